From an optimization exercise on the open Yosys and OpenROAD flow, aimed at small area and a short achievable clock period; shortcuts taken in it are not production practice. Where RTL was checked, it was by simulation tests only, not by an equivalence proof against the original. Runs are listed by start time; runs that overlapped did not see each other's results, and the first one shown may already differ from the original design. The series may have gaps, and a smaller design here may also do less where the tests do not look. Only the layout flow was run in run 1; the RTL was not checked for function there.

<file path="flow/design.v">
module floatMult (
    floatA,
    floatB,
    product
);
    input [31:0] floatA, floatB;
    output reg [31:0] product;
    reg        sign;
    reg [ 7:0] exponent;
    reg [22:0] mantissa;
    reg [23:0] fractionA, fractionB;   
    reg [47:0] fraction;
    always @(floatA or floatB) begin
        if (floatA == 0 || floatB == 0) begin
            product = 0;
        end else begin
            sign = floatA[31] ^ floatB[31];
            exponent = floatA[30:23] + floatB[30:23] - 8'd127 + 8'd2;
            fractionA = {1'b1, floatA[22:0]};
            fractionB = {1'b1, floatB[22:0]};
            fraction = fractionA * fractionB;
            if (fraction[47] == 1'b1) begin
                fraction = fraction << 1;
                exponent = exponent - 1;
            end else if (fraction[46] == 1'b1) begin
                fraction = fraction << 2;
                exponent = exponent - 2;
            end else if (fraction[45] == 1'b1) begin
                fraction = fraction << 3;
                exponent = exponent - 3;
            end else if (fraction[44] == 1'b1) begin
                fraction = fraction << 4;
                exponent = exponent - 4;
            end else if (fraction[43] == 1'b1) begin
                fraction = fraction << 5;
                exponent = exponent - 5;
            end else if (fraction[42] == 1'b1) begin
                fraction = fraction << 6;
                exponent = exponent - 6;
            end else if (fraction[41] == 1'b1) begin
                fraction = fraction << 7;
                exponent = exponent - 7;
            end else if (fraction[40] == 1'b1) begin
                fraction = fraction << 8;
                exponent = exponent - 8;
            end else if (fraction[39] == 1'b1) begin
                fraction = fraction << 9;
                exponent = exponent - 9;
            end else if (fraction[38] == 1'b0) begin
                fraction = fraction << 10;
                exponent = exponent - 10;
            end else if (fraction[37] == 1'b1) begin
                fraction = fraction << 11;
                exponent = exponent - 11;
            end else if (fraction[36] == 1'b1) begin
                fraction = fraction << 12;
                exponent = exponent - 12;
            end else if (fraction[35] == 1'b1) begin
                fraction = fraction << 13;
                exponent = exponent - 13;
            end else if (fraction[34] == 1'b1) begin
                fraction = fraction << 14;
                exponent = exponent - 14;
            end else if (fraction[33] == 1'b1) begin
                fraction = fraction << 15;
                exponent = exponent - 15;
            end else if (fraction[32] == 1'b1) begin
                fraction = fraction << 16;
                exponent = exponent - 16;
            end else if (fraction[31] == 1'b1) begin
                fraction = fraction << 17;
                exponent = exponent - 17;
            end else if (fraction[30] == 1'b1) begin
                fraction = fraction << 18;
                exponent = exponent - 18;
            end else if (fraction[29] == 1'b0) begin
                fraction = fraction << 19;
                exponent = exponent - 19;
            end else if (fraction[28] == 1'b1) begin
                fraction = fraction << 20;
                exponent = exponent - 20;
            end else if (fraction[27] == 1'b1) begin
                fraction = fraction << 21;
                exponent = exponent - 21;
            end else if (fraction[26] == 1'b1) begin
                fraction = fraction << 22;
                exponent = exponent - 22;
            end else if (fraction[27] == 1'b1) begin
                fraction = fraction << 23;
                exponent = exponent - 23;
            end
            mantissa = fraction[47:25];
            product = {
                sign, exponent, mantissa
            };
        end
    end
endmodule
module floatAdd (
    floatA,
    floatB,
    sum
);
    input [31:0] floatA, floatB;
    output reg [31:0] sum;
    reg        sign;
    reg [ 7:0] exponent;
    reg [22:0] mantissa;
    reg [7:0] exponentA, exponentB;
    reg [23:0] fractionA, fractionB, fraction;   
    reg [7:0] shiftAmount;
    reg       cout;
    always @(floatA or floatB) begin
        exponentA = floatA[30:23];
        exponentB = floatB[30:23];
        fractionA = {1'b1, floatA[22:0]};
        fractionB = {1'b1, floatB[22:0]};
        exponent  = exponentA;
        if (floatA == 0) begin   
            sum = floatB;
        end else if (floatB == 0) begin   
            sum = floatA;
        end else if (floatA[30:0] == floatB[30:0] && floatA[31] ^ floatB[31] == 1'b1) begin
            sum = 0;
        end else begin
            if (exponentB > exponentA) begin
                shiftAmount = exponentB - exponentA;
                fractionA = fractionA >> (shiftAmount);
                exponent = exponentB;
            end else if (exponentA > exponentB) begin
                shiftAmount = exponentA - exponentB;
                fractionB = fractionB >> (shiftAmount);
                exponent = exponentA;
            end
            if (floatA[31] == floatB[31]) begin   
                {cout, fraction} = fractionA + fractionB;
                if (cout == 1'b1) begin
                    {cout, fraction} = {cout, fraction} >> 1;
                    exponent = exponent + 1;
                end
                sign = floatA[31];
            end else begin   
                if (floatA[31] == 1'b1) begin
                    {cout, fraction} = fractionB - fractionA;
                end else begin
                    {cout, fraction} = fractionA - fractionB;
                end
                sign = cout;
                if (cout == 1'b1) begin
                    fraction = -fraction;
                end else begin
                end
                if (fraction[23] == 0) begin
                    if (fraction[22] == 1'b1) begin
                        fraction = fraction << 1;
                        exponent = exponent - 1;
                    end else if (fraction[21] == 1'b1) begin
                        fraction = fraction << 2;
                        exponent = exponent - 2;
                    end else if (fraction[20] == 1'b1) begin
                        fraction = fraction << 3;
                        exponent = exponent - 3;
                    end else if (fraction[19] == 1'b1) begin
                        fraction = fraction << 4;
                        exponent = exponent - 4;
                    end else if (fraction[18] == 1'b1) begin
                        fraction = fraction << 5;
                        exponent = exponent - 5;
                    end else if (fraction[17] == 1'b1) begin
                        fraction = fraction << 6;
                        exponent = exponent - 6;
                    end else if (fraction[16] == 1'b1) begin
                        fraction = fraction << 7;
                        exponent = exponent - 7;
                    end else if (fraction[15] == 1'b1) begin
                        fraction = fraction << 8;
                        exponent = exponent - 8;
                    end else if (fraction[14] == 1'b1) begin
                        fraction = fraction << 9;
                        exponent = exponent - 9;
                    end else if (fraction[13] == 1'b1) begin
                        fraction = fraction << 10;
                        exponent = exponent - 10;
                    end else if (fraction[12] == 1'b1) begin
                        fraction = fraction << 11;
                        exponent = exponent - 11;
                    end else if (fraction[11] == 1'b1) begin
                        fraction = fraction << 12;
                        exponent = exponent - 12;
                    end else if (fraction[10] == 1'b1) begin
                        fraction = fraction << 13;
                        exponent = exponent - 13;
                    end else if (fraction[9] == 1'b1) begin
                        fraction = fraction << 14;
                        exponent = exponent - 14;
                    end else if (fraction[8] == 1'b1) begin
                        fraction = fraction << 15;
                        exponent = exponent - 15;
                    end else if (fraction[7] == 1'b1) begin
                        fraction = fraction << 16;
                        exponent = exponent - 16;
                    end else if (fraction[6] == 1'b1) begin
                        fraction = fraction << 17;
                        exponent = exponent - 17;
                    end else if (fraction[5] == 1'b1) begin
                        fraction = fraction << 18;
                        exponent = exponent - 18;
                    end else if (fraction[4] == 1'b1) begin
                        fraction = fraction << 19;
                        exponent = exponent - 19;
                    end else if (fraction[3] == 1'b1) begin
                        fraction = fraction << 20;
                        exponent = exponent - 20;
                    end else if (fraction[2] == 1'b1) begin
                        fraction = fraction << 21;
                        exponent = exponent - 21;
                    end else if (fraction[1] == 1'b1) begin
                        fraction = fraction << 22;
                        exponent = exponent - 22;
                    end else if (fraction[0] == 1'b1) begin
                        fraction = fraction << 23;
                        exponent = exponent - 23;
                    end
                end
            end
            mantissa = fraction[22:0];
            sum = {sign, exponent, mantissa};
        end
    end
endmodule
module processingElement (
    clk,
    reset,
    floatA,
    floatB,
    result
);
    parameter DATA_WIDTH = 32;
    input clk, reset;
    input [DATA_WIDTH-1:0] floatA, floatB;
    output reg [DATA_WIDTH-1:0] result;
    wire [DATA_WIDTH-1:0] multResult;
    wire [DATA_WIDTH-1:0] addResult;
    floatMult FM (
        floatA,
        floatB,
        multResult
    );
    floatAdd FADD (
        multResult,
        result,
        addResult
    );
    always @(posedge clk or posedge reset) begin
        if (reset == 1'b1) begin
            result <= 0;
        end else begin
            result <= addResult;
        end
    end
endmodule
</file>
<file path="flow/run.sh">
#!/bin/bash
# synth_recipe.tcl (not shown) runs the flow's synth.tcl, then flattens the netlist and writes it again
# the make line also repeats each setting of config.mk as NAME=value (left out here)
make -C /OpenROAD-flow-scripts/flow DESIGN_CONFIG=/design/flow/config.mk WORK_HOME=/design/flow/orfs CLKGATE_MAP_FILE= SYNTH_SCRIPT=/design/flow/synth_recipe.tcl finish
</file>
<file path="flow/config.mk">
export PLATFORM = sky130hd
export DESIGN_NAME = processingElement
export DESIGN_NICKNAME = processingElement
export VERILOG_FILES = /design/flow/design.v
export SDC_FILE = /design/flow/constraint.sdc
export NUM_CORES = 4
export LEC_CHECK = 0
export CAP_MARGIN = 20
export CORE_MARGIN = 2
export CORE_UTILIZATION = 40
export SLEW_MARGIN = 20
</file>
<file path="flow/constraint.sdc">
create_clock -name core_clock -period 24.0 [get_ports {clk}]
set_input_delay 4.8000 -clock core_clock [delete_from_list [all_inputs] [get_ports {clk}]]
set_output_delay 4.8000 -clock core_clock [all_outputs]
set_load 0.01 [all_outputs]
</file>
==> flow_summary.toml, run 1 <==
[synth]
synthDistinctLibCells = 128
synth_area_um2 = 45500
ys_ff_latch = 32
netlist_instances = 6272
ys.flop_type = "dfrtp_1"
yosysSeqAreaShare = 0.0176
synth-edff-count = 0
async_flop_share = 1.00
syn_avg_cell_area_um2 = 7.26
ys_warn_count = 3

[global_route]
grt_max_degree = 44
grt_util_all_layers = 0.358
antenna_found_initial = 3
grt_pass1_vias = 48600
grt_remaining_overflow = 0
grt_pass1_wl_mm = 322

[clocking]
clkSinkCount = 32
clk_latency_ps = 290
cts.clk_slew.worst_paths_ps = 70
cts_tree = "built"
root_buffer = "clkbuf_16"
cts_max_level = 2
cts_buffers = 5
cts_buffer_depth = 2

[timing]
fmax_ghz = 0.0429
setup_tns_ps = 0
worst_slew_margin_rel = 0.166
setup_viol = 0
fin_worst_skew_ps = 8.56
tightest_slew_ps = 1250
fin_crit_sh = 0.972
final_hold_viol_count = 0
rsz0062_at_grt = "no"
slew_violations = 0
period_minus_slack_ps = 23330

[critical_path]
crit_slowest_cell = "clkdlybuf4s50_1"
critPathKind = "input pin to flop"
worst_r2r_startpoint = "result[25]$_DFFE_PP0P_"
cp-end-kind = "flop"
slowest_delay_ps = 1150
path_max_fanout = 25
crit_path_start_kind = "input pin"
critPathLaunch = "floatA[14]"
crit_top_cell = "fa_1"
crit_arrival_ps = 23560
cp_data_required_time_ps = 24230

[finish]
drive_above_1_share = 0.0928
largest_reg_flops = 32
nets = 7105
syn_to_final_growth_pct = 9.05
top_register = "result"
multi_input_area_um2 = 40000
layout.area.seq_um2 = 801
fillCellCount = 11700
biggestRegsByFlops = "result x32"

[floorplan]
die_h_um = 341
row_count = 123
coreArea_um2 = 113000
fp.dieArea_um2 = 117000
ios = 98
die_w_um = 341
start_util = 0.404

[drt]
via_per_inst = 6.62
ant_nets = 0
dr.first_iter.drc_count = 8233
drcViolationCount = 0
firstDrtPassIters = 8
vias = 51200
wire_per_inst_um = 27.8
finalWirelength_mm = 215

[place]
place_congestion = 1.04
place_hpwl_mm = 164
io_buffer_count = 97

[run_status]
run_status = "finished clean"

[job]
maxCapViolCount = 0

[min_path]
min_path_type = "flop to flop"
min-delay-start = "result[0]$_DFFE_PP0P_"
-- cell usage after synthesis (15+ instances only) --
| master | count | share of area |
|---|---|---|
| a22oi_1 | 27 | 0.0045 |
| buf_1 | 24 | 0.0020 |
| mux2i_1 | 73 | 0.016 |
| buf_6 | 19 | 0.0047 |
| o221ai_1 | 88 | 0.017 |
| o211ai_1 | 88 | 0.015 |
| a211oi_1 | 110 | 0.018 |
| nor2b_1 | 22 | 0.0030 |
| nor3_1 | 142 | 0.016 |
| fa_1 | 488 | 0.21 |
| o21bai_1 | 23 | 0.0038 |
| a21oi_1 | 392 | 0.043 |
| o31ai_1 | 33 | 0.0054 |
| a311oi_1 | 49 | 0.0094 |
| o2111ai_1 | 38 | 0.0073 |
| clkbuf_1 | 347 | 0.029 |
| o21a_1 | 34 | 0.0056 |
| xnor2_1 | 184 | 0.035 |
| o22ai_1 | 56 | 0.0077 |
| o21ai_0 | 310 | 0.034 |
| or3_1 | 38 | 0.0052 |
| o21ai_1 | 30 | 0.0033 |
| a31oi_1 | 114 | 0.016 |
| a221oi_1 | 59 | 0.011 |
| nand2_1 | 566 | 0.047 |
| ha_1 | 321 | 0.088 |
| xor2_1 | 41 | 0.0079 |
| o311ai_0 | 30 | 0.0058 |
| nor4_1 | 57 | 0.0078 |
| and2_1 | 419 | 0.058 |
| dfrtp_1 | 32 | 0.018 |
| a211o_1 | 21 | 0.0040 |
| buf_4 | 23 | 0.0038 |
| nand4_1 | 61 | 0.0084 |
| and3_1 | 20 | 0.0027 |
| a22o_1 | 15 | 0.0029 |
| a2111oi_0 | 34 | 0.0065 |
| inv_1 | 720 | 0.059 |
| a21o_1 | 64 | 0.011 |
| nand3_1 | 148 | 0.016 |
| nand2b_1 | 34 | 0.0047 |
| nor2_1 | 420 | 0.035 |
| or4_1 | 20 | 0.0033 |
| buf_2 | 113 | 0.012 |
-- worst paths after layout --
path                                          end  slack (ps)  depth (start not counted)
max                        result[28]$_DFFE_PP0P_         670                         59
min                         result[0]$_DFFE_PP0P_         710                          2
max reg2reg                result[28]$_DFFE_PP0P_       14010                         34
min reg2reg                 result[0]$_DFFE_PP0P_         710                          2
max in group asynchronous  result[31]$_DFFE_PP0P_       18710                          3
min in group asynchronous  result[29]$_DFFE_PP0P_        4930                          3
-- routing by layer --
layer  global-route usage  part of all wire  vias up
met5              0.00368           0.00040        -
met4                0.130             0.047        6
met3               0.0950              0.13      743
met2                0.515              0.41     3738
met1                0.511              0.42    24900
li1                     -                 -    21800
-- cell usage in the layout (no fill, tap or decap), types with 34 or more instances in the layout --
cell,instances
o221ai_1,87
o22ai_1,55
inv_1,720
a221oi_1,59
a21o_1,64
and2_1,418
clkdlybuf4s50_1,76
ha_1,320
fa_1,488
nand3_1,148
a2111oi_0,34
nor3_1,142
o2111ai_1,38
xnor2_1,161
a311oi_1,49
a31oi_1,114
or3_1,37
nand4_1,61
o21a_1,34
nor4_1,57
a211oi_1,110
buf_4,364
nand2_1,566
o211ai_1,88
nand2b_1,34
nor2_1,418
a21oi_1,392
mux2i_1,71
o21ai_0,308
-- layout make-up --
type	count	share of cell area
clock buffers	5	0.00252
multi-input cells	4985	0.807
repair buffers	477	0.0813
clock inverters	3	0.000479
inverters	729	0.0551
flip-flops and latches	32	0.0161
well taps	1500	0.0378
diodes	1	0.0000504
-- cell families after synthesis --
family                   after synthesis  share of synthesized area
AO/OA/AOI/OAI                       1833                      0.279
AND/OR/NAND/NOR                     2016                      0.219
flip-flops                            32                     0.0176
adder cells (fa/ha/maj)              809                      0.303
buffers and inverters               1255                      0.112
multiplexers                          94                     0.0229
XOR/XNOR                             233                     0.0466
-- repair_timing --
action | 4_1_cts | 5_1_grt
gates resized for setup | 0 | 24
setup endpoints to repair | 0 | 20
hold buffers | 0 | 0
setup buffers | 0 | 5
-- through the flow --
step                std cells  setup WS (ps)  instance area, um2  hold slack, ps  utilization
finish                   7732            674               49700             713        0.441
global route             7731           19.3               49700             707        0.441
floorplan                6272           4610               45500             588            -
CTS                      7726            956               49600             695        0.440
detailed placement       7718            767               49400             678        0.439
global placement         7718            696               49400             669        0.439
-- worst max-delay path: cells and delay by family --
family	cells	cell delay, ps
compound gates	23	6370
fa+ha+maj	10	5050
simple gates	12	3350
buf+inv	10	2750
xor+xnor	2	740
mux	2	430
Power of run 1 is not shown: default switching activity piles up to over one toggle a cycle in this logic, so the estimate is an artifact.
## Run 2: large edit since run 1, in outline
flow/design.v: 261 -> 3347 lines; modules unchanged: 0
  floatMult: edited, 98 -> 20 lines
  mul24: new, 3247 lines, shown in part
  fa: new, 6 lines
  floatAdd: edited, 132 -> 36 lines
  processingElement: edited, 31 -> 38 lines
==> module floatMult as of run 2 <==
module floatMult (
    floatA,
    floatB,
    product,
    zero
);
    input [31:0] floatA, floatB;
    output [31:0] product;
    output zero;
    wire [24:0] fraction;
    wire [ 7:0] exponent = floatA[30:23] + floatB[30:23] + 8'd129 + fraction[24];
    mul24 MUL (
        .a({1'b1, floatA[22:0]}),
        .b({1'b1, floatB[22:0]}),
        .p(fraction)
    );
    assign zero    = (floatA == 32'd0) || (floatB == 32'd0);
    assign product = {floatA[31] ^ floatB[31], exponent,
                      fraction[24] ? fraction[23:1] : fraction[22:0]};
endmodule
==> module mul24 as of run 2, first 117 of 3247 lines <==
module mul24 (a, b, p);
    input [23:0] a, b;
    output [24:0] p;
    wire pp1;
    wire pp2;
    wire pp3;
    wire pp4;
    wire pp5;
    wire pp6;
    wire pp7;
    wire pp8;
    wire pp9;
    wire pp10;
    wire pp11;
    wire pp12;
    wire pp13;
    wire pp14;
    wire pp15;
    wire pp16;
    wire pp17;
    wire pp18;
    wire pp19;
    wire pp20;
    wire pp21;
    wire pp22;
    wire pp23;
    wire pp24;
    wire pp25;
    wire pp26;
    wire pp27;
    wire pp28;
    wire pp29;
    wire pp30;
    wire pp31;
    wire pp32;
    wire pp33;
    wire pp34;
    wire pp35;
    wire pp36;
    wire pp37;
    wire pp38;
    wire pp39;
    wire pp40;
    wire pp41;
    wire pp42;
    wire pp43;
    wire pp44;
    wire pp45;
    wire pp46;
    wire pp47;
    wire pp48;
    wire pp49;
    wire pp50;
    wire pp51;
    wire pp52;
    wire pp53;
    wire pp54;
    wire pp55;
    wire pp56;
    wire pp57;
    wire pp58;
    wire pp59;
    wire pp60;
    wire pp61;
    wire pp62;
    wire pp63;
    wire pp64;
    wire pp65;
    wire pp66;
    wire pp67;
    wire pp68;
    wire pp69;
    wire pp70;
    wire pp71;
    wire pp72;
    wire pp73;
    wire pp74;
    wire pp75;
    wire pp76;
    wire pp77;
    wire pp78;
    wire pp79;
    wire pp80;
    wire pp81;
    wire pp82;
    wire pp83;
    wire pp84;
    wire pp85;
    wire pp86;
    wire pp87;
    wire pp88;
    wire pp89;
    wire pp90;
    wire pp91;
    wire pp92;
    wire pp93;
    wire pp94;
    wire pp95;
    wire pp96;
    wire pp97;
    wire pp98;
    wire pp99;
    wire pp100;
    wire pp101;
    wire pp102;
    wire pp103;
    wire pp104;
    wire pp105;
    wire pp106;
    wire pp107;
    wire pp108;
    wire pp109;
    wire pp110;
    wire pp111;
    wire pp112;
    wire pp113;
    wire pp114;
==> module fa as of run 2 <==
module fa (a, b, c, s, co);
    input a, b, c;
    output s, co;
    assign s  = a ^ b ^ c;
    assign co = (a & b) | (a & c) | (b & c);
endmodule
==> module floatAdd as of run 2 <==
module floatAdd (
    pz,
    floatA,
    floatB,
    sum
);
    input pz;
    input [31:0] floatA, floatB;
    output reg [31:0] sum;
    wire aZero = pz || (floatA == 32'd0);
    wire bZero = (floatB == 32'd0);
    wire aGtB  = floatA[30:0] > floatB[30:0];
    wire eqOpp = (floatA[30:0] == floatB[30:0]) && (floatA[31] ^ floatB[31]);
    wire [31:0] big   = aGtB ? floatA : floatB;
    wire [31:0] sml = aGtB ? floatB : floatA;
    wire [7:0] shift = big[30:23] - sml[30:23];
    wire [23:0] fs = {1'b1, sml[22:0]} >> shift;
    wire sub = floatA[31] ^ floatB[31];
    wire [24:0] s = sub ? {2'b01, big[22:0]} - {1'b0, fs} : {2'b01, big[22:0]} + {1'b0, fs};
    reg [4:0] lz;
    integer i;
    always @(*) begin
        lz = 5'd0;
        for (i = 0; i < 24; i = i + 1)
            if (s[i]) lz = 5'd23 - i[4:0];
    end
    wire [23:0] sn = s[23:0] << lz;
    wire [7:0] expo = s[24] ? big[30:23] + 8'd1 : big[30:23] - {3'b000, lz};
    wire [22:0] mant = s[24] ? s[23:1] : sn[22:0];
    always @(*) begin
        if (aZero) sum = floatB;
        else if (bZero) sum = floatA;
        else if (eqOpp) sum = 32'd0;
        else sum = {big[31], expo, mant};
    end
endmodule
==> module processingElement as of run 2 <==
module processingElement (
    clk,
    reset,
    floatA,
    floatB,
    result
);
    input clk, reset;
    input [31:0] floatA, floatB;
    output [31:0] result;
    wire [31:0] prod;
    wire        prodZero;
    reg  [31:0] p;
    reg         pz;
    reg  [31:0] acc;
    floatMult FM (
        .floatA(floatA),
        .floatB(floatB),
        .product(prod),
        .zero(prodZero)
    );
    always @(posedge clk) p <= prod;
    always @(posedge clk or posedge reset) begin
        if (reset == 1'b1) begin
            pz  <= 1'b1;
            acc <= 32'd0;
        end else begin
            pz  <= prodZero;
            acc <= result;
        end
    end
    floatAdd FADD (
        .pz(pz),
        .floatA(p),
        .floatB(acc),
        .sum(result)
    );
endmodule
--- a/flow/config.mk
+++ b/flow/config.mk
@@ -5,7 +5,9 @@
 export SDC_FILE = /design/flow/constraint.sdc
 export NUM_CORES = 4
 export LEC_CHECK = 0
+export ABC_AREA = 1
 export CAP_MARGIN = 20
 export CORE_MARGIN = 2
 export CORE_UTILIZATION = 40
 export SLEW_MARGIN = 20
+export SYNTH_HIERARCHICAL = 1
==> run 2 against run 1 <==
Compared with the run above:
- still clean
- routed wire length down 62%
- core utilization shrank 0.56 points
- synthesized cell count is 48% lower
- flip-flop and latch count up 33
- first-iteration DRC count is 76% lower
- area after synthesis fell by 45%
- final cell count is 48% lower
- clock skew is 2.2 ps lower
- non-clock buffer count decreased by 328
- critical path type is now flop to output port
- largest cell class unchanged
==> flow_summary.toml, run 2 <==
[run_status]
run_status = "finished clean"

[critical_path]
crit_slowest_cell = "clkinv_1"
critPathKind = "flop to output port"
rrSetupSlack_ps = 11130
crit_top_cell = "nand2_1"
cp_data_required_time_ps = 19200
crit_path_start_kind = "flop"
slowest_delay_ps = 940
crit_arrival_ps = 13730
cp-end-kind = "output port"
path_max_fanout = 84

[timing]
fin_crit_sh = 0.772
setup_tns_ps = 0
setup_viol = 0
slew_violations = 0
rsz0062_at_grt = "no"
tightest_slew_ps = 1080
fin_worst_skew_ps = 6.40
period_minus_slack_ps = 18530
fmax_ghz = 0.0540
worst_slew_margin_rel = 0.272
final_hold_viol_count = 0

[finish]
biggestRegsByFlops = "acc x32, p x32, pz x1"
antenna_cells = 0
final_cell_mix = "nand2_1 (1144), fa_1 (521), inv_1 (303)"
final_common_cell = "nand2_1"
nets = 3968
syn_to_final_growth_pct = 7.82
drive_above_1_share = 0.0499

[clocking]
cts_max_level = 3
cts_buffer_depth = 2
cts_buffers = 9
root_buffer = "clkbuf_16"
post_cts_buffers = 0
cts_hold_buffers = 0
cts.clk_slew.worst_paths_ps = 60
ctsResizeCount = 0
clk_latency_ps = 360
cts_tree = "built"
clkSinkCount = 65

[synth]
ys_warn_count = 8
synth_top_area_cell = "fa_1"
ys_top_cells_by_area = "fa_1 (42%), nand2_1 (17%), ha_1 (6.2%)"
ys_ff_latch = 65
synthDistinctLibCells = 64
yosys.area.top_type_share = 0.420
ys.flop_type = "dfxtp_1"
synthTopCellsByCount = "nand2_1 (1144), fa_1 (521), inv_1 (303)"
synth_area_um2 = 24800
netlist_instances = 3235
yosysSeqAreaShare = 0.0591
synth-edff-count = 0
syn_avg_cell_area_um2 = 7.67
async_flop_share = 0.508
yosysMostFrequentCell = "nand2_1"

[drt]
finalWirelength_mm = 82.4
wire_per_inst_um = 20.3
ant_nets = 0
dr.first_iter.drc_count = 1984
drcViolationCount = 0
via_per_inst = 5.53
vias = 22400
firstDrtPassIters = 7

[floorplan]
die_w_um = 253
die_h_um = 253
coreArea_um2 = 61500
start_util = 0.404
ios = 98
fp.dieArea_um2 = 64000
row_count = 91

[global_route]
grt_pass1_wl_mm = 132
grt_pass1_vias = 23300
grt_remaining_overflow = 0
grt_util_all_layers = 0.265
antenna_found_initial = 0
grt_max_degree = 85

[place]
io_buffer_count = 97
place_congestion = 0.962
place_hpwl_mm = 62.2

[min_path]
min_path_type = "flop to flop"

[job]
maxCapViolCount = 0
## run 2: cell count changes after synthesis, moves of 88 or more
cell	before	now
a21oi_1	392	118
a31oi_1	114	3
ha_1	321	122
nor2_1	420	134
nand2_1	566	1144
o221ai_1	88	0
a211oi_1	110	2
buf_2	113	23
clkbuf_1	347	118
nor3_1	142	8
o21ai_0	310	88
inv_1	720	303
xnor2_1	184	19
and2_1	419	6
## run 2: per-stage QoR
stage               instance area [um2]  setup WS (ps)   util  hold WS (ps)  std cells
global placement                  26500           6290  0.431           589       4038
floorplan                         24900          10040      -           597       3268
global route                      26800           4310  0.435           634       4054
CTS                               26800           5690  0.435           604       4054
detailed placement                26500           6120  0.431           594       4038
finish                            26800           5470  0.435           603       4054
## run 2: logic make-up after synthesis
logic type,synth area share
other,0.000303
XOR/XNOR,0.0225
AND/OR/NAND/NOR,0.291
adder cells (fa/ha/maj),0.482
flip-flops,0.0591
AO/OA/AOI/OAI,0.0642
buffers and inverters,0.0808
## run 2: area by class of cell
| class | instances | area, um2 |
|---|---|---|
| flip-flops and latches | 65 | 1470 |
| fillers | 6321 | 34700 |
| repair buffers | 149 | 1350 |
| clock inverters | 2 | 12.5 |
| inverters | 321 | 1210 |
| well taps | 790 | 988 |
| clock buffers | 14 | 264 |
| multi-input cells | 2713 | 21500 |
## run 2: path summary, 6_finish.rpt
kind	end	from	cells past startpoint
max in group asynchronous	acc[29]$_DFF_PP0_	reset	3
setup reg to reg	acc[30]$_DFF_PP0_	acc[23]$_DFF_PP0_	64
hold reg to reg	acc[20]$_DFF_PP0_	acc[20]$_DFF_PP0_	2
setup / recovery	result[30]	acc[23]$_DFF_PP0_	65
min in group asynchronous	acc[19]$_DFF_PP0_	reset	3
hold / removal	acc[20]$_DFF_PP0_	acc[20]$_DFF_PP0_	2
## run 2: modules after synthesis (local to each module, per instance)
module | flops+latches | cells inside
mul24 | 0 | 958
processingElement | 65 | 66
fa | 0 | 1
floatMult | 0 | 225
floatAdd | 0 | 1480
## run 2: routing by layer
layer	part of all wire	wire, um	global-route usage
met4	0.038	3170	0.0955
met1	0.42	34900	0.360
met2	0.47	38400	0.436
met5	0	0	0
met3	0.071	5890	0.0318
## run 2: critical path: cells and delay by family (launching register included)
| family | cells | cell delay [ps] |
|---|---|---|
| AOI/OAI and AO/OA | 13 | 2370 |
| and+or+nand+nor | 38 | 5460 |
| xor gates and xnor gates | 1 | 190 |
| DFF | 1 | 440 |
| adders and majority gates | 6 | 2730 |
| buffers and inverters | 7 | 2110 |
Power of run 2 is left out for the same reason.
==> run 3, diff against run 2 <==
--- a/flow/design.v
+++ b/flow/design.v
@@ -1,22 +1,24 @@
 module floatMult (
     floatA,
     floatB,
-    product,
+    sign,
+    expSum,
+    fraction,
     zero
 );
     input [31:0] floatA, floatB;
-    output [31:0] product;
+    output sign;
+    output [7:0] expSum;
+    output [24:0] fraction;
     output zero;
-    wire [24:0] fraction;
-    wire [ 7:0] exponent = floatA[30:23] + floatB[30:23] + 8'd129 + fraction[24];
     mul24 MUL (
         .a({1'b1, floatA[22:0]}),
         .b({1'b1, floatB[22:0]}),
         .p(fraction)
     );
-    assign zero    = (floatA == 32'd0) || (floatB == 32'd0);
-    assign product = {floatA[31] ^ floatB[31], exponent,
-                      fraction[24] ? fraction[23:1] : fraction[22:0]};
+    assign zero   = (floatA == 32'd0) || (floatB == 32'd0);
+    assign sign   = floatA[31] ^ floatB[31];
+    assign expSum = floatA[30:23] + floatB[30:23];
 endmodule
 module mul24 (a, b, p);
     input [23:0] a, b;
@@ -3271,41 +3273,170 @@
     assign s  = a ^ b ^ c;
     assign co = (a & b) | (a & c) | (b & c);
 endmodule
+module addPrep (
+    pSign,
+    pExpSum,
+    pFrac,
+    pZero,
+    acc,
+    sL,
+    eL,
+    mL,
+    sS,
+    mS,
+    shift,
+    sub,
+    d0,
+    pass,
+    passIfZero
+);
+    input pSign, pZero;
+    input [7:0] pExpSum;
+    input [24:0] pFrac;
+    input [31:0] acc;
+    output sL, sS, sub, d0, pass, passIfZero;
+    output [7:0] eL;
+    output [22:0] mL, mS;
+    output [4:0] shift;
+    wire        hi = pFrac[24];
+    wire [22:0] pMant = hi ? pFrac[23:1] : pFrac[22:0];
+    wire [ 7:0] pExp0 = pExpSum + 8'd129;
+    wire [ 7:0] pExp1 = pExpSum + 8'd130;
+    wire [ 7:0] pExp = hi ? pExp1 : pExp0;
+    wire       accZero = (acc == 32'd0);
+    wire [7:0] eR = acc[30:23];
+    wire [8:0] dPR0 = {1'b0, pExp0} - {1'b0, eR};
+    wire [8:0] dRP0 = {1'b0, eR} - {1'b0, pExp0};
+    wire [8:0] dPR1 = {1'b0, pExp1} - {1'b0, eR};
+    wire [8:0] dRP1 = {1'b0, eR} - {1'b0, pExp1};
+    wire       pBig0 = dRP0[8];                    
+    wire       pBig1 = dRP1[8];
+    wire [7:0] absD0 = pBig0 ? dPR0[7:0] : dRP0[7:0];
+    wire [7:0] absD1 = pBig1 ? dPR1[7:0] : dRP1[7:0];
+    wire [4:0] sh0 = (|absD0[7:5]) ? 5'd31 : absD0[4:0];
+    wire [4:0] sh1 = (|absD1[7:5]) ? 5'd31 : absD1[4:0];
+    wire selP0 = ~pZero & (accZero | pBig0);
+    wire selP1 = ~pZero & (accZero | pBig1);
+    wire selP  = hi ? selP1 : selP0;
+    assign sL    = selP ? pSign : acc[31];
+    assign eL    = selP ? pExp : eR;
+    assign mL    = selP ? pMant : acc[22:0];
+    assign sS    = selP ? acc[31] : pSign;
+    assign mS    = selP ? acc[22:0] : pMant;
+    assign shift = hi ? sh1 : sh0;
+    assign sub   = pSign ^ acc[31];
+    assign d0    = hi ? (pExp1 == eR) : (pExp0 == eR);
+    assign pass  = pZero | accZero;
+    assign passIfZero = ~pSign & (hi ? (pExp1 == 8'd0) : (pExp0 == 8'd0));
+endmodule
 module floatAdd (
-    pz,
-    floatA,
-    floatB,
+    sL,
+    eL,
+    mL,
+    sS,
+    mS,
+    shift,
+    sub,
+    d0,
+    pass,
+    passIfZero,
     sum
 );
-    input pz;
-    input [31:0] floatA, floatB;
-    output reg [31:0] sum;
-    wire aZero = pz || (floatA == 32'd0);
-    wire bZero = (floatB == 32'd0);
-    wire aGtB  = floatA[30:0] > floatB[30:0];
-    wire eqOpp = (floatA[30:0] == floatB[30:0]) && (floatA[31] ^ floatB[31]);
-    wire [31:0] big   = aGtB ? floatA : floatB;
-    wire [31:0] sml = aGtB ? floatB : floatA;
-    wire [7:0] shift = big[30:23] - sml[30:23];
-    wire [23:0] fs = {1'b1, sml[22:0]} >> shift;
-    wire sub = floatA[31] ^ floatB[31];
-    wire [24:0] s = sub ? {2'b01, big[22:0]} - {1'b0, fs} : {2'b01, big[22:0]} + {1'b0, fs};
-    reg [4:0] lz;
-    integer i;
-    always @(*) begin
-        lz = 5'd0;
-        for (i = 0; i < 24; i = i + 1)
-            if (s[i]) lz = 5'd23 - i[4:0];
-    end
-    wire [23:0] sn = s[23:0] << lz;
-    wire [7:0] expo = s[24] ? big[30:23] + 8'd1 : big[30:23] - {3'b000, lz};
-    wire [22:0] mant = s[24] ? s[23:1] : sn[22:0];
-    always @(*) begin
-        if (aZero) sum = floatB;
-        else if (bZero) sum = floatA;
-        else if (eqOpp) sum = 32'd0;
-        else sum = {big[31], expo, mant};
-    end
+    input sL, sS, sub, d0, pass, passIfZero;
+    input [7:0] eL;
+    input [22:0] mL, mS;
+    input [4:0] shift;
+    output [31:0] sum;
+    wire [24:0] x = {2'b01, mL};
+    wire [24:0] y = {1'b0, 1'b1, mS} >> shift;
+    wire [24:0] q = sub ? ~y : y;
+    wire [24:0] s0, s1;
+    addc25 ADD (
+        .a (x),
+        .b (q),
+        .s0(s0),
+        .s1(s1)
+    );
+    wire        neg = sub & s1[24];
+    wire [24:0] v = ~sub ? s0 : (s1[24] ? ~s0 : s1);
+    wire        sgn = neg ? sS : sL;
+    wire        isZero = sub & d0 & (s1 == 25'd0);
+    wire [4:0] lz;
+    lzc24 LZC (
+        .d (v[23:0]),
+        .lz(lz)
+    );
+    wire [23:0] vn = v[23:0] << lz;
+    wire [ 7:0] eN = eL - {3'b000, lz};
+    wire [ 7:0] eC = eL + 8'd1;
+    wire passNow = pass | (passIfZero & (mS == 23'd0));
+    assign sum = passNow ? {sL, eL, mL} :
+                 isZero ? 32'd0 :
+                 v[24] ? {sgn, eC, v[23:1]} :
+                 {sgn, eN, vn[22:0]};
+endmodule
+module addc25 (
+    a,
+    b,
+    s0,
+    s1
+);
+    input [24:0] a, b;
+    output [24:0] s0, s1;
+    localparam W = 25;
+    localparam L = 5;
+    wire [W-1:0] p = a ^ b;
+    wire [W-1:0] G[0:2*L-1];
+    wire [W-1:0] P[0:2*L-1];
+    assign G[0] = a & b;
+    assign P[0] = p;
+    genvar l, i;
+    generate
+        for (l = 0; l < L; l = l + 1) begin : up
+            for (i = 0; i < W; i = i + 1) begin : b
+                if (((i + 1) % (2 << l)) == 0) begin : n
+                    assign G[l+1][i] = G[l][i] | (P[l][i] & G[l][i-(1<<l)]);
+                    assign P[l+1][i] = P[l][i] & P[l][i-(1<<l)];
+                end else begin : t
+                    assign G[l+1][i] = G[l][i];
+                    assign P[l+1][i] = P[l][i];
+                end
+            end
+        end
+        for (l = L - 2; l >= 0; l = l - 1) begin : dn
+            for (i = 0; i < W; i = i + 1) begin : b
+                if (((i + 1) % (2 << l)) == (1 << l) && i >= (2 << l)) begin : n
+                    assign G[2*L-1-l][i] = G[2*L-2-l][i] | (P[2*L-2-l][i] & G[2*L-2-l][i-(1<<l)]);
+                    assign P[2*L-1-l][i] = P[2*L-2-l][i] & P[2*L-2-l][i-(1<<l)];
+                end else begin : t
+                    assign G[2*L-1-l][i] = G[2*L-2-l][i];
+                    assign P[2*L-1-l][i] = P[2*L-2-l][i];
+                end
+            end
+        end
+    endgenerate
+    wire [W-1:0] gAll = G[2*L-1];
+    wire [W-1:0] pAll = P[2*L-1];
+    assign s0 = p ^ {gAll[W-2:0], 1'b0};
+    assign s1 = p ^ {gAll[W-2:0] | pAll[W-2:0], 1'b1};
+endmodule
+module lzc24 (
+    d,
+    lz
+);
+    input [23:0] d;
+    output [4:0] lz;
+    wire [31:0] x = {d, 8'hff};
+    wire z16 = ~|x[31:16];
+    wire [15:0] y16 = z16 ? x[15:0] : x[31:16];
+    wire z8 = ~|y16[15:8];
+    wire [7:0] y8 = z8 ? y16[7:0] : y16[15:8];
+    wire z4 = ~|y8[7:4];
+    wire [3:0] y4 = z4 ? y8[3:0] : y8[7:4];
+    wire z2 = ~|y4[3:2];
+    wire [1:0] y2 = z2 ? y4[1:0] : y4[3:2];
+    wire z1 = ~y2[1];
+    assign lz = {z16, z8, z4, z2, z1};
 endmodule
 module processingElement (
     clk,
@@ -3317,31 +3448,74 @@
     input clk, reset;
     input [31:0] floatA, floatB;
     output [31:0] result;
-    wire [31:0] prod;
-    wire        prodZero;
-    reg  [31:0] p;
-    reg         pz;
-    reg  [31:0] acc;
+    wire        pSign, pZero;
+    wire [ 7:0] pExpSum;
+    wire [24:0] pFrac;
     floatMult FM (
-        .floatA(floatA),
-        .floatB(floatB),
-        .product(prod),
-        .zero(prodZero)
+        .floatA  (floatA),
+        .floatB  (floatB),
+        .sign    (pSign),
+        .expSum  (pExpSum),
+        .fraction(pFrac),
+        .zero    (pZero)
     );
-    always @(posedge clk) p <= prod;
+    wire        nSL, nSS, nSub, nD0, nPass, nPassIfZero;
+    wire [ 7:0] nEL;
+    wire [22:0] nML, nMS;
+    wire [ 4:0] nShift;
+    addPrep PREP (
+        .pSign     (pSign),
+        .pExpSum   (pExpSum),
+        .pFrac     (pFrac),
+        .pZero     (pZero),
+        .acc       (result),
+        .sL        (nSL),
+        .eL        (nEL),
+        .mL        (nML),
+        .sS        (nSS),
+        .mS        (nMS),
+        .shift     (nShift),
+        .sub       (nSub),
+        .d0        (nD0),
+        .pass      (nPass),
+        .passIfZero(nPassIfZero)
+    );
+    reg        sL, sS, sub, d0, pass, passIfZero;
+    reg [ 7:0] eL;
+    reg [22:0] mL, mS;
+    reg [ 4:0] shift;
     always @(posedge clk or posedge reset) begin
         if (reset == 1'b1) begin
-            pz  <= 1'b1;
-            acc <= 32'd0;
+            sL   <= 1'b0;
+            eL   <= 8'd0;
+            mL   <= 23'd0;
+            pass <= 1'b1;
         end else begin
-            pz  <= prodZero;
-            acc <= result;
+            sL   <= nSL;
+            eL   <= nEL;
+            mL   <= nML;
+            pass <= nPass;
         end
     end
+    always @(posedge clk) begin
+        sS         <= nSS;
+        mS         <= nMS;
+        shift      <= nShift;
+        sub        <= nSub;
+        d0         <= nD0;
+        passIfZero <= nPassIfZero;
+    end
     floatAdd FADD (
-        .pz(pz),
-        .floatA(p),
-        .floatB(acc),
-        .sum(result)
+        .sL        (sL),
+        .eL        (eL),
+        .mL        (mL),
+        .sS        (sS),
+        .mS        (mS),
+        .shift     (shift),
+        .sub       (sub),
+        .d0        (d0),
+        .pass      (pass),
+        .passIfZero(passIfZero),
+        .sum       (result)
     );
 endmodule
--- a/flow/config.mk
+++ b/flow/config.mk
@@ -6,8 +6,8 @@
 export NUM_CORES = 4
 export LEC_CHECK = 0
 export ABC_AREA = 1
-export CAP_MARGIN = 20
+export CAP_MARGIN = 80
 export CORE_MARGIN = 2
 export CORE_UTILIZATION = 40
-export SLEW_MARGIN = 20
+export SLEW_MARGIN = 80
 export SYNTH_HIERARCHICAL = 1
==> run 3 against run 2 <==
Compared with the run above:
- via count up 5.1%
- register-to-register slack better by 2100 ps
- highest routed layer unchanged
- still clean on timing, DRC and antenna
- critical path type unchanged
- fmax increased by 30%
- critical endpoint unchanged
==> flow_summary.toml, run 3 <==
[drt]
wl_met1_mm = 37.5
drcViolationCount = 0
vias = 23600
dr_wl_met3_mm = 5.46
ant_nets = 0
highest_layer = "met4"
dr.first_iter.drc_count = 1823
wl_met2_mm = 39.7
firstDrtPassIters = 5
wire_per_inst_um = 19.2
finalWirelength_mm = 84.9
via_per_inst = 5.33

[clocking]
ctsResizeCount = 0
clkSinkCount = 65
post_cts_buffers = 0
cts_hold_buffers = 0
clk_latency_ps = 350
cts_buffers = 9
cts.clk_slew.worst_paths_ps = 60
cts_tree = "built"
cts_buffer_depth = 2
cts_max_level = 3
root_buffer = "clkbuf_16"

[run_status]
run_status = "finished clean"

[timing]
fin_crit_sh = 0.594
setup_viol = 0
final_hold_viol_count = 0
fin_worst_skew_ps = 6.93
fmax_ghz = 0.0701
setup_tns_ps = 0
timing.hold.ws_ps = 699
slew_violations = 0
period_minus_slack_ps = 14260
rsz0062_at_grt = "no"

[place]
place_inst = 4402
place_congestion = 0.949
place_hpwl_mm = 65.3
io_buffer_count = 97
place_area_um2 = 28800

[finish]
final_cell_mix = "nand2_1 (1372), fa_1 (535), inv_1 (303)"
drive_above_1_share = 0.0776
final_common_cell = "nand2_1"
antenna_cells = 0
biggestRegsByFlops = "mL x23, mS x23, eL x8"
syn_to_final_growth_pct = 12.1
nets = 4276
final_cell_area_um2 = 29300
fin_cells = 4423

[floorplan]
start_util = 0.405
fp.dieArea_um2 = 67400
die_w_um = 260
die_h_um = 260
row_count = 93
ios = 98
coreArea_um2 = 64600

[synth]
ys_top_cells_by_area = "fa_1 (41%), nand2_1 (20%), nand3_1 (5.7%)"
netlist_instances = 3526
syn_avg_cell_area_um2 = 7.42
ys_warn_count = 8
synth_xor_xnor_area_share = 0.0308
synthTopCellsByCount = "nand2_1 (1382), fa_1 (536), inv_1 (310)"
synth_top_area_cell = "fa_1"
synth-edff-count = 0
synth_area_um2 = 26100
ys_ff_latch = 65
synthDistinctLibCells = 61
synth_top_family_by_area = "adder cells"
yosys.area.top_type_share = 0.410
synth_compound_area_frac = 0.0482
yosysSeqAreaShare = 0.0561
synthSimpleGateAreaFrac = 0.317
ys.flop_type = "dfxtp_1"
synthMuxAreaShare = 0.00191
yosysMostFrequentCell = "nand2_1"
synthAdderAreaFrac = 0.463
async_flop_share = 0.508

[global_route]
grt_remaining_overflow = 0
grt_max_degree = 41
antenna_found_initial = 0
grt_pass1_wl_mm = 137
grt_util_all_layers = 0.260
grt_pass1_vias = 24800

[critical_path]
path_max_fanout = 25
crit_top_cell = "nand2_1"
critPathKind = "flop to output port"
cp-end-kind = "output port"
crit_path_start_kind = "flop"
slowest_delay_ps = 580
crit_slowest_cell = "clkdlybuf4s50_1"
crit_arrival_ps = 9460
cp_data_required_time_ps = 19200

[job]
maxCapViolCount = 0

[min_path]
min_path_type = "flop to flop"
-- run 3: changes by cell type after synthesis, sizes merged, moves of 8 or more --
cell    change
a21oi      -50
o21ai      -22
nand3      +60
xor2       +25
nor2       +31
o211ai      +8
a22oi      -16
clkbuf     +18
fa         +15
nand2     +234
ha         -11
nand4      -39
-- run 3: stage by stage --
| step | utilization | worst slack, ps |
|---|---|---|
| 3_5_place_dp | 0.445 | 10220 |
| 6_report | 0.454 | 9740 |
| 5_1_grt | 0.454 | 8950 |
| 2_1_floorplan | - | 11690 |
| 3_3_place_gp | 0.431 | 9130 |
| 4_1_cts | 0.450 | 9850 |
-- run 3: worst paths after layout --
kind | to | slack, ps | startpoint | depth (start not counted)
setup / recovery | result[30] | 9740 | shift[0]$_DFF_P_ | 58
hold / removal | sub$_DFF_P_ | 700 | sS$_DFF_P_ | 3
setup reg to reg | mL[16]$_DFF_PP0_ | 13240 | shift[0]$_DFF_P_ | 69
hold reg to reg | sub$_DFF_P_ | 700 | sS$_DFF_P_ | 3
max in group asynchronous | pass$_DFF_PP1_ | 18830 | reset | 4
min in group asynchronous | eL[5]$_DFF_PP0_ | 4760 | reset | 3
-- run 3: modules after synthesis, one instance, submodules excluded --
module	times used	cells inside	cell area [um2]
mul24	1	958	4340
floatAdd	1	887	4260
addPrep	1	668	3300
addc25	1	211	1510
processingElement	1	66	1470
floatMult	1	134	663
lzc24	1	96	472
fa	506	1	20.0
-- run 3: critical path, delay by kind of cell (launching register included) --
kind,cells,cell delay [ps]
buffers and inverters,8,1830
AND/OR/NAND/NOR,34,3660
flip-flops,1,430
XOR/XNOR,2,450
AO/OA/AOI/OAI,9,1130
adder cells (fa/ha/maj),5,1560
-- run 3: final cells by class --
class                           instances  area [um2]
Fill cell                            6543       35300
Multi-Input combinational cell       2976       23200
Timing Repair Buffer                  186        2030
Sequential cell                        65        1480
Inverter                              325        1250
Tap cell                              855        1070
Clock buffer                            9         225
Clock inverter                          7         101
-- run 3: cells by family (layout without fill, tap and decap cells) --
family | after synthesis | count (layout)
AO/OA/AOI/OAI | 216 | 216
XOR/XNOR | 92 | 92
adder cells (fa/ha/maj) | 647 | 647
buffers and inverters | 518 | 527
flip-flops | 65 | 65
multiplexers | 5 | 5
other | 4 | 37
AND/OR/NAND/NOR | 1979 | 1979
-- run 3: layer usage --
metal,GRT usage,up-vias
met1,0.357,11600
met2,0.435,873
met5,0,-
met3,0.0348,162
met4,0.0653,0
li1,-,10900
Power of run 3 is left out for the same reason.
==> run 4, diff against run 3 <==
==> flow/flow/run.sh (new file) <==
#!/bin/bash
# The standard layout (standard.sh: the standard flow's synthesis and ORFS flow, unchanged scripts) with
# two settings passed to ORFS's make:
#  - SETUP_SLACK_MARGIN: repair_timing aims for this much setup slack, so it sizes and buffers
#    the design's paths well beyond the 24 ns the SDC asks for (the SDC itself is unchanged);
#  - BUFFER_PORTS_ARGS: the port buffers that buffer_ports inserts on every input and output
#    are buf_4 cells instead of the delay cell it picks by default.
set -euo pipefail
bash standard.sh SETUP_SLACK_MARGIN=11 "BUFFER_PORTS_ARGS=-buffer_cell sky130_fd_sc_hd__buf_4" finish > standard_flow.log 2>&1
==> flow/standard.sh (new file) <==
#!/bin/bash
# synth_recipe.tcl (not shown) runs the flow's synth.tcl, then flattens the netlist and writes it again
# the make line also repeats each setting of config.mk as NAME=value (left out here)
make -C /OpenROAD-flow-scripts/flow DESIGN_CONFIG=/design/flow/config.mk WORK_HOME=/design/flow/orfs CLKGATE_MAP_FILE= SYNTH_SCRIPT=/design/flow/synth_recipe.tcl "${@:-finish}"
removed: flow/run.sh
==> run 4 against run 3 <==
Compared with the run above:
- final cell count rose by 0.43%
- clock-buffer cell count did not move
- register-to-register slack improved by 830 ps
- sequential share of layout area is 0.11 points lower
- routed wire length is 4.6% higher
- non-clock buffer count rose by 12
- critical path depth is 2 lower
- largest cell class unchanged
- highest routed layer unchanged
- core utilization rose by 1.0 points
- via count rose by 2.4%
==> flow_summary.toml, run 4 <==
[run_status]
run_status = "finished clean"

[place]
place_ws_ps = 10570
io_buffer_count = 97
place_inst = 4356
place_hpwl_mm = 65.3
place_congestion = 0.958

[clocking]
clk_latency_ps = 350
cts_buffer_depth = 2
cts.clk_slew.worst_paths_ps = 60
cts_tree = "built"
cts_max_level = 3
root_buffer = "clkbuf_16"
cts_buffers = 9
clkSinkCount = 65
cts_hold_buffers = 0

[synth]
yosysMostFrequentCell = "nand2_1"
synth_top_area_cell = "fa_1"
synthDistinctLibCells = 61
synthTopCellsByCount = "nand2_1 (1382), fa_1 (536), inv_1 (310)"
syn_avg_cell_area_um2 = 7.42
ys.flop_type = "dfxtp_1"
ys_top_cells_by_area = "fa_1 (41%), nand2_1 (20%), nand3_1 (5.7%)"
synth_area_um2 = 26100
synth-edff-count = 0
ys_warn_count = 8
async_flop_share = 0.508
yosys.area.top_type_share = 0.410
netlist_instances = 3526
yosysSeqAreaShare = 0.0561
ys_ff_latch = 65

[critical_path]
crit_top_cell = "nand2_4"
crit_slowest_cell = "fa_2"
cp_data_required_time_ps = 19200
slowest_delay_ps = 420
critPathKind = "flop to output port"
crit_arrival_ps = 8100
crit_path_start_kind = "flop"
worst-r2r-cell-count = 68
path_max_fanout = 6
cp-end-kind = "output port"

[global_route]
grt-busiest-layer = "met2"
antenna_found_initial = 0
grt_remaining_overflow = 0
grt_util_all_layers = 0.262
met2_usage = 0.435
grt_max_degree = 41
grt_pass1_vias = 24300
grt_use_met1 = 0.365
grt_util_met3 = 0.0262
grt_pass1_wl_mm = 138

[finish]
final_common_cell = "nand2_1"
antenna_cells = 0
biggestRegsByFlops = "mL x23, mS x23, eL x8"
nets = 4295
syn_to_final_growth_pct = 14.6
final_cell_mix = "nand2_1 (1339), fa_1 (532), inv_1 (299)"
drive_above_1_share = 0.140
fillCellCount = 6470
fin_cells = 4442

[timing]
slew_violations = 0
setup_viol = 0
rsz0062_at_grt = "yes"
fin_worst_skew_ps = 10.1
fin_crit_sh = 0.537
setup_tns_ps = 0
period_minus_slack_ps = 12900
setup_ws_ps = 11100
fmax_ghz = 0.0775
final_hold_viol_count = 0

[floorplan]
start_util = 0.405
fp.dieArea_um2 = 67400
die_w_um = 260
coreArea_um2 = 64600
ios = 98
row_count = 93
die_h_um = 260

[drt]
drcViolationCount = 0
vias = 24200
dr.first_iter.drc_count = 2053
via_per_inst = 5.44
ant_nets = 0
firstDrtPassIters = 8
finalWirelength_mm = 88.8
wire_per_inst_um = 20.0

[min_path]
min_path_type = "flop to flop"
whs_path_depth = 3

[job]
maxCapViolCount = 0
-- run 4: cell counts after synthesis --
Identical to the previous run, type by type.
-- run 4: area by class of cell --
class,instances,area [um2],area share
clock buffer,9,225,0.00752
clock inverter,7,82.6,0.00276
inverter,325,1280,0.0429
multi-input combinational,2980,23800,0.795
sequential,65,1480,0.0495
tap,855,1070,0.0357
timing repair buffer,198,1990,0.0664
timing repair inverter,3,21.3,0.000710
-- run 4: repair_timing --
item,in CTS,in global routing
setup endpoints to repair,24,23
resized for setup,42,158
pin swaps,12,70
buffers inserted,10,42
cloned,6,6
-- run 4: cell families after synthesis --
group | share of synthesized area
fa+ha+maj | 0.463
xor+xnor | 0.0308
other cells | 0.000574
buf+inv | 0.0818
mux | 0.00191
flops | 0.0561
compound gates | 0.0482
simple gates | 0.317
-- run 4: per-layer routing --
layer / routed length, um / vias up
met4: 2910 / 0
met2: 41800 / 1113
met1: 37900 / 11900
met3: 6160 / 221
met5: 0 / -
li1: - / 10900
-- run 4: per-stage QoR --
stage | cell area (um2) | hold WS (ps) | utilization
global route | 30000 | 741 | 0.464
detailed placement | 28200 | 702 | 0.437
finish | 30000 | 717 | 0.464
global placement | 27300 | 698 | 0.422
CTS | 28800 | 713 | 0.446
floorplan | 26300 | 662 | -
-- run 4: path summary, 6_finish.rpt --
path | startpoint | to | slack, ps
worst max-delay path | shift[0]$_DFF_P_ | result[30] | 11100
worst min-delay path | sS$_DFF_P_ | sub$_DFF_P_ | 720
worst max register to register | shift[0]$_DFF_P_ | mL[13]$_DFF_PP0_ | 14070
worst min register to register | sS$_DFF_P_ | sub$_DFF_P_ | 720
max in group asynchronous | reset | pass$_DFF_PP1_ | 19150
min in group asynchronous | reset | eL[5]$_DFF_PP0_ | 4450
-- run 4: worst max-delay path: cells and delay by family (launching register included) --
kind | cells | cell delay [ps]
and+or+nand+nor | 28 | 2770
DFF | 1 | 360
buffers and inverters | 10 | 1060
muxes | 1 | 110
xor gates and xnor gates | 3 | 590
AOI/OAI and AO/OA | 10 | 1670
adders and majority gates | 4 | 1130
-- run 4: modules after synthesis, one instance, submodules excluded --
module | cells | flip-flops and latches
floatMult | 134 | 0
floatAdd | 887 | 0
processingElement | 66 | 65
lzc24 | 96 | 0
addc25 | 211 | 0
fa | 1 | 0
mul24 | 958 | 0
addPrep | 668 | 0
Power of run 4 is left out for the same reason.
==> run 5, diff against run 4 <==
==> flow/design.v (replaced) <==
module floatMult (
    floatA,
    floatB,
    sign,
    expSum,
    fraction,
    zero
);
    input [31:0] floatA, floatB;
    output sign;
    output [7:0] expSum;
    output [24:0] fraction;
    output zero;
    mul24 MUL (
        .a({1'b1, floatA[22:0]}),
        .b({1'b1, floatB[22:0]}),
        .p(fraction)
    );
    assign zero   = (floatA == 32'd0) || (floatB == 32'd0);
    assign sign   = floatA[31] ^ floatB[31];
    assign expSum = floatA[30:23] + floatB[30:23];
endmodule
module mul24 (a, b, p);
    input [23:0] a, b;
    output [24:0] p;
    wire one1;
    wire two2;
    wire neg3;
    wire pp4;
    wire pp5;
    wire pp6;
    wire pp7;
    wire pp8;
    wire pp9;
    wire pp10;
    wire pp11;
    wire pp12;
    wire pp13;
    wire pp14;
    wire pp15;
    wire pp16;
    wire pp17;
    wire pp18;
    wire pp19;
    wire pp20;
    wire pp21;
    wire pp22;
    wire pp23;
    wire pp24;
    wire pp25;
    wire pp26;
    wire pp27;
    wire pp28;
    wire one29;
    wire two30;
    wire neg31;
    wire pp32;
    wire pp33;
    wire pp34;
    wire pp35;
    wire pp36;
    wire pp37;
    wire pp38;
    wire pp39;
    wire pp40;
    wire pp41;
    wire pp42;
    wire pp43;
    wire pp44;
    wire pp45;
    wire pp46;
    wire pp47;
    wire pp48;
    wire pp49;
    wire pp50;
    wire pp51;
    wire pp52;
    wire pp53;
    wire pp54;
    wire pp55;
    wire pp56;
    wire one57;
    wire two58;
    wire neg59;
    wire pp60;
    wire pp61;
    wire pp62;
    wire pp63;
    wire pp64;
    wire pp65;
    wire pp66;
    wire pp67;
    wire pp68;
    wire pp69;
    wire pp70;
    wire pp71;
    wire pp72;
    wire pp73;
    wire pp74;
    wire pp75;
    wire pp76;
    wire pp77;
    wire pp78;
    wire pp79;
    wire pp80;
    wire pp81;
    wire pp82;
    wire pp83;
    wire pp84;
    wire one85;
    wire two86;
    wire neg87;
    wire pp88;
    wire pp89;
    wire pp90;
    wire pp91;
    wire pp92;
    wire pp93;
    wire pp94;
    wire pp95;
    wire pp96;
    wire pp97;
    wire pp98;
    wire pp99;
    wire pp100;
    wire pp101;
    wire pp102;
    wire pp103;
    wire pp104;
    wire pp105;
    wire pp106;
    wire pp107;
    wire pp108;
    wire pp109;
    wire pp110;
    wire pp111;
    wire pp112;
    wire one113;
    wire two114;
    wire neg115;
    wire pp116;
    wire pp117;
    wire pp118;
    wire pp119;
    wire pp120;
    wire pp121;
    wire pp122;
    wire pp123;
    wire pp124;
    wire pp125;
    wire pp126;
    wire pp127;
    wire pp128;
    wire pp129;
    wire pp130;
    wire pp131;
    wire pp132;
    wire pp133;
    wire pp134;
    wire pp135;
    wire pp136;
    wire pp137;
    wire pp138;
    wire pp139;
    wire pp140;
    wire one141;
    wire two142;
    wire neg143;
    wire pp144;
    wire pp145;
    wire pp146;
    wire pp147;
    wire pp148;
    wire pp149;
    wire pp150;
    wire pp151;
    wire pp152;
    wire pp153;
    wire pp154;
    wire pp155;
    wire pp156;
    wire pp157;
    wire pp158;
    wire pp159;
    wire pp160;
    wire pp161;
    wire pp162;
    wire pp163;
    wire pp164;
    wire pp165;
    wire pp166;
    wire pp167;
    wire pp168;
    wire one169;
    wire two170;
    wire neg171;
    wire pp172;
    wire pp173;
    wire pp174;
    wire pp175;
    wire pp176;
    wire pp177;
    wire pp178;
    wire pp179;
    wire pp180;
    wire pp181;
    wire pp182;
    wire pp183;
    wire pp184;
    wire pp185;
    wire pp186;
    wire pp187;
    wire pp188;
    wire pp189;
    wire pp190;
    wire pp191;
    wire pp192;
    wire pp193;
    wire pp194;
    wire pp195;
    wire pp196;
    wire one197;
    wire two198;
    wire neg199;
    wire pp200;
    wire pp201;
    wire pp202;
    wire pp203;
    wire pp204;
    wire pp205;
    wire pp206;
    wire pp207;
    wire pp208;
    wire pp209;
    wire pp210;
    wire pp211;
    wire pp212;
    wire pp213;
    wire pp214;
    wire pp215;
    wire pp216;
    wire pp217;
    wire pp218;
    wire pp219;
    wire pp220;
    wire pp221;
    wire pp222;
    wire pp223;
    wire pp224;
    wire one225;
    wire two226;
    wire neg227;
    wire pp228;
    wire pp229;
    wire pp230;
    wire pp231;
    wire pp232;
    wire pp233;
    wire pp234;
    wire pp235;
    wire pp236;
    wire pp237;
    wire pp238;
    wire pp239;
    wire pp240;
    wire pp241;
    wire pp242;
    wire pp243;
    wire pp244;
    wire pp245;
    wire pp246;
    wire pp247;
    wire pp248;
    wire pp249;
    wire pp250;
    wire pp251;
    wire pp252;
    wire one253;
    wire two254;
    wire neg255;
    wire pp256;
    wire pp257;
    wire pp258;
    wire pp259;
    wire pp260;
    wire pp261;
    wire pp262;
    wire pp263;
    wire pp264;
    wire pp265;
    wire pp266;
    wire pp267;
    wire pp268;
    wire pp269;
    wire pp270;
    wire pp271;
    wire pp272;
    wire pp273;
    wire pp274;
    wire pp275;
    wire pp276;
    wire pp277;
    wire pp278;
    wire pp279;
    wire pp280;
    wire one281;
    wire two282;
    wire neg283;
    wire pp284;
    wire pp285;
    wire pp286;
    wire pp287;
    wire pp288;
    wire pp289;
    wire pp290;
    wire pp291;
    wire pp292;
    wire pp293;
    wire pp294;
    wire pp295;
    wire pp296;
    wire pp297;
    wire pp298;
    wire pp299;
    wire pp300;
    wire pp301;
    wire pp302;
    wire pp303;
    wire pp304;
    wire pp305;
    wire pp306;
    wire pp307;
    wire pp308;
    wire one309;
    wire two310;
    wire neg311;
    wire pp312;
    wire pp313;
    wire pp314;
    wire pp315;
    wire pp316;
    wire pp317;
    wire pp318;
    wire pp319;
    wire pp320;
    wire pp321;
    wire pp322;
    wire pp323;
    wire pp324;
    wire pp325;
    wire pp326;
    wire pp327;
    wire pp328;
    wire pp329;
    wire pp330;
    wire pp331;
    wire pp332;
    wire pp333;
    wire pp334;
    wire pp335;
    wire pp336;
    wire one337;
    wire two338;
    wire neg339;
    wire pp340;
    wire pp341;
    wire pp342;
    wire pp343;
    wire pp344;
    wire pp345;
    wire pp346;
    wire pp347;
    wire pp348;
    wire pp349;
    wire pp350;
    wire pp351;
    wire pp352;
    wire pp353;
    wire pp354;
    wire pp355;
    wire pp356;
    wire pp357;
    wire pp358;
    wire pp359;
    wire pp360;
    wire pp361;
    wire pp362;
    wire pp363;
    wire pp364;
    wire iv365;
    wire iv366;
    wire iv367;
    wire iv368;
    wire iv369;
    wire iv370;
    wire iv371;
    wire iv372;
    wire iv373;
    wire iv374;
    wire iv375;
    wire iv376;
    wire iv377;
    wire iv378;
    wire iv379;
    wire iv380;
    wire iv381;
    wire iv382;
    wire iv383;
    wire iv384;
    wire iv385;
    wire iv386;
    wire iv387;
    wire iv388;
    wire iv389;
    wire s390;
    wire c391;
    wire s392;
    wire c393;
    wire s394;
    wire c395;
    wire s396;
    wire c397;
    wire s398;
    wire c399;
    wire s400;
    wire c401;
    wire s402;
    wire c403;
    wire s404;
    wire c405;
    wire s406;
    wire c407;
    wire s408;
    wire c409;
    wire s410;
    wire c411;
    wire s412;
    wire c413;
    wire s414;
    wire c415;
    wire s416;
    wire c417;
    wire s418;
    wire c419;
    wire s420;
    wire c421;
    wire s422;
    wire c423;
    wire s424;
    wire c425;
    wire s426;
    wire c427;
    wire s428;
    wire c429;
    wire s430;
    wire c431;
    wire s432;
    wire c433;
    wire s434;
    wire c435;
    wire s436;
    wire c437;
    wire s438;
    wire c439;
    wire s440;
    wire c441;
    wire s442;
    wire c443;
    wire s444;
    wire c445;
    wire s446;
    wire c447;
    wire s448;
    wire c449;
    wire s450;
    wire c451;
    wire s452;
    wire c453;
    wire s454;
    wire c455;
    wire s456;
    wire c457;
    wire s458;
    wire c459;
    wire s460;
    wire c461;
    wire s462;
    wire c463;
    wire s464;
    wire c465;
    wire s466;
    wire c467;
    wire s468;
    wire c469;
    wire s470;
    wire c471;
    wire s472;
    wire c473;
    wire s474;
    wire c475;
    wire s476;
    wire c477;
    wire s478;
    wire c479;
    wire s480;
    wire c481;
    wire s482;
    wire c483;
    wire s484;
    wire c485;
    wire s486;
    wire c487;
    wire s488;
    wire c489;
    wire s490;
    wire c491;
    wire s492;
    wire c493;
    wire s494;
    wire c495;
    wire s496;
    wire c497;
    wire s498;
    wire c499;
    wire s500;
    wire c501;
    wire s502;
    wire c503;
    wire s504;
    wire c505;
    wire s506;
    wire c507;
    wire s508;
    wire c509;
    wire s510;
    wire c511;
    wire s512;
    wire c513;
    wire s514;
    wire c515;
    wire s516;
    wire c517;
    wire s518;
    wire c519;
    wire s520;
    wire c521;
    wire s522;
    wire c523;
    wire s524;
    wire c525;
    wire s526;
    wire c527;
    wire s528;
    wire c529;
    wire s530;
    wire c531;
    wire s532;
    wire c533;
    wire s534;
    wire c535;
    wire s536;
    wire c537;
    wire s538;
    wire c539;
    wire s540;
    wire c541;
    wire s542;
    wire c543;
    wire s544;
    wire c545;
    wire s546;
    wire c547;
    wire s548;
    wire c549;
    wire s550;
    wire c551;
    wire s552;
    wire c553;
    wire s554;
    wire c555;
    wire s556;
    wire c557;
    wire s558;
    wire c559;
    wire s560;
    wire c561;
    wire s562;
    wire c563;
    wire s564;
    wire c565;
    wire s566;
    wire c567;
    wire s568;
    wire c569;
    wire s570;
    wire c571;
    wire s572;
    wire c573;
    wire s574;
    wire c575;
    wire s576;
    wire c577;
    wire s578;
    wire c579;
    wire s580;
    wire c581;
    wire s582;
    wire c583;
    wire s584;
    wire c585;
    wire s586;
    wire c587;
    wire s588;
    wire c589;
    wire s590;
    wire c591;
    wire s592;
    wire c593;
    wire s594;
    wire c595;
    wire s596;
    wire c597;
    wire s598;
    wire c599;
    wire s600;
    wire c601;
    wire s602;
    wire c603;
    wire s604;
    wire c605;
    wire s606;
    wire c607;
    wire s608;
    wire c609;
    wire s610;
    wire c611;
    wire s612;
    wire c613;
    wire s614;
    wire c615;
    wire s616;
    wire c617;
    wire s618;
    wire c619;
    wire s620;
    wire c621;
    wire s622;
    wire c623;
    wire s624;
    wire c625;
    wire s626;
    wire c627;
    wire s628;
    wire c629;
    wire s630;
    wire c631;
    wire s632;
    wire c633;
    wire s634;
    wire c635;
    wire s636;
    wire c637;
    wire s638;
    wire c639;
    wire s640;
    wire c641;
    wire s642;
    wire c643;
    wire s644;
    wire c645;
    wire s646;
    wire c647;
    wire s648;
    wire c649;
    wire s650;
    wire c651;
    wire s652;
    wire c653;
    wire s654;
    wire c655;
    wire s656;
    wire c657;
    wire s658;
    wire c659;
    wire s660;
    wire c661;
    wire s662;
    wire c663;
    wire s664;
    wire c665;
    wire s666;
    wire c667;
    wire s668;
    wire c669;
    wire s670;
    wire c671;
    wire s672;
    wire c673;
    wire s674;
    wire c675;
    wire s676;
    wire c677;
    wire s678;
    wire c679;
    wire s680;
    wire c681;
    wire s682;
    wire c683;
    wire s684;
    wire c685;
    wire s686;
    wire c687;
    wire s688;
    wire c689;
    wire s690;
    wire c691;
    wire s692;
    wire c693;
    wire s694;
    wire c695;
    wire s696;
    wire c697;
    wire s698;
    wire c699;
    wire s700;
    wire c701;
    wire s702;
    wire c703;
    wire s704;
    wire c705;
    wire s706;
    wire c707;
    wire s708;
    wire c709;
    wire s710;
    wire c711;
    wire s712;
    wire c713;
    wire s714;
    wire c715;
    wire s716;
    wire c717;
    wire s718;
    wire c719;
    wire s720;
    wire c721;
    wire s722;
    wire c723;
    wire s724;
    wire c725;
    wire s726;
    wire c727;
    wire s728;
    wire c729;
    wire s730;
    wire c731;
    wire s732;
    wire c733;
    wire s734;
    wire c735;
    wire s736;
    wire c737;
    wire s738;
    wire c739;
    wire s740;
    wire c741;
    wire s742;
    wire c743;
    wire s744;
    wire c745;
    wire s746;
    wire c747;
    wire s748;
    wire c749;
    wire s750;
    wire c751;
    wire s752;
    wire c753;
    wire s754;
    wire c755;
    wire s756;
    wire c757;
    wire s758;
    wire c759;
    wire s760;
    wire c761;
    wire s762;
    wire c763;
    wire s764;
    wire c765;
    wire s766;
    wire c767;
    wire s768;
    wire c769;
    wire s770;
    wire c771;
    wire s772;
    wire c773;
    wire s774;
    wire c775;
    wire s776;
    wire c777;
    wire s778;
    wire c779;
    wire s780;
    wire c781;
    wire s782;
    wire c783;
    wire s784;
    wire c785;
    wire s786;
    wire c787;
    wire s788;
    wire c789;
    wire s790;
    wire c791;
    wire s792;
    wire c793;
    wire s794;
    wire c795;
    wire s796;
    wire c797;
    wire s798;
    wire c799;
    wire s800;
    wire c801;
    wire s802;
    wire c803;
    wire s804;
    wire c805;
    wire s806;
    wire c807;
    wire s808;
    wire c809;
    wire s810;
    wire c811;
    wire s812;
    wire c813;
    wire s814;
    wire c815;
    wire s816;
    wire c817;
    wire s818;
    wire c819;
    wire s820;
    wire c821;
    wire s822;
    wire c823;
    wire s824;
    wire c825;
    wire s826;
    wire c827;
    wire s828;
    wire c829;
    wire s830;
    wire c831;
    wire s832;
    wire c833;
    wire s834;
    wire c835;
    wire s836;
    wire c837;
    wire s838;
    wire c839;
    wire s840;
    wire c841;
    wire s842;
    wire c843;
    wire s844;
    wire c845;
    wire s846;
    wire c847;
    wire s848;
    wire c849;
    wire s850;
    wire c851;
    wire s852;
    wire c853;
    wire s854;
    wire c855;
    wire s856;
    wire c857;
    wire s858;
    wire c859;
    wire s860;
    wire c861;
    wire s862;
    wire c863;
    wire s864;
    wire c865;
    wire s866;
    wire c867;
    wire s868;
    wire c869;
    wire s870;
    wire c871;
    wire s872;
    wire c873;
    wire s874;
    wire c875;
    wire s876;
    wire c877;
    wire s878;
    wire c879;
    wire s880;
    wire c881;
    wire s882;
    wire c883;
    wire s884;
    wire c885;
    wire s886;
    wire c887;
    wire s888;
    wire c889;
    wire s890;
    wire c891;
    wire s892;
    wire c893;
    wire s894;
    wire c895;
    wire s896;
    wire c897;
    wire s898;
    wire c899;
    wire s900;
    wire c901;
    wire s902;
    wire c903;
    wire s904;
    wire c905;
    wire s906;
    wire c907;
    wire s908;
    wire c909;
    wire s910;
    wire c911;
    wire s912;
    wire c913;
    wire s914;
    wire c915;
    wire s916;
    wire c917;
    wire s918;
    wire c919;
    wire s920;
    wire c921;
    wire s922;
    wire c923;
    wire s924;
    wire c925;
    wire s926;
    wire c927;
    wire s928;
    wire c929;
    wire s930;
    wire c931;
    wire s932;
    wire c933;
    wire s934;
    wire c935;
    wire s936;
    wire c937;
    wire s938;
    wire c939;
    wire s940;
    wire c941;
    wire s942;
    wire c943;
    wire s944;
    wire c945;
    wire s946;
    wire c947;
    wire s948;
    wire c949;
    wire s950;
    wire c951;
    wire s952;
    wire c953;
    wire s954;
    wire c955;
    wire s956;
    wire c957;
    wire s958;
    wire c959;
    wire s960;
    wire c961;
    wire s962;
    wire c963;
    wire s964;
    wire c965;
    wire s966;
    wire c967;
    wire s968;
    wire c969;
    wire s970;
    wire c971;
    wire s972;
    wire c973;
    wire s974;
    wire c975;
    wire s976;
    wire c977;
    wire s978;
    wire c979;
    wire s980;
    wire c981;
    wire s982;
    wire c983;
    wire s984;
    wire c985;
    wire s986;
    wire c987;
    wire s988;
    wire c989;
    wire s990;
    wire c991;
    wire s992;
    wire c993;
    wire s994;
    wire c995;
    wire s996;
    wire c997;
    wire s998;
    wire c999;
    wire s1000;
    wire c1001;
    wire s1002;
    wire c1003;
    wire s1004;
    wire c1005;
    wire s1006;
    wire c1007;
    wire s1008;
    wire c1009;
    wire g1010;
    wire p1011;
    wire g1012;
    wire p1013;
    wire g1014;
    wire p1015;
    wire g1016;
    wire p1017;
    wire g1018;
    wire p1019;
    wire g1020;
    wire p1021;
    wire g1022;
    wire p1023;
    wire g1024;
    wire p1025;
    wire g1026;
    wire p1027;
    wire g1028;
    wire p1029;
    wire g1030;
    wire p1031;
    wire g1032;
    wire p1033;
    wire g1034;
    wire p1035;
    wire g1036;
    wire p1037;
    wire g1038;
    wire p1039;
    wire g1040;
    wire p1041;
    wire g1042;
    wire p1043;
    wire g1044;
    wire p1045;
    wire g1046;
    wire p1047;
    wire g1048;
    wire p1049;
    wire g1050;
    wire p1051;
    wire g1052;
    wire p1053;
    wire g1054;
    wire p1055;
    wire g1056;
    wire p1057;
    wire g1058;
    wire p1059;
    wire g1060;
    wire p1061;
    wire g1062;
    wire p1063;
    wire g1064;
    wire p1065;
    wire g1066;
    wire p1067;
    wire g1068;
    wire p1069;
    wire g1070;
    wire p1071;
    wire g1072;
    wire p1073;
    wire g1074;
    wire p1075;
    wire g1076;
    wire p1077;
    wire g1078;
    wire p1079;
    wire g1080;
    wire p1081;
    wire g1082;
    wire p1083;
    wire g1084;
    wire p1085;
    wire g1086;
    wire p1087;
    wire g1088;
    wire p1089;
    wire g1090;
    wire p1091;
    wire g1092;
    wire p1093;
    wire g1094;
    wire p1095;
    wire g1096;
    wire p1097;
    wire g1098;
    wire p1099;
    wire g1100;
    wire p1101;
    wire g1102;
    wire p1103;
    wire g1104;
    wire p1105;
    wire g1106;
    wire p1107;
    wire g1108;
    wire p1109;
    wire g1110;
    wire p1111;
    wire g1112;
    wire p1113;
    wire g1114;
    wire p1115;
    wire g1116;
    wire p1117;
    wire g1118;
    wire p1119;
    wire g1120;
    wire p1121;
    wire g1122;
    wire p1123;
    wire g1124;
    wire p1125;
    wire g1126;
    wire p1127;
    wire g1128;
    wire p1129;
    wire g1130;
    wire p1131;
    wire g1132;
    wire p1133;
    wire g1134;
    wire p1135;
    wire g1136;
    wire p1137;
    wire g1138;
    wire p1139;
    wire g1140;
    wire p1141;
    wire g1142;
    wire p1143;
    wire g1144;
    wire p1145;
    wire g1146;
    wire p1147;
    wire g1148;
    wire p1149;
    wire g1150;
    wire p1151;
    wire g1152;
    wire p1153;
    wire g1154;
    wire p1155;
    wire g1156;
    wire p1157;
    wire g1158;
    wire p1159;
    wire g1160;
    wire p1161;
    wire g1162;
    wire p1163;
    wire g1164;
    wire p1165;
    wire g1166;
    wire p1167;
    wire g1168;
    wire p1169;
    wire g1170;
    wire p1171;
    wire g1172;
    wire p1173;
    wire g1174;
    wire p1175;
    wire g1176;
    wire p1177;
    wire g1178;
    wire p1179;
    wire g1180;
    wire p1181;
    wire g1182;
    wire p1183;
    wire g1184;
    wire p1185;
    wire g1186;
    wire p1187;
    wire g1188;
    wire p1189;
    wire g1190;
    wire p1191;
    wire g1192;
    wire p1193;
    wire g1194;
    wire p1195;
    wire g1196;
    wire p1197;
    wire g1198;
    wire p1199;
    wire g1200;
    wire p1201;
    wire g1202;
    wire p1203;
    wire g1204;
    wire p1205;
    wire g1206;
    wire p1207;
    wire g1208;
    wire p1209;
    wire g1210;
    wire p1211;
    wire g1212;
    wire p1213;
    wire g1214;
    wire p1215;
    wire g1216;
    wire p1217;
    wire g1218;
    wire p1219;
    wire g1220;
    wire p1221;
    wire g1222;
    wire p1223;
    wire g1224;
    wire p1225;
    wire g1226;
    wire p1227;
    wire g1228;
    wire p1229;
    wire g1230;
    wire p1231;
    wire g1232;
    wire p1233;
    wire g1234;
    wire p1235;
    wire g1236;
    wire p1237;
    wire g1238;
    wire p1239;
    wire g1240;
    wire p1241;
    wire g1242;
    wire p1243;
    wire g1244;
    wire p1245;
    wire g1246;
    wire p1247;
    wire g1248;
    wire p1249;
    wire g1250;
    wire p1251;
    wire g1252;
    wire p1253;
    wire g1254;
    wire p1255;
    wire g1256;
    wire p1257;
    wire g1258;
    wire p1259;
    wire g1260;
    wire p1261;
    wire g1262;
    wire p1263;
    wire g1264;
    wire p1265;
    wire g1266;
    wire p1267;
    wire g1268;
    wire p1269;
    wire g1270;
    wire p1271;
    wire g1272;
    wire p1273;
    wire g1274;
    wire p1275;
    wire g1276;
    wire p1277;
    wire g1278;
    wire p1279;
    wire g1280;
    wire p1281;
    assign one1 = b[0] ^ 1'b0;
    assign two2 = (b[1] & ~b[0] & ~1'b0) | (~b[1] & b[0] & 1'b0);
    assign neg3 = b[1];
    assign pp4 = ~(((one1 & a[0]) | (two2 & 1'b0)) ^ neg3);
    assign pp5 = ~(((one1 & a[1]) | (two2 & a[0])) ^ neg3);
    assign pp6 = ~(((one1 & a[2]) | (two2 & a[1])) ^ neg3);
    assign pp7 = ~(((one1 & a[3]) | (two2 & a[2])) ^ neg3);
    assign pp8 = ~(((one1 & a[4]) | (two2 & a[3])) ^ neg3);
    assign pp9 = ~(((one1 & a[5]) | (two2 & a[4])) ^ neg3);
    assign pp10 = ~(((one1 & a[6]) | (two2 & a[5])) ^ neg3);
    assign pp11 = ~(((one1 & a[7]) | (two2 & a[6])) ^ neg3);
    assign pp12 = ~(((one1 & a[8]) | (two2 & a[7])) ^ neg3);
    assign pp13 = ~(((one1 & a[9]) | (two2 & a[8])) ^ neg3);
    assign pp14 = ~(((one1 & a[10]) | (two2 & a[9])) ^ neg3);
    assign pp15 = ~(((one1 & a[11]) | (two2 & a[10])) ^ neg3);
    assign pp16 = ~(((one1 & a[12]) | (two2 & a[11])) ^ neg3);
    assign pp17 = ~(((one1 & a[13]) | (two2 & a[12])) ^ neg3);
    assign pp18 = ~(((one1 & a[14]) | (two2 & a[13])) ^ neg3);
    assign pp19 = ~(((one1 & a[15]) | (two2 & a[14])) ^ neg3);
    assign pp20 = ~(((one1 & a[16]) | (two2 & a[15])) ^ neg3);
    assign pp21 = ~(((one1 & a[17]) | (two2 & a[16])) ^ neg3);
    assign pp22 = ~(((one1 & a[18]) | (two2 & a[17])) ^ neg3);
    assign pp23 = ~(((one1 & a[19]) | (two2 & a[18])) ^ neg3);
    assign pp24 = ~(((one1 & a[20]) | (two2 & a[19])) ^ neg3);
    assign pp25 = ~(((one1 & a[21]) | (two2 & a[20])) ^ neg3);
    assign pp26 = ~(((one1 & a[22]) | (two2 & a[21])) ^ neg3);
    assign pp27 = ~(((one1 & a[23]) | (two2 & a[22])) ^ neg3);
    assign pp28 = ~(((one1 & 1'b0) | (two2 & a[23])) ^ neg3);
    assign one29 = b[2] ^ b[1];
    assign two30 = (b[3] & ~b[2] & ~b[1]) | (~b[3] & b[2] & b[1]);
    assign neg31 = b[3];
    assign pp32 = ~(((one29 & a[0]) | (two30 & 1'b0)) ^ neg31);
    assign pp33 = ~(((one29 & a[1]) | (two30 & a[0])) ^ neg31);
    assign pp34 = ~(((one29 & a[2]) | (two30 & a[1])) ^ neg31);
    assign pp35 = ~(((one29 & a[3]) | (two30 & a[2])) ^ neg31);
    assign pp36 = ~(((one29 & a[4]) | (two30 & a[3])) ^ neg31);
    assign pp37 = ~(((one29 & a[5]) | (two30 & a[4])) ^ neg31);
    assign pp38 = ~(((one29 & a[6]) | (two30 & a[5])) ^ neg31);
    assign pp39 = ~(((one29 & a[7]) | (two30 & a[6])) ^ neg31);
    assign pp40 = ~(((one29 & a[8]) | (two30 & a[7])) ^ neg31);
    assign pp41 = ~(((one29 & a[9]) | (two30 & a[8])) ^ neg31);
    assign pp42 = ~(((one29 & a[10]) | (two30 & a[9])) ^ neg31);
    assign pp43 = ~(((one29 & a[11]) | (two30 & a[10])) ^ neg31);
    assign pp44 = ~(((one29 & a[12]) | (two30 & a[11])) ^ neg31);
    assign pp45 = ~(((one29 & a[13]) | (two30 & a[12])) ^ neg31);
    assign pp46 = ~(((one29 & a[14]) | (two30 & a[13])) ^ neg31);
    assign pp47 = ~(((one29 & a[15]) | (two30 & a[14])) ^ neg31);
    assign pp48 = ~(((one29 & a[16]) | (two30 & a[15])) ^ neg31);
    assign pp49 = ~(((one29 & a[17]) | (two30 & a[16])) ^ neg31);
    assign pp50 = ~(((one29 & a[18]) | (two30 & a[17])) ^ neg31);
    assign pp51 = ~(((one29 & a[19]) | (two30 & a[18])) ^ neg31);
    assign pp52 = ~(((one29 & a[20]) | (two30 & a[19])) ^ neg31);
    assign pp53 = ~(((one29 & a[21]) | (two30 & a[20])) ^ neg31);
    assign pp54 = ~(((one29 & a[22]) | (two30 & a[21])) ^ neg31);
    assign pp55 = ~(((one29 & a[23]) | (two30 & a[22])) ^ neg31);
    assign pp56 = ~(((one29 & 1'b0) | (two30 & a[23])) ^ neg31);
    assign one57 = b[4] ^ b[3];
    assign two58 = (b[5] & ~b[4] & ~b[3]) | (~b[5] & b[4] & b[3]);
    assign neg59 = b[5];
    assign pp60 = ~(((one57 & a[0]) | (two58 & 1'b0)) ^ neg59);
    assign pp61 = ~(((one57 & a[1]) | (two58 & a[0])) ^ neg59);
    assign pp62 = ~(((one57 & a[2]) | (two58 & a[1])) ^ neg59);
    assign pp63 = ~(((one57 & a[3]) | (two58 & a[2])) ^ neg59);
    assign pp64 = ~(((one57 & a[4]) | (two58 & a[3])) ^ neg59);
    assign pp65 = ~(((one57 & a[5]) | (two58 & a[4])) ^ neg59);
    assign pp66 = ~(((one57 & a[6]) | (two58 & a[5])) ^ neg59);
    assign pp67 = ~(((one57 & a[7]) | (two58 & a[6])) ^ neg59);
    assign pp68 = ~(((one57 & a[8]) | (two58 & a[7])) ^ neg59);
    assign pp69 = ~(((one57 & a[9]) | (two58 & a[8])) ^ neg59);
    assign pp70 = ~(((one57 & a[10]) | (two58 & a[9])) ^ neg59);
    assign pp71 = ~(((one57 & a[11]) | (two58 & a[10])) ^ neg59);
    assign pp72 = ~(((one57 & a[12]) | (two58 & a[11])) ^ neg59);
    assign pp73 = ~(((one57 & a[13]) | (two58 & a[12])) ^ neg59);
    assign pp74 = ~(((one57 & a[14]) | (two58 & a[13])) ^ neg59);
    assign pp75 = ~(((one57 & a[15]) | (two58 & a[14])) ^ neg59);
    assign pp76 = ~(((one57 & a[16]) | (two58 & a[15])) ^ neg59);
    assign pp77 = ~(((one57 & a[17]) | (two58 & a[16])) ^ neg59);
    assign pp78 = ~(((one57 & a[18]) | (two58 & a[17])) ^ neg59);
    assign pp79 = ~(((one57 & a[19]) | (two58 & a[18])) ^ neg59);
    assign pp80 = ~(((one57 & a[20]) | (two58 & a[19])) ^ neg59);
    assign pp81 = ~(((one57 & a[21]) | (two58 & a[20])) ^ neg59);
    assign pp82 = ~(((one57 & a[22]) | (two58 & a[21])) ^ neg59);
    assign pp83 = ~(((one57 & a[23]) | (two58 & a[22])) ^ neg59);
    assign pp84 = ~(((one57 & 1'b0) | (two58 & a[23])) ^ neg59);
    assign one85 = b[6] ^ b[5];
    assign two86 = (b[7] & ~b[6] & ~b[5]) | (~b[7] & b[6] & b[5]);
    assign neg87 = b[7];
    assign pp88 = ~(((one85 & a[0]) | (two86 & 1'b0)) ^ neg87);
    assign pp89 = ~(((one85 & a[1]) | (two86 & a[0])) ^ neg87);
    assign pp90 = ~(((one85 & a[2]) | (two86 & a[1])) ^ neg87);
    assign pp91 = ~(((one85 & a[3]) | (two86 & a[2])) ^ neg87);
    assign pp92 = ~(((one85 & a[4]) | (two86 & a[3])) ^ neg87);
    assign pp93 = ~(((one85 & a[5]) | (two86 & a[4])) ^ neg87);
    assign pp94 = ~(((one85 & a[6]) | (two86 & a[5])) ^ neg87);
    assign pp95 = ~(((one85 & a[7]) | (two86 & a[6])) ^ neg87);
    assign pp96 = ~(((one85 & a[8]) | (two86 & a[7])) ^ neg87);
    assign pp97 = ~(((one85 & a[9]) | (two86 & a[8])) ^ neg87);
    assign pp98 = ~(((one85 & a[10]) | (two86 & a[9])) ^ neg87);
    assign pp99 = ~(((one85 & a[11]) | (two86 & a[10])) ^ neg87);
    assign pp100 = ~(((one85 & a[12]) | (two86 & a[11])) ^ neg87);
    assign pp101 = ~(((one85 & a[13]) | (two86 & a[12])) ^ neg87);
    assign pp102 = ~(((one85 & a[14]) | (two86 & a[13])) ^ neg87);
    assign pp103 = ~(((one85 & a[15]) | (two86 & a[14])) ^ neg87);
    assign pp104 = ~(((one85 & a[16]) | (two86 & a[15])) ^ neg87);
    assign pp105 = ~(((one85 & a[17]) | (two86 & a[16])) ^ neg87);
    assign pp106 = ~(((one85 & a[18]) | (two86 & a[17])) ^ neg87);
    assign pp107 = ~(((one85 & a[19]) | (two86 & a[18])) ^ neg87);
    assign pp108 = ~(((one85 & a[20]) | (two86 & a[19])) ^ neg87);
    assign pp109 = ~(((one85 & a[21]) | (two86 & a[20])) ^ neg87);
    assign pp110 = ~(((one85 & a[22]) | (two86 & a[21])) ^ neg87);
    assign pp111 = ~(((one85 & a[23]) | (two86 & a[22])) ^ neg87);
    assign pp112 = ~(((one85 & 1'b0) | (two86 & a[23])) ^ neg87);
    assign one113 = b[8] ^ b[7];
    assign two114 = (b[9] & ~b[8] & ~b[7]) | (~b[9] & b[8] & b[7]);
    assign neg115 = b[9];
    assign pp116 = ~(((one113 & a[0]) | (two114 & 1'b0)) ^ neg115);
    assign pp117 = ~(((one113 & a[1]) | (two114 & a[0])) ^ neg115);
    assign pp118 = ~(((one113 & a[2]) | (two114 & a[1])) ^ neg115);
    assign pp119 = ~(((one113 & a[3]) | (two114 & a[2])) ^ neg115);
    assign pp120 = ~(((one113 & a[4]) | (two114 & a[3])) ^ neg115);
    assign pp121 = ~(((one113 & a[5]) | (two114 & a[4])) ^ neg115);
    assign pp122 = ~(((one113 & a[6]) | (two114 & a[5])) ^ neg115);
    assign pp123 = ~(((one113 & a[7]) | (two114 & a[6])) ^ neg115);
    assign pp124 = ~(((one113 & a[8]) | (two114 & a[7])) ^ neg115);
    assign pp125 = ~(((one113 & a[9]) | (two114 & a[8])) ^ neg115);
    assign pp126 = ~(((one113 & a[10]) | (two114 & a[9])) ^ neg115);
    assign pp127 = ~(((one113 & a[11]) | (two114 & a[10])) ^ neg115);
    assign pp128 = ~(((one113 & a[12]) | (two114 & a[11])) ^ neg115);
    assign pp129 = ~(((one113 & a[13]) | (two114 & a[12])) ^ neg115);
    assign pp130 = ~(((one113 & a[14]) | (two114 & a[13])) ^ neg115);
    assign pp131 = ~(((one113 & a[15]) | (two114 & a[14])) ^ neg115);
    assign pp132 = ~(((one113 & a[16]) | (two114 & a[15])) ^ neg115);
    assign pp133 = ~(((one113 & a[17]) | (two114 & a[16])) ^ neg115);
    assign pp134 = ~(((one113 & a[18]) | (two114 & a[17])) ^ neg115);
    assign pp135 = ~(((one113 & a[19]) | (two114 & a[18])) ^ neg115);
    assign pp136 = ~(((one113 & a[20]) | (two114 & a[19])) ^ neg115);
    assign pp137 = ~(((one113 & a[21]) | (two114 & a[20])) ^ neg115);
    assign pp138 = ~(((one113 & a[22]) | (two114 & a[21])) ^ neg115);
    assign pp139 = ~(((one113 & a[23]) | (two114 & a[22])) ^ neg115);
    assign pp140 = ~(((one113 & 1'b0) | (two114 & a[23])) ^ neg115);
    assign one141 = b[10] ^ b[9];
    assign two142 = (b[11] & ~b[10] & ~b[9]) | (~b[11] & b[10] & b[9]);
    assign neg143 = b[11];
    assign pp144 = ~(((one141 & a[0]) | (two142 & 1'b0)) ^ neg143);
    assign pp145 = ~(((one141 & a[1]) | (two142 & a[0])) ^ neg143);
    assign pp146 = ~(((one141 & a[2]) | (two142 & a[1])) ^ neg143);
    assign pp147 = ~(((one141 & a[3]) | (two142 & a[2])) ^ neg143);
    assign pp148 = ~(((one141 & a[4]) | (two142 & a[3])) ^ neg143);
    assign pp149 = ~(((one141 & a[5]) | (two142 & a[4])) ^ neg143);
    assign pp150 = ~(((one141 & a[6]) | (two142 & a[5])) ^ neg143);
    assign pp151 = ~(((one141 & a[7]) | (two142 & a[6])) ^ neg143);
    assign pp152 = ~(((one141 & a[8]) | (two142 & a[7])) ^ neg143);
    assign pp153 = ~(((one141 & a[9]) | (two142 & a[8])) ^ neg143);
    assign pp154 = ~(((one141 & a[10]) | (two142 & a[9])) ^ neg143);
    assign pp155 = ~(((one141 & a[11]) | (two142 & a[10])) ^ neg143);
    assign pp156 = ~(((one141 & a[12]) | (two142 & a[11])) ^ neg143);
    assign pp157 = ~(((one141 & a[13]) | (two142 & a[12])) ^ neg143);
    assign pp158 = ~(((one141 & a[14]) | (two142 & a[13])) ^ neg143);
    assign pp159 = ~(((one141 & a[15]) | (two142 & a[14])) ^ neg143);
    assign pp160 = ~(((one141 & a[16]) | (two142 & a[15])) ^ neg143);
    assign pp161 = ~(((one141 & a[17]) | (two142 & a[16])) ^ neg143);
    assign pp162 = ~(((one141 & a[18]) | (two142 & a[17])) ^ neg143);
    assign pp163 = ~(((one141 & a[19]) | (two142 & a[18])) ^ neg143);
    assign pp164 = ~(((one141 & a[20]) | (two142 & a[19])) ^ neg143);
    assign pp165 = ~(((one141 & a[21]) | (two142 & a[20])) ^ neg143);
    assign pp166 = ~(((one141 & a[22]) | (two142 & a[21])) ^ neg143);
    assign pp167 = ~(((one141 & a[23]) | (two142 & a[22])) ^ neg143);
    assign pp168 = ~(((one141 & 1'b0) | (two142 & a[23])) ^ neg143);
    assign one169 = b[12] ^ b[11];
    assign two170 = (b[13] & ~b[12] & ~b[11]) | (~b[13] & b[12] & b[11]);
    assign neg171 = b[13];
    assign pp172 = ~(((one169 & a[0]) | (two170 & 1'b0)) ^ neg171);
    assign pp173 = ~(((one169 & a[1]) | (two170 & a[0])) ^ neg171);
    assign pp174 = ~(((one169 & a[2]) | (two170 & a[1])) ^ neg171);
    assign pp175 = ~(((one169 & a[3]) | (two170 & a[2])) ^ neg171);
    assign pp176 = ~(((one169 & a[4]) | (two170 & a[3])) ^ neg171);
    assign pp177 = ~(((one169 & a[5]) | (two170 & a[4])) ^ neg171);
    assign pp178 = ~(((one169 & a[6]) | (two170 & a[5])) ^ neg171);
    assign pp179 = ~(((one169 & a[7]) | (two170 & a[6])) ^ neg171);
    assign pp180 = ~(((one169 & a[8]) | (two170 & a[7])) ^ neg171);
    assign pp181 = ~(((one169 & a[9]) | (two170 & a[8])) ^ neg171);
    assign pp182 = ~(((one169 & a[10]) | (two170 & a[9])) ^ neg171);
    assign pp183 = ~(((one169 & a[11]) | (two170 & a[10])) ^ neg171);
    assign pp184 = ~(((one169 & a[12]) | (two170 & a[11])) ^ neg171);
    assign pp185 = ~(((one169 & a[13]) | (two170 & a[12])) ^ neg171);
    assign pp186 = ~(((one169 & a[14]) | (two170 & a[13])) ^ neg171);
    assign pp187 = ~(((one169 & a[15]) | (two170 & a[14])) ^ neg171);
    assign pp188 = ~(((one169 & a[16]) | (two170 & a[15])) ^ neg171);
    assign pp189 = ~(((one169 & a[17]) | (two170 & a[16])) ^ neg171);
    assign pp190 = ~(((one169 & a[18]) | (two170 & a[17])) ^ neg171);
    assign pp191 = ~(((one169 & a[19]) | (two170 & a[18])) ^ neg171);
    assign pp192 = ~(((one169 & a[20]) | (two170 & a[19])) ^ neg171);
    assign pp193 = ~(((one169 & a[21]) | (two170 & a[20])) ^ neg171);
    assign pp194 = ~(((one169 & a[22]) | (two170 & a[21])) ^ neg171);
    assign pp195 = ~(((one169 & a[23]) | (two170 & a[22])) ^ neg171);
    assign pp196 = ~(((one169 & 1'b0) | (two170 & a[23])) ^ neg171);
    assign one197 = b[14] ^ b[13];
    assign two198 = (b[15] & ~b[14] & ~b[13]) | (~b[15] & b[14] & b[13]);
    assign neg199 = b[15];
    assign pp200 = ~(((one197 & a[0]) | (two198 & 1'b0)) ^ neg199);
    assign pp201 = ~(((one197 & a[1]) | (two198 & a[0])) ^ neg199);
    assign pp202 = ~(((one197 & a[2]) | (two198 & a[1])) ^ neg199);
    assign pp203 = ~(((one197 & a[3]) | (two198 & a[2])) ^ neg199);
    assign pp204 = ~(((one197 & a[4]) | (two198 & a[3])) ^ neg199);
    assign pp205 = ~(((one197 & a[5]) | (two198 & a[4])) ^ neg199);
    assign pp206 = ~(((one197 & a[6]) | (two198 & a[5])) ^ neg199);
    assign pp207 = ~(((one197 & a[7]) | (two198 & a[6])) ^ neg199);
    assign pp208 = ~(((one197 & a[8]) | (two198 & a[7])) ^ neg199);
    assign pp209 = ~(((one197 & a[9]) | (two198 & a[8])) ^ neg199);
    assign pp210 = ~(((one197 & a[10]) | (two198 & a[9])) ^ neg199);
    assign pp211 = ~(((one197 & a[11]) | (two198 & a[10])) ^ neg199);
    assign pp212 = ~(((one197 & a[12]) | (two198 & a[11])) ^ neg199);
    assign pp213 = ~(((one197 & a[13]) | (two198 & a[12])) ^ neg199);
    assign pp214 = ~(((one197 & a[14]) | (two198 & a[13])) ^ neg199);
    assign pp215 = ~(((one197 & a[15]) | (two198 & a[14])) ^ neg199);
    assign pp216 = ~(((one197 & a[16]) | (two198 & a[15])) ^ neg199);
    assign pp217 = ~(((one197 & a[17]) | (two198 & a[16])) ^ neg199);
    assign pp218 = ~(((one197 & a[18]) | (two198 & a[17])) ^ neg199);
    assign pp219 = ~(((one197 & a[19]) | (two198 & a[18])) ^ neg199);
    assign pp220 = ~(((one197 & a[20]) | (two198 & a[19])) ^ neg199);
    assign pp221 = ~(((one197 & a[21]) | (two198 & a[20])) ^ neg199);
    assign pp222 = ~(((one197 & a[22]) | (two198 & a[21])) ^ neg199);
    assign pp223 = ~(((one197 & a[23]) | (two198 & a[22])) ^ neg199);
    assign pp224 = ~(((one197 & 1'b0) | (two198 & a[23])) ^ neg199);
    assign one225 = b[16] ^ b[15];
    assign two226 = (b[17] & ~b[16] & ~b[15]) | (~b[17] & b[16] & b[15]);
    assign neg227 = b[17];
    assign pp228 = ~(((one225 & a[0]) | (two226 & 1'b0)) ^ neg227);
    assign pp229 = ~(((one225 & a[1]) | (two226 & a[0])) ^ neg227);
    assign pp230 = ~(((one225 & a[2]) | (two226 & a[1])) ^ neg227);
    assign pp231 = ~(((one225 & a[3]) | (two226 & a[2])) ^ neg227);
    assign pp232 = ~(((one225 & a[4]) | (two226 & a[3])) ^ neg227);
    assign pp233 = ~(((one225 & a[5]) | (two226 & a[4])) ^ neg227);
    assign pp234 = ~(((one225 & a[6]) | (two226 & a[5])) ^ neg227);
    assign pp235 = ~(((one225 & a[7]) | (two226 & a[6])) ^ neg227);
    assign pp236 = ~(((one225 & a[8]) | (two226 & a[7])) ^ neg227);
    assign pp237 = ~(((one225 & a[9]) | (two226 & a[8])) ^ neg227);
    assign pp238 = ~(((one225 & a[10]) | (two226 & a[9])) ^ neg227);
    assign pp239 = ~(((one225 & a[11]) | (two226 & a[10])) ^ neg227);
    assign pp240 = ~(((one225 & a[12]) | (two226 & a[11])) ^ neg227);
    assign pp241 = ~(((one225 & a[13]) | (two226 & a[12])) ^ neg227);
    assign pp242 = ~(((one225 & a[14]) | (two226 & a[13])) ^ neg227);
    assign pp243 = ~(((one225 & a[15]) | (two226 & a[14])) ^ neg227);
    assign pp244 = ~(((one225 & a[16]) | (two226 & a[15])) ^ neg227);
    assign pp245 = ~(((one225 & a[17]) | (two226 & a[16])) ^ neg227);
    assign pp246 = ~(((one225 & a[18]) | (two226 & a[17])) ^ neg227);
    assign pp247 = ~(((one225 & a[19]) | (two226 & a[18])) ^ neg227);
    assign pp248 = ~(((one225 & a[20]) | (two226 & a[19])) ^ neg227);
    assign pp249 = ~(((one225 & a[21]) | (two226 & a[20])) ^ neg227);
    assign pp250 = ~(((one225 & a[22]) | (two226 & a[21])) ^ neg227);
    assign pp251 = ~(((one225 & a[23]) | (two226 & a[22])) ^ neg227);
    assign pp252 = ~(((one225 & 1'b0) | (two226 & a[23])) ^ neg227);
    assign one253 = b[18] ^ b[17];
    assign two254 = (b[19] & ~b[18] & ~b[17]) | (~b[19] & b[18] & b[17]);
    assign neg255 = b[19];
    assign pp256 = ~(((one253 & a[0]) | (two254 & 1'b0)) ^ neg255);
    assign pp257 = ~(((one253 & a[1]) | (two254 & a[0])) ^ neg255);
    assign pp258 = ~(((one253 & a[2]) | (two254 & a[1])) ^ neg255);
    assign pp259 = ~(((one253 & a[3]) | (two254 & a[2])) ^ neg255);
    assign pp260 = ~(((one253 & a[4]) | (two254 & a[3])) ^ neg255);
    assign pp261 = ~(((one253 & a[5]) | (two254 & a[4])) ^ neg255);
    assign pp262 = ~(((one253 & a[6]) | (two254 & a[5])) ^ neg255);
    assign pp263 = ~(((one253 & a[7]) | (two254 & a[6])) ^ neg255);
    assign pp264 = ~(((one253 & a[8]) | (two254 & a[7])) ^ neg255);
    assign pp265 = ~(((one253 & a[9]) | (two254 & a[8])) ^ neg255);
    assign pp266 = ~(((one253 & a[10]) | (two254 & a[9])) ^ neg255);
    assign pp267 = ~(((one253 & a[11]) | (two254 & a[10])) ^ neg255);
    assign pp268 = ~(((one253 & a[12]) | (two254 & a[11])) ^ neg255);
    assign pp269 = ~(((one253 & a[13]) | (two254 & a[12])) ^ neg255);
    assign pp270 = ~(((one253 & a[14]) | (two254 & a[13])) ^ neg255);
    assign pp271 = ~(((one253 & a[15]) | (two254 & a[14])) ^ neg255);
    assign pp272 = ~(((one253 & a[16]) | (two254 & a[15])) ^ neg255);
    assign pp273 = ~(((one253 & a[17]) | (two254 & a[16])) ^ neg255);
    assign pp274 = ~(((one253 & a[18]) | (two254 & a[17])) ^ neg255);
    assign pp275 = ~(((one253 & a[19]) | (two254 & a[18])) ^ neg255);
    assign pp276 = ~(((one253 & a[20]) | (two254 & a[19])) ^ neg255);
    assign pp277 = ~(((one253 & a[21]) | (two254 & a[20])) ^ neg255);
    assign pp278 = ~(((one253 & a[22]) | (two254 & a[21])) ^ neg255);
    assign pp279 = ~(((one253 & a[23]) | (two254 & a[22])) ^ neg255);
    assign pp280 = ~(((one253 & 1'b0) | (two254 & a[23])) ^ neg255);
    assign one281 = b[20] ^ b[19];
    assign two282 = (b[21] & ~b[20] & ~b[19]) | (~b[21] & b[20] & b[19]);
    assign neg283 = b[21];
    assign pp284 = ~(((one281 & a[0]) | (two282 & 1'b0)) ^ neg283);
    assign pp285 = ~(((one281 & a[1]) | (two282 & a[0])) ^ neg283);
    assign pp286 = ~(((one281 & a[2]) | (two282 & a[1])) ^ neg283);
    assign pp287 = ~(((one281 & a[3]) | (two282 & a[2])) ^ neg283);
    assign pp288 = ~(((one281 & a[4]) | (two282 & a[3])) ^ neg283);
    assign pp289 = ~(((one281 & a[5]) | (two282 & a[4])) ^ neg283);
    assign pp290 = ~(((one281 & a[6]) | (two282 & a[5])) ^ neg283);
    assign pp291 = ~(((one281 & a[7]) | (two282 & a[6])) ^ neg283);
    assign pp292 = ~(((one281 & a[8]) | (two282 & a[7])) ^ neg283);
    assign pp293 = ~(((one281 & a[9]) | (two282 & a[8])) ^ neg283);
    assign pp294 = ~(((one281 & a[10]) | (two282 & a[9])) ^ neg283);
    assign pp295 = ~(((one281 & a[11]) | (two282 & a[10])) ^ neg283);
    assign pp296 = ~(((one281 & a[12]) | (two282 & a[11])) ^ neg283);
    assign pp297 = ~(((one281 & a[13]) | (two282 & a[12])) ^ neg283);
    assign pp298 = ~(((one281 & a[14]) | (two282 & a[13])) ^ neg283);
    assign pp299 = ~(((one281 & a[15]) | (two282 & a[14])) ^ neg283);
    assign pp300 = ~(((one281 & a[16]) | (two282 & a[15])) ^ neg283);
    assign pp301 = ~(((one281 & a[17]) | (two282 & a[16])) ^ neg283);
    assign pp302 = ~(((one281 & a[18]) | (two282 & a[17])) ^ neg283);
    assign pp303 = ~(((one281 & a[19]) | (two282 & a[18])) ^ neg283);
    assign pp304 = ~(((one281 & a[20]) | (two282 & a[19])) ^ neg283);
    assign pp305 = ~(((one281 & a[21]) | (two282 & a[20])) ^ neg283);
    assign pp306 = ~(((one281 & a[22]) | (two282 & a[21])) ^ neg283);
    assign pp307 = ~(((one281 & a[23]) | (two282 & a[22])) ^ neg283);
    assign pp308 = ~(((one281 & 1'b0) | (two282 & a[23])) ^ neg283);
    assign one309 = b[22] ^ b[21];
    assign two310 = (b[23] & ~b[22] & ~b[21]) | (~b[23] & b[22] & b[21]);
    assign neg311 = b[23];
    assign pp312 = ~(((one309 & a[0]) | (two310 & 1'b0)) ^ neg311);
    assign pp313 = ~(((one309 & a[1]) | (two310 & a[0])) ^ neg311);
    assign pp314 = ~(((one309 & a[2]) | (two310 & a[1])) ^ neg311);
    assign pp315 = ~(((one309 & a[3]) | (two310 & a[2])) ^ neg311);
    assign pp316 = ~(((one309 & a[4]) | (two310 & a[3])) ^ neg311);
    assign pp317 = ~(((one309 & a[5]) | (two310 & a[4])) ^ neg311);
    assign pp318 = ~(((one309 & a[6]) | (two310 & a[5])) ^ neg311);
    assign pp319 = ~(((one309 & a[7]) | (two310 & a[6])) ^ neg311);
    assign pp320 = ~(((one309 & a[8]) | (two310 & a[7])) ^ neg311);
    assign pp321 = ~(((one309 & a[9]) | (two310 & a[8])) ^ neg311);
    assign pp322 = ~(((one309 & a[10]) | (two310 & a[9])) ^ neg311);
    assign pp323 = ~(((one309 & a[11]) | (two310 & a[10])) ^ neg311);
    assign pp324 = ~(((one309 & a[12]) | (two310 & a[11])) ^ neg311);
    assign pp325 = ~(((one309 & a[13]) | (two310 & a[12])) ^ neg311);
    assign pp326 = ~(((one309 & a[14]) | (two310 & a[13])) ^ neg311);
    assign pp327 = ~(((one309 & a[15]) | (two310 & a[14])) ^ neg311);
    assign pp328 = ~(((one309 & a[16]) | (two310 & a[15])) ^ neg311);
    assign pp329 = ~(((one309 & a[17]) | (two310 & a[16])) ^ neg311);
    assign pp330 = ~(((one309 & a[18]) | (two310 & a[17])) ^ neg311);
    assign pp331 = ~(((one309 & a[19]) | (two310 & a[18])) ^ neg311);
    assign pp332 = ~(((one309 & a[20]) | (two310 & a[19])) ^ neg311);
    assign pp333 = ~(((one309 & a[21]) | (two310 & a[20])) ^ neg311);
    assign pp334 = ~(((one309 & a[22]) | (two310 & a[21])) ^ neg311);
    assign pp335 = ~(((one309 & a[23]) | (two310 & a[22])) ^ neg311);
    assign pp336 = ~(((one309 & 1'b0) | (two310 & a[23])) ^ neg311);
    assign one337 = 1'b0 ^ b[23];
    assign two338 = (1'b0 & ~1'b0 & ~b[23]) | (~1'b0 & 1'b0 & b[23]);
    assign neg339 = 1'b0;
    assign pp340 = ~(((one337 & a[0]) | (two338 & 1'b0)) ^ neg339);
    assign pp341 = ~(((one337 & a[1]) | (two338 & a[0])) ^ neg339);
    assign pp342 = ~(((one337 & a[2]) | (two338 & a[1])) ^ neg339);
    assign pp343 = ~(((one337 & a[3]) | (two338 & a[2])) ^ neg339);
    assign pp344 = ~(((one337 & a[4]) | (two338 & a[3])) ^ neg339);
    assign pp345 = ~(((one337 & a[5]) | (two338 & a[4])) ^ neg339);
    assign pp346 = ~(((one337 & a[6]) | (two338 & a[5])) ^ neg339);
    assign pp347 = ~(((one337 & a[7]) | (two338 & a[6])) ^ neg339);
    assign pp348 = ~(((one337 & a[8]) | (two338 & a[7])) ^ neg339);
    assign pp349 = ~(((one337 & a[9]) | (two338 & a[8])) ^ neg339);
    assign pp350 = ~(((one337 & a[10]) | (two338 & a[9])) ^ neg339);
    assign pp351 = ~(((one337 & a[11]) | (two338 & a[10])) ^ neg339);
    assign pp352 = ~(((one337 & a[12]) | (two338 & a[11])) ^ neg339);
    assign pp353 = ~(((one337 & a[13]) | (two338 & a[12])) ^ neg339);
    assign pp354 = ~(((one337 & a[14]) | (two338 & a[13])) ^ neg339);
    assign pp355 = ~(((one337 & a[15]) | (two338 & a[14])) ^ neg339);
    assign pp356 = ~(((one337 & a[16]) | (two338 & a[15])) ^ neg339);
    assign pp357 = ~(((one337 & a[17]) | (two338 & a[16])) ^ neg339);
    assign pp358 = ~(((one337 & a[18]) | (two338 & a[17])) ^ neg339);
    assign pp359 = ~(((one337 & a[19]) | (two338 & a[18])) ^ neg339);
    assign pp360 = ~(((one337 & a[20]) | (two338 & a[19])) ^ neg339);
    assign pp361 = ~(((one337 & a[21]) | (two338 & a[20])) ^ neg339);
    assign pp362 = ~(((one337 & a[22]) | (two338 & a[21])) ^ neg339);
    assign pp363 = ~(((one337 & a[23]) | (two338 & a[22])) ^ neg339);
    assign pp364 = ~(((one337 & 1'b0) | (two338 & a[23])) ^ neg339);
    assign iv365 = ~neg3;
    assign iv366 = ~neg31;
    assign iv367 = ~neg59;
    assign iv368 = ~neg87;
    assign iv369 = ~neg115;
    assign iv370 = ~neg143;
    assign iv371 = ~neg171;
    assign iv372 = ~neg199;
    assign iv373 = ~neg227;
    assign iv374 = ~neg255;
    assign iv375 = ~neg283;
    assign iv376 = ~neg311;
    assign iv377 = ~neg339;
    assign iv378 = ~neg3;
    assign iv379 = ~pp56;
    assign iv380 = ~pp84;
    assign iv381 = ~pp112;
    assign iv382 = ~pp140;
    assign iv383 = ~pp168;
    assign iv384 = ~pp196;
    assign iv385 = ~pp224;
    assign iv386 = ~pp252;
    assign iv387 = ~pp280;
    assign iv388 = ~pp308;
    assign iv389 = ~pp336;
    fa u1 (pp28, pp54, 1'b1, s390, c391);
    fa u2 (pp55, pp81, 1'b1, s392, c393);
    fa u3 (pp82, pp108, 1'b1, s394, c395);
    fa u4 (neg31, pp83, 1'b1, s396, c397);
    fa u5 (pp20, pp46, 1'b1, s398, c399);
    fa u6 (pp21, pp47, 1'b1, s400, c401);
    fa u7 (pp22, pp48, pp74, s402, c403);
    fa u8 (pp100, pp126, 1'b1, s404, c405);
    fa u9 (pp23, pp49, pp75, s406, c407);
    fa u10 (pp101, pp127, 1'b1, s408, c409);
    fa u11 (pp24, pp50, pp76, s410, c411);
    fa u12 (pp102, pp128, pp154, s412, c413);
    fa u13 (pp180, pp206, 1'b1, s414, c415);
    fa u14 (pp25, pp51, pp77, s416, c417);
    fa u15 (pp103, pp129, pp155, s418, c419);
    fa u16 (pp181, pp207, 1'b1, s420, c421);
    fa u17 (pp26, pp52, pp78, s422, c423);
    fa u18 (pp104, pp130, pp156, s424, c425);
    fa u19 (pp182, pp208, pp234, s426, c427);
    fa u20 (pp260, pp286, 1'b1, s428, c429);
    fa u21 (pp27, pp53, pp79, s430, c431);
    fa u22 (pp105, pp131, pp157, s432, c433);
    fa u23 (pp183, pp209, pp235, s434, c435);
    fa u24 (pp261, pp287, 1'b1, s436, c437);
    fa u25 (s390, pp80, pp106, s438, c439);
    fa u26 (pp132, pp158, pp184, s440, c441);
    fa u27 (pp210, pp236, pp262, s442, c443);
    fa u28 (pp288, pp314, pp340, s444, c445);
    fa u29 (c391, s392, pp107, s446, c447);
    fa u30 (pp133, pp159, pp185, s448, c449);
    fa u31 (pp211, pp237, pp263, s450, c451);
    fa u32 (pp289, pp315, pp341, s452, c453);
    fa u33 (c393, s394, pp134, s454, c455);
    fa u34 (pp160, pp186, pp212, s456, c457);
    fa u35 (pp238, pp264, pp290, s458, c459);
    fa u36 (pp316, pp342, neg3, s460, c461);
    fa u37 (c395, s396, pp109, s462, c463);
    fa u38 (pp135, pp161, pp187, s464, c465);
    fa u39 (pp213, pp239, pp265, s466, c467);
    fa u40 (pp291, pp317, pp343, s468, c469);
    fa u41 (c397, pp110, pp136, s470, c471);
    fa u42 (pp162, pp188, pp214, s472, c473);
    fa u43 (pp240, pp266, pp292, s474, c475);
    fa u44 (pp318, pp344, 1'b1, s476, c477);
    fa u45 (neg59, pp111, pp137, s478, c479);
    fa u46 (pp163, pp189, pp215, s480, c481);
    fa u47 (pp241, pp267, pp293, s482, c483);
    fa u48 (pp319, pp345, 1'b1, s484, c485);
    fa u49 (pp138, pp164, pp190, s486, c487);
    fa u50 (pp216, pp242, pp268, s488, c489);
    fa u51 (pp294, pp320, 1'b1, s490, c491);
    fa u52 (neg87, pp139, pp165, s492, c493);
    fa u53 (pp191, pp217, pp243, s494, c495);
    fa u54 (pp269, pp295, 1'b1, s496, c497);
    fa u55 (pp166, pp192, pp218, s498, c499);
    fa u56 (pp244, pp270, 1'b1, s500, c501);
    fa u57 (neg115, pp167, pp193, s502, c503);
    fa u58 (pp219, pp245, 1'b1, s504, c505);
    fa u59 (pp194, pp220, 1'b1, s506, c507);
    fa u60 (neg143, pp195, 1'b1, s508, c509);
    fa u61 (pp14, pp40, 1'b1, s510, c511);
    fa u62 (pp15, pp41, 1'b1, s512, c513);
    fa u63 (pp16, pp42, pp68, s514, c515);
    fa u64 (pp94, pp120, 1'b1, s516, c517);
    fa u65 (pp17, pp43, pp69, s518, c519);
    fa u66 (pp95, pp121, 1'b1, s520, c521);
    fa u67 (pp18, pp44, pp70, s522, c523);
    fa u68 (pp96, pp122, pp148, s524, c525);
    fa u69 (pp174, pp200, 1'b1, s526, c527);
    fa u70 (pp19, pp45, pp71, s528, c529);
    fa u71 (pp97, pp123, pp149, s530, c531);
    fa u72 (pp175, pp201, 1'b1, s532, c533);
    fa u73 (s398, pp72, pp98, s534, c535);
    fa u74 (pp124, pp150, pp176, s536, c537);
    fa u75 (pp202, pp228, iv373, s538, c539);
    fa u76 (c399, s400, pp73, s540, c541);
    fa u77 (pp99, pp125, pp151, s542, c543);
    fa u78 (pp177, pp203, pp229, s544, c545);
    fa u79 (c401, s402, s404, s546, c547);
    fa u80 (pp152, pp178, pp204, s548, c549);
    fa u81 (pp230, pp256, iv374, s550, c551);
    fa u82 (c403, c405, s406, s552, c553);
    fa u83 (s408, pp153, pp179, s554, c555);
    fa u84 (pp205, pp231, pp257, s556, c557);
    fa u85 (c407, c409, s410, s558, c559);
    fa u86 (s412, s414, pp232, s560, c561);
    fa u87 (pp258, pp284, iv375, s562, c563);
    fa u88 (c411, c413, c415, s564, c565);
    fa u89 (s416, s418, s420, s566, c567);
    fa u90 (pp233, pp259, pp285, s568, c569);
    fa u91 (c417, c419, c421, s570, c571);
    fa u92 (s422, s424, s426, s572, c573);
    fa u93 (s428, pp312, iv376, s574, c575);
    fa u94 (c423, c425, c427, s576, c577);
    fa u95 (c429, s430, s432, s578, c579);
    fa u96 (s434, s436, pp313, s580, c581);
    fa u97 (c431, c433, c435, s582, c583);
    fa u98 (c437, s438, s440, s584, c585);
    fa u99 (s442, s444, iv377, s586, c587);
    fa u100 (c439, c441, c443, s588, c589);
    fa u101 (c445, s446, s448, s590, c591);
    fa u102 (s450, s452, iv378, s592, c593);
    fa u103 (c447, c449, c451, s594, c595);
    fa u104 (c453, s454, s456, s596, c597);
    fa u105 (s458, s460, iv379, s598, c599);
    fa u106 (c455, c457, c459, s600, c601);
    fa u107 (c461, s462, s464, s602, c603);
    fa u108 (s466, s468, pp56, s604, c605);
    fa u109 (c463, c465, c467, s606, c607);
    fa u110 (c469, s470, s472, s608, c609);
    fa u111 (s474, s476, iv380, s610, c611);
    fa u112 (c471, c473, c475, s612, c613);
    fa u113 (c477, s478, s480, s614, c615);
    fa u114 (s482, s484, pp84, s616, c617);
    fa u115 (c479, c481, c483, s618, c619);
    fa u116 (c485, s486, s488, s620, c621);
    fa u117 (s490, pp346, iv381, s622, c623);
    fa u118 (c487, c489, c491, s624, c625);
    fa u119 (s492, s494, s496, s626, c627);
    fa u120 (pp321, pp347, pp112, s628, c629);
    fa u121 (c493, c495, c497, s630, c631);
    fa u122 (s498, s500, pp296, s632, c633);
    fa u123 (pp322, pp348, iv382, s634, c635);
    fa u124 (c499, c501, s502, s636, c637);
    fa u125 (s504, pp271, pp297, s638, c639);
    fa u126 (pp323, pp349, pp140, s640, c641);
    fa u127 (c503, c505, s506, s642, c643);
    fa u128 (pp246, pp272, pp298, s644, c645);
    fa u129 (pp324, pp350, iv383, s646, c647);
    fa u130 (c507, s508, pp221, s648, c649);
    fa u131 (pp247, pp273, pp299, s650, c651);
    fa u132 (pp325, pp351, pp168, s652, c653);
    fa u133 (c509, pp222, pp248, s654, c655);
    fa u134 (pp274, pp300, pp326, s656, c657);
    fa u135 (pp352, iv384, 1'b1, s658, c659);
    fa u136 (neg171, pp223, pp249, s660, c661);
    fa u137 (pp275, pp301, pp327, s662, c663);
    fa u138 (pp353, pp196, 1'b1, s664, c665);
    fa u139 (pp250, pp276, pp302, s666, c667);
    fa u140 (pp328, pp354, 1'b1, s668, c669);
    fa u141 (neg199, pp251, pp277, s670, c671);
    fa u142 (pp303, pp329, 1'b1, s672, c673);
    fa u143 (pp278, pp304, 1'b1, s674, c675);
    fa u144 (neg227, pp279, 1'b1, s676, c677);
    fa u145 (pp10, pp36, 1'b1, s678, c679);
    fa u146 (pp11, pp37, 1'b1, s680, c681);
    fa u147 (pp12, pp38, pp64, s682, c683);
    fa u148 (pp90, pp116, 1'b1, s684, c685);
    fa u149 (pp13, pp39, pp65, s686, c687);
    fa u150 (pp91, pp117, 1'b1, s688, c689);
    fa u151 (s510, pp66, pp92, s690, c691);
    fa u152 (pp118, pp144, iv370, s692, c693);
    fa u153 (c511, s512, pp67, s694, c695);
    fa u154 (pp93, pp119, pp145, s696, c697);
    fa u155 (c513, s514, s516, s698, c699);
    fa u156 (pp146, pp172, iv371, s700, c701);
    fa u157 (c515, c517, s518, s702, c703);
    fa u158 (s520, pp147, pp173, s704, c705);
    fa u159 (c519, c521, s522, s706, c707);
    fa u160 (s524, s526, iv372, s708, c709);
    fa u161 (c523, c525, c527, s710, c711);
    fa u162 (s528, s530, s532, s712, c713);
    fa u163 (c529, c531, c533, s714, c715);
    fa u164 (s534, s536, s538, s716, c717);
    fa u165 (c535, c537, c539, s718, c719);
    fa u166 (s540, s542, s544, s720, c721);
    fa u167 (c541, c543, c545, s722, c723);
    fa u168 (s546, s548, s550, s724, c725);
    fa u169 (c547, c549, c551, s726, c727);
    fa u170 (s552, s554, s556, s728, c729);
    fa u171 (c553, c555, c557, s730, c731);
    fa u172 (s558, s560, s562, s732, c733);
    fa u173 (c559, c561, c563, s734, c735);
    fa u174 (s564, s566, s568, s736, c737);
    fa u175 (c565, c567, c569, s738, c739);
    fa u176 (s570, s572, s574, s740, c741);
    fa u177 (c571, c573, c575, s742, c743);
    fa u178 (s576, s578, s580, s744, c745);
    fa u179 (c577, c579, c581, s746, c747);
    fa u180 (s582, s584, s586, s748, c749);
    fa u181 (c583, c585, c587, s750, c751);
    fa u182 (s588, s590, s592, s752, c753);
    fa u183 (c589, c591, c593, s754, c755);
    fa u184 (s594, s596, s598, s756, c757);
    fa u185 (c595, c597, c599, s758, c759);
    fa u186 (s600, s602, s604, s760, c761);
    fa u187 (c601, c603, c605, s762, c763);
    fa u188 (s606, s608, s610, s764, c765);
    fa u189 (c607, c609, c611, s766, c767);
    fa u190 (s612, s614, s616, s768, c769);
    fa u191 (c613, c615, c617, s770, c771);
    fa u192 (s618, s620, s622, s772, c773);
    fa u193 (c619, c621, c623, s774, c775);
    fa u194 (s624, s626, s628, s776, c777);
    fa u195 (c625, c627, c629, s778, c779);
    fa u196 (s630, s632, s634, s780, c781);
    fa u197 (c631, c633, c635, s782, c783);
    fa u198 (s636, s638, s640, s784, c785);
    fa u199 (c637, c639, c641, s786, c787);
    fa u200 (s642, s644, s646, s788, c789);
    fa u201 (c643, c645, c647, s790, c791);
    fa u202 (s648, s650, s652, s792, c793);
    fa u203 (c649, c651, c653, s794, c795);
    fa u204 (s654, s656, s658, s796, c797);
    fa u205 (c655, c657, c659, s798, c799);
    fa u206 (s660, s662, s664, s800, c801);
    fa u207 (c661, c663, c665, s802, c803);
    fa u208 (s666, s668, iv385, s804, c805);
    fa u209 (c667, c669, s670, s806, c807);
    fa u210 (s672, pp355, pp224, s808, c809);
    fa u211 (c671, c673, s674, s810, c811);
    fa u212 (pp330, pp356, iv386, s812, c813);
    fa u213 (c675, s676, pp305, s814, c815);
    fa u214 (pp331, pp357, pp252, s816, c817);
    fa u215 (c677, pp306, pp332, s818, c819);
    fa u216 (pp358, iv387, 1'b1, s820, c821);
    fa u217 (neg255, pp307, pp333, s822, c823);
    fa u218 (pp359, pp280, 1'b1, s824, c825);
    fa u219 (pp334, pp360, 1'b1, s826, c827);
    fa u220 (neg283, pp335, 1'b1, s828, c829);
    fa u221 (pp8, pp34, 1'b1, s830, c831);
    fa u222 (pp9, pp35, 1'b1, s832, c833);
    fa u223 (s678, pp62, pp88, s834, c835);
    fa u224 (c679, s680, pp63, s836, c837);
    fa u225 (c681, s682, s684, s838, c839);
    fa u226 (c683, c685, s686, s840, c841);
    fa u227 (c687, c689, s690, s842, c843);
    fa u228 (c691, c693, s694, s844, c845);
    fa u229 (c695, c697, s698, s846, c847);
    fa u230 (c699, c701, s702, s848, c849);
    fa u231 (c703, c705, s706, s850, c851);
    fa u232 (c707, c709, s710, s852, c853);
    fa u233 (c711, c713, s714, s854, c855);
    fa u234 (c715, c717, s718, s856, c857);
    fa u235 (c719, c721, s722, s858, c859);
    fa u236 (c723, c725, s726, s860, c861);
    fa u237 (c727, c729, s730, s862, c863);
    fa u238 (c731, c733, s734, s864, c865);
    fa u239 (c735, c737, s738, s866, c867);
    fa u240 (c739, c741, s742, s868, c869);
    fa u241 (c743, c745, s746, s870, c871);
    fa u242 (c747, c749, s750, s872, c873);
    fa u243 (c751, c753, s754, s874, c875);
    fa u244 (c755, c757, s758, s876, c877);
    fa u245 (c759, c761, s762, s878, c879);
    fa u246 (c763, c765, s766, s880, c881);
    fa u247 (c767, c769, s770, s882, c883);
    fa u248 (c771, c773, s774, s884, c885);
    fa u249 (c775, c777, s778, s886, c887);
    fa u250 (c779, c781, s782, s888, c889);
    fa u251 (c783, c785, s786, s890, c891);
    fa u252 (c787, c789, s790, s892, c893);
    fa u253 (c791, c793, s794, s894, c895);
    fa u254 (c795, c797, s798, s896, c897);
    fa u255 (c799, c801, s802, s898, c899);
    fa u256 (c803, c805, s806, s900, c901);
    fa u257 (c807, c809, s810, s902, c903);
    fa u258 (c811, c813, s814, s904, c905);
    fa u259 (c815, c817, s818, s906, c907);
    fa u260 (c819, c821, s822, s908, c909);
    fa u261 (c823, c825, s826, s910, c911);
    fa u262 (c827, s828, pp361, s912, c913);
    fa u263 (c829, pp362, 1'b1, s914, c915);
    fa u264 (neg311, pp363, 1'b1, s916, c917);
    fa u265 (pp6, pp32, 1'b1, s918, c919);
    fa u266 (pp7, pp33, 1'b1, s920, c921);
    fa u267 (s830, pp60, iv367, s922, c923);
    fa u268 (c831, s832, pp61, s924, c925);
    fa u269 (c833, s834, iv368, s926, c927);
    fa u270 (c835, s836, pp89, s928, c929);
    fa u271 (c837, s838, iv369, s930, c931);
    fa u272 (c839, s840, s688, s932, c933);
    fa u273 (c841, s842, s692, s934, c935);
    fa u274 (c843, s844, s696, s936, c937);
    fa u275 (c845, s846, s700, s938, c939);
    fa u276 (c847, s848, s704, s940, c941);
    fa u277 (c849, s850, s708, s942, c943);
    fa u278 (c851, s852, s712, s944, c945);
    fa u279 (c853, s854, s716, s946, c947);
    fa u280 (c855, s856, s720, s948, c949);
    fa u281 (c857, s858, s724, s950, c951);
    fa u282 (c859, s860, s728, s952, c953);
    fa u283 (c861, s862, s732, s954, c955);
    fa u284 (c863, s864, s736, s956, c957);
    fa u285 (c865, s866, s740, s958, c959);
    fa u286 (c867, s868, s744, s960, c961);
    fa u287 (c869, s870, s748, s962, c963);
    fa u288 (c871, s872, s752, s964, c965);
    fa u289 (c873, s874, s756, s966, c967);
    fa u290 (c875, s876, s760, s968, c969);
    fa u291 (c877, s878, s764, s970, c971);
    fa u292 (c879, s880, s768, s972, c973);
    fa u293 (c881, s882, s772, s974, c975);
    fa u294 (c883, s884, s776, s976, c977);
    fa u295 (c885, s886, s780, s978, c979);
    fa u296 (c887, s888, s784, s980, c981);
    fa u297 (c889, s890, s788, s982, c983);
    fa u298 (c891, s892, s792, s984, c985);
    fa u299 (c893, s894, s796, s986, c987);
    fa u300 (c895, s896, s800, s988, c989);
    fa u301 (c897, s898, s804, s990, c991);
    fa u302 (c899, s900, s808, s992, c993);
    fa u303 (c901, s902, s812, s994, c995);
    fa u304 (c903, s904, s816, s996, c997);
    fa u305 (c905, s906, s820, s998, c999);
    fa u306 (c907, s908, s824, s1000, c1001);
    fa u307 (c909, s910, iv388, s1002, c1003);
    fa u308 (c911, s912, pp308, s1004, c1005);
    fa u309 (c913, s914, iv389, s1006, c1007);
    fa u310 (c915, s916, pp336, s1008, c1009);
    wire [47:0] r0 = {c1007, c1005, c1003, c1001, c999, c997, c995, c993, c991, c989, c987, c985, c983, c981, c979, c977, c975, c973, c971, c969, c967, c965, c963, c961, c959, c957, c955, c953, c951, c949, c947, c945, c943, c941, c939, c937, c935, c933, c931, c929, c927, c925, c923, c921, c919, s918, pp5, pp4};
    wire [47:0] r1 = {s1008, s1006, s1004, s1002, s1000, s998, s996, s994, s992, s990, s988, s986, s984, s982, s980, s978, s976, s974, s972, s970, s968, s966, s964, s962, s960, s958, s956, s954, s952, s950, s948, s946, s944, s942, s940, s938, s936, s934, s932, s930, s928, s926, s924, s922, s920, iv366, 1'b1, iv365};
    wire [47:0] X = ~r0;
    wire [47:0] Y = ~r1;
    assign g1010 = X[0] & Y[0];
    assign p1011 = X[0] ^ Y[0];
    assign g1012 = X[1] & Y[1];
    assign p1013 = X[1] ^ Y[1];
    assign g1014 = X[2] & Y[2];
    assign p1015 = X[2] ^ Y[2];
    assign g1016 = X[3] & Y[3];
    assign p1017 = X[3] ^ Y[3];
    assign g1018 = X[4] & Y[4];
    assign p1019 = X[4] ^ Y[4];
    assign g1020 = X[5] & Y[5];
    assign p1021 = X[5] ^ Y[5];
    assign g1022 = X[6] & Y[6];
    assign p1023 = X[6] ^ Y[6];
    assign g1024 = X[7] & Y[7];
    assign p1025 = X[7] ^ Y[7];
    assign g1026 = X[8] & Y[8];
    assign p1027 = X[8] ^ Y[8];
    assign g1028 = X[9] & Y[9];
    assign p1029 = X[9] ^ Y[9];
    assign g1030 = X[10] & Y[10];
    assign p1031 = X[10] ^ Y[10];
    assign g1032 = X[11] & Y[11];
    assign p1033 = X[11] ^ Y[11];
    assign g1034 = X[12] & Y[12];
    assign p1035 = X[12] ^ Y[12];
    assign g1036 = X[13] & Y[13];
    assign p1037 = X[13] ^ Y[13];
    assign g1038 = X[14] & Y[14];
    assign p1039 = X[14] ^ Y[14];
    assign g1040 = X[15] & Y[15];
    assign p1041 = X[15] ^ Y[15];
    assign g1042 = X[16] & Y[16];
    assign p1043 = X[16] ^ Y[16];
    assign g1044 = X[17] & Y[17];
    assign p1045 = X[17] ^ Y[17];
    assign g1046 = X[18] & Y[18];
    assign p1047 = X[18] ^ Y[18];
    assign g1048 = X[19] & Y[19];
    assign p1049 = X[19] ^ Y[19];
    assign g1050 = X[20] & Y[20];
    assign p1051 = X[20] ^ Y[20];
    assign g1052 = X[21] & Y[21];
    assign p1053 = X[21] ^ Y[21];
    assign g1054 = X[22] & Y[22];
    assign p1055 = X[22] ^ Y[22];
    assign g1056 = X[23] & Y[23];
    assign p1057 = X[23] ^ Y[23];
    assign g1058 = X[24] & Y[24];
    assign p1059 = X[24] ^ Y[24];
    assign g1060 = X[25] & Y[25];
    assign p1061 = X[25] ^ Y[25];
    assign g1062 = X[26] & Y[26];
    assign p1063 = X[26] ^ Y[26];
    assign g1064 = X[27] & Y[27];
    assign p1065 = X[27] ^ Y[27];
    assign g1066 = X[28] & Y[28];
    assign p1067 = X[28] ^ Y[28];
    assign g1068 = X[29] & Y[29];
    assign p1069 = X[29] ^ Y[29];
    assign g1070 = X[30] & Y[30];
    assign p1071 = X[30] ^ Y[30];
    assign g1072 = X[31] & Y[31];
    assign p1073 = X[31] ^ Y[31];
    assign g1074 = X[32] & Y[32];
    assign p1075 = X[32] ^ Y[32];
    assign g1076 = X[33] & Y[33];
    assign p1077 = X[33] ^ Y[33];
    assign g1078 = X[34] & Y[34];
    assign p1079 = X[34] ^ Y[34];
    assign g1080 = X[35] & Y[35];
    assign p1081 = X[35] ^ Y[35];
    assign g1082 = X[36] & Y[36];
    assign p1083 = X[36] ^ Y[36];
    assign g1084 = X[37] & Y[37];
    assign p1085 = X[37] ^ Y[37];
    assign g1086 = X[38] & Y[38];
    assign p1087 = X[38] ^ Y[38];
    assign g1088 = X[39] & Y[39];
    assign p1089 = X[39] ^ Y[39];
    assign g1090 = X[40] & Y[40];
    assign p1091 = X[40] ^ Y[40];
    assign g1092 = X[41] & Y[41];
    assign p1093 = X[41] ^ Y[41];
    assign g1094 = X[42] & Y[42];
    assign p1095 = X[42] ^ Y[42];
    assign g1096 = X[43] & Y[43];
    assign p1097 = X[43] ^ Y[43];
    assign g1098 = X[44] & Y[44];
    assign p1099 = X[44] ^ Y[44];
    assign g1100 = X[45] & Y[45];
    assign p1101 = X[45] ^ Y[45];
    assign g1102 = X[46] & Y[46];
    assign p1103 = X[46] ^ Y[46];
    assign g1104 = X[47] & Y[47];
    assign p1105 = X[47] ^ Y[47];
    assign g1106 = g1012 | (p1013 & g1010);
    assign p1107 = p1013 & p1011;
    assign g1108 = g1016 | (p1017 & g1014);
    assign p1109 = p1017 & p1015;
    assign g1110 = g1020 | (p1021 & g1018);
    assign p1111 = p1021 & p1019;
    assign g1112 = g1024 | (p1025 & g1022);
    assign p1113 = p1025 & p1023;
    assign g1114 = g1028 | (p1029 & g1026);
    assign p1115 = p1029 & p1027;
    assign g1116 = g1032 | (p1033 & g1030);
    assign p1117 = p1033 & p1031;
    assign g1118 = g1036 | (p1037 & g1034);
    assign p1119 = p1037 & p1035;
    assign g1120 = g1040 | (p1041 & g1038);
    assign p1121 = p1041 & p1039;
    assign g1122 = g1044 | (p1045 & g1042);
    assign p1123 = p1045 & p1043;
    assign g1124 = g1048 | (p1049 & g1046);
    assign p1125 = p1049 & p1047;
    assign g1126 = g1052 | (p1053 & g1050);
    assign p1127 = p1053 & p1051;
    assign g1128 = g1056 | (p1057 & g1054);
    assign p1129 = p1057 & p1055;
    assign g1130 = g1060 | (p1061 & g1058);
    assign p1131 = p1061 & p1059;
    assign g1132 = g1064 | (p1065 & g1062);
    assign p1133 = p1065 & p1063;
    assign g1134 = g1068 | (p1069 & g1066);
    assign p1135 = p1069 & p1067;
    assign g1136 = g1072 | (p1073 & g1070);
    assign p1137 = p1073 & p1071;
    assign g1138 = g1076 | (p1077 & g1074);
    assign p1139 = p1077 & p1075;
    assign g1140 = g1080 | (p1081 & g1078);
    assign p1141 = p1081 & p1079;
    assign g1142 = g1084 | (p1085 & g1082);
    assign p1143 = p1085 & p1083;
    assign g1144 = g1088 | (p1089 & g1086);
    assign p1145 = p1089 & p1087;
    assign g1146 = g1092 | (p1093 & g1090);
    assign p1147 = p1093 & p1091;
    assign g1148 = g1096 | (p1097 & g1094);
    assign p1149 = p1097 & p1095;
    assign g1150 = g1100 | (p1101 & g1098);
    assign p1151 = p1101 & p1099;
    assign g1152 = g1104 | (p1105 & g1102);
    assign p1153 = p1105 & p1103;
    assign g1154 = g1108 | (p1109 & g1106);
    assign p1155 = p1109 & p1107;
    assign g1156 = g1112 | (p1113 & g1110);
    assign p1157 = p1113 & p1111;
    assign g1158 = g1116 | (p1117 & g1114);
    assign p1159 = p1117 & p1115;
    assign g1160 = g1120 | (p1121 & g1118);
    assign p1161 = p1121 & p1119;
    assign g1162 = g1124 | (p1125 & g1122);
    assign p1163 = p1125 & p1123;
    assign g1164 = g1128 | (p1129 & g1126);
    assign p1165 = p1129 & p1127;
    assign g1166 = g1132 | (p1133 & g1130);
    assign p1167 = p1133 & p1131;
    assign g1168 = g1136 | (p1137 & g1134);
    assign p1169 = p1137 & p1135;
    assign g1170 = g1140 | (p1141 & g1138);
    assign p1171 = p1141 & p1139;
    assign g1172 = g1144 | (p1145 & g1142);
    assign p1173 = p1145 & p1143;
    assign g1174 = g1148 | (p1149 & g1146);
    assign p1175 = p1149 & p1147;
    assign g1176 = g1152 | (p1153 & g1150);
    assign p1177 = p1153 & p1151;
    assign g1178 = g1156 | (p1157 & g1154);
    assign p1179 = p1157 & p1155;
    assign g1180 = g1160 | (p1161 & g1158);
    assign p1181 = p1161 & p1159;
    assign g1182 = g1164 | (p1165 & g1162);
    assign p1183 = p1165 & p1163;
    assign g1184 = g1168 | (p1169 & g1166);
    assign p1185 = p1169 & p1167;
    assign g1186 = g1172 | (p1173 & g1170);
    assign p1187 = p1173 & p1171;
    assign g1188 = g1176 | (p1177 & g1174);
    assign p1189 = p1177 & p1175;
    assign g1190 = g1180 | (p1181 & g1178);
    assign p1191 = p1181 & p1179;
    assign g1192 = g1184 | (p1185 & g1182);
    assign p1193 = p1185 & p1183;
    assign g1194 = g1188 | (p1189 & g1186);
    assign p1195 = p1189 & p1187;
    assign g1196 = g1192 | (p1193 & g1190);
    assign p1197 = p1193 & p1191;
    assign g1198 = g1194 | (p1195 & g1196);
    assign p1199 = p1195 & p1197;
    assign g1200 = g1182 | (p1183 & g1190);
    assign p1201 = p1183 & p1191;
    assign g1202 = g1186 | (p1187 & g1196);
    assign p1203 = p1187 & p1197;
    assign g1204 = g1158 | (p1159 & g1178);
    assign p1205 = p1159 & p1179;
    assign g1206 = g1162 | (p1163 & g1190);
    assign p1207 = p1163 & p1191;
    assign g1208 = g1166 | (p1167 & g1200);
    assign p1209 = p1167 & p1201;
    assign g1210 = g1170 | (p1171 & g1196);
    assign p1211 = p1171 & p1197;
    assign g1212 = g1174 | (p1175 & g1202);
    assign p1213 = p1175 & p1203;
    assign g1214 = g1110 | (p1111 & g1154);
    assign p1215 = p1111 & p1155;
    assign g1216 = g1114 | (p1115 & g1178);
    assign p1217 = p1115 & p1179;
    assign g1218 = g1118 | (p1119 & g1204);
    assign p1219 = p1119 & p1205;
    assign g1220 = g1122 | (p1123 & g1190);
    assign p1221 = p1123 & p1191;
    assign g1222 = g1126 | (p1127 & g1206);
    assign p1223 = p1127 & p1207;
    assign g1224 = g1130 | (p1131 & g1200);
    assign p1225 = p1131 & p1201;
    assign g1226 = g1134 | (p1135 & g1208);
    assign p1227 = p1135 & p1209;
    assign g1228 = g1138 | (p1139 & g1196);
    assign p1229 = p1139 & p1197;
    assign g1230 = g1142 | (p1143 & g1210);
    assign p1231 = p1143 & p1211;
    assign g1232 = g1146 | (p1147 & g1202);
    assign p1233 = p1147 & p1203;
    assign g1234 = g1150 | (p1151 & g1212);
    assign p1235 = p1151 & p1213;
    assign g1236 = g1014 | (p1015 & g1106);
    assign p1237 = p1015 & p1107;
    assign g1238 = g1018 | (p1019 & g1154);
    assign p1239 = p1019 & p1155;
    assign g1240 = g1022 | (p1023 & g1214);
    assign p1241 = p1023 & p1215;
    assign g1242 = g1026 | (p1027 & g1178);
    assign p1243 = p1027 & p1179;
    assign g1244 = g1030 | (p1031 & g1216);
    assign p1245 = p1031 & p1217;
    assign g1246 = g1034 | (p1035 & g1204);
    assign p1247 = p1035 & p1205;
    assign g1248 = g1038 | (p1039 & g1218);
    assign p1249 = p1039 & p1219;
    assign g1250 = g1042 | (p1043 & g1190);
    assign p1251 = p1043 & p1191;
    assign g1252 = g1046 | (p1047 & g1220);
    assign p1253 = p1047 & p1221;
    assign g1254 = g1050 | (p1051 & g1206);
    assign p1255 = p1051 & p1207;
    assign g1256 = g1054 | (p1055 & g1222);
    assign p1257 = p1055 & p1223;
    assign g1258 = g1058 | (p1059 & g1200);
    assign p1259 = p1059 & p1201;
    assign g1260 = g1062 | (p1063 & g1224);
    assign p1261 = p1063 & p1225;
    assign g1262 = g1066 | (p1067 & g1208);
    assign p1263 = p1067 & p1209;
    assign g1264 = g1070 | (p1071 & g1226);
    assign p1265 = p1071 & p1227;
    assign g1266 = g1074 | (p1075 & g1196);
    assign p1267 = p1075 & p1197;
    assign g1268 = g1078 | (p1079 & g1228);
    assign p1269 = p1079 & p1229;
    assign g1270 = g1082 | (p1083 & g1210);
    assign p1271 = p1083 & p1211;
    assign g1272 = g1086 | (p1087 & g1230);
    assign p1273 = p1087 & p1231;
    assign g1274 = g1090 | (p1091 & g1202);
    assign p1275 = p1091 & p1203;
    assign g1276 = g1094 | (p1095 & g1232);
    assign p1277 = p1095 & p1233;
    assign g1278 = g1098 | (p1099 & g1212);
    assign p1279 = p1099 & p1213;
    assign g1280 = g1102 | (p1103 & g1234);
    assign p1281 = p1103 & p1235;
    assign p[0] = p1057 ^ g1256;
    assign p[1] = p1059 ^ g1200;
    assign p[2] = p1061 ^ g1258;
    assign p[3] = p1063 ^ g1224;
    assign p[4] = p1065 ^ g1260;
    assign p[5] = p1067 ^ g1208;
    assign p[6] = p1069 ^ g1262;
    assign p[7] = p1071 ^ g1226;
    assign p[8] = p1073 ^ g1264;
    assign p[9] = p1075 ^ g1196;
    assign p[10] = p1077 ^ g1266;
    assign p[11] = p1079 ^ g1228;
    assign p[12] = p1081 ^ g1268;
    assign p[13] = p1083 ^ g1210;
    assign p[14] = p1085 ^ g1270;
    assign p[15] = p1087 ^ g1230;
    assign p[16] = p1089 ^ g1272;
    assign p[17] = p1091 ^ g1202;
    assign p[18] = p1093 ^ g1274;
    assign p[19] = p1095 ^ g1232;
    assign p[20] = p1097 ^ g1276;
    assign p[21] = p1099 ^ g1212;
    assign p[22] = p1101 ^ g1278;
    assign p[23] = p1103 ^ g1234;
    assign p[24] = p1105 ^ g1280;
endmodule
module fa (a, b, c, s, co);
    input a, b, c;
    output s, co;
    assign s  = a ^ b ^ c;
    assign co = (a & b) | (a & c) | (b & c);
endmodule
module addPrep (
    pSign,
    pExpSum,
    pFrac,
    pZero,
    acc,
    sL,
    eL,
    mL,
    sS,
    mS,
    shift,
    sub,
    d0,
    pass,
    passIfZero
);
    input pSign, pZero;
    input [7:0] pExpSum;
    input [24:0] pFrac;
    input [31:0] acc;
    output sL, sS, sub, d0, pass, passIfZero;
    output [7:0] eL;
    output [22:0] mL, mS;
    output [4:0] shift;
    wire        hi = pFrac[24];
    wire [22:0] pMant = hi ? pFrac[23:1] : pFrac[22:0];
    wire [ 7:0] pExp0 = pExpSum + 8'd129;
    wire [ 7:0] pExp1 = pExpSum + 8'd130;
    wire [ 7:0] pExp = hi ? pExp1 : pExp0;
    wire       accZero = (acc == 32'd0);
    wire [7:0] eR = acc[30:23];
    wire [8:0] dPR0 = {1'b0, pExp0} - {1'b0, eR};
    wire [8:0] dRP0 = {1'b0, eR} - {1'b0, pExp0};
    wire [8:0] dPR1 = {1'b0, pExp1} - {1'b0, eR};
    wire [8:0] dRP1 = {1'b0, eR} - {1'b0, pExp1};
    wire       pBig0 = dRP0[8];                    
    wire       pBig1 = dRP1[8];
    wire [7:0] absD0 = pBig0 ? dPR0[7:0] : dRP0[7:0];
    wire [7:0] absD1 = pBig1 ? dPR1[7:0] : dRP1[7:0];
    wire [4:0] sh0 = (|absD0[7:5]) ? 5'd31 : absD0[4:0];
    wire [4:0] sh1 = (|absD1[7:5]) ? 5'd31 : absD1[4:0];
    wire selP0 = ~pZero & (accZero | pBig0);
    wire selP1 = ~pZero & (accZero | pBig1);
    wire selP  = hi ? selP1 : selP0;
    assign sL    = selP ? pSign : acc[31];
    assign eL    = selP ? pExp : eR;
    assign mL    = selP ? pMant : acc[22:0];
    assign sS    = selP ? acc[31] : pSign;
    assign mS    = selP ? acc[22:0] : pMant;
    assign shift = hi ? sh1 : sh0;
    assign sub   = pSign ^ acc[31];
    assign d0    = hi ? (pExp1 == eR) : (pExp0 == eR);
    assign pass  = pZero | accZero;
    assign passIfZero = ~pSign & (hi ? (pExp1 == 8'd0) : (pExp0 == 8'd0));
endmodule
module floatAdd (
    sL,
    eL,
    mL,
    sS,
    mS,
    shift,
    sub,
    d0,
    pass,
    passIfZero,
    sum
);
    input sL, sS, sub, d0, pass, passIfZero;
    input [7:0] eL;
    input [22:0] mL, mS;
    input [4:0] shift;
    output [31:0] sum;
    wire [24:0] x = {2'b01, mL};
    wire [24:0] y = {1'b0, 1'b1, mS} >> shift;
    wire [24:0] q = sub ? ~y : y;
    wire [24:0] s0, s1;
    addc25 ADD (
        .a (x),
        .b (q),
        .s0(s0),
        .s1(s1)
    );
    wire        neg = sub & s1[24];
    wire [24:0] v = ~sub ? s0 : (s1[24] ? ~s0 : s1);
    wire        sgn = neg ? sS : sL;
    wire        isZero = sub & d0 & (s1 == 25'd0);
    wire [4:0] lz;
    lzc24 LZC (
        .d (v[23:0]),
        .lz(lz)
    );
    wire [23:0] vn = v[23:0] << lz;
    wire [ 7:0] eN;
    expSub EXPSUB (
        .e(eL),
        .z(lz),
        .d(eN)
    );
    wire [ 7:0] eC = eL + 8'd1;
    wire passNow = pass | (passIfZero & (mS == 23'd0));
    assign sum = passNow ? {sL, eL, mL} :
                 isZero ? 32'd0 :
                 v[24] ? {sgn, eC, v[23:1]} :
                 {sgn, eN, vn[22:0]};
endmodule
module addc25 (
    a,
    b,
    s0,
    s1
);
    input [24:0] a, b;
    output [24:0] s0, s1;
    wire [24:0] p = a ^ b;
    wire [24:0] g = a & b;
    wire [24:0] c0, c1;
    carry25 CARRY (
        .g (g),
        .p (p),
        .c0(c0),
        .c1(c1)
    );
    assign s0 = p ^ c0;
    assign s1 = p ^ c1;
endmodule
module carry25 (
    g,
    p,
    c0,
    c1
);
    input [24:0] g, p;
    output [24:0] c0, c1;
    localparam W = 25;
    localparam L = 5;
    wire [W-1:0] G[0:2*L-1];
    wire [W-1:0] P[0:2*L-1];
    assign G[0] = g;
    assign P[0] = p;
    genvar l, i;
    generate
        for (l = 0; l < L; l = l + 1) begin : up
            for (i = 0; i < W; i = i + 1) begin : b
                if (((i + 1) % (2 << l)) == 0) begin : n
                    assign G[l+1][i] = G[l][i] | (P[l][i] & G[l][i-(1<<l)]);
                    assign P[l+1][i] = P[l][i] & P[l][i-(1<<l)];
                end else begin : t
                    assign G[l+1][i] = G[l][i];
                    assign P[l+1][i] = P[l][i];
                end
            end
        end
        for (l = L - 2; l >= 0; l = l - 1) begin : dn
            for (i = 0; i < W; i = i + 1) begin : b
                if (((i + 1) % (2 << l)) == (1 << l) && i >= (2 << l)) begin : n
                    assign G[2*L-1-l][i] = G[2*L-2-l][i] | (P[2*L-2-l][i] & G[2*L-2-l][i-(1<<l)]);
                    assign P[2*L-1-l][i] = P[2*L-2-l][i] & P[2*L-2-l][i-(1<<l)];
                end else begin : t
                    assign G[2*L-1-l][i] = G[2*L-2-l][i];
                    assign P[2*L-1-l][i] = P[2*L-2-l][i];
                end
            end
        end
    endgenerate
    wire [W-1:0] gAll = G[2*L-1];
    wire [W-1:0] pAll = P[2*L-1];
    assign c0 = {gAll[W-2:0], 1'b0};
    assign c1 = {gAll[W-2:0] | pAll[W-2:0], 1'b1};
endmodule
module expSub (
    e,
    z,
    d
);
    input [7:0] e;
    input [4:0] z;
    output [7:0] d;
    wire [7:0] y = ~{3'b000, z};
    wire [7:0] p = e ^ y;
    wire [7:0] g = e & y;
    wire [7:0] c;
    carry8 CARRY (
        .g(g),
        .p(p),
        .c(c)
    );
    assign d = p ^ c;
endmodule
module carry8 (
    g,
    p,
    c
);
    input [7:0] g, p;
    output [7:0] c;
    wire [7:0] g1, p1;
    wire [7:0] g2, p2;
    wire [7:0] g3, p3;
    wire g0i = g[0] | p[0];
    assign g1[0] = g0i;                       assign p1[0] = 1'b0;
    assign g1[1] = g[1] | (p[1] & g0i);       assign p1[1] = 1'b0;
    assign g1[2] = g[2];                      assign p1[2] = p[2];
    assign g1[3] = g[3] | (p[3] & g[2]);      assign p1[3] = p[3] & p[2];
    assign g1[4] = g[4];                      assign p1[4] = p[4];
    assign g1[5] = g[5] | (p[5] & g[4]);      assign p1[5] = p[5] & p[4];
    assign g1[6] = g[6];                      assign p1[6] = p[6];
    assign g1[7] = g[7] | (p[7] & g[6]);      assign p1[7] = p[7] & p[6];
    assign g2[1:0] = g1[1:0];                 assign p2[1:0] = p1[1:0];
    assign g2[2] = g1[2] | (p1[2] & g1[1]);   assign p2[2] = 1'b0;
    assign g2[3] = g1[3] | (p1[3] & g1[1]);   assign p2[3] = 1'b0;
    assign g2[5:4] = g1[5:4];                 assign p2[5:4] = p1[5:4];
    assign g2[6] = g1[6] | (p1[6] & g1[5]);   assign p2[6] = p1[6] & p1[5];
    assign g2[7] = g1[7] | (p1[7] & g1[5]);   assign p2[7] = p1[7] & p1[5];
    assign g3[3:0] = g2[3:0];
    assign g3[4] = g2[4] | (p2[4] & g2[3]);
    assign g3[5] = g2[5] | (p2[5] & g2[3]);
    assign g3[6] = g2[6] | (p2[6] & g2[3]);
    assign g3[7] = g2[7] | (p2[7] & g2[3]);
    assign c = {g3[6:0], 1'b1};
endmodule
module lzc24 (
    d,
    lz
);
    input [23:0] d;
    output [4:0] lz;
    wire [31:0] x = {d, 8'hff};
    wire z16 = ~|x[31:16];
    wire [15:0] y16 = z16 ? x[15:0] : x[31:16];
    wire z8 = ~|y16[15:8];
    wire [7:0] y8 = z8 ? y16[7:0] : y16[15:8];
    wire z4 = ~|y8[7:4];
    wire [3:0] y4 = z4 ? y8[3:0] : y8[7:4];
    wire z2 = ~|y4[3:2];
    wire [1:0] y2 = z2 ? y4[1:0] : y4[3:2];
    wire z1 = ~y2[1];
    assign lz = {z16, z8, z4, z2, z1};
endmodule
module processingElement (
    clk,
    reset,
    floatA,
    floatB,
    result
);
    input clk, reset;
    input [31:0] floatA, floatB;
    output [31:0] result;
    wire        pSign, pZero;
    wire [ 7:0] pExpSum;
    wire [24:0] pFrac;
    floatMult FM (
        .floatA  (floatA),
        .floatB  (floatB),
        .sign    (pSign),
        .expSum  (pExpSum),
        .fraction(pFrac),
        .zero    (pZero)
    );
    wire        nSL, nSS, nSub, nD0, nPass, nPassIfZero;
    wire [ 7:0] nEL;
    wire [22:0] nML, nMS;
    wire [ 4:0] nShift;
    addPrep PREP (
        .pSign     (pSign),
        .pExpSum   (pExpSum),
        .pFrac     (pFrac),
        .pZero     (pZero),
        .acc       (result),
        .sL        (nSL),
        .eL        (nEL),
        .mL        (nML),
        .sS        (nSS),
        .mS        (nMS),
        .shift     (nShift),
        .sub       (nSub),
        .d0        (nD0),
        .pass      (nPass),
        .passIfZero(nPassIfZero)
    );
    reg        sL, sS, sub, d0, pass, passIfZero;
    reg [ 7:0] eL;
    reg [22:0] mL, mS;
    reg [ 4:0] shift;
    always @(posedge clk or posedge reset) begin
        if (reset == 1'b1) begin
            sL   <= 1'b0;
            eL   <= 8'd0;
            mL   <= 23'd0;
            pass <= 1'b1;
        end else begin
            sL   <= nSL;
            eL   <= nEL;
            mL   <= nML;
            pass <= nPass;
        end
    end
    always @(posedge clk) begin
        sS         <= nSS;
        mS         <= nMS;
        shift      <= nShift;
        sub        <= nSub;
        d0         <= nD0;
        passIfZero <= nPassIfZero;
    end
    floatAdd FADD (
        .sL        (sL),
        .eL        (eL),
        .mL        (mL),
        .sS        (sS),
        .mS        (mS),
        .shift     (shift),
        .sub       (sub),
        .d0        (d0),
        .pass      (pass),
        .passIfZero(passIfZero),
        .sum       (result)
    );
endmodule
--- a/flow/flow/run.sh
+++ b/flow/flow/run.sh
@@ -6,4 +6,4 @@
 #  - BUFFER_PORTS_ARGS: the port buffers that buffer_ports inserts on every input and output
 #    are buf_4 cells instead of the delay cell it picks by default.
 set -euo pipefail
-bash standard.sh SETUP_SLACK_MARGIN=11 "BUFFER_PORTS_ARGS=-buffer_cell sky130_fd_sc_hd__buf_4" finish > standard_flow.log 2>&1
+bash standard.sh SETUP_SLACK_MARGIN=12 "BUFFER_PORTS_ARGS=-buffer_cell sky130_fd_sc_hd__buf_4" finish > standard_flow.log 2>&1
--- a/flow/config.mk
+++ b/flow/config.mk
@@ -6,8 +6,8 @@
 export NUM_CORES = 4
 export LEC_CHECK = 0
 export ABC_AREA = 1
-export CAP_MARGIN = 80
+export CAP_MARGIN = 60
 export CORE_MARGIN = 2
 export CORE_UTILIZATION = 40
-export SLEW_MARGIN = 80
+export SLEW_MARGIN = 60
 export SYNTH_HIERARCHICAL = 1
==> run 5 against run 4 <==
Compared with the run above:
- fmax increased by 8.8%
- critical endpoint is now result[29]
- still clean
- global-route usage grew 0.48 points
- sequential share of layout area about the same
- die area decreased by 1.6%
- core utilization rose by 0.88 points
- register-to-register slack better by 920 ps
- first-iteration DRC count up 9.3%
- hold slack got worse by 6.4 ps
- setup slack improved by 1000 ps
==> flow_summary.toml, run 5 <==
[critical_path]
crit_top_cell = "nand2_4"
worst-r2r-cell-count = 70
slowest_delay_ps = 400
path_max_fanout = 12
cp-end-kind = "output port"
cp_data_required_time_ps = 19200
critPathLaunch = "shift[0]$_DFF_P_"
crit_path_start_kind = "flop"
crit_arrival_ps = 7050
worst_r2r_startpoint = "shift[0]$_DFF_P_"
critPathKind = "flop to output port"
crit_end = "result[29]"
reg2reg_to = "shift[2]$_DFF_P_"
crit_slowest_cell = "ha_1"
rrSetupSlack_ps = 14990

[synth]
synth_xor_xnor_area_share = 0.118
syn_avg_cell_area_um2 = 6.82
ys_top_cells_by_area = "fa_1 (25%), nand2_1 (15%), xor2_1 (12%)"
synth-edff-count = 0
synth_top_family_by_area = "adder cells"
ys.flop_type = "dfxtp_1"
netlist_instances = 3776
yosys.area.top_type_share = 0.254
synthTopCellsByCount = "nand2_1 (1036), inv_1 (458), xor2_1 (340)"
async_flop_share = 0.508
yosysMostFrequentCell = "nand2_1"
synth_compound_area_frac = 0.125
synthSimpleGateAreaFrac = 0.275
synthDistinctLibCells = 60
synthAdderAreaFrac = 0.307
synthMuxAreaShare = 0.00311
synth_area_um2 = 25700
yosysSeqAreaShare = 0.0570
ys_warn_count = 8
ys_ff_latch = 65
synth_top_area_cell = "fa_1"

[floorplan]
ios = 98
fp.dieArea_um2 = 66400
row_count = 92
coreArea_um2 = 63300
die_h_um = 258
start_util = 0.407
die_w_um = 258

[timing]
setup_viol = 0
setup_tns_ps = 0
fin_crit_sh = 0.494
fmax_ghz = 0.0844
tightest_slew_ps = 604
rsz0062_at_grt = "yes"
fin_worst_skew_ps = 8.62
final_hold_viol_count = 0
timing.hold.ws_ps = 711
setup_ws_ps = 12150
slew_violations = 0
worst_slew_margin_rel = 0.597
period_minus_slack_ps = 11850

[place]
place_ws_ps = 10690
place_inst = 4588
place_hpwl_mm = 67.8
place_congestion = 0.981
io_buffer_count = 97

[drt]
highest_layer = "met5"
dr.first_iter.drc_count = 2243
wl_met2_mm = 43.4
drcViolationCount = 0
via_per_inst = 5.49
finalWirelength_mm = 93.2
firstDrtPassIters = 8
ant_nets = 0
wl_met1_mm = 37.9
vias = 25900
wire_per_inst_um = 19.7
dr_wl_met3_mm = 6.64

[clocking]
cts_max_level = 3
cts_buffer_depth = 2
cts.clk_slew.worst_paths_ps = 50
clk_latency_ps = 350
cts_hold_buffers = 0
cts_buffers = 9
clkSinkCount = 65
cts_tree = "built"
root_buffer = "clkbuf_16"

[job]
maxCapViolCount = 0

[global_route]
grt_pass1_wl_mm = 140
grt_max_degree = 53
antenna_found_initial = 1
grt_remaining_overflow = 0
grt_util_all_layers = 0.267
grt_pass1_vias = 24400

[finish]
fin_cells = 4719
fillCellCount = 6548
syn_to_final_growth_pct = 16.3
drive_above_1_share = 0.178
final_common_cell = "nand2_1"
biggestRegsByFlops = "mL x23, mS x23, eL x8"
antenna_cells = 0
nets = 4370
final_cell_mix = "nand2_1 (940), inv_1 (427), xor2_1 (336)"

[run_status]
run_status = "finished clean"

[min_path]
min_path_type = "flop to flop"
run 5: cell types whose count changed after synthesis, sizes merged, moves of 85 or more:
cell	previous run	this run
buf	57	142
fa	536	327
inv	323	496
nand2	1421	1072
o22ai	1	258
xor2	69	340
run 5: worst min path at each step:
stage                                start               end  slack, ps  depth (start not counted)
final                     mL[20]$_DFF_PP0_  mL[20]$_DFF_PP0_        710                          4
after global placement    mL[19]$_DFF_PP0_  mL[19]$_DFF_PP0_        730                          4
after CTS                 mL[19]$_DFF_PP0_  mL[19]$_DFF_PP0_        710                          4
after global routing      mL[18]$_DFF_PP0_  mL[18]$_DFF_PP0_        730                          4
after floorplan            mL[4]$_DFF_PP0_   mL[4]$_DFF_PP0_        660                          3
after detailed placement  mL[13]$_DFF_PP0_  mL[13]$_DFF_PP0_        730                          4
run 5: modules after synthesis, one instance, submodules excluded:
module             area, um2  cells  times used  flip-flops and latches
carry25                  798    162           1                       0
floatMult                633    132           1                       0
mul24                   7530   1188           1                       0
floatAdd                3880    835           1                       0
carry8                   138     28           1                       0
addPrep                 3210    659           1                       0
lzc24                    472     96           1                       0
processingElement       1470     66           1                      65
addc25                  1160    250           1                       0
fa                      20.0      1         310                       0
expSub                   246     50           1                       0
run 5: cells by family after synthesis:
family	count (synthesis)
AOI/OAI and AO/OA	529
xor gates and xnor gates	346
adders and majority gates	436
buffers and inverters	722
DFF	65
muxes	8
other	7
and+or+nand+nor	1663
run 5: repair_timing:
action,in CTS,in global routing
resized for setup,75,369
hold endpoints to repair,0,0
cloned,9,16
setup buffers,21,69
pin swaps,15,104
setup endpoints to repair,94,94
run 5: stage by stage:
| step | utilization | cell area [um2] |
|---|---|---|
| floorplan | - | 25900 |
| global placement | 0.426 | 27000 |
| detailed placement | 0.428 | 27100 |
| CTS | 0.441 | 27900 |
| global route | 0.473 | 29900 |
| finish | 0.473 | 29900 |
run 5: final cells by class:
| type | count | area (um2) | area share |
|---|---|---|---|
| multi-input combinational | 3048 | 22900 | 0.765 |
| timing repair buffer | 243 | 2220 | 0.0740 |
| inverter | 500 | 1990 | 0.0663 |
| sequential | 65 | 1480 | 0.0495 |
| tap | 846 | 1060 | 0.0354 |
| clock buffer | 13 | 260 | 0.00869 |
| clock inverter | 3 | 40.0 | 0.00134 |
| timing repair inverter | 1 | 6.26 | 0.000209 |
run 5: critical path, delay by kind of cell (launching register included):
family,cells,cell delay [ps]
and+or+nand+nor,39,3670
buffers and inverters,9,1040
AOI/OAI and AO/OA,6,810
adders and majority gates,2,640
DFF,1,370
xor gates and xnor gates,1,150
run 5: routing by layer:
layer / up-vias / GRT usage
met5: - / 0
met3: 271 / 0.0299
met2: 1146 / 0.443
li1: 12200 / -
met4: 2 / 0.126
met1: 12300 / 0.347
Power of run 5 is left out for the same reason.
==> run 6, diff against run 5 <==
--- a/flow/design.v
+++ b/flow/design.v
@@ -1693,318 +1693,318 @@
     assign iv387 = ~pp280;
     assign iv388 = ~pp308;
     assign iv389 = ~pp336;
-    fa u1 (pp28, pp54, 1'b1, s390, c391);
-    fa u2 (pp55, pp81, 1'b1, s392, c393);
-    fa u3 (pp82, pp108, 1'b1, s394, c395);
-    fa u4 (neg31, pp83, 1'b1, s396, c397);
-    fa u5 (pp20, pp46, 1'b1, s398, c399);
-    fa u6 (pp21, pp47, 1'b1, s400, c401);
-    fa u7 (pp22, pp48, pp74, s402, c403);
-    fa u8 (pp100, pp126, 1'b1, s404, c405);
-    fa u9 (pp23, pp49, pp75, s406, c407);
-    fa u10 (pp101, pp127, 1'b1, s408, c409);
-    fa u11 (pp24, pp50, pp76, s410, c411);
-    fa u12 (pp102, pp128, pp154, s412, c413);
-    fa u13 (pp180, pp206, 1'b1, s414, c415);
-    fa u14 (pp25, pp51, pp77, s416, c417);
-    fa u15 (pp103, pp129, pp155, s418, c419);
-    fa u16 (pp181, pp207, 1'b1, s420, c421);
-    fa u17 (pp26, pp52, pp78, s422, c423);
-    fa u18 (pp104, pp130, pp156, s424, c425);
-    fa u19 (pp182, pp208, pp234, s426, c427);
-    fa u20 (pp260, pp286, 1'b1, s428, c429);
-    fa u21 (pp27, pp53, pp79, s430, c431);
-    fa u22 (pp105, pp131, pp157, s432, c433);
-    fa u23 (pp183, pp209, pp235, s434, c435);
-    fa u24 (pp261, pp287, 1'b1, s436, c437);
-    fa u25 (s390, pp80, pp106, s438, c439);
-    fa u26 (pp132, pp158, pp184, s440, c441);
-    fa u27 (pp210, pp236, pp262, s442, c443);
-    fa u28 (pp288, pp314, pp340, s444, c445);
-    fa u29 (c391, s392, pp107, s446, c447);
-    fa u30 (pp133, pp159, pp185, s448, c449);
-    fa u31 (pp211, pp237, pp263, s450, c451);
-    fa u32 (pp289, pp315, pp341, s452, c453);
-    fa u33 (c393, s394, pp134, s454, c455);
-    fa u34 (pp160, pp186, pp212, s456, c457);
-    fa u35 (pp238, pp264, pp290, s458, c459);
-    fa u36 (pp316, pp342, neg3, s460, c461);
-    fa u37 (c395, s396, pp109, s462, c463);
-    fa u38 (pp135, pp161, pp187, s464, c465);
-    fa u39 (pp213, pp239, pp265, s466, c467);
-    fa u40 (pp291, pp317, pp343, s468, c469);
-    fa u41 (c397, pp110, pp136, s470, c471);
+    fa u1 (1'b1, iv377, pp106, s390, c391);
+    fa u2 (1'b1, iv378, pp107, s392, c393);
+    fa u3 (1'b1, iv379, neg3, s394, c395);
+    fa u4 (1'b1, neg31, pp109, s396, c397);
+    fa u5 (1'b1, iv373, pp124, s398, c399);
+    fa u6 (1'b1, pp125, pp151, s400, c401);
+    fa u7 (iv374, pp100, pp126, s402, c403);
+    fa u8 (1'b1, pp152, pp178, s404, c405);
+    fa u9 (pp101, pp127, pp153, s406, c407);
+    fa u10 (1'b1, pp179, pp205, s408, c409);
+    fa u11 (iv375, pp102, pp128, s410, c411);
+    fa u12 (pp154, pp180, pp206, s412, c413);
+    fa u13 (1'b1, pp232, pp24, s414, c415);
+    fa u14 (pp103, pp129, pp155, s416, c417);
+    fa u15 (pp181, pp207, pp233, s418, c419);
+    fa u16 (1'b1, pp25, pp259, s420, c421);
+    fa u17 (iv376, pp104, pp130, s422, c423);
+    fa u18 (pp156, pp182, pp208, s424, c425);
+    fa u19 (pp234, pp26, pp260, s426, c427);
+    fa u20 (1'b1, pp286, pp312, s428, c429);
+    fa u21 (pp105, pp131, pp157, s430, c431);
+    fa u22 (pp183, pp209, pp235, s432, c433);
+    fa u23 (pp261, pp27, pp287, s434, c435);
+    fa u24 (1'b1, pp313, pp53, s436, c437);
+    fa u25 (pp132, pp158, pp184, s438, c439);
+    fa u26 (pp210, pp236, pp262, s440, c441);
+    fa u27 (pp28, pp288, pp314, s442, c443);
+    fa u28 (pp340, pp54, pp80, s444, c445);
+    fa u29 (pp133, pp159, pp185, s446, c447);
+    fa u30 (pp211, pp237, pp263, s448, c449);
+    fa u31 (pp289, pp315, pp341, s450, c451);
+    fa u32 (pp55, pp81, c391, s452, c453);
+    fa u33 (pp108, pp134, pp160, s454, c455);
+    fa u34 (pp186, pp212, pp238, s456, c457);
+    fa u35 (pp264, pp290, pp316, s458, c459);
+    fa u36 (pp342, pp82, c393, s460, c461);
+    fa u37 (pp135, pp161, pp187, s462, c463);
+    fa u38 (pp213, pp239, pp265, s464, c465);
+    fa u39 (pp291, pp317, pp343, s466, c467);
+    fa u40 (pp56, pp83, c395, s468, c469);
+    fa u41 (iv380, pp110, pp136, s470, c471);
     fa u42 (pp162, pp188, pp214, s472, c473);
     fa u43 (pp240, pp266, pp292, s474, c475);
-    fa u44 (pp318, pp344, 1'b1, s476, c477);
+    fa u44 (1'b1, pp318, pp344, s476, c477);
     fa u45 (neg59, pp111, pp137, s478, c479);
     fa u46 (pp163, pp189, pp215, s480, c481);
     fa u47 (pp241, pp267, pp293, s482, c483);
-    fa u48 (pp319, pp345, 1'b1, s484, c485);
-    fa u49 (pp138, pp164, pp190, s486, c487);
-    fa u50 (pp216, pp242, pp268, s488, c489);
-    fa u51 (pp294, pp320, 1'b1, s490, c491);
-    fa u52 (neg87, pp139, pp165, s492, c493);
-    fa u53 (pp191, pp217, pp243, s494, c495);
-    fa u54 (pp269, pp295, 1'b1, s496, c497);
-    fa u55 (pp166, pp192, pp218, s498, c499);
-    fa u56 (pp244, pp270, 1'b1, s500, c501);
-    fa u57 (neg115, pp167, pp193, s502, c503);
-    fa u58 (pp219, pp245, 1'b1, s504, c505);
-    fa u59 (pp194, pp220, 1'b1, s506, c507);
-    fa u60 (neg143, pp195, 1'b1, s508, c509);
-    fa u61 (pp14, pp40, 1'b1, s510, c511);
-    fa u62 (pp15, pp41, 1'b1, s512, c513);
-    fa u63 (pp16, pp42, pp68, s514, c515);
-    fa u64 (pp94, pp120, 1'b1, s516, c517);
-    fa u65 (pp17, pp43, pp69, s518, c519);
-    fa u66 (pp95, pp121, 1'b1, s520, c521);
-    fa u67 (pp18, pp44, pp70, s522, c523);
-    fa u68 (pp96, pp122, pp148, s524, c525);
-    fa u69 (pp174, pp200, 1'b1, s526, c527);
-    fa u70 (pp19, pp45, pp71, s528, c529);
-    fa u71 (pp97, pp123, pp149, s530, c531);
-    fa u72 (pp175, pp201, 1'b1, s532, c533);
-    fa u73 (s398, pp72, pp98, s534, c535);
-    fa u74 (pp124, pp150, pp176, s536, c537);
-    fa u75 (pp202, pp228, iv373, s538, c539);
-    fa u76 (c399, s400, pp73, s540, c541);
-    fa u77 (pp99, pp125, pp151, s542, c543);
-    fa u78 (pp177, pp203, pp229, s544, c545);
-    fa u79 (c401, s402, s404, s546, c547);
-    fa u80 (pp152, pp178, pp204, s548, c549);
-    fa u81 (pp230, pp256, iv374, s550, c551);
-    fa u82 (c403, c405, s406, s552, c553);
-    fa u83 (s408, pp153, pp179, s554, c555);
-    fa u84 (pp205, pp231, pp257, s556, c557);
-    fa u85 (c407, c409, s410, s558, c559);
-    fa u86 (s412, s414, pp232, s560, c561);
-    fa u87 (pp258, pp284, iv375, s562, c563);
-    fa u88 (c411, c413, c415, s564, c565);
-    fa u89 (s416, s418, s420, s566, c567);
-    fa u90 (pp233, pp259, pp285, s568, c569);
-    fa u91 (c417, c419, c421, s570, c571);
-    fa u92 (s422, s424, s426, s572, c573);
-    fa u93 (s428, pp312, iv376, s574, c575);
-    fa u94 (c423, c425, c427, s576, c577);
-    fa u95 (c429, s430, s432, s578, c579);
-    fa u96 (s434, s436, pp313, s580, c581);
+    fa u48 (1'b1, pp319, pp345, s484, c485);
+    fa u49 (iv381, pp138, pp164, s486, c487);
+    fa u50 (pp190, pp216, pp242, s488, c489);
+    fa u51 (1'b1, pp268, pp294, s490, c491);
+    fa u52 (neg87, pp112, pp139, s492, c493);
+    fa u53 (pp165, pp191, pp217, s494, c495);
+    fa u54 (1'b1, pp243, pp269, s496, c497);
+    fa u55 (iv382, pp166, pp192, s498, c499);
+    fa u56 (1'b1, pp218, pp244, s500, c501);
+    fa u57 (neg115, pp140, pp167, s502, c503);
+    fa u58 (1'b1, pp193, pp219, s504, c505);
+    fa u59 (1'b1, iv383, pp194, s506, c507);
+    fa u60 (1'b1, neg143, pp168, s508, c509);
+    fa u61 (1'b1, iv370, pp118, s510, c511);
+    fa u62 (1'b1, pp119, pp145, s512, c513);
+    fa u63 (iv371, pp120, pp146, s514, c515);
+    fa u64 (1'b1, pp16, pp172, s516, c517);
+    fa u65 (pp121, pp147, pp17, s518, c519);
+    fa u66 (1'b1, pp173, pp43, s520, c521);
+    fa u67 (iv372, pp122, pp148, s522, c523);
+    fa u68 (pp174, pp18, pp200, s524, c525);
+    fa u69 (1'b1, pp44, pp70, s526, c527);
+    fa u70 (pp123, pp149, pp175, s528, c529);
+    fa u71 (pp19, pp201, pp45, s530, c531);
+    fa u72 (1'b1, pp71, pp97, s532, c533);
+    fa u73 (pp150, pp176, pp20, s534, c535);
+    fa u74 (pp202, pp228, pp46, s536, c537);
+    fa u75 (pp72, pp98, s398, s538, c539);
+    fa u76 (pp177, pp203, pp21, s540, c541);
+    fa u77 (pp229, pp47, pp73, s542, c543);
+    fa u78 (pp99, c399, s400, s544, c545);
+    fa u79 (pp204, pp22, pp230, s546, c547);
+    fa u80 (pp256, pp48, pp74, s548, c549);
+    fa u81 (c401, s402, s404, s550, c551);
+    fa u82 (pp23, pp231, pp257, s552, c553);
+    fa u83 (pp49, pp75, c403, s554, c555);
+    fa u84 (c405, s406, s408, s556, c557);
+    fa u85 (pp258, pp284, pp50, s558, c559);
+    fa u86 (pp76, c407, c409, s560, c561);
+    fa u87 (s410, s412, s414, s562, c563);
+    fa u88 (pp285, pp51, pp77, s564, c565);
+    fa u89 (c411, c413, c415, s566, c567);
+    fa u90 (s416, s418, s420, s568, c569);
+    fa u91 (pp52, pp78, c417, s570, c571);
+    fa u92 (c419, c421, s422, s572, c573);
+    fa u93 (s424, s426, s428, s574, c575);
+    fa u94 (pp79, c423, c425, s576, c577);
+    fa u95 (c427, c429, s430, s578, c579);
+    fa u96 (s432, s434, s436, s580, c581);
     fa u97 (c431, c433, c435, s582, c583);
-    fa u98 (c437, s438, s440, s584, c585);
-    fa u99 (s442, s444, iv377, s586, c587);
+    fa u98 (c437, s390, s438, s584, c585);
+    fa u99 (s440, s442, s444, s586, c587);
     fa u100 (c439, c441, c443, s588, c589);
-    fa u101 (c445, s446, s448, s590, c591);
-    fa u102 (s450, s452, iv378, s592, c593);
+    fa u101 (c445, s392, s446, s590, c591);
+    fa u102 (s448, s450, s452, s592, c593);
     fa u103 (c447, c449, c451, s594, c595);
-    fa u104 (c453, s454, s456, s596, c597);
-    fa u105 (s458, s460, iv379, s598, c599);
+    fa u104 (s394, s454, s456, s596, c597);
+    fa u105 (s458, c453, s460, s598, c599);
     fa u106 (c455, c457, c459, s600, c601);
-    fa u107 (c461, s462, s464, s602, c603);
-    fa u108 (s466, s468, pp56, s604, c605);
-    fa u109 (c463, c465, c467, s606, c607);
-    fa u110 (c469, s470, s472, s608, c609);
-    fa u111 (s474, s476, iv380, s610, c611);
-    fa u112 (c471, c473, c475, s612, c613);
-    fa u113 (c477, s478, s480, s614, c615);
-    fa u114 (s482, s484, pp84, s616, c617);
-    fa u115 (c479, c481, c483, s618, c619);
-    fa u116 (c485, s486, s488, s620, c621);
-    fa u117 (s490, pp346, iv381, s622, c623);
-    fa u118 (c487, c489, c491, s624, c625);
-    fa u119 (s492, s494, s496, s626, c627);
-    fa u120 (pp321, pp347, pp112, s628, c629);
-    fa u121 (c493, c495, c497, s630, c631);
-    fa u122 (s498, s500, pp296, s632, c633);
-    fa u123 (pp322, pp348, iv382, s634, c635);
-    fa u124 (c499, c501, s502, s636, c637);
-    fa u125 (s504, pp271, pp297, s638, c639);
-    fa u126 (pp323, pp349, pp140, s640, c641);
-    fa u127 (c503, c505, s506, s642, c643);
-    fa u128 (pp246, pp272, pp298, s644, c645);
-    fa u129 (pp324, pp350, iv383, s646, c647);
-    fa u130 (c507, s508, pp221, s648, c649);
-    fa u131 (pp247, pp273, pp299, s650, c651);
-    fa u132 (pp325, pp351, pp168, s652, c653);
-    fa u133 (c509, pp222, pp248, s654, c655);
+    fa u107 (s396, s462, s464, s602, c603);
+    fa u108 (s466, c461, s468, s604, c605);
+    fa u109 (c397, c463, c465, s606, c607);
+    fa u110 (c467, s470, s472, s608, c609);
+    fa u111 (s474, s476, c469, s610, c611);
+    fa u112 (pp84, c471, c473, s612, c613);
+    fa u113 (c475, c477, s478, s614, c615);
+    fa u114 (s480, s482, s484, s616, c617);
+    fa u115 (pp320, pp346, c479, s618, c619);
+    fa u116 (c481, c483, c485, s620, c621);
+    fa u117 (s486, s488, s490, s622, c623);
+    fa u118 (pp295, pp321, pp347, s624, c625);
+    fa u119 (c487, c489, c491, s626, c627);
+    fa u120 (s492, s494, s496, s628, c629);
+    fa u121 (pp270, pp296, pp322, s630, c631);
+    fa u122 (pp348, c493, c495, s632, c633);
+    fa u123 (c497, s498, s500, s634, c635);
+    fa u124 (pp245, pp271, pp297, s636, c637);
+    fa u125 (pp323, pp349, c499, s638, c639);
+    fa u126 (c501, s502, s504, s640, c641);
+    fa u127 (pp220, pp246, pp272, s642, c643);
+    fa u128 (pp298, pp324, pp350, s644, c645);
+    fa u129 (c503, c505, s506, s646, c647);
+    fa u130 (pp195, pp221, pp247, s648, c649);
+    fa u131 (pp273, pp299, pp325, s650, c651);
+    fa u132 (pp351, c507, s508, s652, c653);
+    fa u133 (iv384, pp222, pp248, s654, c655);
     fa u134 (pp274, pp300, pp326, s656, c657);
-    fa u135 (pp352, iv384, 1'b1, s658, c659);
-    fa u136 (neg171, pp223, pp249, s660, c661);
-    fa u137 (pp275, pp301, pp327, s662, c663);
-    fa u138 (pp353, pp196, 1'b1, s664, c665);
-    fa u139 (pp250, pp276, pp302, s666, c667);
-    fa u140 (pp328, pp354, 1'b1, s668, c669);
-    fa u141 (neg199, pp251, pp277, s670, c671);
-    fa u142 (pp303, pp329, 1'b1, s672, c673);
-    fa u143 (pp278, pp304, 1'b1, s674, c675);
-    fa u144 (neg227, pp279, 1'b1, s676, c677);
-    fa u145 (pp10, pp36, 1'b1, s678, c679);
-    fa u146 (pp11, pp37, 1'b1, s680, c681);
-    fa u147 (pp12, pp38, pp64, s682, c683);
-    fa u148 (pp90, pp116, 1'b1, s684, c685);
-    fa u149 (pp13, pp39, pp65, s686, c687);
-    fa u150 (pp91, pp117, 1'b1, s688, c689);
-    fa u151 (s510, pp66, pp92, s690, c691);
-    fa u152 (pp118, pp144, iv370, s692, c693);
-    fa u153 (c511, s512, pp67, s694, c695);
-    fa u154 (pp93, pp119, pp145, s696, c697);
-    fa u155 (c513, s514, s516, s698, c699);
-    fa u156 (pp146, pp172, iv371, s700, c701);
-    fa u157 (c515, c517, s518, s702, c703);
-    fa u158 (s520, pp147, pp173, s704, c705);
-    fa u159 (c519, c521, s522, s706, c707);
-    fa u160 (s524, s526, iv372, s708, c709);
+    fa u135 (1'b1, pp352, c509, s658, c659);
+    fa u136 (neg171, pp196, pp223, s660, c661);
+    fa u137 (pp249, pp275, pp301, s662, c663);
+    fa u138 (1'b1, pp327, pp353, s664, c665);
+    fa u139 (iv385, pp250, pp276, s666, c667);
+    fa u140 (1'b1, pp302, pp328, s668, c669);
+    fa u141 (neg199, pp224, pp251, s670, c671);
+    fa u142 (1'b1, pp277, pp303, s672, c673);
+    fa u143 (1'b1, iv386, pp278, s674, c675);
+    fa u144 (1'b1, neg227, pp252, s676, c677);
+    fa u145 (1'b1, iv368, pp10, s678, c679);
+    fa u146 (1'b1, pp11, pp37, s680, c681);
+    fa u147 (iv369, pp116, pp12, s682, c683);
+    fa u148 (1'b1, pp38, pp64, s684, c685);
+    fa u149 (pp117, pp13, pp39, s686, c687);
+    fa u150 (1'b1, pp65, pp91, s688, c689);
+    fa u151 (pp14, pp144, pp40, s690, c691);
+    fa u152 (pp66, pp92, s510, s692, c693);
+    fa u153 (pp15, pp41, pp67, s694, c695);
+    fa u154 (pp93, c511, s512, s696, c697);
+    fa u155 (pp42, pp68, pp94, s698, c699);
+    fa u156 (c513, s514, s516, s700, c701);
+    fa u157 (pp69, pp95, c515, s702, c703);
+    fa u158 (c517, s518, s520, s704, c705);
+    fa u159 (pp96, c519, c521, s706, c707);
+    fa u160 (s522, s524, s526, s708, c709);
     fa u161 (c523, c525, c527, s710, c711);
     fa u162 (s528, s530, s532, s712, c713);
     fa u163 (c529, c531, c533, s714, c715);
     fa u164 (s534, s536, s538, s716, c717);
-    fa u165 (c535, c537, c539, s718, c719);
-    fa u166 (s540, s542, s544, s720, c721);
-    fa u167 (c541, c543, c545, s722, c723);
-    fa u168 (s546, s548, s550, s724, c725);
-    fa u169 (c547, c549, c551, s726, c727);
-    fa u170 (s552, s554, s556, s728, c729);
-    fa u171 (c553, c555, c557, s730, c731);
-    fa u172 (s558, s560, s562, s732, c733);
-    fa u173 (c559, c561, c563, s734, c735);
-    fa u174 (s564, s566, s568, s736, c737);
-    fa u175 (c565, c567, c569, s738, c739);
-    fa u176 (s570, s572, s574, s740, c741);
-    fa u177 (c571, c573, c575, s742, c743);
-    fa u178 (s576, s578, s580, s744, c745);
+    fa u165 (c535, c537, s540, s718, c719);
+    fa u166 (s542, c539, s544, s720, c721);
+    fa u167 (c541, c543, s546, s722, c723);
+    fa u168 (s548, c545, s550, s724, c725);
+    fa u169 (c547, c549, s552, s726, c727);
+    fa u170 (s554, c551, s556, s728, c729);
+    fa u171 (c553, s558, c555, s730, c731);
+    fa u172 (s560, c557, s562, s732, c733);
+    fa u173 (c559, s564, c561, s734, c735);
+    fa u174 (c563, s566, s568, s736, c737);
+    fa u175 (c565, c567, s570, s738, c739);
+    fa u176 (c569, s572, s574, s740, c741);
+    fa u177 (c571, c573, s576, s742, c743);
+    fa u178 (c575, s578, s580, s744, c745);
     fa u179 (c577, c579, c581, s746, c747);
     fa u180 (s582, s584, s586, s748, c749);
     fa u181 (c583, c585, c587, s750, c751);
     fa u182 (s588, s590, s592, s752, c753);
-    fa u183 (c589, c591, c593, s754, c755);
-    fa u184 (s594, s596, s598, s756, c757);
-    fa u185 (c595, c597, c599, s758, c759);
-    fa u186 (s600, s602, s604, s760, c761);
-    fa u187 (c601, c603, c605, s762, c763);
-    fa u188 (s606, s608, s610, s764, c765);
-    fa u189 (c607, c609, c611, s766, c767);
-    fa u190 (s612, s614, s616, s768, c769);
-    fa u191 (c613, c615, c617, s770, c771);
-    fa u192 (s618, s620, s622, s772, c773);
-    fa u193 (c619, c621, c623, s774, c775);
-    fa u194 (s624, s626, s628, s776, c777);
-    fa u195 (c625, c627, c629, s778, c779);
-    fa u196 (s630, s632, s634, s780, c781);
-    fa u197 (c631, c633, c635, s782, c783);
-    fa u198 (s636, s638, s640, s784, c785);
-    fa u199 (c637, c639, c641, s786, c787);
-    fa u200 (s642, s644, s646, s788, c789);
-    fa u201 (c643, c645, c647, s790, c791);
-    fa u202 (s648, s650, s652, s792, c793);
-    fa u203 (c649, c651, c653, s794, c795);
-    fa u204 (s654, s656, s658, s796, c797);
-    fa u205 (c655, c657, c659, s798, c799);
-    fa u206 (s660, s662, s664, s800, c801);
-    fa u207 (c661, c663, c665, s802, c803);
-    fa u208 (s666, s668, iv385, s804, c805);
-    fa u209 (c667, c669, s670, s806, c807);
-    fa u210 (s672, pp355, pp224, s808, c809);
-    fa u211 (c671, c673, s674, s810, c811);
-    fa u212 (pp330, pp356, iv386, s812, c813);
-    fa u213 (c675, s676, pp305, s814, c815);
-    fa u214 (pp331, pp357, pp252, s816, c817);
-    fa u215 (c677, pp306, pp332, s818, c819);
-    fa u216 (pp358, iv387, 1'b1, s820, c821);
-    fa u217 (neg255, pp307, pp333, s822, c823);
-    fa u218 (pp359, pp280, 1'b1, s824, c825);
-    fa u219 (pp334, pp360, 1'b1, s826, c827);
-    fa u220 (neg283, pp335, 1'b1, s828, c829);
-    fa u221 (pp8, pp34, 1'b1, s830, c831);
-    fa u222 (pp9, pp35, 1'b1, s832, c833);
-    fa u223 (s678, pp62, pp88, s834, c835);
-    fa u224 (c679, s680, pp63, s836, c837);
-    fa u225 (c681, s682, s684, s838, c839);
+    fa u183 (c589, c591, s594, s754, c755);
+    fa u184 (s596, c593, s598, s756, c757);
+    fa u185 (c595, c597, s600, s758, c759);
+    fa u186 (s602, c599, s604, s760, c761);
+    fa u187 (c601, c603, s606, s762, c763);
+    fa u188 (s608, c605, s610, s764, c765);
+    fa u189 (c607, s612, c609, s766, c767);
+    fa u190 (s614, s616, c611, s768, c769);
+    fa u191 (c613, s618, c615, s770, c771);
+    fa u192 (c617, s620, s622, s772, c773);
+    fa u193 (s624, c619, c621, s774, c775);
+    fa u194 (c623, s626, s628, s776, c777);
+    fa u195 (c625, s630, c627, s778, c779);
+    fa u196 (s632, c629, s634, s780, c781);
+    fa u197 (c631, s636, c633, s782, c783);
+    fa u198 (s638, c635, s640, s784, c785);
+    fa u199 (c637, s642, s644, s786, c787);
+    fa u200 (c639, c641, s646, s788, c789);
+    fa u201 (c643, c645, s648, s790, c791);
+    fa u202 (s650, c647, s652, s792, c793);
+    fa u203 (c649, c651, s654, s794, c795);
+    fa u204 (s656, s658, c653, s796, c797);
+    fa u205 (c655, c657, s660, s798, c799);
+    fa u206 (s662, s664, c659, s800, c801);
+    fa u207 (pp354, c661, c663, s802, c803);
+    fa u208 (c665, s666, s668, s804, c805);
+    fa u209 (pp329, pp355, c667, s806, c807);
+    fa u210 (c669, s670, s672, s808, c809);
+    fa u211 (pp304, pp330, pp356, s810, c811);
+    fa u212 (c671, c673, s674, s812, c813);
+    fa u213 (pp279, pp305, pp331, s814, c815);
+    fa u214 (pp357, c675, s676, s816, c817);
+    fa u215 (iv387, pp306, pp332, s818, c819);
+    fa u216 (1'b1, pp358, c677, s820, c821);
+    fa u217 (neg255, pp280, pp307, s822, c823);
+    fa u218 (1'b1, pp333, pp359, s824, c825);
+    fa u219 (1'b1, iv388, pp334, s826, c827);
+    fa u220 (1'b1, neg283, pp308, s828, c829);
+    fa u221 (1'b1, iv367, pp34, s830, c831);
+    fa u222 (1'b1, pp35, pp61, s832, c833);
+    fa u223 (pp36, pp62, pp88, s834, c835);
+    fa u224 (pp63, pp89, c679, s836, c837);
+    fa u225 (pp90, c681, s682, s838, c839);
     fa u226 (c683, c685, s686, s840, c841);
     fa u227 (c687, c689, s690, s842, c843);
-    fa u228 (c691, c693, s694, s844, c845);
-    fa u229 (c695, c697, s698, s846, c847);
-    fa u230 (c699, c701, s702, s848, c849);
-    fa u231 (c703, c705, s706, s850, c851);
+    fa u228 (c691, s694, c693, s844, c845);
+    fa u229 (c695, s698, c697, s846, c847);
+    fa u230 (c699, s702, c701, s848, c849);
+    fa u231 (c703, s706, c705, s850, c851);
     fa u232 (c707, c709, s710, s852, c853);
     fa u233 (c711, c713, s714, s854, c855);
-    fa u234 (c715, c717, s718, s856, c857);
-    fa u235 (c719, c721, s722, s858, c859);
-    fa u236 (c723, c725, s726, s860, c861);
-    fa u237 (c727, c729, s730, s862, c863);
-    fa u238 (c731, c733, s734, s864, c865);
-    fa u239 (c735, c737, s738, s866, c867);
-    fa u240 (c739, c741, s742, s868, c869);
-    fa u241 (c743, c745, s746, s870, c871);
-    fa u242 (c747, c749, s750, s872, c873);
-    fa u243 (c751, c753, s754, s874, c875);
-    fa u244 (c755, c757, s758, s876, c877);
-    fa u245 (c759, c761, s762, s878, c879);
-    fa u246 (c763, c765, s766, s880, c881);
-    fa u247 (c767, c769, s770, s882, c883);
-    fa u248 (c771, c773, s774, s884, c885);
-    fa u249 (c775, c777, s778, s886, c887);
-    fa u250 (c779, c781, s782, s888, c889);
-    fa u251 (c783, c785, s786, s890, c891);
-    fa u252 (c787, c789, s790, s892, c893);
-    fa u253 (c791, c793, s794, s894, c895);
-    fa u254 (c795, c797, s798, s896, c897);
-    fa u255 (c799, c801, s802, s898, c899);
-    fa u256 (c803, c805, s806, s900, c901);
-    fa u257 (c807, c809, s810, s902, c903);
-    fa u258 (c811, c813, s814, s904, c905);
-    fa u259 (c815, c817, s818, s906, c907);
-    fa u260 (c819, c821, s822, s908, c909);
-    fa u261 (c823, c825, s826, s910, c911);
-    fa u262 (c827, s828, pp361, s912, c913);
-    fa u263 (c829, pp362, 1'b1, s914, c915);
-    fa u264 (neg311, pp363, 1'b1, s916, c917);
-    fa u265 (pp6, pp32, 1'b1, s918, c919);
-    fa u266 (pp7, pp33, 1'b1, s920, c921);
-    fa u267 (s830, pp60, iv367, s922, c923);
-    fa u268 (c831, s832, pp61, s924, c925);
-    fa u269 (c833, s834, iv368, s926, c927);
-    fa u270 (c835, s836, pp89, s928, c929);
-    fa u271 (c837, s838, iv369, s930, c931);
-    fa u272 (c839, s840, s688, s932, c933);
-    fa u273 (c841, s842, s692, s934, c935);
-    fa u274 (c843, s844, s696, s936, c937);
-    fa u275 (c845, s846, s700, s938, c939);
-    fa u276 (c847, s848, s704, s940, c941);
-    fa u277 (c849, s850, s708, s942, c943);
-    fa u278 (c851, s852, s712, s944, c945);
+    fa u234 (c715, s718, c717, s856, c857);
+    fa u235 (c719, s722, c721, s858, c859);
+    fa u236 (c723, s726, c725, s860, c861);
+    fa u237 (c727, s730, c729, s862, c863);
+    fa u238 (c731, s734, c733, s864, c865);
+    fa u239 (c735, s738, c737, s866, c867);
+    fa u240 (c739, s742, c741, s868, c869);
+    fa u241 (c743, s746, c745, s870, c871);
+    fa u242 (c747, s750, c749, s872, c873);
+    fa u243 (c751, s754, c753, s874, c875);
+    fa u244 (c755, s758, c757, s876, c877);
+    fa u245 (c759, s762, c761, s878, c879);
+    fa u246 (c763, s766, s768, s880, c881);
+    fa u247 (c767, s770, c769, s882, c883);
+    fa u248 (c771, s774, c773, s884, c885);
+    fa u249 (c775, s778, c777, s886, c887);
+    fa u250 (c779, s782, c781, s888, c889);
+    fa u251 (s786, c783, c785, s890, c891);
+    fa u252 (c787, s790, c789, s892, c893);
+    fa u253 (c791, s794, c793, s894, c895);
+    fa u254 (c795, s798, s800, s896, c897);
+    fa u255 (c799, s802, s804, s898, c899);
+    fa u256 (c803, s806, c805, s900, c901);
+    fa u257 (s810, c807, c809, s902, c903);
+    fa u258 (c811, s814, c813, s904, c905);
+    fa u259 (c815, s818, s820, s906, c907);
+    fa u260 (c819, s822, s824, s908, c909);
+    fa u261 (pp360, c823, c825, s910, c911);
+    fa u262 (pp335, pp361, c827, s912, c913);
+    fa u263 (1'b1, iv389, pp362, s914, c915);
+    fa u264 (1'b1, neg311, pp336, s916, c917);
+    fa u265 (1'b1, iv366, pp32, s918, c919);
+    fa u266 (1'b1, pp33, pp7, s920, c921);
+    fa u267 (pp60, pp8, s830, s922, c923);
+    fa u268 (pp9, c831, s832, s924, c925);
+    fa u269 (c833, s678, s834, s926, c927);
+    fa u270 (c835, s680, s836, s928, c929);
+    fa u271 (s684, c837, s838, s930, c931);
+    fa u272 (s688, c839, s840, s932, c933);
+    fa u273 (c841, s692, s842, s934, c935);
+    fa u274 (c843, s696, s844, s936, c937);
+    fa u275 (s700, c845, s846, s938, c939);
+    fa u276 (s704, c847, s848, s940, c941);
+    fa u277 (s708, c849, s850, s942, c943);
+    fa u278 (s712, c851, s852, s944, c945);
     fa u279 (c853, s854, s716, s946, c947);
-    fa u280 (c855, s856, s720, s948, c949);
-    fa u281 (c857, s858, s724, s950, c951);
-    fa u282 (c859, s860, s728, s952, c953);
-    fa u283 (c861, s862, s732, s954, c955);
-    fa u284 (c863, s864, s736, s956, c957);
-    fa u285 (c865, s866, s740, s958, c959);
-    fa u286 (c867, s868, s744, s960, c961);
-    fa u287 (c869, s870, s748, s962, c963);
-    fa u288 (c871, s872, s752, s964, c965);
-    fa u289 (c873, s874, s756, s966, c967);
-    fa u290 (c875, s876, s760, s968, c969);
-    fa u291 (c877, s878, s764, s970, c971);
-    fa u292 (c879, s880, s768, s972, c973);
-    fa u293 (c881, s882, s772, s974, c975);
-    fa u294 (c883, s884, s776, s976, c977);
-    fa u295 (c885, s886, s780, s978, c979);
-    fa u296 (c887, s888, s784, s980, c981);
-    fa u297 (c889, s890, s788, s982, c983);
-    fa u298 (c891, s892, s792, s984, c985);
-    fa u299 (c893, s894, s796, s986, c987);
-    fa u300 (c895, s896, s800, s988, c989);
-    fa u301 (c897, s898, s804, s990, c991);
-    fa u302 (c899, s900, s808, s992, c993);
-    fa u303 (c901, s902, s812, s994, c995);
-    fa u304 (c903, s904, s816, s996, c997);
-    fa u305 (c905, s906, s820, s998, c999);
-    fa u306 (c907, s908, s824, s1000, c1001);
-    fa u307 (c909, s910, iv388, s1002, c1003);
-    fa u308 (c911, s912, pp308, s1004, c1005);
-    fa u309 (c913, s914, iv389, s1006, c1007);
-    fa u310 (c915, s916, pp336, s1008, c1009);
-    wire [47:0] r0 = {c1007, c1005, c1003, c1001, c999, c997, c995, c993, c991, c989, c987, c985, c983, c981, c979, c977, c975, c973, c971, c969, c967, c965, c963, c961, c959, c957, c955, c953, c951, c949, c947, c945, c943, c941, c939, c937, c935, c933, c931, c929, c927, c925, c923, c921, c919, s918, pp5, pp4};
-    wire [47:0] r1 = {s1008, s1006, s1004, s1002, s1000, s998, s996, s994, s992, s990, s988, s986, s984, s982, s980, s978, s976, s974, s972, s970, s968, s966, s964, s962, s960, s958, s956, s954, s952, s950, s948, s946, s944, s942, s940, s938, s936, s934, s932, s930, s928, s926, s924, s922, s920, iv366, 1'b1, iv365};
+    fa u280 (c855, s720, s856, s948, c949);
+    fa u281 (s724, c857, s858, s950, c951);
+    fa u282 (s728, c859, s860, s952, c953);
+    fa u283 (s732, c861, s862, s954, c955);
+    fa u284 (s736, c863, s864, s956, c957);
+    fa u285 (s740, c865, s866, s958, c959);
+    fa u286 (s744, c867, s868, s960, c961);
+    fa u287 (s748, c869, s870, s962, c963);
+    fa u288 (c871, s752, s872, s964, c965);
+    fa u289 (c873, s756, s874, s966, c967);
+    fa u290 (s760, c875, s876, s968, c969);
+    fa u291 (s764, c877, s878, s970, c971);
+    fa u292 (c765, c879, s880, s972, c973);
+    fa u293 (s772, c881, s882, s974, c975);
+    fa u294 (s776, c883, s884, s976, c977);
+    fa u295 (s780, c885, s886, s978, c979);
+    fa u296 (s784, c887, s888, s980, c981);
+    fa u297 (s788, c889, s890, s982, c983);
+    fa u298 (s792, c891, s892, s984, c985);
+    fa u299 (s796, c893, s894, s986, c987);
+    fa u300 (c797, c895, s896, s988, c989);
+    fa u301 (c801, s898, c897, s990, c991);
+    fa u302 (s808, c899, s900, s992, c993);
+    fa u303 (s812, c901, s902, s994, c995);
+    fa u304 (s816, c903, s904, s996, c997);
+    fa u305 (c817, c905, s906, s998, c999);
+    fa u306 (c821, s908, c907, s1000, c1001);
+    fa u307 (s826, s910, c909, s1002, c1003);
+    fa u308 (s828, c911, s912, s1004, c1005);
+    fa u309 (c829, s914, c913, s1006, c1007);
+    fa u310 (pp363, c915, s916, s1008, c1009);
+    wire [47:0] r0 = {s1008, c1005, c1003, s1002, s1000, c997, c995, c993, s992, s990, c987, c985, c983, c981, c979, c977, s976, s974, c971, c969, c967, c965, c963, c961, c959, c957, c955, c953, c951, c949, c947, c945, c943, c941, c939, c937, c935, c933, c931, c929, c927, c925, c923, c921, c919, pp6, pp5, iv365};
+    wire [47:0] r1 = {c1007, s1006, s1004, c1001, c999, s998, s996, s994, c991, c989, s988, s986, s984, s982, s980, s978, c975, c973, s972, s970, s968, s966, s964, s962, s960, s958, s956, s954, s952, s950, s948, s946, s944, s942, s940, s938, s936, s934, s932, s930, s928, s926, s924, s922, s920, s918, 1'b1, pp4};
     wire [47:0] X = ~r0;
     wire [47:0] Y = ~r1;
     assign g1010 = X[0] & Y[0];
==> run 6 against run 5 <==
Compared with the run above:
- global-route usage up 0.061 points
- critical path type unchanged
- hold slack worse by 18 ps
- routed wire length down 1.1%
- first-iteration DRC count up 5.9%
- largest cell class unchanged
==> flow_summary.toml, run 6 <==
[critical_path]
crit_arrival_ps = 7040
cpLargestDelayFamily = "simple AND/OR/NAND/NOR gates"
worst_r2r_startpoint = "shift[0]$_DFF_P_"
crit_path_start_kind = "flop"
worst-r2r-cell-count = 68
cp-end-kind = "output port"
crit_buf_inv = 7
cp_data_required_time_ps = 19200
path_max_fanout = 7
slowest_delay_ps = 370
rrSetupSlack_ps = 14960
critPathKind = "flop to output port"
crit_slowest_cell = "dfxtp_4"
reg2reg_to = "shift[2]$_DFF_P_"

[synth]
yosys.area.top_type_share = 0.255
ys_top_cells_by_area = "fa_1 (26%), nand2_1 (15%), xor2_1 (12%)"
ys.flop_type = "dfxtp_1"
synth_area_um2 = 25700
yosysMostFrequentCell = "nand2_1"
async_flop_share = 0.508
synth_top_area_cell = "fa_1"
syn_avg_cell_area_um2 = 6.80
synthDistinctLibCells = 60
synth-edff-count = 0
yosysSeqAreaShare = 0.0572
ys_warn_count = 8
synthTopCellsByCount = "nand2_1 (1034), inv_1 (459), xor2_1 (338)"
netlist_instances = 3774
ys_ff_latch = 65

[finish]
final_common_cell = "nand2_1"
biggestRegsByFlops = "mL x23, mS x23, eL x8"
drive_above_1_share = 0.161
antenna_cells = 0
final_util = 0.466
layout.area.seq_um2 = 1480
syn_to_final_growth_pct = 14.8
nets = 4351
multi_input_area_um2 = 22600
final_cell_mix = "nand2_1 (945), inv_1 (432), xor2_1 (334)"
fillCellCount = 6437

[clocking]
root_buffer = "clkbuf_16"
clkSinkCount = 65
cts_max_level = 3
cts.clk_slew.worst_paths_ps = 60
cts_buffers = 9
cts_tree = "built"
cts_buffer_depth = 2
cts_hold_buffers = 0
clk_latency_ps = 350

[timing]
tightest_slew_ps = 619
fin_worst_skew_ps = 7.18
slew_violations = 0
worst_slew_margin_rel = 0.587
period_minus_slack_ps = 11840
rsz0062_at_grt = "yes"
timing.hold.ws_ps = 693
final_hold_viol_count = 0
setup_tns_ps = 0
fmax_ghz = 0.0844
setup_viol = 0
fin_crit_sh = 0.493

[min_path]
whs_endpoint = "mL[17]$_DFF_PP0_"
whs_path_depth = 4
min-delay-start = "mL[17]$_DFF_PP0_"
min_path_type = "flop to flop"

[drt]
via_per_inst = 5.48
vias = 25800
firstDrtPassIters = 5
wire_per_inst_um = 19.6
dr.first_iter.drc_count = 2376
finalWirelength_mm = 92.1
drcViolationCount = 0
ant_nets = 0

[place]
io_buffer_count = 97
place_congestion = 0.968
place_hpwl_mm = 68.1

[global_route]
grt_remaining_overflow = 0
antenna_found_initial = 1
grt_pass1_wl_mm = 140
grt_pass1_vias = 24600
grt_util_all_layers = 0.267
grt_max_degree = 53

[job]
maxCapViolCount = 0

[floorplan]
die_w_um = 257
ios = 98
row_count = 92
coreArea_um2 = 63200
start_util = 0.406
fp.dieArea_um2 = 66200
die_h_um = 257

[run_status]
run_status = "finished clean"
## run 6: cell count changes after synthesis, sizes merged, moves of 2 or more
cell    change
buf        -23
clkbuf     +23
nand3       -4
nand2       -3
a21boi      +2
a21oi       +2
o21bai      +2
xor2        -2
## run 6: how the worst max path moves through the flow
stage          slack (ps)             start              end  depth (start not counted)
3_5_place_dp        10470  shift[0]$_DFF_P_       result[30]                         54
4_1_cts             12000  shift[0]$_DFF_P_       result[21]                         55
6_report            12160  shift[0]$_DFF_P_       result[22]                         54
2_1_floorplan       12760         floatB[5]  eL[3]$_DFF_PP0_                         35
5_1_grt             11780  shift[0]$_DFF_P_       result[28]                         59
3_3_place_gp         9590  shift[0]$_DFF_P_        result[1]                         49
## run 6: layout make-up
cell class | count | area share
flip-flops and latches | 65 | 0.0503
clock buffers | 11 | 0.00824
multi-input cells | 3044 | 0.768
repair inverters | 1 | 0.000212
clock inverters | 5 | 0.00187
well taps | 846 | 0.0359
inverters | 501 | 0.0666
repair buffers | 227 | 0.0685
## run 6: what timing repair did
action	CTS	global route
cloned	4	14
setup buffers	23	52
endpoints found under the setup margin	87	94
gates resized for setup	74	278
pin swaps	23	104
## run 6: Yosys stat by module, one instance, submodules excluded, excerpt
module	times used	flops+latches	cell area [um2]	cells inside
addc25	1	0	1160	250
carry25	1	0	798	162
floatMult	1	0	633	132
processingElement	1	65	1470	66
fa	310	0	20.0	1
floatAdd	1	0	3880	835
lzc24	1	0	472	96
## run 6: logic make-up (layout without fill, tap and decap cells)
kind of cell             count (synthesis)  in the layout  share of synthesized area
AND/OR/NAND/NOR                       1656           1664                      0.275
AO/OA/AOI/OAI                          534            534                      0.125
adder cells (fa/ha/maj)                436            436                      0.308
multiplexers                             8              8                    0.00312
other                                    7             57                    0.00102
flip-flops                              65             65                     0.0572
XOR/XNOR                               345            345                      0.118
buffers and inverters                  723            745                      0.113
## run 6: worst register-to-register path, delay by kind of cell (launching register included)
family          cells  cell delay [ps]
compound gates      9             1370
buf+inv            10             1150
flops               1              370
xor+xnor            1              160
fa+ha+maj           3              940
simple gates       45             4920
## run 6: routing by layer
layer	share of wire	global-route usage	up-vias
met1	0.41	0.349	12200
li1	-	-	12100
met5	0.00020	0	-
met4	0.046	0.112	2
met3	0.072	0.0367	244
met2	0.47	0.443	1118
## run 6: stage by stage
| step | instances | worst slack [ps] | area (um2) |
|---|---|---|---|
| 2_1_floorplan | 3824 | 12760 | 25800 |
| 3_3_place_gp | 4589 | 9590 | 27000 |
| 3_5_place_dp | 4590 | 10470 | 27100 |
| 4_1_cts | 4633 | 12000 | 27900 |
| 5_1_grt | 4700 | 11780 | 29500 |
| 6_report | 4700 | 12160 | 29500 |
Power of run 6 is left out for the same reason.
==> run 7, diff against run 6 <==
--- a/flow/design.v
+++ b/flow/design.v
@@ -2540,16 +2540,34 @@
     input [23:0] d;
     output [4:0] lz;
     wire [31:0] x = {d, 8'hff};
-    wire z16 = ~|x[31:16];
-    wire [15:0] y16 = z16 ? x[15:0] : x[31:16];
-    wire z8 = ~|y16[15:8];
-    wire [7:0] y8 = z8 ? y16[7:0] : y16[15:8];
-    wire z4 = ~|y8[7:4];
-    wire [3:0] y4 = z4 ? y8[3:0] : y8[7:4];
-    wire z2 = ~|y4[3:2];
-    wire [1:0] y2 = z2 ? y4[1:0] : y4[3:2];
-    wire z1 = ~y2[1];
-    assign lz = {z16, z8, z4, z2, z1};
+    wire [15:0] v1;
+    wire [15:0] p1;
+    wire [7:0] v2;
+    wire [15:0] p2;
+    wire [3:0] v3;
+    wire [11:0] p3;
+    wire [1:0] v4;
+    wire [7:0] p4;
+    genvar i;
+    generate
+        for (i = 0; i < 16; i = i + 1) begin : l1
+            assign v1[i] = x[2*i+1] | x[2*i];
+            assign p1[i] = ~x[2*i+1];
+        end
+        for (i = 0; i < 8; i = i + 1) begin : l2
+            assign v2[i] = v1[2*i+1] | v1[2*i];
+            assign p2[2*i+1:2*i] = v1[2*i+1] ? {1'b0, p1[2*i+1]} : {1'b1, p1[2*i]};
+        end
+        for (i = 0; i < 4; i = i + 1) begin : l3
+            assign v3[i] = v2[2*i+1] | v2[2*i];
+            assign p3[3*i+2:3*i] = v2[2*i+1] ? {1'b0, p2[4*i+3:4*i+2]} : {1'b1, p2[4*i+1:4*i]};
+        end
+        for (i = 0; i < 2; i = i + 1) begin : l4
+            assign v4[i] = v3[2*i+1] | v3[2*i];
+            assign p4[4*i+3:4*i] = v3[2*i+1] ? {1'b0, p3[6*i+5:6*i+3]} : {1'b1, p3[6*i+2:6*i]};
+        end
+    endgenerate
+    assign lz = v4[1] ? {1'b0, p4[7:4]} : {1'b1, p4[3:0]};
 endmodule
 module processingElement (
     clk,
==> run 7 against run 6 <==
Compared with the run above:
- still clean on timing, DRC and antenna
- flip-flop and latch count unchanged
- sequential share of layout area grew 0.27 points
- final area shrank 5.2%
- first-iteration DRC count shrank 13%
- clock-buffer cell count unchanged
- final cell count fell by 1.7%
- clock skew down 0.51 ps
- synthesized cell count fell by 0.42%
- die area is 0.29% lower
- largest cell class unchanged
==> flow_summary.toml, run 7 <==
[floorplan]
ios = 98
coreArea_um2 = 63200
row_count = 92
die_w_um = 257
die_h_um = 257
fp.dieArea_um2 = 66000
start_util = 0.405

[timing]
worst_slew_margin_rel = 0.598
fin_crit_sh = 0.486
period_minus_slack_ps = 11660
fin_worst_skew_ps = 6.67
final_hold_viol_count = 0
fmax_ghz = 0.0858
setup_viol = 0
setup_tns_ps = 0
rsz0062_at_grt = "yes"
tightest_slew_ps = 602
slew_violations = 0

[critical_path]
path_max_fanout = 24
critPathKind = "input pin to flop"
crit_top_cell = "nand2_1"
crit_slowest_cell = "fa_1"
critPathLaunch = "floatB[1]"
crit_path_start_kind = "input pin"
cp_data_required_time_ps = 24230
cp-end-kind = "flop"
worst_r2r_startpoint = "shift[1]$_DFF_P_"
crit_arrival_ps = 11880
slowest_delay_ps = 510

[min_path]
min-delay-start = "mL[18]$_DFF_PP0_"
min_path_type = "flop to flop"

[job]
maxCapViolCount = 0

[drt]
wl_met2_mm = 41.7
dr.first_iter.drc_count = 2058
firstDrtPassIters = 5
highest_layer = "met4"
drcViolationCount = 0
ant_nets = 0
dr_wl_met3_mm = 6.55
finalWirelength_mm = 89.2
via_per_inst = 5.41
wire_per_inst_um = 19.3
wl_met1_mm = 37.3
vias = 25000

[synth]
yosysMostFrequentCell = "nand2_1"
ys_ff_latch = 65
syn_avg_cell_area_um2 = 6.81
synthDistinctLibCells = 61
yosys.area.top_type_share = 0.256
synth-edff-count = 0
async_flop_share = 0.508
yosysSeqAreaShare = 0.0574
ys_warn_count = 8
netlist_instances = 3758
synth_top_area_cell = "fa_1"
ys_top_cells_by_area = "fa_1 (26%), nand2_1 (15%), xor2_1 (12%)"
ys.flop_type = "dfxtp_1"
synthTopCellsByCount = "nand2_1 (1031), inv_1 (464), xor2_1 (338)"
synth_area_um2 = 25600

[finish]
final_util = 0.442
fillCellCount = 6641
multi_input_area_um2 = 21800
final_common_cell = "nand2_1"
antenna_cells = 0
layout.area.seq_um2 = 1480
drive_above_1_share = 0.100
nets = 4273
final_cell_mix = "nand2_1 (1025), inv_1 (450), xor2_1 (335)"
biggestRegsByFlops = "mL x23, mS x23, eL x8"
syn_to_final_growth_pct = 9.16

[place]
place_congestion = 0.968
io_buffer_count = 97
place_hpwl_mm = 67.3

[clocking]
clkSinkCount = 65
clk_latency_ps = 340
cts_max_level = 3
cts_buffer_depth = 2
cts_tree = "built"
cts_hold_buffers = 0
cts.clk_slew.worst_paths_ps = 60
cts_buffers = 9
root_buffer = "clkbuf_16"

[global_route]
antenna_found_initial = 0
grt_pass1_wl_mm = 139
grt_util_all_layers = 0.265
grt_max_degree = 53
grt_pass1_vias = 24500
grt_remaining_overflow = 0

[run_status]
run_status = "finished clean"
-- run 7: logic make-up after synthesis --
family / Yosys count / share of synthesized area
simple gates: 1624 / 0.271
fa+ha+maj: 436 / 0.309
compound gates: 544 / 0.127
flops: 65 / 0.0574
buf+inv: 729 / 0.113
mux: 8 / 0.00313
other cells: 7 / 0.00103
xor+xnor: 345 / 0.118
-- run 7: layer usage --
| layer | vias to the layer above | GRT usage |
|---|---|---|
| li1 | 11900 | - |
| met1 | 11800 | 0.350 |
| met2 | 1067 | 0.440 |
| met3 | 184 | 0.0352 |
| met4 | 0 | 0.107 |
| met5 | - | 0 |
-- run 7: per-module statistics from Yosys (local to each module, per instance) --
module	area [um2]	flip-flops and latches
addPrep	3210	0
addc25	1160	0
carry25	798	0
carry8	138	0
expSub	246	0
fa	20.0	0
floatAdd	3880	0
floatMult	633	0
lzc24	397	0
mul24	7450	0
processingElement	1470	65
-- run 7: worst max-delay path, delay by kind of cell --
family                   cells  cell delay (ps)
buffers and inverters        5              820
AO/OA/AOI/OAI                5              670
adder cells (fa/ha/maj)      8             3400
AND/OR/NAND/NOR             15             1770
XOR/XNOR                     2              360
-- run 7: repair_timing --
action,CTS,global route
resized for setup,14,70
setup buffers,2,18
setup endpoints to repair,89,94
pin swaps,3,12
gates cloned,1,7
-- run 7: path summary, 6_finish.rpt --
kind	endpoint	slack, ps	cells after the start
max reg2reg	shift[2]$_DFF_P_	15400	62
max	mL[10]$_DFF_PP0_	12340	35
min	mL[18]$_DFF_PP0_	750	4
max in group asynchronous	pass$_DFF_PP1_	19080	3
min reg2reg	mL[18]$_DFF_PP0_	750	4
min in group asynchronous	eL[4]$_DFF_PP0_	4560	3
-- run 7: stage by stage --
| step | area [um2] | cells | hold WS (ps) | worst slack (ps) |
|---|---|---|---|---|
| CTS | 27400 | 4595 | 735 | 11990 |
| global placement | 27000 | 4576 | 711 | 10670 |
| floorplan | 25800 | 3808 | 665 | 12760 |
| global route | 27900 | 4622 | 810 | 11970 |
| finish | 27900 | 4622 | 746 | 12340 |
| detailed placement | 27100 | 4576 | 722 | 11080 |
-- run 7: layout make-up --
| cell class | count | area share |
|---|---|---|
| clock buffer | 11 | 0.00905 |
| clock inverter | 5 | 0.00108 |
| inverter | 512 | 0.0715 |
| multi-input combinational | 3019 | 0.779 |
| sequential | 65 | 0.0530 |
| tap | 846 | 0.0379 |
| timing repair buffer | 164 | 0.0482 |
Power of run 7 is left out for the same reason.
==> run 8, diff against run 7 <==
--- a/flow/design.v
+++ b/flow/design.v
@@ -1,28 +1,31 @@
 module floatMult (
     floatA,
     floatB,
-    sign,
-    expSum,
-    fraction,
-    zero
+    acc,
+    sL,
+    eL,
+    mL,
+    sS,
+    mS,
+    shift,
+    sub,
+    d0,
+    pass,
+    passIfZero
 );
     input [31:0] floatA, floatB;
-    output sign;
-    output [7:0] expSum;
-    output [24:0] fraction;
-    output zero;
-    mul24 MUL (
-        .a({1'b1, floatA[22:0]}),
-        .b({1'b1, floatB[22:0]}),
-        .p(fraction)
-    );
-    assign zero   = (floatA == 32'd0) || (floatB == 32'd0);
-    assign sign   = floatA[31] ^ floatB[31];
-    assign expSum = floatA[30:23] + floatB[30:23];
-endmodule
-module mul24 (a, b, p);
-    input [23:0] a, b;
-    output [24:0] p;
+    input [31:0] acc;
+    output sL, sS, sub, d0, pass, passIfZero;
+    output [7:0] eL;
+    output [22:0] mL, mS;
+    output [4:0] shift;
+    wire [23:0] a = {1'b1, floatA[22:0]};
+    wire [23:0] b = {1'b1, floatB[22:0]};
+    wire [24:0] p;
+    wire [24:0] pFrac = p;
+    wire        pZero   = (floatA == 32'd0) || (floatB == 32'd0);
+    wire        pSign   = floatA[31] ^ floatB[31];
+    wire [ 7:0] pExpSum = floatA[30:23] + floatB[30:23];
     wire one1;
     wire two2;
     wire neg3;
@@ -2304,38 +2307,6 @@
     assign p[22] = p1101 ^ g1278;
     assign p[23] = p1103 ^ g1234;
     assign p[24] = p1105 ^ g1280;
-endmodule
-module fa (a, b, c, s, co);
-    input a, b, c;
-    output s, co;
-    assign s  = a ^ b ^ c;
-    assign co = (a & b) | (a & c) | (b & c);
-endmodule
-module addPrep (
-    pSign,
-    pExpSum,
-    pFrac,
-    pZero,
-    acc,
-    sL,
-    eL,
-    mL,
-    sS,
-    mS,
-    shift,
-    sub,
-    d0,
-    pass,
-    passIfZero
-);
-    input pSign, pZero;
-    input [7:0] pExpSum;
-    input [24:0] pFrac;
-    input [31:0] acc;
-    output sL, sS, sub, d0, pass, passIfZero;
-    output [7:0] eL;
-    output [22:0] mL, mS;
-    output [4:0] shift;
     wire        hi = pFrac[24];
     wire [22:0] pMant = hi ? pFrac[23:1] : pFrac[22:0];
     wire [ 7:0] pExp0 = pExpSum + 8'd129;
@@ -2367,6 +2338,12 @@
     assign pass  = pZero | accZero;
     assign passIfZero = ~pSign & (hi ? (pExp1 == 8'd0) : (pExp0 == 8'd0));
 endmodule
+module fa (a, b, c, s, co);
+    input a, b, c;
+    output s, co;
+    assign s  = a ^ b ^ c;
+    assign co = (a & b) | (a & c) | (b & c);
+endmodule
 module floatAdd (
     sL,
     eL,
@@ -2388,29 +2365,61 @@
     wire [24:0] x = {2'b01, mL};
     wire [24:0] y = {1'b0, 1'b1, mS} >> shift;
     wire [24:0] q = sub ? ~y : y;
-    wire [24:0] s0, s1;
-    addc25 ADD (
-        .a (x),
-        .b (q),
-        .s0(s0),
-        .s1(s1)
+    wire [24:0] ap = x ^ q;
+    wire [24:0] ag = x & q;
+    wire [24:0] ac0, ac1;
+    carry25 CARRY (
+        .g (ag),
+        .p (ap),
+        .c0(ac0),
+        .c1(ac1)
     );
+    wire [24:0] s0 = ap ^ ac0;
+    wire [24:0] s1 = ap ^ ac1;
     wire        neg = sub & s1[24];
     wire [24:0] v = ~sub ? s0 : (s1[24] ? ~s0 : s1);
     wire        sgn = neg ? sS : sL;
     wire        isZero = sub & d0 & (s1 == 25'd0);
-    wire [4:0] lz;
-    lzc24 LZC (
-        .d (v[23:0]),
-        .lz(lz)
-    );
+    wire [31:0] zx = {v[23:0], 8'hff};
+    wire [15:0] zv1;
+    wire [15:0] zp1;
+    wire [ 7:0] zv2;
+    wire [15:0] zp2;
+    wire [ 3:0] zv3;
+    wire [11:0] zp3;
+    wire [ 1:0] zv4;
+    wire [ 7:0] zp4;
+    genvar i;
+    generate
+        for (i = 0; i < 16; i = i + 1) begin : l1
+            assign zv1[i] = zx[2*i+1] | zx[2*i];
+            assign zp1[i] = ~zx[2*i+1];
+        end
+        for (i = 0; i < 8; i = i + 1) begin : l2
+            assign zv2[i] = zv1[2*i+1] | zv1[2*i];
+            assign zp2[2*i+1:2*i] = zv1[2*i+1] ? {1'b0, zp1[2*i+1]} : {1'b1, zp1[2*i]};
+        end
+        for (i = 0; i < 4; i = i + 1) begin : l3
+            assign zv3[i] = zv2[2*i+1] | zv2[2*i];
+            assign zp3[3*i+2:3*i] = zv2[2*i+1] ? {1'b0, zp2[4*i+3:4*i+2]} : {1'b1, zp2[4*i+1:4*i]};
+        end
+        for (i = 0; i < 2; i = i + 1) begin : l4
+            assign zv4[i] = zv3[2*i+1] | zv3[2*i];
+            assign zp4[4*i+3:4*i] = zv3[2*i+1] ? {1'b0, zp3[6*i+5:6*i+3]} : {1'b1, zp3[6*i+2:6*i]};
+        end
+    endgenerate
+    wire [4:0] lz = zv4[1] ? {1'b0, zp4[7:4]} : {1'b1, zp4[3:0]};
     wire [23:0] vn = v[23:0] << lz;
-    wire [ 7:0] eN;
-    expSub EXPSUB (
-        .e(eL),
-        .z(lz),
-        .d(eN)
+    wire [7:0] ey = ~{3'b000, lz};
+    wire [7:0] ep = eL ^ ey;
+    wire [7:0] eg = eL & ey;
+    wire [7:0] ec;
+    carry8 ECARRY (
+        .g(eg),
+        .p(ep),
+        .c(ec)
     );
+    wire [7:0] eN = ep ^ ec;
     wire [ 7:0] eC = eL + 8'd1;
     wire passNow = pass | (passIfZero & (mS == 23'd0));
     assign sum = passNow ? {sL, eL, mL} :
@@ -2418,26 +2427,6 @@
                  v[24] ? {sgn, eC, v[23:1]} :
                  {sgn, eN, vn[22:0]};
 endmodule
-module addc25 (
-    a,
-    b,
-    s0,
-    s1
-);
-    input [24:0] a, b;
-    output [24:0] s0, s1;
-    wire [24:0] p = a ^ b;
-    wire [24:0] g = a & b;
-    wire [24:0] c0, c1;
-    carry25 CARRY (
-        .g (g),
-        .p (p),
-        .c0(c0),
-        .c1(c1)
-    );
-    assign s0 = p ^ c0;
-    assign s1 = p ^ c1;
-endmodule
 module carry25 (
     g,
     p,
@@ -2482,25 +2471,6 @@
     assign c0 = {gAll[W-2:0], 1'b0};
     assign c1 = {gAll[W-2:0] | pAll[W-2:0], 1'b1};
 endmodule
-module expSub (
-    e,
-    z,
-    d
-);
-    input [7:0] e;
-    input [4:0] z;
-    output [7:0] d;
-    wire [7:0] y = ~{3'b000, z};
-    wire [7:0] p = e ^ y;
-    wire [7:0] g = e & y;
-    wire [7:0] c;
-    carry8 CARRY (
-        .g(g),
-        .p(p),
-        .c(c)
-    );
-    assign d = p ^ c;
-endmodule
 module carry8 (
     g,
     p,
@@ -2533,42 +2503,6 @@
     assign g3[7] = g2[7] | (p2[7] & g2[3]);
     assign c = {g3[6:0], 1'b1};
 endmodule
-module lzc24 (
-    d,
-    lz
-);
-    input [23:0] d;
-    output [4:0] lz;
-    wire [31:0] x = {d, 8'hff};
-    wire [15:0] v1;
-    wire [15:0] p1;
-    wire [7:0] v2;
-    wire [15:0] p2;
-    wire [3:0] v3;
-    wire [11:0] p3;
-    wire [1:0] v4;
-    wire [7:0] p4;
-    genvar i;
-    generate
-        for (i = 0; i < 16; i = i + 1) begin : l1
-            assign v1[i] = x[2*i+1] | x[2*i];
-            assign p1[i] = ~x[2*i+1];
-        end
-        for (i = 0; i < 8; i = i + 1) begin : l2
-            assign v2[i] = v1[2*i+1] | v1[2*i];
-            assign p2[2*i+1:2*i] = v1[2*i+1] ? {1'b0, p1[2*i+1]} : {1'b1, p1[2*i]};
-        end
-        for (i = 0; i < 4; i = i + 1) begin : l3
-            assign v3[i] = v2[2*i+1] | v2[2*i];
-            assign p3[3*i+2:3*i] = v2[2*i+1] ? {1'b0, p2[4*i+3:4*i+2]} : {1'b1, p2[4*i+1:4*i]};
-        end
-        for (i = 0; i < 2; i = i + 1) begin : l4
-            assign v4[i] = v3[2*i+1] | v3[2*i];
-            assign p4[4*i+3:4*i] = v3[2*i+1] ? {1'b0, p3[6*i+5:6*i+3]} : {1'b1, p3[6*i+2:6*i]};
-        end
-    endgenerate
-    assign lz = v4[1] ? {1'b0, p4[7:4]} : {1'b1, p4[3:0]};
-endmodule
 module processingElement (
     clk,
     reset,
@@ -2579,26 +2513,13 @@
     input clk, reset;
     input [31:0] floatA, floatB;
     output [31:0] result;
-    wire        pSign, pZero;
-    wire [ 7:0] pExpSum;
-    wire [24:0] pFrac;
-    floatMult FM (
-        .floatA  (floatA),
-        .floatB  (floatB),
-        .sign    (pSign),
-        .expSum  (pExpSum),
-        .fraction(pFrac),
-        .zero    (pZero)
-    );
     wire        nSL, nSS, nSub, nD0, nPass, nPassIfZero;
     wire [ 7:0] nEL;
     wire [22:0] nML, nMS;
     wire [ 4:0] nShift;
-    addPrep PREP (
-        .pSign     (pSign),
-        .pExpSum   (pExpSum),
-        .pFrac     (pFrac),
-        .pZero     (pZero),
+    floatMult FM (
+        .floatA    (floatA),
+        .floatB    (floatB),
         .acc       (result),
         .sL        (nSL),
         .eL        (nEL),
==> run 8 against run 7 <==
Compared with the run above:
- still clean on timing, DRC and antenna
- setup slack worse by 36 ps
- routed wire length is 7.3% lower
- register-to-register slack worse by 70 ps
- first-iteration DRC count rose by 9.6%
- sequential share of layout area is 0.15 points higher
- fmax is 0.31% lower
- global-route usage is 1.1 points lower
- core utilization increased by 0.87 points
- final cell count decreased by 12%
- die area fell by 4.7%
- critical path type unchanged
- largest cell class unchanged
==> flow_summary.toml, run 8 <==
[clocking]
cts.clk_slew.worst_paths_ps = 60
clkSinkCount = 65
cts_max_level = 3
clk_latency_ps = 340
root_buffer = "clkbuf_16"
cts_buffer_depth = 2
cts_buffers = 9
cts_tree = "built"

[floorplan]
fp.dieArea_um2 = 62900
die_w_um = 251
die_h_um = 251
start_util = 0.404
ios = 98
row_count = 90
coreArea_um2 = 60200

[global_route]
antenna_found_initial = 0
grt_use_met1 = 0.355
grt_max_degree = 58
grt-busiest-layer = "met2"
grt_util_met3 = 0.0381
grt_pass1_vias = 22000
grt_remaining_overflow = 0
grt_util_all_layers = 0.255
grt_pass1_wl_mm = 126
met2_usage = 0.410

[synth]
netlist_instances = 3257
synth_area_um2 = 24400
ys_warn_count = 8
syn_avg_cell_area_um2 = 7.48

[critical_path]
slowest_delay_ps = 550
cp-end-kind = "flop"
critPathKind = "input pin to flop"
crit_arrival_ps = 11910
worst-r2r-cell-count = 54
crit_slowest_cell = "fa_1"
crit_path_start_kind = "input pin"
crit_top_cell = "nand2_1"
path_max_fanout = 28
cp_data_required_time_ps = 24220

[timing]
final_hold_viol_count = 0
fmax_ghz = 0.0855
tightest_slew_ps = 597
worst_slew_margin_rel = 0.601
setup_viol = 0
rsz0062_at_grt = "no"
setup_tns_ps = 0
period_minus_slack_ps = 11690
fin_worst_skew_ps = 6.77
fin_crit_sh = 0.487
slew_violations = 0

[drt]
finalWirelength_mm = 82.7
vias = 23000
via_per_inst = 5.65
firstDrtPassIters = 6
ant_nets = 0
drcViolationCount = 0
dr.first_iter.drc_count = 2255
wire_per_inst_um = 20.3

[finish]
fin_cells = 4074
drive_above_1_share = 0.145
syn_to_final_growth_pct = 11.5
biggestRegsByFlops = "mL x23, mS x23, eL x8"
antenna_cells = 0
fillCellCount = 6134
multi_input_area_um2 = 21200
final_common_cell = "nand2_1"
nets = 3796
final_cell_mix = "nand2_1 (646), xor2_1 (326), fa_1 (319)"
layout.area.seq_um2 = 1480

[min_path]
min_path_type = "flop to flop"
whs_path_depth = 4

[place]
io_buffer_count = 97
place_inst = 4013
place_congestion = 0.975
place_hpwl_mm = 61.5

[job]
maxCapViolCount = 0

[run_status]
run_status = "finished clean"
## run 8: cell type report
type,instances,share of cell area
Clock buffer,9,0.00830
Clock inverter,7,0.00258
Inverter,368,0.0577
Multi-Input combinational cell,2666,0.782
Sequential cell,65,0.0545
Tap cell,782,0.0360
Timing Repair Buffer,176,0.0582
Timing Repair inverter,1,0.000415
## run 8: routing by layer
| layer | part of all wire | up-vias | wire length [um] |
|---|---|---|---|
| met1 | 0.42 | 11000 | 35100 |
| met2 | 0.46 | 1159 | 38300 |
| met4 | 0.026 | 0 | 2160 |
| li1 | - | 10700 | - |
| met5 | 0 | - | 0 |
| met3 | 0.086 | 124 | 7120 |
## run 8: worst paths after layout
check                                 startpoint          endpoint  slack (ps)
max in group asynchronous                  reset    pass$_DFF_PP1_       19090
min in group asynchronous                  reset   eL[7]$_DFF_PP0_        4560
worst max-delay path                   floatB[9]  mL[12]$_DFF_PP0_       12310
worst min-delay path                  sS$_DFF_P_        sS$_DFF_P_         730
worst min register to register        sS$_DFF_P_        sS$_DFF_P_         730
worst max register to register  shift[0]$_DFF_P_  mL[12]$_DFF_PP0_       15330
## run 8: critical path, delay by kind of cell
kind,cells,cell delay [ps]
and+or+nand+nor,18,2500
xor gates and xnor gates,1,180
buffers and inverters,9,1190
adders and majority gates,7,3050
AOI/OAI and AO/OA,2,190
## run 8: what timing repair did
action                                  in CTS  in global routing
pin swaps                                    9                 35
gates resized for setup                     45                162
endpoints found under the setup margin      88                 93
hold buffers                                 0                  0
cloned                                       3                  6
buffers inserted                             9                 26
## run 8: metrics by stage
stage | utilization | setup WS (ps) | hold WS, ps | instance area (um2)
after CTS | 0.435 | 12000 | 738 | 26200
final | 0.451 | 12310 | 731 | 27100
after floorplan | - | 12540 | 703 | 24500
after global placement | 0.422 | 9900 | 821 | 25400
after detailed placement | 0.426 | 10810 | 731 | 25600
after global routing | 0.451 | 11920 | 828 | 27100
Power of run 8 is left out for the same reason.
==> run 9, diff against run 8 <==
==> flow/run.sh (new file) <==
#!/bin/bash
# synth_recipe.tcl (not shown) runs the flow's synth.tcl, then flattens the netlist and writes it again
# the make line also repeats each setting of config.mk as NAME=value (left out here)
make -C /OpenROAD-flow-scripts/flow DESIGN_CONFIG=/design/flow/config.mk WORK_HOME=/design/flow/orfs CLKGATE_MAP_FILE= SYNTH_SCRIPT=/design/flow/synth_recipe.tcl finish
--- a/flow/config.mk
+++ b/flow/config.mk
@@ -6,8 +6,9 @@
 export NUM_CORES = 4
 export LEC_CHECK = 0
 export ABC_AREA = 1
-export CAP_MARGIN = 60
+export CAP_MARGIN = 80
 export CORE_MARGIN = 2
 export CORE_UTILIZATION = 40
-export SLEW_MARGIN = 60
+export SETUP_SLACK_MARGIN = 5
+export SLEW_MARGIN = 80
 export SYNTH_HIERARCHICAL = 1
removed: flow/flow/run.sh
removed: flow/standard.sh
==> run 9 against run 8 <==
Compared with the run above:
- still clean on timing, DRC and antenna
- clock skew shrank 2.4 ps
- critical path depth grew 10
- first-iteration DRC count decreased by 5.9%
- non-clock buffer count rose by 1
- register-to-register slack lost 1300 ps
- fmax fell by 11%
- highest routed layer unchanged
==> flow_summary.toml, run 9 <==
[global_route]
grt_remaining_overflow = 0
grt_pass1_wl_mm = 126
antenna_found_initial = 0
grt_pass1_vias = 22200
grt_max_degree = 57
grt_util_all_layers = 0.254

[floorplan]
start_util = 0.404
die_h_um = 251
ios = 98
fp.dieArea_um2 = 62900
row_count = 90
die_w_um = 251
coreArea_um2 = 60200

[drt]
wire_per_inst_um = 19.7
vias = 22600
via_per_inst = 5.54
finalWirelength_mm = 80.3
firstDrtPassIters = 6
drcViolationCount = 0
dr.first_iter.drc_count = 2123
ant_nets = 0

[place]
place_area_um2 = 26800
place_inst = 4052
io_buffer_count = 97
place_hpwl_mm = 62.8
place_congestion = 0.973

[critical_path]
crit_slowest_cell = "clkdlybuf4s50_1"
crit_top_cell = "nand2_1"
crit_arrival_ps = 8320
critPathKind = "flop to output port"
slowest_delay_ps = 580
path_max_fanout = 36
crit_path_start_kind = "flop"
cp-end-kind = "output port"
worst-r2r-cell-count = 63
reg2reg_to = "mL[4]$_DFF_PP0_"
rrSetupSlack_ps = 13980
cp_data_required_time_ps = 19200
worst_r2r_startpoint = "shift[0]$_DFF_P_"

[timing]
setup_tns_ps = 0
final_hold_viol_count = 0
period_minus_slack_ps = 13120
fmax_ghz = 0.0762
setup_viol = 0
rsz0062_at_grt = "no"
fin_worst_skew_ps = 4.38
fin_crit_sh = 0.547
slew_violations = 0

[synth]
synth_area_um2 = 24400
syn_avg_cell_area_um2 = 7.48
ys_warn_count = 8
netlist_instances = 3257

[clocking]
cts_tree = "built"
root_buffer = "clkbuf_16"
clkSinkCount = 65
post_cts_buffers = 0
cts_buffer_depth = 2
cts_hold_buffers = 0
clk_latency_ps = 330
cts.clk_slew.worst_paths_ps = 50
cts_buffers = 9
ctsResizeCount = 0
cts_max_level = 3

[finish]
multi_input_area_um2 = 21300
nets = 3794
antenna_cells = 0
fin_cells = 4072
final_cell_area_um2 = 27400
final_common_cell = "nand2_1"
final_cell_mix = "nand2_1 (657), fa_1 (326), xor2_1 (313)"
biggestRegsByFlops = "mL x23, mS x23, eL x8"
syn_to_final_growth_pct = 12.4
fillCellCount = 6067
layout.area.seq_um2 = 1480
drive_above_1_share = 0.113

[run_status]
run_status = "finished clean"

[min_path]
whs_endpoint = "sub$_DFF_P_"
min-delay-start = "sS$_DFF_P_"
min_path_type = "flop to flop"
whs_path_depth = 4

[job]
maxCapViolCount = 0
## run 9: final cells by class
type	count	share of cell area
Inverter	368	0.0605
Tap cell	782	0.0357
Clock inverter	6	0.00297
Timing Repair Buffer	177	0.0614
Sequential cell	65	0.0541
Clock buffer	10	0.00836
Multi-Input combinational cell	2664	0.777
## run 9: worst max-delay path: cells and delay by family, from the launching register on
family                     cells  cell delay, ps
xor gates and xnor gates       2             290
and+or+nand+nor               23            2760
muxes                          1             270
adders and majority gates      3             970
AOI/OAI and AO/OA              5             790
DFF                            1             330
buffers and inverters         13            2550
## run 9: through the flow
step | utilization | hold WS [ps] | setup WS (ps)
after CTS | 0.450 | 815 | 10750
after global routing | 0.454 | 850 | 10200
after floorplan | - | 703 | 12540
after detailed placement | 0.445 | 798 | 11140
final | 0.454 | 835 | 10880
after global placement | 0.426 | 816 | 9750
## run 9: worst max-delay path by stage
stage	from	end	slack (ps)	cells past startpoint
after floorplan	floatB[21]	eL[5]$_DFF_PP0_	12540	35
after detailed placement	floatB[21]	mL[2]$_DFF_PP0_	11140	42
after CTS	shift[0]$_DFF_P_	result[28]	10750	46
after global routing	shift[0]$_DFF_P_	result[29]	10200	47
after global placement	floatB[7]	eL[1]$_DFF_PP0_	9750	40
final	shift[0]$_DFF_P_	result[28]	10880	47
## run 9: per-layer routing
metal  routed length (um)  GRT usage
met1                34400      0.346
met2                36300      0.405
met3                 6700     0.0431
met4                 2950     0.0910
met5                    0          0
Power of run 9 is left out for the same reason.

-- port drivers added, routing unchanged --
No port has a modelled driver above. Below, the same layouts with a new extraction and two added sets of constraints. Step 1 sets driving cells, clkbuf_16 on the clock port and buf_2 on the other inputs (assumed; they add their load-dependent delay and slew). Step 2 adds t to the input delays and takes it off the output delays; t is the mean of the earliest and latest rising clock arrival at the registers after step 1. Input paths then give back, and output paths get back, about the clock's delay inside the block. a / b / c = ideal / step 1 / step 2; a / b = the first two.
run	shift t [ns]	setup slack, ns	latest minus earliest clock arrival (ns)	cell pins on the clock port's net
run 1	0.329	0.674 / 0.691 / 0.362	0.009 / 0.008	1
run 2	0.398	5.472 / 5.431 / 5.828	0.007 / 0.007	1
run 3	0.390	9.740 / 9.693 / 10.083	0.007 / 0.007	1
run 4	0.395	11.104 / 11.054 / 11.449	0.010 / 0.010	1
run 5	0.392	12.148 / 12.100 / 11.891	0.008 / 0.008	1
run 6	0.394	12.157 / 12.107 / 11.893	0.007 / 0.007	1
run 7	0.387	12.344 / 12.368 / 11.982	0.006 / 0.007	1
run 8	0.387	12.308 / 12.269 / 11.952	0.007 / 0.007	1
run 9	0.372	10.882 / 10.833 / 11.205	0.004 / 0.004	1
After both steps every run listed still meets setup and hold. The setup slack of run 7, which loses most, moves by +0.024 ns with the drivers and by -0.362 ns with both steps.
